Source: an optimization exercise on an open RTL-to-GDS flow (aim: small area and a short achievable clock period). Production flows keep margins and buffers that such runs may drop.
Where RTL was checked, it was by simulation tests only, not by an equivalence proof against the original.
Runs are listed by start time; runs that overlapped did not see each other's results, and the first one shown may already differ from the original design.
Some runs may be left out. An edit can pass the tests and still lose a function that they never use.
The RTL of runs 9 to 11 was laid out without a check of its function.

==> design.v <==
`timescale 1ns / 1ps
module SIN_LUT(Clk, addr, Dout);
   parameter WIDTH = 18;
   parameter DEPTH = 9;
   input                          Clk;
   output reg    [WIDTH-1:0]      Dout;
   input         [DEPTH-1:0]      addr;
   reg           [DEPTH-1:0]      addr_reg;
   always @ (posedge Clk) begin
      addr_reg <= addr;                       
      case (addr_reg)
         9'b000000000: Dout <= 18'b000000000000000000;
         9'b000000001: Dout <= 18'b111111111111111001;
         9'b000000010: Dout <= 18'b111111111111110011;
         9'b000000011: Dout <= 18'b111111111111101101;
         9'b000000100: Dout <= 18'b111111111111100110;
         9'b000000101: Dout <= 18'b111111111111100000;
         9'b000000110: Dout <= 18'b111111111111011010;
         9'b000000111: Dout <= 18'b111111111111010100;
         9'b000001000: Dout <= 18'b111111111111001101;
         9'b000001001: Dout <= 18'b111111111111000111;
         9'b000001010: Dout <= 18'b111111111111000001;
         9'b000001011: Dout <= 18'b111111111110111010;
         9'b000001100: Dout <= 18'b111111111110110100;
         9'b000001101: Dout <= 18'b111111111110101110;
         9'b000001110: Dout <= 18'b111111111110101000;
         9'b000001111: Dout <= 18'b111111111110100001;
         9'b000010000: Dout <= 18'b111111111110011011;
         9'b000010001: Dout <= 18'b111111111110010101;
         9'b000010010: Dout <= 18'b111111111110001111;
         9'b000010011: Dout <= 18'b111111111110001000;
         9'b000010100: Dout <= 18'b111111111110000010;
         9'b000010101: Dout <= 18'b111111111101111100;
         9'b000010110: Dout <= 18'b111111111101110110;
         9'b000010111: Dout <= 18'b111111111101101111;
         9'b000011000: Dout <= 18'b111111111101101001;
         9'b000011001: Dout <= 18'b111111111101100011;
         9'b000011010: Dout <= 18'b111111111101011101;
         9'b000011011: Dout <= 18'b111111111101010111;
         9'b000011100: Dout <= 18'b111111111101010000;
         9'b000011101: Dout <= 18'b111111111101001010;
         9'b000011110: Dout <= 18'b111111111101000100;
         9'b000011111: Dout <= 18'b111111111100111110;
         9'b000100000: Dout <= 18'b111111111100111000;
         9'b000100001: Dout <= 18'b111111111100110010;
         9'b000100010: Dout <= 18'b111111111100101011;
         9'b000100011: Dout <= 18'b111111111100100101;
         9'b000100100: Dout <= 18'b111111111100011111;
         9'b000100101: Dout <= 18'b111111111100011001;
         9'b000100110: Dout <= 18'b111111111100010011;
         9'b000100111: Dout <= 18'b111111111100001101;
         9'b000101000: Dout <= 18'b111111111100000111;
         9'b000101001: Dout <= 18'b111111111100000001;
         9'b000101010: Dout <= 18'b111111111011111011;
         9'b000101011: Dout <= 18'b111111111011110100;
         9'b000101100: Dout <= 18'b111111111011101110;
         9'b000101101: Dout <= 18'b111111111011101000;
         9'b000101110: Dout <= 18'b111111111011100010;
         9'b000101111: Dout <= 18'b111111111011011100;
         9'b000110000: Dout <= 18'b111111111011010110;
         9'b000110001: Dout <= 18'b111111111011010000;
         9'b000110010: Dout <= 18'b111111111011001010;
         9'b000110011: Dout <= 18'b111111111011000100;
         9'b000110100: Dout <= 18'b111111111010111110;
         9'b000110101: Dout <= 18'b111111111010111000;
         9'b000110110: Dout <= 18'b111111111010110010;
         9'b000110111: Dout <= 18'b111111111010101100;
         9'b000111000: Dout <= 18'b111111111010100111;
         9'b000111001: Dout <= 18'b111111111010100001;
         9'b000111010: Dout <= 18'b111111111010011011;
         9'b000111011: Dout <= 18'b111111111010010101;
         9'b000111100: Dout <= 18'b111111111010001111;
         9'b000111101: Dout <= 18'b111111111010001001;
         9'b000111110: Dout <= 18'b111111111010000011;
         9'b000111111: Dout <= 18'b111111111001111101;
         9'b001000000: Dout <= 18'b111111111001111000;
         9'b001000001: Dout <= 18'b111111111001110010;
         9'b001000010: Dout <= 18'b111111111001101100;
         9'b001000011: Dout <= 18'b111111111001100110;
         9'b001000100: Dout <= 18'b111111111001100001;
         9'b001000101: Dout <= 18'b111111111001011011;
         9'b001000110: Dout <= 18'b111111111001010101;
         9'b001000111: Dout <= 18'b111111111001001111;
         9'b001001000: Dout <= 18'b111111111001001010;
         9'b001001001: Dout <= 18'b111111111001000100;
         9'b001001010: Dout <= 18'b111111111000111110;
         9'b001001011: Dout <= 18'b111111111000111001;
         9'b001001100: Dout <= 18'b111111111000110011;
         9'b001001101: Dout <= 18'b111111111000101101;
         9'b001001110: Dout <= 18'b111111111000101000;
         9'b001001111: Dout <= 18'b111111111000100010;
         9'b001010000: Dout <= 18'b111111111000011101;
         9'b001010001: Dout <= 18'b111111111000010111;
         9'b001010010: Dout <= 18'b111111111000010010;
         9'b001010011: Dout <= 18'b111111111000001100;
         9'b001010100: Dout <= 18'b111111111000000111;
         9'b001010101: Dout <= 18'b111111111000000001;
         9'b001010110: Dout <= 18'b111111110111111100;
         9'b001010111: Dout <= 18'b111111110111110110;
         9'b001011000: Dout <= 18'b111111110111110001;
         9'b001011001: Dout <= 18'b111111110111101100;
         9'b001011010: Dout <= 18'b111111110111100110;
         9'b001011011: Dout <= 18'b111111110111100001;
         9'b001011100: Dout <= 18'b111111110111011100;
         9'b001011101: Dout <= 18'b111111110111010110;
         9'b001011110: Dout <= 18'b111111110111010001;
         9'b001011111: Dout <= 18'b111111110111001100;
         9'b001100000: Dout <= 18'b111111110111000111;
         9'b001100001: Dout <= 18'b111111110111000001;
         9'b001100010: Dout <= 18'b111111110110111100;
         9'b001100011: Dout <= 18'b111111110110110111;
         9'b001100100: Dout <= 18'b111111110110110010;
         9'b001100101: Dout <= 18'b111111110110101101;
         9'b001100110: Dout <= 18'b111111110110101000;
         9'b001100111: Dout <= 18'b111111110110100011;
         9'b001101000: Dout <= 18'b111111110110011110;
         9'b001101001: Dout <= 18'b111111110110011000;
         9'b001101010: Dout <= 18'b111111110110010011;
         9'b001101011: Dout <= 18'b111111110110001110;
         9'b001101100: Dout <= 18'b111111110110001010;
         9'b001101101: Dout <= 18'b111111110110000101;
         9'b001101110: Dout <= 18'b111111110110000000;
         9'b001101111: Dout <= 18'b111111110101111011;
         9'b001110000: Dout <= 18'b111111110101110110;
         9'b001110001: Dout <= 18'b111111110101110001;
         9'b001110010: Dout <= 18'b111111110101101100;
         9'b001110011: Dout <= 18'b111111110101100111;
         9'b001110100: Dout <= 18'b111111110101100011;
         9'b001110101: Dout <= 18'b111111110101011110;
         9'b001110110: Dout <= 18'b111111110101011001;
         9'b001110111: Dout <= 18'b111111110101010100;
         9'b001111000: Dout <= 18'b111111110101010000;
         9'b001111001: Dout <= 18'b111111110101001011;
         9'b001111010: Dout <= 18'b111111110101000111;
         9'b001111011: Dout <= 18'b111111110101000010;
         9'b001111100: Dout <= 18'b111111110100111101;
         9'b001111101: Dout <= 18'b111111110100111001;
         9'b001111110: Dout <= 18'b111111110100110100;
         9'b001111111: Dout <= 18'b111111110100110000;
         9'b010000000: Dout <= 18'b111111110100101011;
         9'b010000001: Dout <= 18'b111111110100100111;
         9'b010000010: Dout <= 18'b111111110100100011;
         9'b010000011: Dout <= 18'b111111110100011110;
         9'b010000100: Dout <= 18'b111111110100011010;
         9'b010000101: Dout <= 18'b111111110100010110;
         9'b010000110: Dout <= 18'b111111110100010001;
         9'b010000111: Dout <= 18'b111111110100001101;
         9'b010001000: Dout <= 18'b111111110100001001;
         9'b010001001: Dout <= 18'b111111110100000101;
         9'b010001010: Dout <= 18'b111111110100000000;
         9'b010001011: Dout <= 18'b111111110011111100;
         9'b010001100: Dout <= 18'b111111110011111000;
         9'b010001101: Dout <= 18'b111111110011110100;
         9'b010001110: Dout <= 18'b111111110011110000;
         9'b010001111: Dout <= 18'b111111110011101100;
         9'b010010000: Dout <= 18'b111111110011101000;
         9'b010010001: Dout <= 18'b111111110011100100;
         9'b010010010: Dout <= 18'b111111110011100000;
         9'b010010011: Dout <= 18'b111111110011011100;
         9'b010010100: Dout <= 18'b111111110011011000;
         9'b010010101: Dout <= 18'b111111110011010100;
         9'b010010110: Dout <= 18'b111111110011010001;
         9'b010010111: Dout <= 18'b111111110011001101;
         9'b010011000: Dout <= 18'b111111110011001001;
         9'b010011001: Dout <= 18'b111111110011000101;
         9'b010011010: Dout <= 18'b111111110011000010;
         9'b010011011: Dout <= 18'b111111110010111110;
         9'b010011100: Dout <= 18'b111111110010111010;
         9'b010011101: Dout <= 18'b111111110010110111;
         9'b010011110: Dout <= 18'b111111110010110011;
         9'b010011111: Dout <= 18'b111111110010110000;
         9'b010100000: Dout <= 18'b111111110010101100;
         9'b010100001: Dout <= 18'b111111110010101001;
         9'b010100010: Dout <= 18'b111111110010100101;
         9'b010100011: Dout <= 18'b111111110010100010;
         9'b010100100: Dout <= 18'b111111110010011110;
         9'b010100101: Dout <= 18'b111111110010011011;
         9'b010100110: Dout <= 18'b111111110010011000;
         9'b010100111: Dout <= 18'b111111110010010100;
         9'b010101000: Dout <= 18'b111111110010010001;
         9'b010101001: Dout <= 18'b111111110010001110;
         9'b010101010: Dout <= 18'b111111110010001011;
         9'b010101011: Dout <= 18'b111111110010001000;
         9'b010101100: Dout <= 18'b111111110010000101;
         9'b010101101: Dout <= 18'b111111110010000001;
         9'b010101110: Dout <= 18'b111111110001111110;
         9'b010101111: Dout <= 18'b111111110001111011;
         9'b010110000: Dout <= 18'b111111110001111000;
         9'b010110001: Dout <= 18'b111111110001110101;
         9'b010110010: Dout <= 18'b111111110001110011;
         9'b010110011: Dout <= 18'b111111110001110000;
         9'b010110100: Dout <= 18'b111111110001101101;
         9'b010110101: Dout <= 18'b111111110001101010;
         9'b010110110: Dout <= 18'b111111110001100111;
         9'b010110111: Dout <= 18'b111111110001100101;
         9'b010111000: Dout <= 18'b111111110001100010;
         9'b010111001: Dout <= 18'b111111110001011111;
         9'b010111010: Dout <= 18'b111111110001011101;
         9'b010111011: Dout <= 18'b111111110001011010;
         9'b010111100: Dout <= 18'b111111110001010111;
         9'b010111101: Dout <= 18'b111111110001010101;
         9'b010111110: Dout <= 18'b111111110001010010;
         9'b010111111: Dout <= 18'b111111110001010000;
         9'b011000000: Dout <= 18'b111111110001001101;
         9'b011000001: Dout <= 18'b111111110001001011;
         9'b011000010: Dout <= 18'b111111110001001001;
         9'b011000011: Dout <= 18'b111111110001000110;
         9'b011000100: Dout <= 18'b111111110001000100;
         9'b011000101: Dout <= 18'b111111110001000010;
         9'b011000110: Dout <= 18'b111111110001000000;
         9'b011000111: Dout <= 18'b111111110000111101;
         9'b011001000: Dout <= 18'b111111110000111011;
         9'b011001001: Dout <= 18'b111111110000111001;
         9'b011001010: Dout <= 18'b111111110000110111;
         9'b011001011: Dout <= 18'b111111110000110101;
         9'b011001100: Dout <= 18'b111111110000110011;
         9'b011001101: Dout <= 18'b111111110000110001;
         9'b011001110: Dout <= 18'b111111110000101111;
         9'b011001111: Dout <= 18'b111111110000101101;
         9'b011010000: Dout <= 18'b111111110000101100;
         9'b011010001: Dout <= 18'b111111110000101010;
         9'b011010010: Dout <= 18'b111111110000101000;
         9'b011010011: Dout <= 18'b111111110000100110;
         9'b011010100: Dout <= 18'b111111110000100101;
         9'b011010101: Dout <= 18'b111111110000100011;
         9'b011010110: Dout <= 18'b111111110000100001;
         9'b011010111: Dout <= 18'b111111110000100000;
         9'b011011000: Dout <= 18'b111111110000011110;
         9'b011011001: Dout <= 18'b111111110000011101;
         9'b011011010: Dout <= 18'b111111110000011011;
         9'b011011011: Dout <= 18'b111111110000011010;
         9'b011011100: Dout <= 18'b111111110000011000;
         9'b011011101: Dout <= 18'b111111110000010111;
         9'b011011110: Dout <= 18'b111111110000010110;
         9'b011011111: Dout <= 18'b111111110000010100;
         9'b011100000: Dout <= 18'b111111110000010011;
         9'b011100001: Dout <= 18'b111111110000010010;
         9'b011100010: Dout <= 18'b111111110000010001;
         9'b011100011: Dout <= 18'b111111110000010000;
         9'b011100100: Dout <= 18'b111111110000001111;
         9'b011100101: Dout <= 18'b111111110000001110;
         9'b011100110: Dout <= 18'b111111110000001101;
         9'b011100111: Dout <= 18'b111111110000001100;
         9'b011101000: Dout <= 18'b111111110000001011;
         9'b011101001: Dout <= 18'b111111110000001010;
         9'b011101010: Dout <= 18'b111111110000001001;
         9'b011101011: Dout <= 18'b111111110000001000;
         9'b011101100: Dout <= 18'b111111110000000111;
         9'b011101101: Dout <= 18'b111111110000000110;
         9'b011101110: Dout <= 18'b111111110000000110;
         9'b011101111: Dout <= 18'b111111110000000101;
         9'b011110000: Dout <= 18'b111111110000000100;
         9'b011110001: Dout <= 18'b111111110000000100;
         9'b011110010: Dout <= 18'b111111110000000011;
         9'b011110011: Dout <= 18'b111111110000000011;
         9'b011110100: Dout <= 18'b111111110000000010;
         9'b011110101: Dout <= 18'b111111110000000010;
         9'b011110110: Dout <= 18'b111111110000000001;
         9'b011110111: Dout <= 18'b111111110000000001;
         9'b011111000: Dout <= 18'b111111110000000001;
         9'b011111001: Dout <= 18'b111111110000000000;
         9'b011111010: Dout <= 18'b111111110000000000;
         9'b011111011: Dout <= 18'b111111110000000000;
         9'b011111100: Dout <= 18'b111111110000000000;
         9'b011111101: Dout <= 18'b111111110000000000;
         9'b011111110: Dout <= 18'b111111110000000000;
         9'b011111111: Dout <= 18'b111111110000000000;
         9'b100000000: Dout <= 18'b111111110000000000;
         9'b100000001: Dout <= 18'b111111110000000000;
         9'b100000010: Dout <= 18'b111111110000000000;
         9'b100000011: Dout <= 18'b111111110000000000;
         9'b100000100: Dout <= 18'b111111110000000000;
         9'b100000101: Dout <= 18'b111111110000000000;
         9'b100000110: Dout <= 18'b111111110000000000;
         9'b100000111: Dout <= 18'b111111110000000000;
         9'b100001000: Dout <= 18'b111111110000000001;
         9'b100001001: Dout <= 18'b111111110000000001;
         9'b100001010: Dout <= 18'b111111110000000001;
         9'b100001011: Dout <= 18'b111111110000000010;
         9'b100001100: Dout <= 18'b111111110000000010;
         9'b100001101: Dout <= 18'b111111110000000011;
         9'b100001110: Dout <= 18'b111111110000000011;
         9'b100001111: Dout <= 18'b111111110000000100;
         9'b100010000: Dout <= 18'b111111110000000100;
         9'b100010001: Dout <= 18'b111111110000000101;
         9'b100010010: Dout <= 18'b111111110000000110;
         9'b100010011: Dout <= 18'b111111110000000110;
         9'b100010100: Dout <= 18'b111111110000000111;
         9'b100010101: Dout <= 18'b111111110000001000;
         9'b100010110: Dout <= 18'b111111110000001001;
         9'b100010111: Dout <= 18'b111111110000001010;
         9'b100011000: Dout <= 18'b111111110000001011;
         9'b100011001: Dout <= 18'b111111110000001100;
         9'b100011010: Dout <= 18'b111111110000001101;
         9'b100011011: Dout <= 18'b111111110000001110;
         9'b100011100: Dout <= 18'b111111110000001111;
         9'b100011101: Dout <= 18'b111111110000010000;
         9'b100011110: Dout <= 18'b111111110000010001;
         9'b100011111: Dout <= 18'b111111110000010010;
         9'b100100000: Dout <= 18'b111111110000010011;
         9'b100100001: Dout <= 18'b111111110000010100;
         9'b100100010: Dout <= 18'b111111110000010110;
         9'b100100011: Dout <= 18'b111111110000010111;
         9'b100100100: Dout <= 18'b111111110000011000;
         9'b100100101: Dout <= 18'b111111110000011010;
         9'b100100110: Dout <= 18'b111111110000011011;
         9'b100100111: Dout <= 18'b111111110000011101;
         9'b100101000: Dout <= 18'b111111110000011110;
         9'b100101001: Dout <= 18'b111111110000100000;
         9'b100101010: Dout <= 18'b111111110000100001;
         9'b100101011: Dout <= 18'b111111110000100011;
         9'b100101100: Dout <= 18'b111111110000100101;
         9'b100101101: Dout <= 18'b111111110000100110;
         9'b100101110: Dout <= 18'b111111110000101000;
         9'b100101111: Dout <= 18'b111111110000101010;
         9'b100110000: Dout <= 18'b111111110000101100;
         9'b100110001: Dout <= 18'b111111110000101101;
         9'b100110010: Dout <= 18'b111111110000101111;
         9'b100110011: Dout <= 18'b111111110000110001;
         9'b100110100: Dout <= 18'b111111110000110011;
         9'b100110101: Dout <= 18'b111111110000110101;
         9'b100110110: Dout <= 18'b111111110000110111;
         9'b100110111: Dout <= 18'b111111110000111001;
         9'b100111000: Dout <= 18'b111111110000111011;
         9'b100111001: Dout <= 18'b111111110000111101;
         9'b100111010: Dout <= 18'b111111110001000000;
         9'b100111011: Dout <= 18'b111111110001000010;
         9'b100111100: Dout <= 18'b111111110001000100;
         9'b100111101: Dout <= 18'b111111110001000110;
         9'b100111110: Dout <= 18'b111111110001001001;
         9'b100111111: Dout <= 18'b111111110001001011;
         9'b101000000: Dout <= 18'b111111110001001101;
         9'b101000001: Dout <= 18'b111111110001010000;
         9'b101000010: Dout <= 18'b111111110001010010;
         9'b101000011: Dout <= 18'b111111110001010101;
         9'b101000100: Dout <= 18'b111111110001010111;
         9'b101000101: Dout <= 18'b111111110001011010;
         9'b101000110: Dout <= 18'b111111110001011101;
         9'b101000111: Dout <= 18'b111111110001011111;
         9'b101001000: Dout <= 18'b111111110001100010;
         9'b101001001: Dout <= 18'b111111110001100101;
         9'b101001010: Dout <= 18'b111111110001100111;
         9'b101001011: Dout <= 18'b111111110001101010;
         9'b101001100: Dout <= 18'b111111110001101101;
         9'b101001101: Dout <= 18'b111111110001110000;
         9'b101001110: Dout <= 18'b111111110001110011;
         9'b101001111: Dout <= 18'b111111110001110101;
         9'b101010000: Dout <= 18'b111111110001111000;
         9'b101010001: Dout <= 18'b111111110001111011;
         9'b101010010: Dout <= 18'b111111110001111110;
         9'b101010011: Dout <= 18'b111111110010000001;
         9'b101010100: Dout <= 18'b111111110010000101;
         9'b101010101: Dout <= 18'b111111110010001000;
         9'b101010110: Dout <= 18'b111111110010001011;
         9'b101010111: Dout <= 18'b111111110010001110;
         9'b101011000: Dout <= 18'b111111110010010001;
         9'b101011001: Dout <= 18'b111111110010010100;
         9'b101011010: Dout <= 18'b111111110010011000;
         9'b101011011: Dout <= 18'b111111110010011011;
         9'b101011100: Dout <= 18'b111111110010011110;
         9'b101011101: Dout <= 18'b111111110010100010;
         9'b101011110: Dout <= 18'b111111110010100101;
         9'b101011111: Dout <= 18'b111111110010101001;
         9'b101100000: Dout <= 18'b111111110010101100;
         9'b101100001: Dout <= 18'b111111110010110000;
         9'b101100010: Dout <= 18'b111111110010110011;
         9'b101100011: Dout <= 18'b111111110010110111;
         9'b101100100: Dout <= 18'b111111110010111010;
         9'b101100101: Dout <= 18'b111111110010111110;
         9'b101100110: Dout <= 18'b111111110011000010;
         9'b101100111: Dout <= 18'b111111110011000101;
         9'b101101000: Dout <= 18'b111111110011001001;
         9'b101101001: Dout <= 18'b111111110011001101;
         9'b101101010: Dout <= 18'b111111110011010001;
         9'b101101011: Dout <= 18'b111111110011010100;
         9'b101101100: Dout <= 18'b111111110011011000;
         9'b101101101: Dout <= 18'b111111110011011100;
         9'b101101110: Dout <= 18'b111111110011100000;
         9'b101101111: Dout <= 18'b111111110011100100;
         9'b101110000: Dout <= 18'b111111110011101000;
         9'b101110001: Dout <= 18'b111111110011101100;
         9'b101110010: Dout <= 18'b111111110011110000;
         9'b101110011: Dout <= 18'b111111110011110100;
         9'b101110100: Dout <= 18'b111111110011111000;
         9'b101110101: Dout <= 18'b111111110011111100;
         9'b101110110: Dout <= 18'b111111110100000000;
         9'b101110111: Dout <= 18'b111111110100000101;
         9'b101111000: Dout <= 18'b111111110100001001;
         9'b101111001: Dout <= 18'b111111110100001101;
         9'b101111010: Dout <= 18'b111111110100010001;
         9'b101111011: Dout <= 18'b111111110100010110;
         9'b101111100: Dout <= 18'b111111110100011010;
         9'b101111101: Dout <= 18'b111111110100011110;
         9'b101111110: Dout <= 18'b111111110100100011;
         9'b101111111: Dout <= 18'b111111110100100111;
         9'b110000000: Dout <= 18'b111111110100101011;
         9'b110000001: Dout <= 18'b111111110100110000;
         9'b110000010: Dout <= 18'b111111110100110100;
         9'b110000011: Dout <= 18'b111111110100111001;
         9'b110000100: Dout <= 18'b111111110100111101;
         9'b110000101: Dout <= 18'b111111110101000010;
         9'b110000110: Dout <= 18'b111111110101000111;
         9'b110000111: Dout <= 18'b111111110101001011;
         9'b110001000: Dout <= 18'b111111110101010000;
         9'b110001001: Dout <= 18'b111111110101010100;
         9'b110001010: Dout <= 18'b111111110101011001;
         9'b110001011: Dout <= 18'b111111110101011110;
         9'b110001100: Dout <= 18'b111111110101100011;
         9'b110001101: Dout <= 18'b111111110101100111;
         9'b110001110: Dout <= 18'b111111110101101100;
         9'b110001111: Dout <= 18'b111111110101110001;
         9'b110010000: Dout <= 18'b111111110101110110;
         9'b110010001: Dout <= 18'b111111110101111011;
         9'b110010010: Dout <= 18'b111111110110000000;
         9'b110010011: Dout <= 18'b111111110110000101;
         9'b110010100: Dout <= 18'b111111110110001010;
         9'b110010101: Dout <= 18'b111111110110001110;
         9'b110010110: Dout <= 18'b111111110110010011;
         9'b110010111: Dout <= 18'b111111110110011000;
         9'b110011000: Dout <= 18'b111111110110011110;
         9'b110011001: Dout <= 18'b111111110110100011;
         9'b110011010: Dout <= 18'b111111110110101000;
         9'b110011011: Dout <= 18'b111111110110101101;
         9'b110011100: Dout <= 18'b111111110110110010;
         9'b110011101: Dout <= 18'b111111110110110111;
         9'b110011110: Dout <= 18'b111111110110111100;
         9'b110011111: Dout <= 18'b111111110111000001;
         9'b110100000: Dout <= 18'b111111110111000111;
         9'b110100001: Dout <= 18'b111111110111001100;
         9'b110100010: Dout <= 18'b111111110111010001;
         9'b110100011: Dout <= 18'b111111110111010110;
         9'b110100100: Dout <= 18'b111111110111011100;
         9'b110100101: Dout <= 18'b111111110111100001;
         9'b110100110: Dout <= 18'b111111110111100110;
         9'b110100111: Dout <= 18'b111111110111101100;
         9'b110101000: Dout <= 18'b111111110111110001;
         9'b110101001: Dout <= 18'b111111110111110110;
         9'b110101010: Dout <= 18'b111111110111111100;
         9'b110101011: Dout <= 18'b111111111000000001;
         9'b110101100: Dout <= 18'b111111111000000111;
         9'b110101101: Dout <= 18'b111111111000001100;
         9'b110101110: Dout <= 18'b111111111000010010;
         9'b110101111: Dout <= 18'b111111111000010111;
         9'b110110000: Dout <= 18'b111111111000011101;
         9'b110110001: Dout <= 18'b111111111000100010;
         9'b110110010: Dout <= 18'b111111111000101000;
         9'b110110011: Dout <= 18'b111111111000101101;
         9'b110110100: Dout <= 18'b111111111000110011;
         9'b110110101: Dout <= 18'b111111111000111001;
         9'b110110110: Dout <= 18'b111111111000111110;
         9'b110110111: Dout <= 18'b111111111001000100;
         9'b110111000: Dout <= 18'b111111111001001010;
         9'b110111001: Dout <= 18'b111111111001001111;
         9'b110111010: Dout <= 18'b111111111001010101;
         9'b110111011: Dout <= 18'b111111111001011011;
         9'b110111100: Dout <= 18'b111111111001100001;
         9'b110111101: Dout <= 18'b111111111001100110;
         9'b110111110: Dout <= 18'b111111111001101100;
         9'b110111111: Dout <= 18'b111111111001110010;
         9'b111000000: Dout <= 18'b111111111001111000;
         9'b111000001: Dout <= 18'b111111111001111101;
         9'b111000010: Dout <= 18'b111111111010000011;
         9'b111000011: Dout <= 18'b111111111010001001;
         9'b111000100: Dout <= 18'b111111111010001111;
         9'b111000101: Dout <= 18'b111111111010010101;
         9'b111000110: Dout <= 18'b111111111010011011;
         9'b111000111: Dout <= 18'b111111111010100001;
         9'b111001000: Dout <= 18'b111111111010100111;
         9'b111001001: Dout <= 18'b111111111010101100;
         9'b111001010: Dout <= 18'b111111111010110010;
         9'b111001011: Dout <= 18'b111111111010111000;
         9'b111001100: Dout <= 18'b111111111010111110;
         9'b111001101: Dout <= 18'b111111111011000100;
         9'b111001110: Dout <= 18'b111111111011001010;
         9'b111001111: Dout <= 18'b111111111011010000;
         9'b111010000: Dout <= 18'b111111111011010110;
         9'b111010001: Dout <= 18'b111111111011011100;
         9'b111010010: Dout <= 18'b111111111011100010;
         9'b111010011: Dout <= 18'b111111111011101000;
         9'b111010100: Dout <= 18'b111111111011101110;
         9'b111010101: Dout <= 18'b111111111011110100;
         9'b111010110: Dout <= 18'b111111111011111011;
         9'b111010111: Dout <= 18'b111111111100000001;
         9'b111011000: Dout <= 18'b111111111100000111;
         9'b111011001: Dout <= 18'b111111111100001101;
         9'b111011010: Dout <= 18'b111111111100010011;
         9'b111011011: Dout <= 18'b111111111100011001;
         9'b111011100: Dout <= 18'b111111111100011111;
         9'b111011101: Dout <= 18'b111111111100100101;
         9'b111011110: Dout <= 18'b111111111100101011;
         9'b111011111: Dout <= 18'b111111111100110010;
         9'b111100000: Dout <= 18'b111111111100111000;
         9'b111100001: Dout <= 18'b111111111100111110;
         9'b111100010: Dout <= 18'b111111111101000100;
         9'b111100011: Dout <= 18'b111111111101001010;
         9'b111100100: Dout <= 18'b111111111101010000;
         9'b111100101: Dout <= 18'b111111111101010111;
         9'b111100110: Dout <= 18'b111111111101011101;
         9'b111100111: Dout <= 18'b111111111101100011;
         9'b111101000: Dout <= 18'b111111111101101001;
         9'b111101001: Dout <= 18'b111111111101101111;
         9'b111101010: Dout <= 18'b111111111101110110;
         9'b111101011: Dout <= 18'b111111111101111100;
         9'b111101100: Dout <= 18'b111111111110000010;
         9'b111101101: Dout <= 18'b111111111110001000;
         9'b111101110: Dout <= 18'b111111111110001111;
         9'b111101111: Dout <= 18'b111111111110010101;
         9'b111110000: Dout <= 18'b111111111110011011;
         9'b111110001: Dout <= 18'b111111111110100001;
         9'b111110010: Dout <= 18'b111111111110101000;
         9'b111110011: Dout <= 18'b111111111110101110;
         9'b111110100: Dout <= 18'b111111111110110100;
         9'b111110101: Dout <= 18'b111111111110111010;
         9'b111110110: Dout <= 18'b111111111111000001;
         9'b111110111: Dout <= 18'b111111111111000111;
         9'b111111000: Dout <= 18'b111111111111001101;
         9'b111111001: Dout <= 18'b111111111111010100;
         9'b111111010: Dout <= 18'b111111111111011010;
         9'b111111011: Dout <= 18'b111111111111100000;
         9'b111111100: Dout <= 18'b111111111111100110;
         9'b111111101: Dout <= 18'b111111111111101101;
         9'b111111110: Dout <= 18'b111111111111110011;
         9'b111111111: Dout <= 18'b111111111111111001;
      endcase
   end
endmodule
`timescale 1ns / 1ps
module COS_LUT(Clk, addr, Dout);
   parameter WIDTH = 18;
   parameter DEPTH = 9;
   input                          Clk;
   output reg    [WIDTH-1:0]      Dout;
   input         [DEPTH-1:0]      addr;
   reg           [DEPTH-1:0]      addr_reg;
   always @ (posedge Clk) begin
      addr_reg <= addr;                       
      case (addr_reg)
         9'b000000000: Dout <= 18'b000000010000000000;
         9'b000000001: Dout <= 18'b000000001111111111;
         9'b000000010: Dout <= 18'b000000001111111111;
         9'b000000011: Dout <= 18'b000000001111111111;
         9'b000000100: Dout <= 18'b000000001111111111;
         9'b000000101: Dout <= 18'b000000001111111111;
         9'b000000110: Dout <= 18'b000000001111111111;
         9'b000000111: Dout <= 18'b000000001111111111;
         9'b000001000: Dout <= 18'b000000001111111110;
         9'b000001001: Dout <= 18'b000000001111111110;
         9'b000001010: Dout <= 18'b000000001111111110;
         9'b000001011: Dout <= 18'b000000001111111101;
         9'b000001100: Dout <= 18'b000000001111111101;
         9'b000001101: Dout <= 18'b000000001111111100;
         9'b000001110: Dout <= 18'b000000001111111100;
         9'b000001111: Dout <= 18'b000000001111111011;
         9'b000010000: Dout <= 18'b000000001111111011;
         9'b000010001: Dout <= 18'b000000001111111010;
         9'b000010010: Dout <= 18'b000000001111111001;
         9'b000010011: Dout <= 18'b000000001111111001;
         9'b000010100: Dout <= 18'b000000001111111000;
         9'b000010101: Dout <= 18'b000000001111110111;
         9'b000010110: Dout <= 18'b000000001111110110;
         9'b000010111: Dout <= 18'b000000001111110101;
         9'b000011000: Dout <= 18'b000000001111110100;
         9'b000011001: Dout <= 18'b000000001111110011;
         9'b000011010: Dout <= 18'b000000001111110010;
         9'b000011011: Dout <= 18'b000000001111110001;
         9'b000011100: Dout <= 18'b000000001111110000;
         9'b000011101: Dout <= 18'b000000001111101111;
         9'b000011110: Dout <= 18'b000000001111101110;
         9'b000011111: Dout <= 18'b000000001111101101;
         9'b000100000: Dout <= 18'b000000001111101100;
         9'b000100001: Dout <= 18'b000000001111101011;
         9'b000100010: Dout <= 18'b000000001111101001;
         9'b000100011: Dout <= 18'b000000001111101000;
         9'b000100100: Dout <= 18'b000000001111100111;
         9'b000100101: Dout <= 18'b000000001111100101;
         9'b000100110: Dout <= 18'b000000001111100100;
         9'b000100111: Dout <= 18'b000000001111100010;
         9'b000101000: Dout <= 18'b000000001111100001;
         9'b000101001: Dout <= 18'b000000001111011111;
         9'b000101010: Dout <= 18'b000000001111011110;
         9'b000101011: Dout <= 18'b000000001111011100;
         9'b000101100: Dout <= 18'b000000001111011010;
         9'b000101101: Dout <= 18'b000000001111011001;
         9'b000101110: Dout <= 18'b000000001111010111;
         9'b000101111: Dout <= 18'b000000001111010101;
         9'b000110000: Dout <= 18'b000000001111010011;
         9'b000110001: Dout <= 18'b000000001111010010;
         9'b000110010: Dout <= 18'b000000001111010000;
         9'b000110011: Dout <= 18'b000000001111001110;
         9'b000110100: Dout <= 18'b000000001111001100;
         9'b000110101: Dout <= 18'b000000001111001010;
         9'b000110110: Dout <= 18'b000000001111001000;
         9'b000110111: Dout <= 18'b000000001111000110;
         9'b000111000: Dout <= 18'b000000001111000100;
         9'b000111001: Dout <= 18'b000000001111000010;
         9'b000111010: Dout <= 18'b000000001110111111;
         9'b000111011: Dout <= 18'b000000001110111101;
         9'b000111100: Dout <= 18'b000000001110111011;
         9'b000111101: Dout <= 18'b000000001110111001;
         9'b000111110: Dout <= 18'b000000001110110110;
         9'b000111111: Dout <= 18'b000000001110110100;
         9'b001000000: Dout <= 18'b000000001110110010;
         9'b001000001: Dout <= 18'b000000001110101111;
         9'b001000010: Dout <= 18'b000000001110101101;
         9'b001000011: Dout <= 18'b000000001110101010;
         9'b001000100: Dout <= 18'b000000001110101000;
         9'b001000101: Dout <= 18'b000000001110100101;
         9'b001000110: Dout <= 18'b000000001110100010;
         9'b001000111: Dout <= 18'b000000001110100000;
         9'b001001000: Dout <= 18'b000000001110011101;
         9'b001001001: Dout <= 18'b000000001110011010;
         9'b001001010: Dout <= 18'b000000001110011000;
         9'b001001011: Dout <= 18'b000000001110010101;
         9'b001001100: Dout <= 18'b000000001110010010;
         9'b001001101: Dout <= 18'b000000001110001111;
         9'b001001110: Dout <= 18'b000000001110001100;
         9'b001001111: Dout <= 18'b000000001110001010;
         9'b001010000: Dout <= 18'b000000001110000111;
         9'b001010001: Dout <= 18'b000000001110000100;
         9'b001010010: Dout <= 18'b000000001110000001;
         9'b001010011: Dout <= 18'b000000001101111110;
         9'b001010100: Dout <= 18'b000000001101111010;
         9'b001010101: Dout <= 18'b000000001101110111;
         9'b001010110: Dout <= 18'b000000001101110100;
         9'b001010111: Dout <= 18'b000000001101110001;
         9'b001011000: Dout <= 18'b000000001101101110;
         9'b001011001: Dout <= 18'b000000001101101011;
         9'b001011010: Dout <= 18'b000000001101100111;
         9'b001011011: Dout <= 18'b000000001101100100;
         9'b001011100: Dout <= 18'b000000001101100001;
         9'b001011101: Dout <= 18'b000000001101011101;
         9'b001011110: Dout <= 18'b000000001101011010;
         9'b001011111: Dout <= 18'b000000001101010110;
         9'b001100000: Dout <= 18'b000000001101010011;
         9'b001100001: Dout <= 18'b000000001101001111;
         9'b001100010: Dout <= 18'b000000001101001100;
         9'b001100011: Dout <= 18'b000000001101001000;
         9'b001100100: Dout <= 18'b000000001101000101;
         9'b001100101: Dout <= 18'b000000001101000001;
         9'b001100110: Dout <= 18'b000000001100111101;
         9'b001100111: Dout <= 18'b000000001100111010;
         9'b001101000: Dout <= 18'b000000001100110110;
         9'b001101001: Dout <= 18'b000000001100110010;
         9'b001101010: Dout <= 18'b000000001100101110;
         9'b001101011: Dout <= 18'b000000001100101011;
         9'b001101100: Dout <= 18'b000000001100100111;
         9'b001101101: Dout <= 18'b000000001100100011;
         9'b001101110: Dout <= 18'b000000001100011111;
         9'b001101111: Dout <= 18'b000000001100011011;
         9'b001110000: Dout <= 18'b000000001100010111;
         9'b001110001: Dout <= 18'b000000001100010011;
         9'b001110010: Dout <= 18'b000000001100001111;
         9'b001110011: Dout <= 18'b000000001100001011;
         9'b001110100: Dout <= 18'b000000001100000111;
         9'b001110101: Dout <= 18'b000000001100000011;
         9'b001110110: Dout <= 18'b000000001011111111;
         9'b001110111: Dout <= 18'b000000001011111010;
         9'b001111000: Dout <= 18'b000000001011110110;
         9'b001111001: Dout <= 18'b000000001011110010;
         9'b001111010: Dout <= 18'b000000001011101110;
         9'b001111011: Dout <= 18'b000000001011101001;
         9'b001111100: Dout <= 18'b000000001011100101;
         9'b001111101: Dout <= 18'b000000001011100001;
         9'b001111110: Dout <= 18'b000000001011011100;
         9'b001111111: Dout <= 18'b000000001011011000;
         9'b010000000: Dout <= 18'b000000001011010100;
         9'b010000001: Dout <= 18'b000000001011001111;
         9'b010000010: Dout <= 18'b000000001011001011;
         9'b010000011: Dout <= 18'b000000001011000110;
         9'b010000100: Dout <= 18'b000000001011000010;
         9'b010000101: Dout <= 18'b000000001010111101;
         9'b010000110: Dout <= 18'b000000001010111000;
         9'b010000111: Dout <= 18'b000000001010110100;
         9'b010001000: Dout <= 18'b000000001010101111;
         9'b010001001: Dout <= 18'b000000001010101011;
         9'b010001010: Dout <= 18'b000000001010100110;
         9'b010001011: Dout <= 18'b000000001010100001;
         9'b010001100: Dout <= 18'b000000001010011100;
         9'b010001101: Dout <= 18'b000000001010011000;
         9'b010001110: Dout <= 18'b000000001010010011;
         9'b010001111: Dout <= 18'b000000001010001110;
         9'b010010000: Dout <= 18'b000000001010001001;
         9'b010010001: Dout <= 18'b000000001010000100;
         9'b010010010: Dout <= 18'b000000001001111111;
         9'b010010011: Dout <= 18'b000000001001111010;
         9'b010010100: Dout <= 18'b000000001001110101;
         9'b010010101: Dout <= 18'b000000001001110001;
         9'b010010110: Dout <= 18'b000000001001101100;
         9'b010010111: Dout <= 18'b000000001001100111;
         9'b010011000: Dout <= 18'b000000001001100001;
         9'b010011001: Dout <= 18'b000000001001011100;
         9'b010011010: Dout <= 18'b000000001001010111;
         9'b010011011: Dout <= 18'b000000001001010010;
         9'b010011100: Dout <= 18'b000000001001001101;
         9'b010011101: Dout <= 18'b000000001001001000;
         9'b010011110: Dout <= 18'b000000001001000011;
         9'b010011111: Dout <= 18'b000000001000111110;
         9'b010100000: Dout <= 18'b000000001000111000;
         9'b010100001: Dout <= 18'b000000001000110011;
         9'b010100010: Dout <= 18'b000000001000101110;
         9'b010100011: Dout <= 18'b000000001000101001;
         9'b010100100: Dout <= 18'b000000001000100011;
         9'b010100101: Dout <= 18'b000000001000011110;
         9'b010100110: Dout <= 18'b000000001000011001;
         9'b010100111: Dout <= 18'b000000001000010011;
         9'b010101000: Dout <= 18'b000000001000001110;
         9'b010101001: Dout <= 18'b000000001000001001;
         9'b010101010: Dout <= 18'b000000001000000011;
         9'b010101011: Dout <= 18'b000000000111111110;
         9'b010101100: Dout <= 18'b000000000111111000;
         9'b010101101: Dout <= 18'b000000000111110011;
         9'b010101110: Dout <= 18'b000000000111101101;
         9'b010101111: Dout <= 18'b000000000111101000;
         9'b010110000: Dout <= 18'b000000000111100010;
         9'b010110001: Dout <= 18'b000000000111011101;
         9'b010110010: Dout <= 18'b000000000111010111;
         9'b010110011: Dout <= 18'b000000000111010010;
         9'b010110100: Dout <= 18'b000000000111001100;
         9'b010110101: Dout <= 18'b000000000111000110;
         9'b010110110: Dout <= 18'b000000000111000001;
         9'b010110111: Dout <= 18'b000000000110111011;
         9'b010111000: Dout <= 18'b000000000110110101;
         9'b010111001: Dout <= 18'b000000000110110000;
         9'b010111010: Dout <= 18'b000000000110101010;
         9'b010111011: Dout <= 18'b000000000110100100;
         9'b010111100: Dout <= 18'b000000000110011110;
         9'b010111101: Dout <= 18'b000000000110011001;
         9'b010111110: Dout <= 18'b000000000110010011;
         9'b010111111: Dout <= 18'b000000000110001101;
         9'b011000000: Dout <= 18'b000000000110000111;
         9'b011000001: Dout <= 18'b000000000110000010;
         9'b011000010: Dout <= 18'b000000000101111100;
         9'b011000011: Dout <= 18'b000000000101110110;
         9'b011000100: Dout <= 18'b000000000101110000;
         9'b011000101: Dout <= 18'b000000000101101010;
         9'b011000110: Dout <= 18'b000000000101100100;
         9'b011000111: Dout <= 18'b000000000101011110;
         9'b011001000: Dout <= 18'b000000000101011000;
         9'b011001001: Dout <= 18'b000000000101010011;
         9'b011001010: Dout <= 18'b000000000101001101;
         9'b011001011: Dout <= 18'b000000000101000111;
         9'b011001100: Dout <= 18'b000000000101000001;
         9'b011001101: Dout <= 18'b000000000100111011;
         9'b011001110: Dout <= 18'b000000000100110101;
         9'b011001111: Dout <= 18'b000000000100101111;
         9'b011010000: Dout <= 18'b000000000100101001;
         9'b011010001: Dout <= 18'b000000000100100011;
         9'b011010010: Dout <= 18'b000000000100011101;
         9'b011010011: Dout <= 18'b000000000100010111;
         9'b011010100: Dout <= 18'b000000000100010001;
         9'b011010101: Dout <= 18'b000000000100001011;
         9'b011010110: Dout <= 18'b000000000100000100;
         9'b011010111: Dout <= 18'b000000000011111110;
         9'b011011000: Dout <= 18'b000000000011111000;
         9'b011011001: Dout <= 18'b000000000011110010;
         9'b011011010: Dout <= 18'b000000000011101100;
         9'b011011011: Dout <= 18'b000000000011100110;
         9'b011011100: Dout <= 18'b000000000011100000;
         9'b011011101: Dout <= 18'b000000000011011010;
         9'b011011110: Dout <= 18'b000000000011010100;
         9'b011011111: Dout <= 18'b000000000011001101;
         9'b011100000: Dout <= 18'b000000000011000111;
         9'b011100001: Dout <= 18'b000000000011000001;
         9'b011100010: Dout <= 18'b000000000010111011;
         9'b011100011: Dout <= 18'b000000000010110101;
         9'b011100100: Dout <= 18'b000000000010101111;
         9'b011100101: Dout <= 18'b000000000010101000;
         9'b011100110: Dout <= 18'b000000000010100010;
         9'b011100111: Dout <= 18'b000000000010011100;
         9'b011101000: Dout <= 18'b000000000010010110;
         9'b011101001: Dout <= 18'b000000000010010000;
         9'b011101010: Dout <= 18'b000000000010001001;
         9'b011101011: Dout <= 18'b000000000010000011;
         9'b011101100: Dout <= 18'b000000000001111101;
         9'b011101101: Dout <= 18'b000000000001110111;
         9'b011101110: Dout <= 18'b000000000001110000;
         9'b011101111: Dout <= 18'b000000000001101010;
         9'b011110000: Dout <= 18'b000000000001100100;
         9'b011110001: Dout <= 18'b000000000001011110;
         9'b011110010: Dout <= 18'b000000000001010111;
         9'b011110011: Dout <= 18'b000000000001010001;
         9'b011110100: Dout <= 18'b000000000001001011;
         9'b011110101: Dout <= 18'b000000000001000101;
         9'b011110110: Dout <= 18'b000000000000111110;
         9'b011110111: Dout <= 18'b000000000000111000;
         9'b011111000: Dout <= 18'b000000000000110010;
         9'b011111001: Dout <= 18'b000000000000101011;
         9'b011111010: Dout <= 18'b000000000000100101;
         9'b011111011: Dout <= 18'b000000000000011111;
         9'b011111100: Dout <= 18'b000000000000011001;
         9'b011111101: Dout <= 18'b000000000000010010;
         9'b011111110: Dout <= 18'b000000000000001100;
         9'b011111111: Dout <= 18'b000000000000000110;
         9'b100000000: Dout <= 18'b000000000000000000;
         9'b100000001: Dout <= 18'b111111111111111001;
         9'b100000010: Dout <= 18'b111111111111110011;
         9'b100000011: Dout <= 18'b111111111111101101;
         9'b100000100: Dout <= 18'b111111111111100110;
         9'b100000101: Dout <= 18'b111111111111100000;
         9'b100000110: Dout <= 18'b111111111111011010;
         9'b100000111: Dout <= 18'b111111111111010100;
         9'b100001000: Dout <= 18'b111111111111001101;
         9'b100001001: Dout <= 18'b111111111111000111;
         9'b100001010: Dout <= 18'b111111111111000001;
         9'b100001011: Dout <= 18'b111111111110111010;
         9'b100001100: Dout <= 18'b111111111110110100;
         9'b100001101: Dout <= 18'b111111111110101110;
         9'b100001110: Dout <= 18'b111111111110101000;
         9'b100001111: Dout <= 18'b111111111110100001;
         9'b100010000: Dout <= 18'b111111111110011011;
         9'b100010001: Dout <= 18'b111111111110010101;
         9'b100010010: Dout <= 18'b111111111110001111;
         9'b100010011: Dout <= 18'b111111111110001000;
         9'b100010100: Dout <= 18'b111111111110000010;
         9'b100010101: Dout <= 18'b111111111101111100;
         9'b100010110: Dout <= 18'b111111111101110110;
         9'b100010111: Dout <= 18'b111111111101101111;
         9'b100011000: Dout <= 18'b111111111101101001;
         9'b100011001: Dout <= 18'b111111111101100011;
         9'b100011010: Dout <= 18'b111111111101011101;
         9'b100011011: Dout <= 18'b111111111101010111;
         9'b100011100: Dout <= 18'b111111111101010000;
         9'b100011101: Dout <= 18'b111111111101001010;
         9'b100011110: Dout <= 18'b111111111101000100;
         9'b100011111: Dout <= 18'b111111111100111110;
         9'b100100000: Dout <= 18'b111111111100111000;
         9'b100100001: Dout <= 18'b111111111100110010;
         9'b100100010: Dout <= 18'b111111111100101011;
         9'b100100011: Dout <= 18'b111111111100100101;
         9'b100100100: Dout <= 18'b111111111100011111;
         9'b100100101: Dout <= 18'b111111111100011001;
         9'b100100110: Dout <= 18'b111111111100010011;
         9'b100100111: Dout <= 18'b111111111100001101;
         9'b100101000: Dout <= 18'b111111111100000111;
         9'b100101001: Dout <= 18'b111111111100000001;
         9'b100101010: Dout <= 18'b111111111011111011;
         9'b100101011: Dout <= 18'b111111111011110100;
         9'b100101100: Dout <= 18'b111111111011101110;
         9'b100101101: Dout <= 18'b111111111011101000;
         9'b100101110: Dout <= 18'b111111111011100010;
         9'b100101111: Dout <= 18'b111111111011011100;
         9'b100110000: Dout <= 18'b111111111011010110;
         9'b100110001: Dout <= 18'b111111111011010000;
         9'b100110010: Dout <= 18'b111111111011001010;
         9'b100110011: Dout <= 18'b111111111011000100;
         9'b100110100: Dout <= 18'b111111111010111110;
         9'b100110101: Dout <= 18'b111111111010111000;
         9'b100110110: Dout <= 18'b111111111010110010;
         9'b100110111: Dout <= 18'b111111111010101100;
         9'b100111000: Dout <= 18'b111111111010100111;
         9'b100111001: Dout <= 18'b111111111010100001;
         9'b100111010: Dout <= 18'b111111111010011011;
         9'b100111011: Dout <= 18'b111111111010010101;
         9'b100111100: Dout <= 18'b111111111010001111;
         9'b100111101: Dout <= 18'b111111111010001001;
         9'b100111110: Dout <= 18'b111111111010000011;
         9'b100111111: Dout <= 18'b111111111001111101;
         9'b101000000: Dout <= 18'b111111111001111000;
         9'b101000001: Dout <= 18'b111111111001110010;
         9'b101000010: Dout <= 18'b111111111001101100;
         9'b101000011: Dout <= 18'b111111111001100110;
         9'b101000100: Dout <= 18'b111111111001100001;
         9'b101000101: Dout <= 18'b111111111001011011;
         9'b101000110: Dout <= 18'b111111111001010101;
         9'b101000111: Dout <= 18'b111111111001001111;
         9'b101001000: Dout <= 18'b111111111001001010;
         9'b101001001: Dout <= 18'b111111111001000100;
         9'b101001010: Dout <= 18'b111111111000111110;
         9'b101001011: Dout <= 18'b111111111000111001;
         9'b101001100: Dout <= 18'b111111111000110011;
         9'b101001101: Dout <= 18'b111111111000101101;
         9'b101001110: Dout <= 18'b111111111000101000;
         9'b101001111: Dout <= 18'b111111111000100010;
         9'b101010000: Dout <= 18'b111111111000011101;
         9'b101010001: Dout <= 18'b111111111000010111;
         9'b101010010: Dout <= 18'b111111111000010010;
         9'b101010011: Dout <= 18'b111111111000001100;
         9'b101010100: Dout <= 18'b111111111000000111;
         9'b101010101: Dout <= 18'b111111111000000001;
         9'b101010110: Dout <= 18'b111111110111111100;
         9'b101010111: Dout <= 18'b111111110111110110;
         9'b101011000: Dout <= 18'b111111110111110001;
         9'b101011001: Dout <= 18'b111111110111101100;
         9'b101011010: Dout <= 18'b111111110111100110;
         9'b101011011: Dout <= 18'b111111110111100001;
         9'b101011100: Dout <= 18'b111111110111011100;
         9'b101011101: Dout <= 18'b111111110111010110;
         9'b101011110: Dout <= 18'b111111110111010001;
         9'b101011111: Dout <= 18'b111111110111001100;
         9'b101100000: Dout <= 18'b111111110111000111;
         9'b101100001: Dout <= 18'b111111110111000001;
         9'b101100010: Dout <= 18'b111111110110111100;
         9'b101100011: Dout <= 18'b111111110110110111;
         9'b101100100: Dout <= 18'b111111110110110010;
         9'b101100101: Dout <= 18'b111111110110101101;
         9'b101100110: Dout <= 18'b111111110110101000;
         9'b101100111: Dout <= 18'b111111110110100011;
         9'b101101000: Dout <= 18'b111111110110011110;
         9'b101101001: Dout <= 18'b111111110110011000;
         9'b101101010: Dout <= 18'b111111110110010011;
         9'b101101011: Dout <= 18'b111111110110001110;
         9'b101101100: Dout <= 18'b111111110110001010;
         9'b101101101: Dout <= 18'b111111110110000101;
         9'b101101110: Dout <= 18'b111111110110000000;
         9'b101101111: Dout <= 18'b111111110101111011;
         9'b101110000: Dout <= 18'b111111110101110110;
         9'b101110001: Dout <= 18'b111111110101110001;
         9'b101110010: Dout <= 18'b111111110101101100;
         9'b101110011: Dout <= 18'b111111110101100111;
         9'b101110100: Dout <= 18'b111111110101100011;
         9'b101110101: Dout <= 18'b111111110101011110;
         9'b101110110: Dout <= 18'b111111110101011001;
         9'b101110111: Dout <= 18'b111111110101010100;
         9'b101111000: Dout <= 18'b111111110101010000;
         9'b101111001: Dout <= 18'b111111110101001011;
         9'b101111010: Dout <= 18'b111111110101000111;
         9'b101111011: Dout <= 18'b111111110101000010;
         9'b101111100: Dout <= 18'b111111110100111101;
         9'b101111101: Dout <= 18'b111111110100111001;
         9'b101111110: Dout <= 18'b111111110100110100;
         9'b101111111: Dout <= 18'b111111110100110000;
         9'b110000000: Dout <= 18'b111111110100101011;
         9'b110000001: Dout <= 18'b111111110100100111;
         9'b110000010: Dout <= 18'b111111110100100011;
         9'b110000011: Dout <= 18'b111111110100011110;
         9'b110000100: Dout <= 18'b111111110100011010;
         9'b110000101: Dout <= 18'b111111110100010110;
         9'b110000110: Dout <= 18'b111111110100010001;
         9'b110000111: Dout <= 18'b111111110100001101;
         9'b110001000: Dout <= 18'b111111110100001001;
         9'b110001001: Dout <= 18'b111111110100000101;
         9'b110001010: Dout <= 18'b111111110100000000;
         9'b110001011: Dout <= 18'b111111110011111100;
         9'b110001100: Dout <= 18'b111111110011111000;
         9'b110001101: Dout <= 18'b111111110011110100;
         9'b110001110: Dout <= 18'b111111110011110000;
         9'b110001111: Dout <= 18'b111111110011101100;
         9'b110010000: Dout <= 18'b111111110011101000;
         9'b110010001: Dout <= 18'b111111110011100100;
         9'b110010010: Dout <= 18'b111111110011100000;
         9'b110010011: Dout <= 18'b111111110011011100;
         9'b110010100: Dout <= 18'b111111110011011000;
         9'b110010101: Dout <= 18'b111111110011010100;
         9'b110010110: Dout <= 18'b111111110011010001;
         9'b110010111: Dout <= 18'b111111110011001101;
         9'b110011000: Dout <= 18'b111111110011001001;
         9'b110011001: Dout <= 18'b111111110011000101;
         9'b110011010: Dout <= 18'b111111110011000010;
         9'b110011011: Dout <= 18'b111111110010111110;
         9'b110011100: Dout <= 18'b111111110010111010;
         9'b110011101: Dout <= 18'b111111110010110111;
         9'b110011110: Dout <= 18'b111111110010110011;
         9'b110011111: Dout <= 18'b111111110010110000;
         9'b110100000: Dout <= 18'b111111110010101100;
         9'b110100001: Dout <= 18'b111111110010101001;
         9'b110100010: Dout <= 18'b111111110010100101;
         9'b110100011: Dout <= 18'b111111110010100010;
         9'b110100100: Dout <= 18'b111111110010011110;
         9'b110100101: Dout <= 18'b111111110010011011;
         9'b110100110: Dout <= 18'b111111110010011000;
         9'b110100111: Dout <= 18'b111111110010010100;
         9'b110101000: Dout <= 18'b111111110010010001;
         9'b110101001: Dout <= 18'b111111110010001110;
         9'b110101010: Dout <= 18'b111111110010001011;
         9'b110101011: Dout <= 18'b111111110010001000;
         9'b110101100: Dout <= 18'b111111110010000101;
         9'b110101101: Dout <= 18'b111111110010000001;
         9'b110101110: Dout <= 18'b111111110001111110;
         9'b110101111: Dout <= 18'b111111110001111011;
         9'b110110000: Dout <= 18'b111111110001111000;
         9'b110110001: Dout <= 18'b111111110001110101;
         9'b110110010: Dout <= 18'b111111110001110011;
         9'b110110011: Dout <= 18'b111111110001110000;
         9'b110110100: Dout <= 18'b111111110001101101;
         9'b110110101: Dout <= 18'b111111110001101010;
         9'b110110110: Dout <= 18'b111111110001100111;
         9'b110110111: Dout <= 18'b111111110001100101;
         9'b110111000: Dout <= 18'b111111110001100010;
         9'b110111001: Dout <= 18'b111111110001011111;
         9'b110111010: Dout <= 18'b111111110001011101;
         9'b110111011: Dout <= 18'b111111110001011010;
         9'b110111100: Dout <= 18'b111111110001010111;
         9'b110111101: Dout <= 18'b111111110001010101;
         9'b110111110: Dout <= 18'b111111110001010010;
         9'b110111111: Dout <= 18'b111111110001010000;
         9'b111000000: Dout <= 18'b111111110001001101;
         9'b111000001: Dout <= 18'b111111110001001011;
         9'b111000010: Dout <= 18'b111111110001001001;
         9'b111000011: Dout <= 18'b111111110001000110;
         9'b111000100: Dout <= 18'b111111110001000100;
         9'b111000101: Dout <= 18'b111111110001000010;
         9'b111000110: Dout <= 18'b111111110001000000;
         9'b111000111: Dout <= 18'b111111110000111101;
         9'b111001000: Dout <= 18'b111111110000111011;
         9'b111001001: Dout <= 18'b111111110000111001;
         9'b111001010: Dout <= 18'b111111110000110111;
         9'b111001011: Dout <= 18'b111111110000110101;
         9'b111001100: Dout <= 18'b111111110000110011;
         9'b111001101: Dout <= 18'b111111110000110001;
         9'b111001110: Dout <= 18'b111111110000101111;
         9'b111001111: Dout <= 18'b111111110000101101;
         9'b111010000: Dout <= 18'b111111110000101100;
         9'b111010001: Dout <= 18'b111111110000101010;
         9'b111010010: Dout <= 18'b111111110000101000;
         9'b111010011: Dout <= 18'b111111110000100110;
         9'b111010100: Dout <= 18'b111111110000100101;
         9'b111010101: Dout <= 18'b111111110000100011;
         9'b111010110: Dout <= 18'b111111110000100001;
         9'b111010111: Dout <= 18'b111111110000100000;
         9'b111011000: Dout <= 18'b111111110000011110;
         9'b111011001: Dout <= 18'b111111110000011101;
         9'b111011010: Dout <= 18'b111111110000011011;
         9'b111011011: Dout <= 18'b111111110000011010;
         9'b111011100: Dout <= 18'b111111110000011000;
         9'b111011101: Dout <= 18'b111111110000010111;
         9'b111011110: Dout <= 18'b111111110000010110;
         9'b111011111: Dout <= 18'b111111110000010100;
         9'b111100000: Dout <= 18'b111111110000010011;
         9'b111100001: Dout <= 18'b111111110000010010;
         9'b111100010: Dout <= 18'b111111110000010001;
         9'b111100011: Dout <= 18'b111111110000010000;
         9'b111100100: Dout <= 18'b111111110000001111;
         9'b111100101: Dout <= 18'b111111110000001110;
         9'b111100110: Dout <= 18'b111111110000001101;
         9'b111100111: Dout <= 18'b111111110000001100;
         9'b111101000: Dout <= 18'b111111110000001011;
         9'b111101001: Dout <= 18'b111111110000001010;
         9'b111101010: Dout <= 18'b111111110000001001;
         9'b111101011: Dout <= 18'b111111110000001000;
         9'b111101100: Dout <= 18'b111111110000000111;
         9'b111101101: Dout <= 18'b111111110000000110;
         9'b111101110: Dout <= 18'b111111110000000110;
         9'b111101111: Dout <= 18'b111111110000000101;
         9'b111110000: Dout <= 18'b111111110000000100;
         9'b111110001: Dout <= 18'b111111110000000100;
         9'b111110010: Dout <= 18'b111111110000000011;
         9'b111110011: Dout <= 18'b111111110000000011;
         9'b111110100: Dout <= 18'b111111110000000010;
         9'b111110101: Dout <= 18'b111111110000000010;
         9'b111110110: Dout <= 18'b111111110000000001;
         9'b111110111: Dout <= 18'b111111110000000001;
         9'b111111000: Dout <= 18'b111111110000000001;
         9'b111111001: Dout <= 18'b111111110000000000;
         9'b111111010: Dout <= 18'b111111110000000000;
         9'b111111011: Dout <= 18'b111111110000000000;
         9'b111111100: Dout <= 18'b111111110000000000;
         9'b111111101: Dout <= 18'b111111110000000000;
         9'b111111110: Dout <= 18'b111111110000000000;
         9'b111111111: Dout <= 18'b111111110000000000;
      endcase
   end
endmodule
`timescale 1ns / 1ps
module complexMult(DinA, DinB, DinC, DinD, DoutR, DoutI);
	input 	signed [17:0] DinA, DinB, DinC, DinD;
	output 	[17:0] DoutR, DoutI;
	wire 		signed [35:0] tempReal, tempImag;
	assign 	tempReal = (DinA*DinC)-(DinB*DinD);
	assign 	tempImag = (DinA*DinD)+(DinC*DinB);
	assign	DoutR = tempReal[27:10];
	assign 	DoutI = tempImag[27:10];
endmodule
`timescale 1ns / 1ps
module fft_butterfly(clk, rst, in_valid, k,
                     ar, ai, br, bi,
                     out_valid, y0r, y0i, y1r, y1i);
   input                clk, rst, in_valid;
   input        [8:0]   k;
   input        [17:0]  ar, ai, br, bi;
   output reg           out_valid;
   output reg   [17:0]  y0r, y0i, y1r, y1i;
   reg                  v1;
   reg          [17:0]  ar1, ai1, br1, bi1;
   reg                  v2;
   reg          [17:0]  ar2, ai2, br2, bi2;
   wire         [17:0]  twCos, twSin;
   wire         [17:0]  tr, ti;
   COS_LUT cosTable(.Clk(clk), .addr(k), .Dout(twCos));
   SIN_LUT sinTable(.Clk(clk), .addr(k), .Dout(twSin));
   complexMult bottomTwiddle(.DinA(br2), .DinB(bi2), .DinC(twCos), .DinD(twSin),
                             .DoutR(tr), .DoutI(ti));
   always @(posedge clk) begin
      if (rst) begin
         v1        <= 1'b0;
         v2        <= 1'b0;
         out_valid <= 1'b0;
      end
      else begin
         v1        <= in_valid;
         v2        <= v1;
         out_valid <= v2;
      end
   end
   always @(posedge clk) begin
      ar1 <= ar;  ai1 <= ai;  br1 <= br;  bi1 <= bi;
      ar2 <= ar1; ai2 <= ai1; br2 <= br1; bi2 <= bi1;
      y0r <= ar2 + tr;
      y0i <= ai2 + ti;
      y1r <= ar2 - tr;
      y1i <= ai2 - ti;
   end
endmodule
==> run.sh <==
#!/bin/bash
# synth_recipe.tcl (not shown) runs the flow's synth.tcl, then flattens the netlist and writes it again
# the make line also repeats each setting of config.mk as NAME=value (left out here)
make -C /OpenROAD-flow-scripts/flow DESIGN_CONFIG=/design/flow/config.mk WORK_HOME=/design/flow/orfs CLKGATE_MAP_FILE= SYNTH_SCRIPT=/design/flow/synth_recipe.tcl finish
==> config.mk <==
export PLATFORM = sky130hd
export DESIGN_NAME = fft_butterfly
export DESIGN_NICKNAME = fft_butterfly
export VERILOG_FILES = /design/flow/design.v
export SDC_FILE = /design/flow/constraint.sdc
export NUM_CORES = 4
export LEC_CHECK = 0
export CAP_MARGIN = 20
export CORE_MARGIN = 2
export CORE_UTILIZATION = 40
export PLACE_DENSITY = 0.6
export SLEW_MARGIN = 20
export SYNTH_MEMORY_MAX_BITS = 32768
==> constraint.sdc <==
create_clock -name core_clock -period 10.0 [get_ports {clk}]
set_input_delay 2.0000 -clock core_clock [delete_from_list [all_inputs] [get_ports {clk}]]
set_output_delay 2.0000 -clock core_clock [all_outputs]
set_load 0.01 [all_outputs]
==> key figures, run 1 <==
Yosys
  • Post-synth top area share: 42.8%
  • Post-synthesis xor/xnor area fraction: 3.34%
  • Complex-gate fraction of the synthesized area: 8.50%
  • Largest family of logic cells by synthesized area: adder cells
  • Synth Area in Simple Gates: 13.0%
  • Largest cells by area after synthesis: fa_1 43%, inv_1 10%, dfxtp_1 10%
  • Post-synthesis async set-or-reset flop share: 0%
  • Post-synth EDFFs: 0
  • Cell area after synthesis: about 0.050 mm^2
  • Post-Syn Area per Cell: 8.94 um^2
  • Cells after Synth: around 5600
  • Most common flop cell mapped by yosys: dfxtp_1
  • Synth warnings: 3
  • Synth Area in Adders: 52.3%
  • Cell variety after synth: 81
  • Yosys reg bits: 249
  • Seq/Total Area, Yosys: 9.97%
  • Area leader, netlist: fa_1
  • Mux cell area share after synthesis: 0.438%

Clock network
  • CTS hold repair buffers: 0
  • CTS-repair resized insts: 0
  • Clock slew at reported path FFs: 0.06 ns
  • Root Driver: clkbuf_16
  • Num CTS Buffers: 34
  • H-tree level count: 2
  • CTS tree: done
  • Post-CTS Setup Bufs: 0
  • Worst skew pair latency: 0.60 ns
  • Clock sinks: 249
  • Max clock buf depth: 3

Cells and area
  • Final Non-Filler Cells: 7259
  • Share of post-route cells with drive strength above 1: 3.88%
  • Fin nets: 7127
  • Area delta synth->final: 9.22%
  • Commonest non-fill, non-tap cell in the layout: inv_1
  • Most frequent cells in the layout: 1337 x inv_1, 1068 x fa_1, 643 x nand2_1, 378 x ha_1, 344 x and2_1

STA
  • Final period util: between 90% and 100%
  • Setup TNS: 0 ns
  • Highest Clock Rate: 107 MHz
  • Clock skew: 0.0373 ns
  • Setup violators final: 0
  • Worst-Margin Slew: 1.12 ns
  • Worst setup margin: ~0.66 ns
  • Max-slew violation count: 0
  • Worst hold slack: 0.318 ns
  • Max transition margin: between 20% and 30%
  • Final Hold Fails: 0
  • Final min period: ~9.3 ns
  • RSZ-0062 raised after global routing: no

Die
  • Initial Utilization: about two fifths
  • Die area: roughly 0.13 mm^2
  • Std-Cell Core Area: around 0.12 mm^2
  • Die X: 357 um
  • Die Ht: about 360 um
  • Row count: 129
  • IO Count: 157

GRT
  • First-pass GRT wire length: ~230 mm
  • Vias in the first global route: about 40000
  • GR Util All Layers: between 20% and 30%
  • Grt total ovfl: 0
  • Largest net degree at the start of global routing: 89
  • Initial antenna violation count: 1

Routing
  • ANT nets after route: 0
  • Via density: roughly 5.1
  • Routed via count: 37200
  • Iteration-0 DRC count of the detailed router: 2690
  • Wirelength per Cell: between 15 and 20 um
  • First-pass iteration count of the detailed router: 6
  • DRT Wirelength: 142 mm
  • Residual DRC: 0

Setup path
  • CP required: ~11 ns
  • Most used cell along the critical path: fa_1
  • Worst Setup End Kind: flip-flop
  • Worst Path Arrival: 9.83 ns
  • Slowest-stage cell, CP: dfxtp_1
  • Setup CP Type: reg2reg
  • Crit-path max cell delay: 0.94 ns
  • FF-to-FF path depth: 34
  • CP max FO: 14
  • CP startpoint kind: flip-flop

Placement
  • Dpl cells: 7198
  • Post-DP HPWL: 115 mm
  • Routability Congestion: 0.975
  • Worst slack, placed: 0.649 ns
  • IO Port Bufs: 156

Min path
  • Worst hold path depth: 0
  • Hold WC Path Type: reg2reg

Outcome
  • Outcome: complete, no violations

Run
  • Max-cap viol count: 0
==> Yosys cell counts, types with 43 or more instances <==
cell type	instances
xnor2_1	146
nor2b_1	45
and2_1	344
nand3_1	43
a21oi_1	198
nand2_1	643
inv_1	1338
xor2_1	43
dfxtp_1	249
nor2_1	179
fa_1	1068
ha_1	378
a211oi_1	46
clkbuf_1	238
o21ai_0	163
==> layout make-up <==
cell class / count / area (um^2)
Multi-Input combinational cell: 3699 / 38800
Fill cell: 12100 / 69200
Tap cell: 1637 / 2050
Timing Repair Buffer: 271 / 2490
Antenna cell: 1 / 2.50
Clock inverter: 19 / 283
Clock buffer: 41 / 951
Sequential cell: 249 / 5010
Inverter: 1342 / 5040
==> layer usage <==
| metal | global-route usage (%) | vias up | part of all wire, % | routed length (um) |
|---|---|---|---|---|
| met5 | 0 | - | 0 | 0 |
| met4 | 9.39 | 0 | 4.4 | 6330 |
| met3 | 3.14 | 288 | 6.5 | 9260 |
| met2 | 38.8 | 1330 | 49 | 69300 |
| met1 | 30.0 | 18900 | 40 | 57600 |
| li1 | - | 16700 | - | - |
==> through the flow <==
step	util (%)	area (um^2)
final	44.1	54600
after floorplan	-	50000
after global placement	43.1	53300
after detailed placement	43.1	53300
after global routing	44.1	54600
after CTS	44.1	54600
==> kinds of logic (layout without fill, tap and decap cells) <==
family	after synthesis	after routing
compound gates	666	666
flops	249	249
buf+inv	1643	1673
simple gates	1382	1382
other cells	0	1
mux	14	14
xor+xnor	190	190
fa+ha+maj	1447	1447
==> critical path, delay by kind of cell (launching register included) <==
kind,cells,cell delay (ns)
and+or+nand+nor,8,1.37
buffers and inverters,7,0.69
adders and majority gates,10,4.59
xor gates and xnor gates,2,0.34
DFF,1,0.94
AOI/OAI and AO/OA,7,1.30
==> worst paths after layout <==
path                 from  endpoint  slack, ns
hold reg to reg   ai1[14]   ai2[14]       0.32
setup / recovery   br2[8]   y1r[17]       0.66
hold / removal    ai1[14]   ai2[14]       0.32
setup reg to reg   br2[8]   y1r[17]       0.66
Power of run 1 is left out: the tool's default activity adds up to more than one toggle a clock period on the data nets, which glitch-free logic cannot reach.
## Run 2: large edit since run 1, in outline
design.v: 1102 -> 1923 lines; modules unchanged: 0
  SIN_LUT: edited, 525 -> 265 lines
  COS_LUT: edited, 525 -> 265 lines, not shown
  complexMult: edited, 9 -> 1333 lines, shown in part
  fft_butterfly: edited, 39 -> 56 lines
==> module SIN_LUT as of run 2 <==
module SIN_LUT(addr, Dout);
   input      [7:0]  addr;
   output reg [9:0]  Dout;
   always @(*) begin
      case (addr)
         8'd0: Dout = 10'h0;
         8'd1: Dout = 10'h6;
         8'd2: Dout = 10'hc;
         8'd3: Dout = 10'h12;
         8'd4: Dout = 10'h19;
         8'd5: Dout = 10'h1f;
         8'd6: Dout = 10'h25;
         8'd7: Dout = 10'h2b;
         8'd8: Dout = 10'h32;
         8'd9: Dout = 10'h38;
         8'd10: Dout = 10'h3e;
         8'd11: Dout = 10'h45;
         8'd12: Dout = 10'h4b;
         8'd13: Dout = 10'h51;
         8'd14: Dout = 10'h57;
         8'd15: Dout = 10'h5e;
         8'd16: Dout = 10'h64;
         8'd17: Dout = 10'h6a;
         8'd18: Dout = 10'h70;
         8'd19: Dout = 10'h77;
         8'd20: Dout = 10'h7d;
         8'd21: Dout = 10'h83;
         8'd22: Dout = 10'h89;
         8'd23: Dout = 10'h90;
         8'd24: Dout = 10'h96;
         8'd25: Dout = 10'h9c;
         8'd26: Dout = 10'ha2;
         8'd27: Dout = 10'ha8;
         8'd28: Dout = 10'haf;
         8'd29: Dout = 10'hb5;
         8'd30: Dout = 10'hbb;
         8'd31: Dout = 10'hc1;
         8'd32: Dout = 10'hc7;
         8'd33: Dout = 10'hcd;
         8'd34: Dout = 10'hd4;
         8'd35: Dout = 10'hda;
         8'd36: Dout = 10'he0;
         8'd37: Dout = 10'he6;
         8'd38: Dout = 10'hec;
         8'd39: Dout = 10'hf2;
         8'd40: Dout = 10'hf8;
         8'd41: Dout = 10'hfe;
         8'd42: Dout = 10'h104;
         8'd43: Dout = 10'h10b;
         8'd44: Dout = 10'h111;
         8'd45: Dout = 10'h117;
         8'd46: Dout = 10'h11d;
         8'd47: Dout = 10'h123;
         8'd48: Dout = 10'h129;
         8'd49: Dout = 10'h12f;
         8'd50: Dout = 10'h135;
         8'd51: Dout = 10'h13b;
         8'd52: Dout = 10'h141;
         8'd53: Dout = 10'h147;
         8'd54: Dout = 10'h14d;
         8'd55: Dout = 10'h153;
         8'd56: Dout = 10'h158;
         8'd57: Dout = 10'h15e;
         8'd58: Dout = 10'h164;
         8'd59: Dout = 10'h16a;
         8'd60: Dout = 10'h170;
         8'd61: Dout = 10'h176;
         8'd62: Dout = 10'h17c;
         8'd63: Dout = 10'h182;
         8'd64: Dout = 10'h187;
         8'd65: Dout = 10'h18d;
         8'd66: Dout = 10'h193;
         8'd67: Dout = 10'h199;
         8'd68: Dout = 10'h19e;
         8'd69: Dout = 10'h1a4;
         8'd70: Dout = 10'h1aa;
         8'd71: Dout = 10'h1b0;
         8'd72: Dout = 10'h1b5;
         8'd73: Dout = 10'h1bb;
         8'd74: Dout = 10'h1c1;
         8'd75: Dout = 10'h1c6;
         8'd76: Dout = 10'h1cc;
         8'd77: Dout = 10'h1d2;
         8'd78: Dout = 10'h1d7;
         8'd79: Dout = 10'h1dd;
         8'd80: Dout = 10'h1e2;
         8'd81: Dout = 10'h1e8;
         8'd82: Dout = 10'h1ed;
         8'd83: Dout = 10'h1f3;
         8'd84: Dout = 10'h1f8;
         8'd85: Dout = 10'h1fe;
         8'd86: Dout = 10'h203;
         8'd87: Dout = 10'h209;
         8'd88: Dout = 10'h20e;
         8'd89: Dout = 10'h213;
         8'd90: Dout = 10'h219;
         8'd91: Dout = 10'h21e;
         8'd92: Dout = 10'h223;
         8'd93: Dout = 10'h229;
         8'd94: Dout = 10'h22e;
         8'd95: Dout = 10'h233;
         8'd96: Dout = 10'h238;
         8'd97: Dout = 10'h23e;
         8'd98: Dout = 10'h243;
         8'd99: Dout = 10'h248;
         8'd100: Dout = 10'h24d;
         8'd101: Dout = 10'h252;
         8'd102: Dout = 10'h257;
         8'd103: Dout = 10'h25c;
         8'd104: Dout = 10'h261;
         8'd105: Dout = 10'h267;
         8'd106: Dout = 10'h26c;
         8'd107: Dout = 10'h271;
         8'd108: Dout = 10'h275;
         8'd109: Dout = 10'h27a;
         8'd110: Dout = 10'h27f;
         8'd111: Dout = 10'h284;
         8'd112: Dout = 10'h289;
         8'd113: Dout = 10'h28e;
         8'd114: Dout = 10'h293;
         8'd115: Dout = 10'h298;
         8'd116: Dout = 10'h29c;
         8'd117: Dout = 10'h2a1;
         8'd118: Dout = 10'h2a6;
         8'd119: Dout = 10'h2ab;
         8'd120: Dout = 10'h2af;
         8'd121: Dout = 10'h2b4;
         8'd122: Dout = 10'h2b8;
         8'd123: Dout = 10'h2bd;
         8'd124: Dout = 10'h2c2;
         8'd125: Dout = 10'h2c6;
         8'd126: Dout = 10'h2cb;
         8'd127: Dout = 10'h2cf;
         8'd128: Dout = 10'h2d4;
         8'd129: Dout = 10'h2d8;
         8'd130: Dout = 10'h2dc;
         8'd131: Dout = 10'h2e1;
         8'd132: Dout = 10'h2e5;
         8'd133: Dout = 10'h2e9;
         8'd134: Dout = 10'h2ee;
         8'd135: Dout = 10'h2f2;
         8'd136: Dout = 10'h2f6;
         8'd137: Dout = 10'h2fa;
         8'd138: Dout = 10'h2ff;
         8'd139: Dout = 10'h303;
         8'd140: Dout = 10'h307;
         8'd141: Dout = 10'h30b;
         8'd142: Dout = 10'h30f;
         8'd143: Dout = 10'h313;
         8'd144: Dout = 10'h317;
         8'd145: Dout = 10'h31b;
         8'd146: Dout = 10'h31f;
         8'd147: Dout = 10'h323;
         8'd148: Dout = 10'h327;
         8'd149: Dout = 10'h32b;
         8'd150: Dout = 10'h32e;
         8'd151: Dout = 10'h332;
         8'd152: Dout = 10'h336;
         8'd153: Dout = 10'h33a;
         8'd154: Dout = 10'h33d;
         8'd155: Dout = 10'h341;
         8'd156: Dout = 10'h345;
         8'd157: Dout = 10'h348;
         8'd158: Dout = 10'h34c;
         8'd159: Dout = 10'h34f;
         8'd160: Dout = 10'h353;
         8'd161: Dout = 10'h356;
         8'd162: Dout = 10'h35a;
         8'd163: Dout = 10'h35d;
         8'd164: Dout = 10'h361;
         8'd165: Dout = 10'h364;
         8'd166: Dout = 10'h367;
         8'd167: Dout = 10'h36b;
         8'd168: Dout = 10'h36e;
         8'd169: Dout = 10'h371;
         8'd170: Dout = 10'h374;
         8'd171: Dout = 10'h377;
         8'd172: Dout = 10'h37a;
         8'd173: Dout = 10'h37e;
         8'd174: Dout = 10'h381;
         8'd175: Dout = 10'h384;
         8'd176: Dout = 10'h387;
         8'd177: Dout = 10'h38a;
         8'd178: Dout = 10'h38c;
         8'd179: Dout = 10'h38f;
         8'd180: Dout = 10'h392;
         8'd181: Dout = 10'h395;
         8'd182: Dout = 10'h398;
         8'd183: Dout = 10'h39a;
         8'd184: Dout = 10'h39d;
         8'd185: Dout = 10'h3a0;
         8'd186: Dout = 10'h3a2;
         8'd187: Dout = 10'h3a5;
         8'd188: Dout = 10'h3a8;
         8'd189: Dout = 10'h3aa;
         8'd190: Dout = 10'h3ad;
         8'd191: Dout = 10'h3af;
         8'd192: Dout = 10'h3b2;
         8'd193: Dout = 10'h3b4;
         8'd194: Dout = 10'h3b6;
         8'd195: Dout = 10'h3b9;
         8'd196: Dout = 10'h3bb;
         8'd197: Dout = 10'h3bd;
         8'd198: Dout = 10'h3bf;
         8'd199: Dout = 10'h3c2;
         8'd200: Dout = 10'h3c4;
         8'd201: Dout = 10'h3c6;
         8'd202: Dout = 10'h3c8;
         8'd203: Dout = 10'h3ca;
         8'd204: Dout = 10'h3cc;
         8'd205: Dout = 10'h3ce;
         8'd206: Dout = 10'h3d0;
         8'd207: Dout = 10'h3d2;
         8'd208: Dout = 10'h3d3;
         8'd209: Dout = 10'h3d5;
         8'd210: Dout = 10'h3d7;
         8'd211: Dout = 10'h3d9;
         8'd212: Dout = 10'h3da;
         8'd213: Dout = 10'h3dc;
         8'd214: Dout = 10'h3de;
         8'd215: Dout = 10'h3df;
         8'd216: Dout = 10'h3e1;
         8'd217: Dout = 10'h3e2;
         8'd218: Dout = 10'h3e4;
         8'd219: Dout = 10'h3e5;
         8'd220: Dout = 10'h3e7;
         8'd221: Dout = 10'h3e8;
         8'd222: Dout = 10'h3e9;
         8'd223: Dout = 10'h3eb;
         8'd224: Dout = 10'h3ec;
         8'd225: Dout = 10'h3ed;
         8'd226: Dout = 10'h3ee;
         8'd227: Dout = 10'h3ef;
         8'd228: Dout = 10'h3f0;
         8'd229: Dout = 10'h3f1;
         8'd230: Dout = 10'h3f2;
         8'd231: Dout = 10'h3f3;
         8'd232: Dout = 10'h3f4;
         8'd233: Dout = 10'h3f5;
         8'd234: Dout = 10'h3f6;
         8'd235: Dout = 10'h3f7;
         8'd236: Dout = 10'h3f8;
         8'd237: Dout = 10'h3f9;
         8'd238: Dout = 10'h3f9;
         8'd239: Dout = 10'h3fa;
         8'd240: Dout = 10'h3fb;
         8'd241: Dout = 10'h3fb;
         8'd242: Dout = 10'h3fc;
         8'd243: Dout = 10'h3fc;
         8'd244: Dout = 10'h3fd;
         8'd245: Dout = 10'h3fd;
         8'd246: Dout = 10'h3fe;
         8'd247: Dout = 10'h3fe;
         8'd248: Dout = 10'h3fe;
         8'd249: Dout = 10'h3ff;
         8'd250: Dout = 10'h3ff;
         8'd251: Dout = 10'h3ff;
         8'd252: Dout = 10'h3ff;
         8'd253: Dout = 10'h3ff;
         8'd254: Dout = 10'h3ff;
         8'd255: Dout = 10'h3ff;
         default: Dout = 10'h0;
      endcase
   end
endmodule
==> module complexMult, changes in run 2, first 35 of 1342 lines <==
@@ -1,9 +1,1333 @@
-module complexMult(DinA, DinB, DinC, DinD, DoutR, DoutI);
-	input 	signed [17:0] DinA, DinB, DinC, DinD;
-	output 	[17:0] DoutR, DoutI;
-	wire 		signed [35:0] tempReal, tempImag;
-	assign 	tempReal = (DinA*DinC)-(DinB*DinD);
-	assign 	tempImag = (DinA*DinD)+(DinC*DinB);
-	assign	DoutR = tempReal[27:10];
-	assign 	DoutI = tempImag[27:10];
+module complexMult(br1, bi1, twc1, tws1, pr_r1, pr_r2, pi_r1, pi_r2);
+   input  [17:0] br1, bi1;
+   input  [11:0] twc1, tws1;
+   output [27:0] pr_r1, pr_r2, pi_r1, pi_r2;
+   wire m1 = twc1[0] ^ 1'b0;
+   wire m2 = (twc1[1] & ~twc1[0] & ~1'b0) | (~twc1[1] & twc1[0] & 1'b0);
+   wire m3 = twc1[2] ^ twc1[1];
+   wire m4 = (twc1[3] & ~twc1[2] & ~twc1[1]) | (~twc1[3] & twc1[2] & twc1[1]);
+   wire m5 = twc1[4] ^ twc1[3];
+   wire m6 = (twc1[5] & ~twc1[4] & ~twc1[3]) | (~twc1[5] & twc1[4] & twc1[3]);
+   wire m7 = twc1[6] ^ twc1[5];
+   wire m8 = (twc1[7] & ~twc1[6] & ~twc1[5]) | (~twc1[7] & twc1[6] & twc1[5]);
+   wire m9 = twc1[8] ^ twc1[7];
+   wire m10 = (twc1[9] & ~twc1[8] & ~twc1[7]) | (~twc1[9] & twc1[8] & twc1[7]);
+   wire m11 = twc1[10] ^ twc1[9];
+   wire m12 = (twc1[11] & ~twc1[10] & ~twc1[9]) | (~twc1[11] & twc1[10] & twc1[9]);
+   wire m13 = tws1[0] ^ 1'b0;
+   wire m14 = (tws1[1] & ~tws1[0] & ~1'b0) | (~tws1[1] & tws1[0] & 1'b0);
+   wire m15 = tws1[2] ^ tws1[1];
+   wire m16 = (tws1[3] & ~tws1[2] & ~tws1[1]) | (~tws1[3] & tws1[2] & tws1[1]);
+   wire m17 = tws1[4] ^ tws1[3];
+   wire m18 = (tws1[5] & ~tws1[4] & ~tws1[3]) | (~tws1[5] & tws1[4] & tws1[3]);
+   wire m19 = tws1[6] ^ tws1[5];
+   wire m20 = (tws1[7] & ~tws1[6] & ~tws1[5]) | (~tws1[7] & tws1[6] & tws1[5]);
+   wire m21 = tws1[8] ^ tws1[7];
+   wire m22 = (tws1[9] & ~tws1[8] & ~tws1[7]) | (~tws1[9] & tws1[8] & tws1[7]);
==> module fft_butterfly as of run 2 <==
module fft_butterfly(clk, rst, in_valid, k,
                     ar, ai, br, bi,
                     out_valid, y0r, y0i, y1r, y1i);
   input                clk, rst, in_valid;
   input        [8:0]   k;
   input        [17:0]  ar, ai, br, bi;
   output reg           out_valid;
   output reg   [17:0]  y0r, y0i, y1r, y1i;
   wire [9:0]  tp, tq;
   COS_LUT cosTable(.addr(k[7:0]), .Dout(tp));
   SIN_LUT sinTable(.addr(k[7:0]), .Dout(tq));
   wire        tz = (k[7:0] == 8'd0);
   wire [11:0] twc = tz ? {1'b0, ~k[8], 10'd0} : (k[8] ? {2'b11, ~tq} : {2'b00, tp});
   wire [11:0] tws = tz ? {k[8], k[8], 10'd0} : {2'b11, ~(k[8] ? tp : tq)};
   reg                  v1, v2;
   reg          [17:0]  ar1, ai1, br1, bi1;
   reg          [11:0]  twc1, tws1;
   wire         [27:0]  pr_r1, pr_r2, pi_r1, pi_r2;
   complexMult bottomTwiddle(.br1(br1), .bi1(bi1), .twc1(twc1), .tws1(tws1),
                             .pr_r1(pr_r1), .pr_r2(pr_r2), .pi_r1(pi_r1), .pi_r2(pi_r2));
   wire         [10:0]  lr = {1'b0, pr_r1[9:0]} + {1'b0, pr_r2[9:0]};
   wire         [10:0]  li = {1'b0, pi_r1[9:0]} + {1'b0, pi_r2[9:0]};
   reg          [17:0]  ar2, ai2, hr1, hr2, hi1, hi2;
   reg                  cr2, ci2;
   wire         [17:0]  sr  = ar2 ^ hr1 ^ hr2;
   wire         [17:0]  c0r = (ar2 & hr1) | (ar2 & hr2) | (hr1 & hr2);
   wire         [17:0]  c1r = (ar2 & ~hr1) | (ar2 & ~hr2) | (~hr1 & ~hr2);
   wire         [17:0]  si  = ai2 ^ hi1 ^ hi2;
   wire         [17:0]  c0i = (ai2 & hi1) | (ai2 & hi2) | (hi1 & hi2);
   wire         [17:0]  c1i = (ai2 & ~hi1) | (ai2 & ~hi2) | (~hi1 & ~hi2);
   wire         [18:0]  d1r = {sr, 1'b1} + {c1r[16:0], 1'b1, ~cr2};
   wire         [18:0]  d1i = {si, 1'b1} + {c1i[16:0], 1'b1, ~ci2};
   always @(posedge clk) begin
      if (rst) begin
         v1        <= 1'b0;
         v2        <= 1'b0;
         out_valid <= 1'b0;
      end
      else begin
         v1        <= in_valid;
         v2        <= v1;
         out_valid <= v2;
      end
   end
   always @(posedge clk) begin
      ar1 <= ar;  ai1 <= ai;  br1 <= br;  bi1 <= bi;
      twc1 <= twc; tws1 <= tws;
      ar2 <= ar1; ai2 <= ai1;
      hr1 <= pr_r1[27:10]; hr2 <= pr_r2[27:10]; cr2 <= lr[10];
      hi1 <= pi_r1[27:10]; hi2 <= pi_r2[27:10]; ci2 <= li[10];
      y0r <= sr + {c0r[16:0], cr2};
      y0i <= si + {c0i[16:0], ci2};
      y1r <= d1r[18:1];
      y1i <= d1i[18:1];
   end
endmodule
--- a/config.mk
+++ b/config.mk
@@ -5,6 +5,7 @@
 export SDC_FILE = /design/flow/constraint.sdc
 export NUM_CORES = 4
 export LEC_CHECK = 0
+export ABC_AREA = 1
 export CAP_MARGIN = 20
 export CORE_MARGIN = 2
 export CORE_UTILIZATION = 40
==> run 2 against run 1 <==
  * Die area shrank 36%
  * Sequential cell count increased by 29
  * First-iteration DRC count grew 13%
  * Clock skew down 0.013 ns
  * Sequential share of layout area grew 6.6 points
  * Still clean
  * Critical endpoint is now ci2
==> key figures, run 2 <==
STA
  • Worst-Margin Slew: between 1 and 1.5 ns
  • Setup violators final: 0
  • Highest Clock Rate: 179 MHz
  • Clock skew: 0.0243 ns
  • Max transition margin: 23.7%
  • Max-slew violation count: 0
  • Final Hold Fails: 0
  • Final period util: 56.0%
  • RSZ-0062 raised after global routing: no
  • Setup TNS: 0 ns
  • Final min period: 5.60 ns

Yosys
  • Post-synthesis xor/xnor area fraction: 12.8%
  • Largest cells by area after synthesis: fa_1 27%, dfxtp_1 17%, xor2_1 12%
  • Most common flop cell mapped by yosys: dfxtp_1
  • Complex-gate fraction of the synthesized area: 13.1%
  • Seq/Total Area, Yosys: between 10% and 20%
  • Synth Area in Simple Gates: 13.0%
  • Yosys reg bits: approximately 280
  • Cell variety after synth: 47
  • Mux cell area share after synthesis: 0%
  • Post-synthesis async set-or-reset flop share: 0%
  • Cell with the most instances after synthesis: nand2_1
  • Synth Area in Adders: 32.9%
  • Post-synth top area share: 26.6%
  • Synth warnings: 3
  • Cells after Synth: 3879
  • Largest family of logic cells by synthesized area: adder cells
  • Area leader, netlist: fa_1
  • Post-synth EDFFs: 0
  • Post-Syn Area per Cell: approximately 8.2 um^2
  • Most frequent cells after synthesis: 611 x nand2_1, 589 x inv_1, 439 x xor2_1
  • Cell area after synthesis: 0.0319 mm^2

Cells and area
  • Commonest non-fill, non-tap cell in the layout: nand2_1
  • Share of post-route cells with drive strength above 1: 4.39%
  • Fin nets: 4559
  • Ant diodes: 0
  • Area delta synth->final: 10.8%
  • Layout fillers: a little under 8000
  • Most frequent cells in the layout: 608 x nand2_1, 589 x inv_1, 439 x xor2_1, 424 x fa_1, 376 x o22ai_1

Placement
  • Routability Congestion: between 0.9 and 1
  • Post-DP HPWL: 79.7 mm
  • IO Port Bufs: 156

GRT
  • Vias in the first global route: 27900
  • Grt total ovfl: 0
  • Initial antenna violation count: 1
  • GR Util All Layers: 26.3%
  • Largest net degree at the start of global routing: between 70 and 80
  • First-pass GRT wire length: 167 mm

Setup path
  • CP max FO: 28
  • Setup CP Type: reg2reg
  • FF-to-FF End: ci2
  • Setup crit end: ci2
  • FF-to-FF path depth: 17
  • Worst Path Arrival: a little over 6 ns
  • Worst Setup End Kind: flip-flop
  • CP startpoint: tws1[5]
  • CP startpoint kind: flip-flop
  • CP required: roughly 10 ns
  • R2R Setup Slk: 4.40 ns
  • RR Startpoint: tws1[5]

Routing
  • Residual DRC: 0
  • Routed via count: between 20000 and 30000
  • Wirelength per Cell: 21.8 um
  • Iteration-0 DRC count of the detailed router: 3035
  • Via density: ~5.6
  • DRT Wirelength: between 100 and 150 mm
  • ANT nets after route: 0
  • First-pass iteration count of the detailed router: 6

Clock network
  • Clock sinks: around 280
  • Max clock buf depth: 3
  • CTS-repair resized insts: 0
  • Clock slew at reported path FFs: 0.06 ns
  • H-tree level count: 2
  • CTS hold repair buffers: 0
  • Post-CTS Setup Bufs: 0
  • Root Driver: clkbuf_16
  • CTS tree: done
  • Num CTS Buffers: 37
  • Worst skew pair latency: between 0.5 and 0.6 ns

Die
  • Die X: 286 um
  • Initial Utilization: 40.4%
  • Die area: between 0.08 and 0.09 mm^2
  • Std-Cell Core Area: 0.0789 mm^2
  • IO Count: 157
  • Row count: approximately 100
  • Die Ht: 286 um

Min path
  • Worst hold path depth: 0
  • Hold WC Path Type: reg2reg

Outcome
  • Outcome: complete, no violations

Run
  • Max-cap viol count: 0
==> run 2: cell count changes in the layout (fill, tap and decap cells not counted), sizes merged, moves of 46 or more <==
cell | before | now
xnor2 | 147 | 27
nand3 | 43 | 193
and2 | 345 | 1
inv | 1347 | 611
a211oi | 49 | 3
ha | 378 | 159
xor2 | 43 | 439
buf | 115 | 61
fa | 1068 | 424
a21oi | 200 | 109
o22ai | 22 | 376
==> run 2: logic make-up after synthesis <==
logic type,count (synthesis)
xor gates and xnor gates,466
AOI/OAI and AO/OA,698
and+or+nand+nor,1002
adders and majority gates,583
DFF,278
buffers and inverters,852
==> run 2: worst max-delay path, cell delays in order, from the launching register on <==
cell	delay, ns
dfxtp_1	0.30
buf_4	0.32
inv_2	0.39
o21ai_2	0.75
buf_4	0.38
o22ai_1	0.12
xor2_1	0.21
fa_1	0.47
fa_1	0.49
inv_1	0.05
fa_1	0.54
fa_1	0.43
ha_1	0.29
ha_1	0.31
a21oi_1	0.12
o21ai_0	0.09
a21oi_1	0.12
o41ai_1	0.08
==> run 2: through the flow <==
stage | instances | instance area [um^2] | worst slack (ns) | utilization, % | hold slack, ns
after global placement | 4902 | 34000 | 4.53 | 43.2 | 0.312
final | 4969 | 35300 | 4.40 | 44.8 | 0.324
after global routing | 4969 | 35300 | 4.21 | 44.8 | 0.330
after floorplan | 3879 | 31900 | 5.66 | - | 0.310
after CTS | 4968 | 35300 | 4.52 | 44.7 | 0.325
after detailed placement | 4902 | 34100 | 4.51 | 43.2 | 0.312
==> run 2: layout make-up <==
class | count | area (um^2) | share of cell area, %
Timing Repair Buffer | 215 | 2010 | 5.70
Sequential cell | 278 | 5570 | 15.8
Clock buffer | 48 | 1050 | 2.97
Inverter | 611 | 2300 | 6.52
Clock inverter | 18 | 181 | 0.514
Tap cell | 1050 | 1310 | 3.72
Multi-Input combinational cell | 2749 | 22900 | 64.8
==> run 2: worst min path at each step <==
stage,from,endpoint,slack [ns]
floorplan,ai1[0],ai2[0],0.31
global placement,ai1[1],ai2[1],0.31
detailed placement,ar1[0],ar2[0],0.31
CTS,ar1[0],ar2[0],0.32
global route,ai1[6],ai2[6],0.33
finish,ai1[6],ai2[6],0.32
==> run 2: per-layer routing <==
metal	GRT usage (%)	up-vias	share of wire (%)
met4	10.9	2	4.4
met3	6.11	330	10
li1	-	12400	-
met5	0	-	0.010
met1	34.2	13400	40
met2	42.2	1610	46
Power of run 2 is not shown: the default activity estimate is doubtful for this run.
--- run 3: outline of the changes from run 2 ---
design.v: 1923 -> 2561 lines; modules unchanged: 0
  HA: new, 6 lines
  COS_LUT: edited, 265 -> 269 lines
  FA: new, 6 lines
  fft_butterfly: edited, 56 -> 2276 lines, shown in part
  removed: SIN_LUT, complexMult
==> module HA as of run 3 <==
module HA(a, b, s, co);
   input  a, b;
   output s, co;
   assign s  = a ^ b;
   assign co = a & b;
endmodule
==> module COS_LUT as of run 3 <==
module COS_LUT(k, c, s);
   input      [8:0]  k;
   output     [11:0] c, s;
   reg        [9:0]  p, q;
   always @(*) begin
      case (k[7:0])
         8'd0: {p, q} = 20'h00000;
         8'd1: {p, q} = 20'hffc06;
         8'd2: {p, q} = 20'hffc0c;
         8'd3: {p, q} = 20'hffc12;
         8'd4: {p, q} = 20'hffc19;
         8'd5: {p, q} = 20'hffc1f;
         8'd6: {p, q} = 20'hffc25;
         8'd7: {p, q} = 20'hffc2b;
         8'd8: {p, q} = 20'hff832;
         8'd9: {p, q} = 20'hff838;
         8'd10: {p, q} = 20'hff83e;
         8'd11: {p, q} = 20'hff445;
         8'd12: {p, q} = 20'hff44b;
         8'd13: {p, q} = 20'hff051;
         8'd14: {p, q} = 20'hff057;
         8'd15: {p, q} = 20'hfec5e;
         8'd16: {p, q} = 20'hfec64;
         8'd17: {p, q} = 20'hfe86a;
         8'd18: {p, q} = 20'hfe470;
         8'd19: {p, q} = 20'hfe477;
         8'd20: {p, q} = 20'hfe07d;
         8'd21: {p, q} = 20'hfdc83;
         8'd22: {p, q} = 20'hfd889;
         8'd23: {p, q} = 20'hfd490;
         8'd24: {p, q} = 20'hfd096;
         8'd25: {p, q} = 20'hfcc9c;
         8'd26: {p, q} = 20'hfc8a2;
         8'd27: {p, q} = 20'hfc4a8;
         8'd28: {p, q} = 20'hfc0af;
         8'd29: {p, q} = 20'hfbcb5;
         8'd30: {p, q} = 20'hfb8bb;
         8'd31: {p, q} = 20'hfb4c1;
         8'd32: {p, q} = 20'hfb0c7;
         8'd33: {p, q} = 20'hfaccd;
         8'd34: {p, q} = 20'hfa4d4;
         8'd35: {p, q} = 20'hfa0da;
         8'd36: {p, q} = 20'hf9ce0;
         8'd37: {p, q} = 20'hf94e6;
         8'd38: {p, q} = 20'hf90ec;
         8'd39: {p, q} = 20'hf88f2;
         8'd40: {p, q} = 20'hf84f8;
         8'd41: {p, q} = 20'hf7cfe;
         8'd42: {p, q} = 20'hf7904;
         8'd43: {p, q} = 20'hf710b;
         8'd44: {p, q} = 20'hf6911;
         8'd45: {p, q} = 20'hf6517;
         8'd46: {p, q} = 20'hf5d1d;
         8'd47: {p, q} = 20'hf5523;
         8'd48: {p, q} = 20'hf4d29;
         8'd49: {p, q} = 20'hf492f;
         8'd50: {p, q} = 20'hf4135;
         8'd51: {p, q} = 20'hf393b;
         8'd52: {p, q} = 20'hf3141;
         8'd53: {p, q} = 20'hf2947;
         8'd54: {p, q} = 20'hf214d;
         8'd55: {p, q} = 20'hf1953;
         8'd56: {p, q} = 20'hf1158;
         8'd57: {p, q} = 20'hf095e;
         8'd58: {p, q} = 20'hefd64;
         8'd59: {p, q} = 20'hef56a;
         8'd60: {p, q} = 20'heed70;
         8'd61: {p, q} = 20'hee576;
         8'd62: {p, q} = 20'hed97c;
         8'd63: {p, q} = 20'hed182;
         8'd64: {p, q} = 20'hec987;
         8'd65: {p, q} = 20'hebd8d;
         8'd66: {p, q} = 20'heb593;
         8'd67: {p, q} = 20'hea999;
         8'd68: {p, q} = 20'hea19e;
         8'd69: {p, q} = 20'he95a4;
         8'd70: {p, q} = 20'he89aa;
         8'd71: {p, q} = 20'he81b0;
         8'd72: {p, q} = 20'he75b5;
         8'd73: {p, q} = 20'he69bb;
         8'd74: {p, q} = 20'he61c1;
         8'd75: {p, q} = 20'he55c6;
         8'd76: {p, q} = 20'he49cc;
         8'd77: {p, q} = 20'he3dd2;
         8'd78: {p, q} = 20'he31d7;
         8'd79: {p, q} = 20'he29dd;
         8'd80: {p, q} = 20'he1de2;
         8'd81: {p, q} = 20'he11e8;
         8'd82: {p, q} = 20'he05ed;
         8'd83: {p, q} = 20'hdf9f3;
         8'd84: {p, q} = 20'hde9f8;
         8'd85: {p, q} = 20'hdddfe;
         8'd86: {p, q} = 20'hdd203;
         8'd87: {p, q} = 20'hdc609;
         8'd88: {p, q} = 20'hdba0e;
         8'd89: {p, q} = 20'hdae13;
         8'd90: {p, q} = 20'hd9e19;
         8'd91: {p, q} = 20'hd921e;
         8'd92: {p, q} = 20'hd8623;
         8'd93: {p, q} = 20'hd7629;
         8'd94: {p, q} = 20'hd6a2e;
         8'd95: {p, q} = 20'hd5a33;
         8'd96: {p, q} = 20'hd4e38;
         8'd97: {p, q} = 20'hd3e3e;
         8'd98: {p, q} = 20'hd3243;
         8'd99: {p, q} = 20'hd2248;
         8'd100: {p, q} = 20'hd164d;
         8'd101: {p, q} = 20'hd0652;
         8'd102: {p, q} = 20'hcf657;
         8'd103: {p, q} = 20'hcea5c;
         8'd104: {p, q} = 20'hcda61;
         8'd105: {p, q} = 20'hcca67;
         8'd106: {p, q} = 20'hcba6c;
         8'd107: {p, q} = 20'hcae71;
         8'd108: {p, q} = 20'hc9e75;
         8'd109: {p, q} = 20'hc8e7a;
         8'd110: {p, q} = 20'hc7e7f;
         8'd111: {p, q} = 20'hc6e84;
         8'd112: {p, q} = 20'hc5e89;
         8'd113: {p, q} = 20'hc4e8e;
         8'd114: {p, q} = 20'hc3e93;
         8'd115: {p, q} = 20'hc2e98;
         8'd116: {p, q} = 20'hc1e9c;
         8'd117: {p, q} = 20'hc0ea1;
         8'd118: {p, q} = 20'hbfea6;
         8'd119: {p, q} = 20'hbeaab;
         8'd120: {p, q} = 20'hbdaaf;
         8'd121: {p, q} = 20'hbcab4;
         8'd122: {p, q} = 20'hbbab8;
         8'd123: {p, q} = 20'hba6bd;
         8'd124: {p, q} = 20'hb96c2;
         8'd125: {p, q} = 20'hb86c6;
         8'd126: {p, q} = 20'hb72cb;
         8'd127: {p, q} = 20'hb62cf;
         8'd128: {p, q} = 20'hb52d4;
         8'd129: {p, q} = 20'hb3ed8;
         8'd130: {p, q} = 20'hb2edc;
         8'd131: {p, q} = 20'hb1ae1;
         8'd132: {p, q} = 20'hb0ae5;
         8'd133: {p, q} = 20'haf6e9;
         8'd134: {p, q} = 20'hae2ee;
         8'd135: {p, q} = 20'had2f2;
         8'd136: {p, q} = 20'habef6;
         8'd137: {p, q} = 20'haaefa;
         8'd138: {p, q} = 20'ha9aff;
         8'd139: {p, q} = 20'ha8703;
         8'd140: {p, q} = 20'ha7307;
         8'd141: {p, q} = 20'ha630b;
         8'd142: {p, q} = 20'ha4f0f;
         8'd143: {p, q} = 20'ha3b13;
         8'd144: {p, q} = 20'ha2717;
         8'd145: {p, q} = 20'ha131b;
         8'd146: {p, q} = 20'h9ff1f;
         8'd147: {p, q} = 20'h9eb23;
         8'd148: {p, q} = 20'h9d727;
         8'd149: {p, q} = 20'h9c72b;
         8'd150: {p, q} = 20'h9b32e;
         8'd151: {p, q} = 20'h99f32;
         8'd152: {p, q} = 20'h98736;
         8'd153: {p, q} = 20'h9733a;
         8'd154: {p, q} = 20'h95f3d;
         8'd155: {p, q} = 20'h94b41;
         8'd156: {p, q} = 20'h93745;
         8'd157: {p, q} = 20'h92348;
         8'd158: {p, q} = 20'h90f4c;
         8'd159: {p, q} = 20'h8fb4f;
         8'd160: {p, q} = 20'h8e353;
         8'd161: {p, q} = 20'h8cf56;
         8'd162: {p, q} = 20'h8bb5a;
         8'd163: {p, q} = 20'h8a75d;
         8'd164: {p, q} = 20'h88f61;
         8'd165: {p, q} = 20'h87b64;
         8'd166: {p, q} = 20'h86767;
         8'd167: {p, q} = 20'h84f6b;
         8'd168: {p, q} = 20'h83b6e;
         8'd169: {p, q} = 20'h82771;
         8'd170: {p, q} = 20'h80f74;
         8'd171: {p, q} = 20'h7fb77;
         8'd172: {p, q} = 20'h7e37a;
         8'd173: {p, q} = 20'h7cf7e;
         8'd174: {p, q} = 20'h7b781;
         8'd175: {p, q} = 20'h7a384;
         8'd176: {p, q} = 20'h78b87;
         8'd177: {p, q} = 20'h7778a;
         8'd178: {p, q} = 20'h75f8c;
         8'd179: {p, q} = 20'h74b8f;
         8'd180: {p, q} = 20'h73392;
         8'd181: {p, q} = 20'h71b95;
         8'd182: {p, q} = 20'h70798;
         8'd183: {p, q} = 20'h6ef9a;
         8'd184: {p, q} = 20'h6d79d;
         8'd185: {p, q} = 20'h6c3a0;
         8'd186: {p, q} = 20'h6aba2;
         8'd187: {p, q} = 20'h693a5;
         8'd188: {p, q} = 20'h67ba8;
         8'd189: {p, q} = 20'h667aa;
         8'd190: {p, q} = 20'h64fad;
         8'd191: {p, q} = 20'h637af;
         8'd192: {p, q} = 20'h61fb2;
         8'd193: {p, q} = 20'h60bb4;
         8'd194: {p, q} = 20'h5f3b6;
         8'd195: {p, q} = 20'h5dbb9;
         8'd196: {p, q} = 20'h5c3bb;
         8'd197: {p, q} = 20'h5abbd;
         8'd198: {p, q} = 20'h593bf;
         8'd199: {p, q} = 20'h57bc2;
         8'd200: {p, q} = 20'h563c4;
         8'd201: {p, q} = 20'h54fc6;
         8'd202: {p, q} = 20'h537c8;
         8'd203: {p, q} = 20'h51fca;
         8'd204: {p, q} = 20'h507cc;
         8'd205: {p, q} = 20'h4efce;
         8'd206: {p, q} = 20'h4d7d0;
         8'd207: {p, q} = 20'h4bfd2;
         8'd208: {p, q} = 20'h4a7d3;
         8'd209: {p, q} = 20'h48fd5;
         8'd210: {p, q} = 20'h477d7;
         8'd211: {p, q} = 20'h45fd9;
         8'd212: {p, q} = 20'h447da;
         8'd213: {p, q} = 20'h42fdc;
         8'd214: {p, q} = 20'h413de;
         8'd215: {p, q} = 20'h3fbdf;
         8'd216: {p, q} = 20'h3e3e1;
         8'd217: {p, q} = 20'h3cbe2;
         8'd218: {p, q} = 20'h3b3e4;
         8'd219: {p, q} = 20'h39be5;
         8'd220: {p, q} = 20'h383e7;
         8'd221: {p, q} = 20'h36be8;
         8'd222: {p, q} = 20'h353e9;
         8'd223: {p, q} = 20'h337eb;
         8'd224: {p, q} = 20'h31fec;
         8'd225: {p, q} = 20'h307ed;
         8'd226: {p, q} = 20'h2efee;
         8'd227: {p, q} = 20'h2d7ef;
         8'd228: {p, q} = 20'h2bff0;
         8'd229: {p, q} = 20'h2a3f1;
         8'd230: {p, q} = 20'h28bf2;
         8'd231: {p, q} = 20'h273f3;
         8'd232: {p, q} = 20'h25bf4;
         8'd233: {p, q} = 20'h243f5;
         8'd234: {p, q} = 20'h227f6;
         8'd235: {p, q} = 20'h20ff7;
         8'd236: {p, q} = 20'h1f7f8;
         8'd237: {p, q} = 20'h1dff9;
         8'd238: {p, q} = 20'h1c3f9;
         8'd239: {p, q} = 20'h1abfa;
         8'd240: {p, q} = 20'h193fb;
         8'd241: {p, q} = 20'h17bfb;
         8'd242: {p, q} = 20'h15ffc;
         8'd243: {p, q} = 20'h147fc;
         8'd244: {p, q} = 20'h12ffd;
         8'd245: {p, q} = 20'h117fd;
         8'd246: {p, q} = 20'h0fbfe;
         8'd247: {p, q} = 20'h0e3fe;
         8'd248: {p, q} = 20'h0cbfe;
         8'd249: {p, q} = 20'h0afff;
         8'd250: {p, q} = 20'h097ff;
         8'd251: {p, q} = 20'h07fff;
         8'd252: {p, q} = 20'h067ff;
         8'd253: {p, q} = 20'h04bff;
         8'd254: {p, q} = 20'h033ff;
         8'd255: {p, q} = 20'h01bff;
         default: {p, q} = 20'h0;
      endcase
   end
   wire       z = (k[7:0] == 8'd0);
   assign c = z ? {1'b0, ~k[8], 10'd0} : (k[8] ? {2'b11, ~q} : {2'b00, p});
   assign s = z ? {k[8], k[8], 10'd0} : {2'b11, ~(k[8] ? p : q)};
endmodule
==> module FA as of run 3 <==
module FA(a, b, c, s, co);
   input a, b, c;
   output s, co;
   assign s  = a ^ b ^ c;
   assign co = (a & b) | (a & c) | (b & c);
endmodule
==> module fft_butterfly, changes in run 3, first 43 of 2310 lines <==
@@ -6,51 +6,2271 @@
    input        [17:0]  ar, ai, br, bi;
    output reg           out_valid;
    output reg   [17:0]  y0r, y0i, y1r, y1i;
-   wire [9:0]  tp, tq;
-   COS_LUT cosTable(.addr(k[7:0]), .Dout(tp));
-   SIN_LUT sinTable(.addr(k[7:0]), .Dout(tq));
-   wire        tz = (k[7:0] == 8'd0);
-   wire [11:0] twc = tz ? {1'b0, ~k[8], 10'd0} : (k[8] ? {2'b11, ~tq} : {2'b00, tp});
-   wire [11:0] tws = tz ? {k[8], k[8], 10'd0} : {2'b11, ~(k[8] ? tp : tq)};
-   reg                  v1, v2;
-   reg          [17:0]  ar1, ai1, br1, bi1;
-   reg          [11:0]  twc1, tws1;
-   wire         [27:0]  pr_r1, pr_r2, pi_r1, pi_r2;
-   complexMult bottomTwiddle(.br1(br1), .bi1(bi1), .twc1(twc1), .tws1(tws1),
-                             .pr_r1(pr_r1), .pr_r2(pr_r2), .pi_r1(pi_r1), .pi_r2(pi_r2));
-   wire         [10:0]  lr = {1'b0, pr_r1[9:0]} + {1'b0, pr_r2[9:0]};
-   wire         [10:0]  li = {1'b0, pi_r1[9:0]} + {1'b0, pi_r2[9:0]};
-   reg          [17:0]  ar2, ai2, hr1, hr2, hi1, hi2;
-   reg                  cr2, ci2;
-   wire         [17:0]  sr  = ar2 ^ hr1 ^ hr2;
-   wire         [17:0]  c0r = (ar2 & hr1) | (ar2 & hr2) | (hr1 & hr2);
-   wire         [17:0]  c1r = (ar2 & ~hr1) | (ar2 & ~hr2) | (~hr1 & ~hr2);
-   wire         [17:0]  si  = ai2 ^ hi1 ^ hi2;
-   wire         [17:0]  c0i = (ai2 & hi1) | (ai2 & hi2) | (hi1 & hi2);
-   wire         [17:0]  c1i = (ai2 & ~hi1) | (ai2 & ~hi2) | (~hi1 & ~hi2);
-   wire         [18:0]  d1r = {sr, 1'b1} + {c1r[16:0], 1'b1, ~cr2};
-   wire         [18:0]  d1i = {si, 1'b1} + {c1i[16:0], 1'b1, ~ci2};
+   reg v1;
+   reg v2;
+   reg v3;
+   reg q1_k_0;
+   reg q1_k_1;
+   reg q1_k_2;
+   reg q1_k_3;
+   reg q1_k_4;
+   reg q1_k_5;
+   reg q1_k_6;
+   reg q1_k_7;
+   reg q1_k_8;
+   reg q2_n25;
+   reg q1_br_0;
+   reg q2_br_0;
--- a/config.mk
+++ b/config.mk
@@ -11,4 +11,5 @@
 export CORE_UTILIZATION = 40
 export PLACE_DENSITY = 0.6
 export SLEW_MARGIN = 20
+export SYNTH_HIERARCHICAL = 1
 export SYNTH_MEMORY_MAX_BITS = 32768
==> run 3 against run 2 <==
  * Global-route usage down 1.7 points
  * Sequential share of layout area rose by 7.1 points
  * Highest routed layer is now met4
  * Wire length rose by 2.8%
  * Clock skew rose by 0.030 ns
  * Still clean on timing, DRC and antenna
  * First-iteration DRC count increased by 15%
  * Clock-buffer cell count is 14 higher
  * Fmax up 28%
  * Non-clock buffer count decreased by 15
  * Core utilization is 0.25 points higher
  * Register-to-register slack improved by 1.2 ns
==> key figures, run 3 <==
Cells and area
  • Fin nets: 4530
  • Layout fillers: 8427
  • Biggest registers after layout: y0i x18, y0r x18
  • Area of the multi-input gates: 0.0239 mm^2
  • FF+latch area: 0.00896 mm^2
  • Area delta synth->final: 11.5%
  • Most frequent cells in the layout: 563 x nand2_1, 489 x xor2_1, 439 x dfxtp_1, 436 x fa_1, 408 x o22ai_1
  • Commonest non-fill, non-tap cell in the layout: nand2_1
  • Final Non-Filler Cells: between 5000 and 6000
  • Ant diodes: 0
  • Share of post-route cells with drive strength above 1: under 10%

Yosys
  • Cell area after synthesis: 0.0351 mm^2
  • Yosys reg bits: 447
  • Post-synth top area share: 25.5%
  • Area leader, netlist: dfxtp_1
  • Largest cells by area after synthesis: dfxtp_1 25%, fa_1 25%, xor2_1 12%
  • Post-Syn Area per Cell: 9.12 um^2
  • Post-synth EDFFs: 0
  • Most frequent cells after synthesis: 563 x nand2_1, 489 x xor2_1, 447 x dfxtp_1
  • Synth warnings: 8
  • Cell variety after synth: 50
  • Seq/Total Area, Yosys: ~25%
  • Cells after Synth: between 3000 and 4000
  • Most common flop cell mapped by yosys: dfxtp_1
  • Post-synthesis async set-or-reset flop share: 0%
  • Cell with the most instances after synthesis: nand2_1

GRT
  • Met1 GRT Util: 34.2%
  • GR Util met2: a little under two fifths
  • Busiest layer in global routing: met2
  • First-pass GRT wire length: between 150 and 200 mm
  • Vias in the first global route: 28600
  • Met3 GRT Util: around 6.4%
  • GR Util All Layers: 24.7%
  • Initial antenna violation count: 0
  • Grt total ovfl: 0
  • Largest net degree at the start of global routing: 62

STA
  • Final min period: 4.38 ns
  • Setup TNS: 0 ns
  • Clock skew: 0.0541 ns
  • Worst-Margin Slew: ~1.2 ns
  • Worst setup margin: 5.62 ns
  • Final period util: 43.8%
  • Setup violators final: 0
  • Highest Clock Rate: 228 MHz
  • Final Hold Fails: 0
  • Max transition margin: 19.7%
  • Worst hold slack: slightly above 0.3 ns
  • Max-slew violation count: 0
  • RSZ-0062 raised after global routing: no

Routing
  • Residual DRC: 0
  • ANT nets after route: 0
  • Wirelength per Cell: 22.1 um
  • Via density: 5.58
  • First-pass iteration count of the detailed router: 10
  • Routed via count: between 20000 and 30000
  • Iteration-0 DRC count of the detailed router: roughly 3500
  • DRT Wirelength: 112 mm

Clock network
  • CTS tree: done
  • Num CTS Buffers: 51
  • Post-CTS Setup Bufs: 0
  • Worst skew pair latency: 0.66 ns
  • H-tree level count: 2
  • Max clock buf depth: 3
  • CTS-repair resized insts: 0
  • Clock slew at reported path FFs: 0.06 ns
  • Root Driver: clkbuf_16
  • CTS hold repair buffers: 0
  • Clock sinks: 447

Run
  • Max-cap viol count: 0

Die
  • Std-Cell Core Area: slightly below 0.09 mm^2
  • IO Count: ~160
  • Die area: 0.0901 mm^2
  • Initial Utilization: 40.4%
  • Row count: 108
  • Die X: roughly 300 um
  • Die Ht: 300 um

Setup path
  • Worst Setup End Kind: flip-flop
  • CP max FO: 24
  • Worst Path Arrival: 4.89 ns
  • Setup CP Type: reg2reg
  • CP startpoint kind: flip-flop
  • CP required: 10.51 ns

Placement
  • Routability Congestion: between 0.9 and 1
  • Post-DP HPWL: 79.8 mm
  • Dpl cells: 4960
  • Worst slack, placed: 5.88 ns
  • IO Port Bufs: 156

Min path
  • Hold WC Path Type: reg2reg

Outcome
  • Outcome: complete, no violations
run 3: cell count changes in the layout (fill, tap and decap cells not counted), moves of 23 or more:
cell	change
clkinv_1	+23
a21oi_1	+37
o22ai_1	+32
nand2_1	-45
nor2_1	+40
xor2_1	+50
nand3_1	-27
dfxtp_1	+162
o21ai_0	-32
inv_1	-331
run 3: kinds of logic (layout without fill, tap and decap cells):
logic type	Yosys count	after routing	synth area share (%)
buffers and inverters	553	598	6.51
flip-flops	447	447	25.5
AO/OA/AOI/OAI	734	734	12.5
adder cells (fa/ha/maj)	587	587	30.3
XOR/XNOR	524	524	13.1
AND/OR/NAND/NOR	1001	1001	12.1
other	1	10	0.0107
run 3: path summary, 6_finish.rpt:
path | from | endpoint | slack [ns] | cells after the start
min reg2reg | q1_ai_12 | q2_ai_12 | 0.31 | 0
min | q1_ai_12 | q2_ai_12 | 0.31 | 0
max reg2reg | q2_bi_6 | q3_n1184 | 5.62 | 8
max | q2_bi_6 | q3_n1184 | 5.62 | 8
run 3: metrics by stage:
stage               util (%)  cell area [um^2]
floorplan                  -             35100
global placement        43.0             37300
detailed placement      43.0             37300
CTS                     45.0             39100
global route            45.0             39100
finish                  45.0             39100
run 3: final cells by class:
cell class / instances / share of cell area, %
repair buffers: 200 / 4.89
flip-flops and latches: 447 / 22.9
inverters: 303 / 2.91
well taps: 1155 / 3.69
clock buffers: 62 / 3.44
multi-input cells: 2856 / 61.1
clock inverters: 33 / 1.08
run 3: Yosys stat by module, one instance, submodules excluded:
module	cells	area, um^2	flip-flops and latches	times used
FA	1	20.0	0	366
HA	1	12.5	0	44
COS_LUT	926	4280	0	1
fft_butterfly	2511	22900	447	1
run 3: routing by layer:
metal | vias to the layer above | routed length, um
li1 | 12600 | -
met5 | - | 0
met4 | 0 | 3490
met3 | 263 | 12900
met2 | 1711 | 49000
met1 | 13600 | 46300
run 3: critical path: stages (launching register included):
cell and delay (ns):
dfxtp_1 0.31, clkinv_1 0.85, o22ai_1 0.57, xor2_1 0.25, fa_1 0.48, fa_1 0.40
fa_1 0.45, fa_1 0.53, fa_1 0.41
Power of run 3 is not shown: the default activity estimate is doubtful for this run.
==> inputs of run 4 (changes only) <==
==> flow/run.sh (new file) <==
#!/bin/bash
# Layout flow: the standard ORFS flow (standard.sh, unchanged synthesis),
# with the port buffers made of sky130_fd_sc_hd__buf_2 cells instead of the
# delay-buffer cells buffer_ports picks by default. Every input and output
# port still gets its own buffer. Each tool's output goes to flow.log here;
# ORFS keeps its per-step logs under orfs/logs/.
set -euo pipefail
cd "$(dirname "$0")/.."
bash standard.sh "BUFFER_PORTS_ARGS=-buffer_cell sky130_fd_sc_hd__buf_2" finish > flow.log 2>&1
==> standard.sh (new file) <==
#!/bin/bash
# synth_recipe.tcl (not shown) runs the flow's synth.tcl, then flattens the netlist and writes it again
# the make line also repeats each setting of config.mk as NAME=value (left out here)
make -C /OpenROAD-flow-scripts/flow DESIGN_CONFIG=/design/flow/config.mk WORK_HOME=/design/flow/orfs CLKGATE_MAP_FILE= SYNTH_SCRIPT=/design/flow/synth_recipe.tcl "${@:-finish}"
removed: run.sh
==> run 4 against run 3 <==
  * Still clean on timing, DRC and antenna
  * Sequential cell count did not move
  * Worst hold slack improved by 0.013 ns
  * Final cell count fell by 0.12%
  * Non-clock buffer count did not move
  * Synthesized area did not move
  * Synthesized cell count did not move
  * Clock skew fell by 0.014 ns
  * Register-to-register slack improved by 0.28 ns
  * Clock-buffer cell count rose by 1
  * Core utilization fell by 0.96 points
  * Critical path type unchanged
  * Highest routed layer unchanged
==> key figures, run 4 <==
Outcome
  • Outcome: complete, no violations

GRT
  • Largest net degree at the start of global routing: 66
  • Grt total ovfl: 0
  • Vias in the first global route: 28100
  • Initial antenna violation count: 0
  • First-pass GRT wire length: 164 mm
  • GR Util All Layers: 23.4%

Routing
  • Iteration-0 DRC count of the detailed router: between 3000 and 4000
  • Residual DRC: 0
  • Routed via count: 28000
  • Wirelength per Cell: roughly 21 um
  • Via density: roughly 5.5
  • ANT nets after route: 0
  • First-pass iteration count of the detailed router: 6
  • DRT Wirelength: 105 mm

Die
  • Die X: ~300 um
  • IO Count: 157
  • Die area: 0.0901 mm^2
  • Initial Utilization: 40.4%
  • Row count: 108
  • Die Ht: roughly 300 um
  • Std-Cell Core Area: 0.0869 mm^2

Clock network
  • Root Driver: clkbuf_16
  • Worst skew pair latency: between 0.6 and 0.7 ns
  • CTS hold repair buffers: 0
  • Clock sinks: roughly 450
  • Max clock buf depth: 3
  • Clock slew at reported path FFs: 0.06 ns
  • CTS tree: done
  • CTS-repair resized insts: 0
  • Num CTS Buffers: 50
  • H-tree level count: 2
  • Post-CTS Setup Bufs: 0

Yosys
  • Post-Syn Area per Cell: 9.12 um^2
  • Cell variety after synth: 50
  • Post-synth EDFFs: 0
  • Post-synth top area share: 25.5%
  • Cells after Synth: 3847
  • Yosys reg bits: 447
  • Most frequent cells after synthesis: 563 x nand2_1, 489 x xor2_1, 447 x dfxtp_1
  • Cell area after synthesis: 0.0351 mm^2
  • Area leader, netlist: dfxtp_1
  • Most common flop cell mapped by yosys: dfxtp_1
  • Largest cells by area after synthesis: dfxtp_1 25%, fa_1 25%, xor2_1 12%
  • Cell with the most instances after synthesis: nand2_1
  • Post-synthesis async set-or-reset flop share: 0%
  • Synth warnings: 8
  • Seq/Total Area, Yosys: between 20% and 30%

Setup path
  • CP startpoint kind: flip-flop
  • Crit-path max cell delay: ~0.75 ns
  • CP max FO: 24
  • CP required: between 10 and 15 ns
  • FF-to-FF path depth: 8
  • R2R Setup Slk: 5.90 ns
  • Most used cell along the critical path: fa_1
  • FF-to-FF End: q3_n1272
  • Cell Chain, Critical Path: inv_1 -> o22ai_1 -> xor2_1 -> fa_1 -> fa_1 -> fa_1 -> fa_1 -> fa_1
  • Worst Setup End Kind: flip-flop
  • Largest delay contributor family on the critical path: adder cells
  • RR Startpoint: q2_br_13
  • Critical path depth in cells: 8
  • Setup CP Type: reg2reg
  • Worst path bufs/invs: 1
  • Worst Path Arrival: 4.60 ns
  • Slowest-stage cell, CP: inv_1

Cells and area
  • Fin nets: roughly 4500
  • FF+latch area: between 0.008 and 0.009 mm^2
  • Area of the multi-input gates: around 0.024 mm^2
  • Area delta synth->final: 9.09%
  • Layout fillers: 8473
  • Commonest non-fill, non-tap cell in the layout: nand2_1
  • Ant diodes: 0
  • Most frequent cells in the layout: 563 x nand2_1, 489 x xor2_1, 440 x dfxtp_1, 436 x fa_1, 408 x o22ai_1
  • Share of post-route cells with drive strength above 1: ~9.6%
  • Biggest registers after layout: y0i x18, y0r x18
  • Post-Route Utilization: 44.1%

STA
  • Setup TNS: 0 ns
  • Highest Clock Rate: 244 MHz
  • Final period util: 41.0%
  • Final Hold Fails: 0
  • Setup violators final: 0
  • Worst hold slack: 0.320 ns
  • Worst-Margin Slew: 1.15 ns
  • RSZ-0062 raised after global routing: no
  • Max transition margin: 23.0%
  • Clock skew: 0.0403 ns
  • Max-slew violation count: 0
  • Final min period: roughly 4.1 ns

Placement
  • Post-DP HPWL: 77.2 mm
  • Routability Congestion: between 0.9 and 1
  • IO Port Bufs: 156

Min path
  • Worst hold path depth: 0
  • Hold path endpoint: q2_ai_2
  • Min-delay src: q1_ai_2
  • Hold WC Path Type: reg2reg

Run
  • Max-cap viol count: 0
-- run 4: cell counts after synthesis --
Identical to the previous run, type by type.
-- run 4: worst reg2reg max path, delay by kind of cell, from the launching register on --
family	cells	cell delay, ns
buffers and inverters	1	0.75
AO/OA/AOI/OAI	1	0.25
flip-flops	1	0.30
XOR/XNOR	1	0.22
adder cells (fa/ha/maj)	5	2.45
-- run 4: Yosys stat by module, one instance, submodules excluded --
module,cells,area (um^2),flops+latches,times used
fft_butterfly,2511,22900,447,1
COS_LUT,926,4280,0,1
HA,1,12.5,0,44
FA,1,20.0,0,366
-- run 4: worst max path at each step --
stage              from  endpoint  slack, ns
2_1_floorplan    q2_n28   q3_n519       6.52
3_3_place_gp    q2_n983   q3_n453       6.01
3_5_place_dp   q2_br_11  q3_n1206       5.97
4_1_cts        q2_br_11  q3_n1206       5.92
5_1_grt          q1_k_0    q2_n85       5.74
6_report       q2_br_13  q3_n1272       5.90
-- run 4: kinds of logic after synthesis --
| kind of cell | after synthesis | synth area share (%) |
|---|---|---|
| XOR/XNOR | 524 | 13.1 |
| adder cells (fa/ha/maj) | 587 | 30.3 |
| AND/OR/NAND/NOR | 1001 | 12.1 |
| buffers and inverters | 553 | 6.51 |
| other | 1 | 0.0107 |
| flip-flops | 447 | 25.5 |
| AO/OA/AOI/OAI | 734 | 12.5 |
-- run 4: stage by stage --
stage / setup WS [ns] / cells / area (um^2)
floorplan: 6.52 / 3856 / 35100
finish: 5.90 / 5050 / 38300
global placement: 6.01 / 4960 / 36500
CTS: 5.92 / 5049 / 38300
global route: 5.74 / 5050 / 38300
detailed placement: 5.97 / 4960 / 36500
-- run 4: cell type report --
| cell class | count | area share (%) |
|---|---|---|
| Clock buffer | 63 | 3.60 |
| Multi-Input combinational cell | 2856 | 62.4 |
| Inverter | 303 | 2.97 |
| Tap cell | 1155 | 3.77 |
| Sequential cell | 447 | 23.4 |
| Timing Repair Buffer | 200 | 2.92 |
| Clock inverter | 26 | 0.918 |
-- run 4: routing by layer --
metal | vias to the layer above | GRT usage (%) | wire [um]
met3 | 246 | 4.74 | 10700
met2 | 1657 | 36.0 | 46100
met5 | - | 0 | 0
li1 | 12600 | - | -
met1 | 13400 | 32.6 | 44600
met4 | 0 | 8.42 | 3860
Power of run 4 is not shown: the default activity estimate is doubtful for this run.
==> inputs of run 5 (changes only) <==
==> run.sh (new file) <==
#!/bin/bash
# synth_recipe.tcl (not shown) runs the flow's synth.tcl, then flattens the netlist and writes it again
# the make line also repeats each setting of config.mk as NAME=value (left out here)
make -C /OpenROAD-flow-scripts/flow DESIGN_CONFIG=/design/flow/config.mk WORK_HOME=/design/flow/orfs CLKGATE_MAP_FILE= SYNTH_SCRIPT=/design/flow/synth_recipe.tcl finish
--- a/config.mk
+++ b/config.mk
@@ -6,10 +6,10 @@
 export NUM_CORES = 4
 export LEC_CHECK = 0
 export ABC_AREA = 1
-export CAP_MARGIN = 20
+export CAP_MARGIN = 50
 export CORE_MARGIN = 2
 export CORE_UTILIZATION = 40
 export PLACE_DENSITY = 0.6
-export SLEW_MARGIN = 20
+export SLEW_MARGIN = 70
 export SYNTH_HIERARCHICAL = 1
 export SYNTH_MEMORY_MAX_BITS = 32768
removed: flow/run.sh
removed: standard.sh
==> run 5 against run 4 <==
  * Still clean
  * Non-clock buffer count up 12
  * Worst hold slack gained 0.0011 ns
  * Clock skew is 0.015 ns higher
  * Design area is 3.8% higher
  * Worst setup slack improved by 0.094 ns
  * Global-route usage up 1.2 points
  * Critical path depth is the same
  * First-iteration DRC count decreased by 1.7%
  * Via count is 1.5% higher
  * Synthesized area is the same
  * Sequential cell count did not move
  * Die area stayed put
  * Critical path type unchanged
  * Largest cell class unchanged
==> key figures, run 5 <==
Outcome
  • Outcome: complete, no violations

Cells and area
  • Most frequent cells in the layout: 559 x nand2_1, 488 x xor2_1, 436 x fa_1, 414 x dfxtp_1, 408 x o22ai_1
  • Biggest registers after layout: y0i x18, y0r x18
  • Final Non-Filler Cells: 5066
  • Area delta synth->final: 13.2%
  • Layout fillers: 8414
  • Ant diodes: 0
  • Fin nets: 4541
  • Area of the multi-input gates: 0.0240 mm^2
  • Share of post-route cells with drive strength above 1: ~8.4%
  • Commonest non-fill, non-tap cell in the layout: nand2_1
  • FF+latch area: about 0.009 mm^2

STA
  • Final min period: roughly 4 ns
  • Setup violators final: 0
  • Final period util: 40.1%
  • Setup TNS: 0 ns
  • Worst setup margin: 5.99 ns
  • Clock skew: 0.0551 ns
  • Worst hold slack: 0.321 ns
  • Max-slew violation count: 0
  • Highest Clock Rate: 249 MHz
  • Final Hold Fails: 0
  • RSZ-0062 raised after global routing: no

GRT
  • Largest net degree at the start of global routing: 62
  • GR Util met2: 37.2%
  • Busiest layer in global routing: met2
  • Met1 GRT Util: between 30% and 40%
  • Grt total ovfl: 0
  • Vias in the first global route: 28600
  • Met3 GRT Util: roughly 6.7%
  • Initial antenna violation count: 2
  • GR Util All Layers: 24.6%
  • First-pass GRT wire length: 171 mm

Min path
  • Hold WC Path Type: reg2reg
  • Min-delay src: q1_ar_9

Clock network
  • CTS-repair resized insts: 0
  • Clock sinks: 447
  • Root Driver: clkbuf_16
  • CTS hold repair buffers: 0
  • Num CTS Buffers: 50
  • CTS tree: done
  • Worst skew pair latency: 0.65 ns
  • Clock slew at reported path FFs: 0.06 ns
  • H-tree level count: 2
  • Max clock buf depth: 3
  • Post-CTS Setup Bufs: 0

Setup path
  • Worst Path Arrival: 4.50 ns
  • CP startpoint kind: flip-flop
  • Setup CP Type: reg2reg
  • CP startpoint: q2_br_17
  • CP max FO: 17
  • Worst Setup End Kind: flip-flop
  • RR Startpoint: q2_br_17
  • CP required: around 10 ns

Yosys
  • Post-synth top area share: 25.5%
  • Post-synth EDFFs: 0
  • Cell with the most instances after synthesis: nand2_1
  • Yosys reg bits: 447
  • Cell variety after synth: 50
  • Cells after Synth: 3847
  • Largest cells by area after synthesis: dfxtp_1 25%, fa_1 25%, xor2_1 12%
  • Seq/Total Area, Yosys: 25.5%
  • Cell area after synthesis: 0.0351 mm^2
  • Post-synthesis async set-or-reset flop share: 0%
  • Synth warnings: 8
  • Most common flop cell mapped by yosys: dfxtp_1
  • Area leader, netlist: dfxtp_1
  • Post-Syn Area per Cell: around 9.1 um^2
  • Most frequent cells after synthesis: 563 x nand2_1, 489 x xor2_1, 447 x dfxtp_1

Die
  • Initial Utilization: 40.4%
  • Die Ht: ~300 um
  • Std-Cell Core Area: slightly below 0.09 mm^2
  • Die area: 0.0901 mm^2
  • Die X: around 300 um
  • IO Count: 157
  • Row count: 108

Placement
  • Dpl cells: 4970
  • Post-DP HPWL: 80.7 mm
  • IO Port Bufs: ~160
  • Worst slack, placed: 6.25 ns
  • Routability Congestion: 0.937

Routing
  • Iteration-0 DRC count of the detailed router: 3177
  • Via density: 5.61
  • ANT nets after route: 0
  • Residual DRC: 0
  • Routed via count: roughly 28000
  • First-pass iteration count of the detailed router: 6
  • Wirelength per Cell: between 20 and 25 um
  • DRT Wirelength: around 110 mm

Run
  • Max-cap viol count: 0
[run 5: kinds of logic (layout without fill, tap and decap cells)]
family / after synthesis / in the layout / synth area share [%]
and+or+nand+nor: 1001 / 1001 / 12.1
buffers and inverters: 553 / 608 / 6.51
DFF: 447 / 447 / 25.5
AOI/OAI and AO/OA: 734 / 734 / 12.5
other: 1 / 10 / 0.0107
xor gates and xnor gates: 524 / 524 / 13.1
adders and majority gates: 587 / 587 / 30.3
[run 5: area by class of cell]
cell class                 instances  area share, %
multi-input combinational       2856           60.3
sequential                       447           22.7
timing repair buffer             212           5.45
tap                             1155           3.64
clock buffer                      58           3.38
inverter                         303           3.11
clock inverter                    35           1.35
[run 5: per-layer routing]
metal,vias to the layer above,routed length (um)
met2,1662,48800
met1,13700,46000
met3,308,12400
li1,12700,-
met5,-,0
met4,0,4200
[run 5: final timing paths]
kind / to / slack (ns) / depth (start not counted)
setup / recovery: q3_n1316 / 5.99 / 8
hold / removal: q2_ar_9 / 0.32 / 0
setup reg to reg: q3_n1316 / 5.99 / 8
hold reg to reg: q2_ar_9 / 0.32 / 0
[run 5: per-module statistics from Yosys (local to each module, per instance)]
module | flip-flops and latches | cells inside | copies in the design
COS_LUT | 0 | 926 | 1
FA | 0 | 1 | 366
HA | 0 | 1 | 44
fft_butterfly | 447 | 2511 | 1
[run 5: through the flow]
step / cell area (um^2) / utilization (%)
final: 39700 / 45.7
after floorplan: 35100 / -
after detailed placement: 37800 / 43.5
after global routing: 39700 / 45.7
after global placement: 37300 / 43.0
after CTS: 39600 / 45.6
[run 5: worst max-delay path, cell delays in order, from the launching register on]
cell and delay, ns:
dfxtp_1 0.52, clkinv_2 0.41, o22ai_1 0.31, xor2_1 0.24, fa_1 0.48, fa_1 0.52
fa_1 0.43, fa_1 0.54, fa_1 0.40
Power of run 5 is not shown: the default activity estimate is doubtful for this run.
==> inputs of run 6 (changes only) <==
==> flow/run.sh (new file) <==
#!/bin/bash
# Layout flow: the standard ORFS flow (standard.sh, unchanged synthesis),
# with two changes to how the layout is made:
#  - the port buffers are sky130_fd_sc_hd__buf_2 cells instead of the delay
#    buffers buffer_ports picks by default (every port still gets a buffer);
#  - ORFS's repair_timing steps aim at a setup margin of SETUP_MARGIN ns below
#    the 10 ns clock, so they size up the slowest paths.
# The clock period and constraints are the design's. Each tool's output goes
# to flow.log here; ORFS keeps its per-step logs under orfs/logs/.
set -euo pipefail
cd "$(dirname "$0")/.."
SETUP_MARGIN=$(cat flow/setup_margin.txt)
bash standard.sh "BUFFER_PORTS_ARGS=-buffer_cell sky130_fd_sc_hd__buf_2" \
  "SETUP_SLACK_MARGIN=$SETUP_MARGIN" finish > flow.log 2>&1
==> flow/setup_margin.txt (new file) <==
6.3
==> standard.sh (new file) <==
#!/bin/bash
# synth_recipe.tcl (not shown) runs the flow's synth.tcl, then flattens the netlist and writes it again
# the make line also repeats each setting of config.mk as NAME=value (left out here)
make -C /OpenROAD-flow-scripts/flow DESIGN_CONFIG=/design/flow/config.mk WORK_HOME=/design/flow/orfs CLKGATE_MAP_FILE= SYNTH_SCRIPT=/design/flow/synth_recipe.tcl "${@:-finish}"
removed: run.sh
==> run 6 against run 5 <==
  * Critical path depth increased by 1
  * Critical endpoint is now q3_n453
  * Sequential cell count unchanged
  * Still clean on timing, DRC and antenna
  * Synthesized area unchanged
  * Synthesized cell count unchanged
  * Largest cell class unchanged
  * Non-clock buffer count decreased by 2
==> key figures, run 6 <==
Outcome
  • Outcome: complete, no violations

Yosys
  • Yosys reg bits: roughly 450
  • Cell with the most instances after synthesis: nand2_1
  • Post-synth EDFFs: 0
  • Cell variety after synth: 50
  • Synth warnings: 8
  • Most frequent cells after synthesis: 563 x nand2_1, 489 x xor2_1, 447 x dfxtp_1
  • Post-synth top area share: about a quarter
  • Post-Syn Area per Cell: 9.12 um^2
  • Seq/Total Area, Yosys: 25.5%
  • Most common flop cell mapped by yosys: dfxtp_1
  • Cell area after synthesis: 0.0351 mm^2
  • Post-synthesis async set-or-reset flop share: 0%
  • Largest cells by area after synthesis: dfxtp_1 25%, fa_1 25%, xor2_1 12%
  • Cells after Synth: 3847
  • Area leader, netlist: dfxtp_1

Routing
  • Met3 WL post-DR: roughly 11 mm
  • DRT Wirelength: 106 mm
  • Residual DRC: 0
  • ANT nets after route: 0
  • Wirelength per Cell: between 20 and 25 um
  • First-pass iteration count of the detailed router: 9
  • Iteration-0 DRC count of the detailed router: 3338
  • Max layer used: met4
  • Via density: 5.54
  • DRT met1 WL: about 45 mm
  • WL met2: 47.0 mm
  • Routed via count: 28000

Setup path
  • Cell Chain, Critical Path: buf_8 -> buf_12 -> inv_1 -> xor2_2 -> fa_1 -> fa_1 -> fa_1 -> fa_1 -> fa_1
  • Most used cell along the critical path: fa_1
  • FF-to-FF path depth: 9
  • Crit-path max cell delay: about 0.50 ns
  • CP required: 10.49 ns
  • Worst Setup End Kind: flip-flop
  • RR Startpoint: q2_n983
  • CP startpoint kind: flip-flop
  • CP max FO: 24
  • Worst Path Arrival: 4.09 ns
  • Slowest-stage cell, CP: fa_1
  • FF-to-FF End: q3_n453
  • R2R Setup Slk: between 6 and 7 ns
  • Setup CP Type: reg2reg

GRT
  • GR Util All Layers: a little under a quarter
  • Grt total ovfl: 0
  • Vias in the first global route: between 20000 and 30000
  • Largest net degree at the start of global routing: 66
  • Initial antenna violation count: 0
  • First-pass GRT wire length: 165 mm

STA
  • Highest Clock Rate: between 200 and 300 MHz
  • Setup TNS: 0 ns
  • Clock skew: 0.0301 ns
  • Max-slew violation count: 0
  • Max transition margin: about two thirds
  • Worst-Margin Slew: 0.496 ns
  • RSZ-0062 raised after global routing: no
  • Final min period: 3.60 ns
  • Final Hold Fails: 0
  • Setup violators final: 0
  • Final period util: 36.0%

Clock network
  • H-tree level count: 2
  • Clock slew at reported path FFs: 0.06 ns
  • Max clock buf depth: 3
  • Post-CTS Setup Bufs: 0
  • CTS hold repair buffers: 0
  • Worst skew pair latency: 0.64 ns
  • Clock sinks: approximately 450
  • Root Driver: clkbuf_16
  • Num CTS Buffers: 50
  • CTS tree: done

Die
  • Row count: 108
  • Die X: 300 um
  • Std-Cell Core Area: just under 0.09 mm^2
  • IO Count: roughly 160
  • Initial Utilization: between 40 and 50%
  • Die area: 0.0901 mm^2
  • Die Ht: 300 um

Min path
  • Hold path endpoint: q3_ai_1
  • Worst hold path depth: 0
  • Hold WC Path Type: reg2reg
  • Min-delay src: q2_ai_1

Run
  • Max-cap viol count: 0

Cells and area
  • Most frequent cells in the layout: 559 x nand2_1, 488 x xor2_1, 436 x fa_1, 412 x dfxtp_1, 408 x o22ai_1
  • Fin nets: between 4000 and 5000
  • Ant diodes: 0
  • Share of post-route cells with drive strength above 1: 12.1%
  • Biggest registers after layout: y0i x18, y0r x18
  • Area delta synth->final: 10.5%
  • Layout fillers: ~8400
  • Commonest non-fill, non-tap cell in the layout: nand2_1

Placement
  • Post-DP HPWL: 78.2 mm
  • IO Port Bufs: 156
  • Routability Congestion: approximately 0.96
## run 6: cell count changes in the layout (fill, tap and decap cells not counted), moves of 3 or more
cell and delta:
dfxtp_4 -7, clkinvlp_4 +4, clkinv_2 -20, buf_6 -3, inv_1 -3, dfxtp_2 +9
nor2_1 +4, clkinv_4 -4, inv_4 +17, clkdlybuf4s50_1 -156, buf_2 +157, bufinv_16 -5
clkbuf_1 +9
## run 6: repair_timing
item	in CTS	in global routing
endpoints found under the setup margin	9	51
pin swaps	0	1
gates resized for setup	2	22
## run 6: layout make-up
class	instances	area, um^2	area share (%)
repair buffers	210	1380	3.56
clock inverters	23	339	0.874
flip-flops and latches	447	9020	23.3
well taps	1155	1450	3.73
multi-input cells	2856	23900	61.8
inverters	303	1260	3.24
clock buffers	68	1390	3.58
## run 6: per-module statistics from Yosys, one instance, submodules excluded
module | area [um^2] | copies in the design
fft_butterfly | 22900 | 1
HA | 12.5 | 44
COS_LUT | 4280 | 1
FA | 20.0 | 366
## run 6: metal layers
| metal | vias to the layer above | global-route usage, % |
|---|---|---|
| met3 | 243 | 4.97 |
| met1 | 13500 | 32.3 |
| met2 | 1594 | 36.5 |
| met4 | 0 | 8.21 |
| li1 | 12700 | - |
| met5 | - | 0 |
## run 6: worst max-delay path by stage
| stage | cells past startpoint | slack, ns | startpoint | to |
|---|---|---|---|---|
| final | 9 | 6.40 | q2_n983 | q3_n453 |
| after global routing | 7 | 6.31 | q2_n784 | q3_n1206 |
| after CTS | 8 | 6.30 | q2_n963 | q3_n453 |
| after detailed placement | 8 | 6.26 | q2_br_17 | q3_n1316 |
| after global placement | 8 | 6.01 | q2_n983 | q3_n453 |
| after floorplan | 9 | 6.52 | q2_n28 | q3_n519 |
## run 6: kinds of logic (layout without fill, tap and decap cells)
group	count (synthesis)	in the layout	share of synthesized area, %
DFF	447	447	25.5
and+or+nand+nor	1001	1001	12.1
xor gates and xnor gates	524	524	13.1
AOI/OAI and AO/OA	734	734	12.5
buffers and inverters	553	604	6.51
other	1	10	0.0107
adders and majority gates	587	587	30.3
## run 6: stage by stage
step / setup WS, ns / hold WS (ns) / utilization, % / instance area [um^2] / std cells
after floorplan: 6.52 / 0.310 / - / 35100 / 3856
after global placement: 6.01 / 0.311 / 42.1 / 36500 / 4960
after detailed placement: 6.26 / 0.312 / 42.5 / 36900 / 4968
after CTS: 6.30 / 0.320 / 44.5 / 38600 / 5059
after global routing: 6.31 / 0.324 / 44.6 / 38800 / 5062
final: 6.40 / 0.324 / 44.6 / 38800 / 5062
## run 6: worst max-delay path, delay by kind of cell (launching register included)
family	cells	cell delay, ns
flops	1	0.33
fa+ha+maj	5	2.23
buf+inv	3	0.60
xor+xnor	1	0.28
Power of run 6 is not shown: the default activity estimate is doubtful for this run.
## Run 7: large edit since run 6, in outline
design.v: 2561 -> 2369 lines; modules unchanged: 2
  COS_LUT: edited, 269 -> 144 lines
  fft_butterfly: edited, 2276 -> 2209 lines, shown in part
==> module COS_LUT as of run 7 <==
module COS_LUT(m, sw, k8, z, c, s);
   input      [7:0]  m;
   input             sw, k8, z;
   output     [11:0] c, s;
   reg        [9:0]  t1, t2;
   always @(*) begin
      case (m)
         8'd0: {t1, t2} = 20'h00000;
         8'd1: {t1, t2} = 20'hffc06;
         8'd2: {t1, t2} = 20'hffc0c;
         8'd3: {t1, t2} = 20'hffc12;
         8'd4: {t1, t2} = 20'hffc19;
         8'd5: {t1, t2} = 20'hffc1f;
         8'd6: {t1, t2} = 20'hffc25;
         8'd7: {t1, t2} = 20'hffc2b;
         8'd8: {t1, t2} = 20'hff832;
         8'd9: {t1, t2} = 20'hff838;
         8'd10: {t1, t2} = 20'hff83e;
         8'd11: {t1, t2} = 20'hff445;
         8'd12: {t1, t2} = 20'hff44b;
         8'd13: {t1, t2} = 20'hff051;
         8'd14: {t1, t2} = 20'hff057;
         8'd15: {t1, t2} = 20'hfec5e;
         8'd16: {t1, t2} = 20'hfec64;
         8'd17: {t1, t2} = 20'hfe86a;
         8'd18: {t1, t2} = 20'hfe470;
         8'd19: {t1, t2} = 20'hfe477;
         8'd20: {t1, t2} = 20'hfe07d;
         8'd21: {t1, t2} = 20'hfdc83;
         8'd22: {t1, t2} = 20'hfd889;
         8'd23: {t1, t2} = 20'hfd490;
         8'd24: {t1, t2} = 20'hfd096;
         8'd25: {t1, t2} = 20'hfcc9c;
         8'd26: {t1, t2} = 20'hfc8a2;
         8'd27: {t1, t2} = 20'hfc4a8;
         8'd28: {t1, t2} = 20'hfc0af;
         8'd29: {t1, t2} = 20'hfbcb5;
         8'd30: {t1, t2} = 20'hfb8bb;
         8'd31: {t1, t2} = 20'hfb4c1;
         8'd32: {t1, t2} = 20'hfb0c7;
         8'd33: {t1, t2} = 20'hfaccd;
         8'd34: {t1, t2} = 20'hfa4d4;
         8'd35: {t1, t2} = 20'hfa0da;
         8'd36: {t1, t2} = 20'hf9ce0;
         8'd37: {t1, t2} = 20'hf94e6;
         8'd38: {t1, t2} = 20'hf90ec;
         8'd39: {t1, t2} = 20'hf88f2;
         8'd40: {t1, t2} = 20'hf84f8;
         8'd41: {t1, t2} = 20'hf7cfe;
         8'd42: {t1, t2} = 20'hf7904;
         8'd43: {t1, t2} = 20'hf710b;
         8'd44: {t1, t2} = 20'hf6911;
         8'd45: {t1, t2} = 20'hf6517;
         8'd46: {t1, t2} = 20'hf5d1d;
         8'd47: {t1, t2} = 20'hf5523;
         8'd48: {t1, t2} = 20'hf4d29;
         8'd49: {t1, t2} = 20'hf492f;
         8'd50: {t1, t2} = 20'hf4135;
         8'd51: {t1, t2} = 20'hf393b;
         8'd52: {t1, t2} = 20'hf3141;
         8'd53: {t1, t2} = 20'hf2947;
         8'd54: {t1, t2} = 20'hf214d;
         8'd55: {t1, t2} = 20'hf1953;
         8'd56: {t1, t2} = 20'hf1158;
         8'd57: {t1, t2} = 20'hf095e;
         8'd58: {t1, t2} = 20'hefd64;
         8'd59: {t1, t2} = 20'hef56a;
         8'd60: {t1, t2} = 20'heed70;
         8'd61: {t1, t2} = 20'hee576;
         8'd62: {t1, t2} = 20'hed97c;
         8'd63: {t1, t2} = 20'hed182;
         8'd64: {t1, t2} = 20'hec987;
         8'd65: {t1, t2} = 20'hebd8d;
         8'd66: {t1, t2} = 20'heb593;
         8'd67: {t1, t2} = 20'hea999;
         8'd68: {t1, t2} = 20'hea19e;
         8'd69: {t1, t2} = 20'he95a4;
         8'd70: {t1, t2} = 20'he89aa;
         8'd71: {t1, t2} = 20'he81b0;
         8'd72: {t1, t2} = 20'he75b5;
         8'd73: {t1, t2} = 20'he69bb;
         8'd74: {t1, t2} = 20'he61c1;
         8'd75: {t1, t2} = 20'he55c6;
         8'd76: {t1, t2} = 20'he49cc;
         8'd77: {t1, t2} = 20'he3dd2;
         8'd78: {t1, t2} = 20'he31d7;
         8'd79: {t1, t2} = 20'he29dd;
         8'd80: {t1, t2} = 20'he1de2;
         8'd81: {t1, t2} = 20'he11e8;
         8'd82: {t1, t2} = 20'he05ed;
         8'd83: {t1, t2} = 20'hdf9f3;
         8'd84: {t1, t2} = 20'hde9f8;
         8'd85: {t1, t2} = 20'hdddfe;
         8'd86: {t1, t2} = 20'hdd203;
         8'd87: {t1, t2} = 20'hdc609;
         8'd88: {t1, t2} = 20'hdba0e;
         8'd89: {t1, t2} = 20'hdae13;
         8'd90: {t1, t2} = 20'hd9e19;
         8'd91: {t1, t2} = 20'hd921e;
         8'd92: {t1, t2} = 20'hd8623;
         8'd93: {t1, t2} = 20'hd7629;
         8'd94: {t1, t2} = 20'hd6a2e;
         8'd95: {t1, t2} = 20'hd5a33;
         8'd96: {t1, t2} = 20'hd4e38;
         8'd97: {t1, t2} = 20'hd3e3e;
         8'd98: {t1, t2} = 20'hd3243;
         8'd99: {t1, t2} = 20'hd2248;
         8'd100: {t1, t2} = 20'hd164d;
         8'd101: {t1, t2} = 20'hd0652;
         8'd102: {t1, t2} = 20'hcf657;
         8'd103: {t1, t2} = 20'hcea5c;
         8'd104: {t1, t2} = 20'hcda61;
         8'd105: {t1, t2} = 20'hcca67;
         8'd106: {t1, t2} = 20'hcba6c;
         8'd107: {t1, t2} = 20'hcae71;
         8'd108: {t1, t2} = 20'hc9e75;
         8'd109: {t1, t2} = 20'hc8e7a;
         8'd110: {t1, t2} = 20'hc7e7f;
         8'd111: {t1, t2} = 20'hc6e84;
         8'd112: {t1, t2} = 20'hc5e89;
         8'd113: {t1, t2} = 20'hc4e8e;
         8'd114: {t1, t2} = 20'hc3e93;
         8'd115: {t1, t2} = 20'hc2e98;
         8'd116: {t1, t2} = 20'hc1e9c;
         8'd117: {t1, t2} = 20'hc0ea1;
         8'd118: {t1, t2} = 20'hbfea6;
         8'd119: {t1, t2} = 20'hbeaab;
         8'd120: {t1, t2} = 20'hbdaaf;
         8'd121: {t1, t2} = 20'hbcab4;
         8'd122: {t1, t2} = 20'hbbab8;
         8'd123: {t1, t2} = 20'hba6bd;
         8'd124: {t1, t2} = 20'hb96c2;
         8'd125: {t1, t2} = 20'hb86c6;
         8'd126: {t1, t2} = 20'hb72cb;
         8'd127: {t1, t2} = 20'hb62cf;
         8'd128: {t1, t2} = 20'hb52d4;
         default: {t1, t2} = 20'h0;
      endcase
   end
   wire [9:0] cm = (sw ? t2 : t1) ^ {10{k8}};
   wire [9:0] sm = ~(sw ? t1 : t2);
   assign c = z ? {1'b0, ~k8, 10'd0} : {k8, k8, cm};
   assign s = z ? {k8, k8, 10'd0} : {2'b11, sm};
endmodule
==> module fft_butterfly, changes in run 7, first 110 of 3779 lines <==
@@ -9,22 +9,24 @@
    reg v1;
    reg v2;
    reg v3;
-   reg q1_k_0;
-   reg q1_k_1;
-   reg q1_k_2;
-   reg q1_k_3;
-   reg q1_k_4;
-   reg q1_k_5;
-   reg q1_k_6;
-   reg q1_k_7;
-   reg q1_k_8;
-   reg q2_n25;
+   reg q1_n1;
+   reg q1_n2;
+   reg q1_n3;
+   reg q1_n4;
+   reg q1_n5;
+   reg q1_n6;
+   reg q1_n7;
+   reg q1_n8;
+   reg q1_n9;
+   reg q1_n10;
+   reg q1_n11;
+   reg q2_n36;
    reg q1_br_0;
    reg q2_br_0;
-   reg q2_n97;
+   reg q2_n72;
    reg q1_br_1;
    reg q2_br_1;
-   reg q2_n26;
+   reg q2_n37;
    reg q1_br_2;
    reg q2_br_2;
    reg q1_br_3;
@@ -57,28 +59,28 @@
    reg q2_br_16;
    reg q1_br_17;
    reg q2_br_17;
-   reg q2_n28;
-   reg q2_n117;
-   reg q2_n29;
-   reg q2_n31;
-   reg q2_n137;
-   reg q2_n32;
-   reg q2_n34;
-   reg q2_n157;
-   reg q2_n35;
-   reg q2_n37;
-   reg q2_n177;
-   reg q2_n38;
+   reg q2_n39;
+   reg q2_n92;
    reg q2_n40;
-   reg q2_n197;
-   reg q2_n41;
+   reg q2_n42;
+   reg q2_n112;
    reg q2_n43;
+   reg q2_n45;
+   reg q2_n132;
+   reg q2_n46;
+   reg q2_n48;
+   reg q2_n152;
+   reg q2_n49;
+   reg q2_n51;
+   reg q2_n172;
+   reg q2_n52;
+   reg q2_n54;
    reg q1_bi_0;
    reg q2_bi_0;
-   reg q2_n216;
+   reg q2_n191;
    reg q1_bi_1;
    reg q2_bi_1;
-   reg q2_n44;
+   reg q2_n55;
    reg q1_bi_2;
    reg q2_bi_2;
    reg q1_bi_3;
@@ -111,72 +113,72 @@
    reg q2_bi_16;
    reg q1_bi_17;
    reg q2_bi_17;
-   reg q2_n46;
-   reg q2_n236;
-   reg q2_n47;
-   reg q2_n49;
-   reg q2_n256;
-   reg q2_n50;
-   reg q2_n52;
-   reg q2_n276;
-   reg q2_n53;
-   reg q2_n55;
-   reg q2_n296;
-   reg q2_n56;
+   reg q2_n57;
+   reg q2_n211;
    reg q2_n58;
-   reg q2_n316;
-   reg q2_n59;
+   reg q2_n60;
+   reg q2_n231;
+   reg q2_n61;
+   reg q2_n63;
+   reg q2_n251;
+   reg q2_n64;
+   reg q2_n66;
==> run 7 against run 6 <==
  * Still clean on timing, DRC and antenna
  * Register-to-register slack got worse by 0.05 ns
  * Sequential cell count fell by 22
  * Core utilization rose by 0.50 points
  * Worst hold slack worse by 0.0095 ns
  * Clock-buffer cell count decreased by 11
  * Critical path type unchanged
  * Largest cell class unchanged
  * Highest routed layer unchanged
==> key figures, run 7 <==
Die
  • Initial Utilization: 40.5%
  • Die X: 292 um
  • Std-Cell Core Area: ~0.082 mm^2
  • IO Count: approximately 160
  • Die area: 0.0854 mm^2
  • Row count: ~110
  • Die Ht: between 200 and 300 um

Setup path
  • RR Startpoint: q2_n66
  • Setup CP Type: reg2reg
  • CP startpoint kind: flip-flop
  • CP required: 10.46 ns
  • FF-to-FF path depth: 8
  • Worst Setup End Kind: flip-flop
  • CP startpoint: q2_n66
  • R2R Setup Slk: 6.35 ns
  • Worst Path Arrival: between 4 and 5 ns
  • FF-to-FF End: q3_n1247
  • CP max FO: 34

Cells and area
  • Commonest non-fill, non-tap cell in the layout: xor2_1
  • Fin nets: between 4000 and 5000
  • Area delta synth->final: 11.5%
  • Ant diodes: 0
  • Biggest registers after layout: y0i x18, y0r x18
  • Layout fillers: 7896
  • Share of post-route cells with drive strength above 1: a little over an eighth
  • Most frequent cells in the layout: 480 x xor2_1, 434 x fa_1, 428 x nand2_1, 398 x dfxtp_1, 397 x o22ai_1

Yosys
  • Post-synthesis async set-or-reset flop share: 0%
  • Synth warnings: 8
  • Cell variety after synth: 52
  • Area leader, netlist: fa_1
  • Post-synth top area share: 26.3%
  • Most common flop cell mapped by yosys: dfxtp_1
  • Yosys reg bits: 425
  • Cell with the most instances after synthesis: xor2_1
  • Post-synth EDFFs: 0
  • Cells after Synth: 3494
  • Seq/Total Area, Yosys: 25.6%
  • Largest cells by area after synthesis: fa_1 26%, dfxtp_1 26%, xor2_1 13%
  • Post-Syn Area per Cell: 9.51 um^2
  • Cell area after synthesis: around 0.033 mm^2
  • Most frequent cells after synthesis: 493 x xor2_1, 436 x fa_1, 428 x nand2_1

Placement
  • Routability Congestion: 0.971
  • IO Port Bufs: 156
  • Post-DP HPWL: 73.0 mm

GRT
  • Vias in the first global route: 26100
  • Grt total ovfl: 0
  • GR Util All Layers: 23.2%
  • Initial antenna violation count: 0
  • First-pass GRT wire length: approximately 150 mm
  • Largest net degree at the start of global routing: 40

STA
  • Final period util: between 30 and 40%
  • Highest Clock Rate: 274 MHz
  • Worst hold slack: 0.314 ns
  • RSZ-0062 raised after global routing: yes
  • Final Hold Fails: 0
  • Setup TNS: 0 ns
  • Final min period: approximately 3.7 ns
  • Setup violators final: 0
  • Clock skew: 0.0384 ns
  • Max-slew violation count: 0

Clock network
  • H-tree level count: 2
  • Clock slew at reported path FFs: 0.07 ns
  • Num CTS Buffers: 48
  • Root Driver: clkbuf_16
  • CTS tree: done
  • Worst skew pair latency: 0.62 ns
  • Clock sinks: 425
  • Max clock buf depth: 3

Routing
  • Via density: 5.61
  • Residual DRC: 0
  • DRT Wirelength: between 100 and 150 mm
  • First-pass iteration count of the detailed router: 8
  • ANT nets after route: 0
  • Routed via count: between 20000 and 30000
  • Iteration-0 DRC count of the detailed router: 2944
  • Wirelength per Cell: about 22 um

Min path
  • Hold WC Path Type: reg2reg
  • Worst hold path depth: 0
  • Hold path endpoint: q2_ai_9
  • Min-delay src: q1_ai_9

Run
  • Max-cap viol count: 0

Outcome
  • Outcome: complete, no violations
[run 7: cell types whose count changed after synthesis, moves of 22 or more]
cell      change
a21oi_1      -42
buf_1        -25
buf_2        -37
clkbuf_1     +38
dfxtp_1      -22
nand2_1     -135
nand3_1      -33
nor2_1       -28
o21ai_0      -38
[run 7: cell type report]
type / instances / area [um^2] / share of cell area [%]
Multi-Input combinational cell: 2573 / 22900 / 61.9
Sequential cell: 425 / 8550 / 23.1
Timing Repair Buffer: 207 / 1380 / 3.73
Tap cell: 1070 / 1340 / 3.61
Clock buffer: 57 / 1280 / 3.47
Inverter: 278 / 1240 / 3.36
Clock inverter: 32 / 318 / 0.858
[run 7: per-stage QoR]
step	instance area, um^2	setup slack (ns)	instances	utilization, %
after floorplan	33300	6.53	3503	-
after detailed placement	35000	6.13	4539	42.6
after global routing	37100	6.25	4642	45.1
after CTS	36600	6.26	4628	44.6
final	37100	6.35	4642	45.1
after global placement	34600	5.58	4539	42.2
[run 7: worst max-delay path by stage]
stage                           to  slack [ns]  cells past startpoint
after floorplan            q3_n494        6.53                      8
after global placement    q3_n1203        5.58                      8
after detailed placement   q3_n472        6.13                      9
after CTS                  q3_n472        6.26                      8
after global routing       q3_n538        6.25                      9
final                     q3_n1247        6.35                      8
[run 7: Yosys stat by module (local to each module, per instance)]
| module | times used | cells |
|---|---|---|
| COS_LUT | 1 | 572 |
| FA | 366 | 1 |
| HA | 44 | 1 |
| fft_butterfly | 1 | 2512 |
[run 7: kinds of logic after synthesis]
logic type / after synthesis / share of synthesized area (%)
xor gates and xnor gates: 536 / 14.2
buffers and inverters: 505 / 6.24
adders and majority gates: 585 / 31.9
AOI/OAI and AO/OA: 649 / 11.8
DFF: 425 / 25.6
muxes: 5 / 0.169
other: 1 / 0.0113
and+or+nand+nor: 788 / 10.1
[run 7: repair_timing]
action / in CTS / in global routing
setup endpoints to repair: 26 / 45
gates resized for setup: 8 / 49
setup buffers: 0 / 7
gates cloned: 0 / 2
hold buffers: 0 / 0
pin swaps: 0 / 11
[run 7: layer usage]
| metal | vias up | wire length [um] | global-route usage [%] |
|---|---|---|---|
| met1 | 12800 | 41500 | 31.5 |
| met5 | - | 0 | 0 |
| met2 | 1429 | 44400 | 36.1 |
| met3 | 263 | 10300 | 5.79 |
| met4 | 0 | 3740 | 7.54 |
| li1 | 11600 | - | - |
[run 7: critical path, stage by stage, from the launching register on]
cell	delay, ns
dfxtp_2	0.47
inv_6	0.20
o22ai_1	0.27
xor2_1	0.22
fa_1	0.47
fa_1	0.48
fa_1	0.41
fa_1	0.53
fa_1	0.41
Power of run 7 is left out: the tool's default activity adds up to more than one toggle a clock period on the data nets, which glitch-free logic cannot reach.
## Run 8: large edit since run 7, in outline
design.v: 2369 -> 2593 lines; modules unchanged: 3
  fft_butterfly: edited, 2209 -> 2433 lines, shown in part
==> module fft_butterfly, changes in run 8, first 103 of 2188 lines <==
@@ -159,29 +159,17 @@
    reg q3_n675;
    reg q3_n688;
    reg q3_n677;
-   reg q3_n192;
-   reg q3_n311;
-   reg q3_n316;
-   reg q3_n322;
-   reg q3_n332;
-   reg q3_n342;
-   reg q3_n345;
    reg q3_n370;
-   reg q3_n373;
-   reg q3_n391;
-   reg q3_n310;
-   reg q3_n312;
-   reg q3_n318;
-   reg q3_n324;
-   reg q3_n334;
-   reg q3_n344;
-   reg q3_n358;
    reg q3_n372;
+   reg q3_n728;
+   reg q3_n373;
    reg q3_n390;
+   reg q3_n391;
    reg q3_n408;
    reg q1_ar_0;
    reg q2_ar_0;
    reg q3_ar_0;
+   reg q3_n428;
    reg q1_ar_1;
    reg q2_ar_1;
    reg q3_ar_1;
@@ -224,89 +212,74 @@
    reg q1_ar_14;
    reg q2_ar_14;
    reg q3_ar_14;
+   reg q3_n702;
    reg q1_ar_15;
    reg q2_ar_15;
    reg q3_ar_15;
+   reg q3_n703;
+   reg q3_n710;
    reg q1_ar_16;
    reg q2_ar_16;
    reg q3_ar_16;
-   reg q1_ar_17;
-   reg q2_ar_17;
-   reg q3_ar_17;
-   reg q3_n428;
-   reg q3_n703;
    reg q3_n711;
-   reg q3_n719;
-   reg q3_n702;
-   reg q3_n710;
    reg q3_n718;
-   reg q3_n721;
-   reg q2_n759;
-   reg q2_n779;
-   reg q2_n799;
-   reg q2_n819;
-   reg q2_n839;
-   reg q2_n859;
-   reg q2_n878;
-   reg q2_n898;
-   reg q2_n918;
-   reg q2_n938;
-   reg q2_n958;
-   reg q2_n978;
-   reg q3_n1113;
-   reg q3_n1096;
-   reg q3_n1116;
-   reg q3_n1137;
-   reg q3_n1138;
+   reg q1_ar_17;
+   reg q2_ar_17;
+   reg q3_n783;
+   reg q2_n822;
+   reg q2_n842;
+   reg q2_n862;
+   reg q2_n882;
+   reg q2_n902;
+   reg q2_n922;
+   reg q2_n941;
+   reg q2_n961;
+   reg q2_n981;
+   reg q2_n1001;
+   reg q2_n1021;
+   reg q2_n1041;
+   reg q3_n1176;
    reg q3_n1159;
-   reg q3_n1160;
-   reg q3_n1181;
-   reg q3_n1182;
-   reg q3_n1203;
-   reg q3_n1204;
-   reg q3_n1225;
-   reg q3_n1226;
-   reg q3_n1247;
-   reg q3_n1248;
-   reg q3_n1269;
-   reg q3_n1270;
==> flow/setup_margin.txt (replaced) <==
6.4
--- a/config.mk
+++ b/config.mk
@@ -8,8 +8,9 @@
 export ABC_AREA = 1
 export CAP_MARGIN = 50
 export CORE_MARGIN = 2
-export CORE_UTILIZATION = 40
-export PLACE_DENSITY = 0.6
+export CORE_UTILIZATION = 55
+export CTS_BUF_LIST = sky130_fd_sc_hd__clkbuf_4 sky130_fd_sc_hd__clkbuf_8
+export PLACE_DENSITY = 0.7
 export SLEW_MARGIN = 70
 export SYNTH_HIERARCHICAL = 1
 export SYNTH_MEMORY_MAX_BITS = 32768
==> run 8 against run 7 <==
  * Sequential cell count down 30
  * First-iteration DRC count fell by 3.4%
  * Synthesized area decreased by 6.1%
  * Die area decreased by 31%
  * Non-clock buffer count is 2 higher
  * Design area down 6.6%
  * Critical endpoint is now q3_n1244
==> key figures, run 8 <==
Outcome
  • Outcome: complete, no violations

Setup path
  • Cell Chain, Critical Path: inv_1 -> clkbuf_8 -> o22ai_2 -> xor2_1 -> fa_1 -> fa_1 -> fa_1 -> fa_1 -> fa_1
  • Crit-path max cell delay: about 0.53 ns
  • Slowest-stage cell, CP: fa_1
  • FF-to-FF path depth: 9
  • CP max FO: 33
  • Worst Setup End Kind: flip-flop
  • FF-to-FF End: q3_n1244
  • Most used cell along the critical path: fa_1
  • Setup crit end: q3_n1244
  • Worst path bufs/invs: 2
  • CP startpoint: q2_n70
  • Critical path depth in cells: 9
  • R2R Setup Slk: 6.43 ns
  • CP startpoint kind: flip-flop
  • CP required: ~11 ns
  • Setup CP Type: reg2reg
  • Worst Path Arrival: just over 4 ns
  • RR Startpoint: q2_n70
  • Largest delay contributor family on the critical path: adder cells

Die
  • Die area: 0.0587 mm^2
  • Std-Cell Core Area: ~0.056 mm^2
  • Row count: 87
  • Die Ht: about 240 um
  • IO Count: between 150 and 200
  • Initial Utilization: 55.5%
  • Die X: 242 um

Yosys
  • Post-synthesis async set-or-reset flop share: 0%
  • Most frequent cells after synthesis: 463 x xor2_1, 438 x fa_1, 417 x nand2_1
  • Synth warnings: 8
  • Area leader, netlist: fa_1
  • Cells after Synth: 3253
  • Most common flop cell mapped by yosys: dfxtp_1
  • Cell variety after synth: 48
  • Post-synth top area share: between 20 and 30%
  • Seq/Total Area, Yosys: about a quarter
  • Cell with the most instances after synthesis: xor2_1
  • Post-synth EDFFs: 0
  • Largest cells by area after synthesis: fa_1 28%, dfxtp_1 25%, xor2_1 13%
  • Cell area after synthesis: approximately 0.031 mm^2
  • Yosys reg bits: 395
  • Post-Syn Area per Cell: 9.59 um^2

Cells and area
  • Layout fillers: between 4000 and 5000
  • Fin nets: 3959
  • Biggest registers after layout: y0r x18, y1i x18
  • Area of the multi-input gates: 0.0215 mm^2
  • Most frequent cells in the layout: 457 x xor2_1, 429 x fa_1, 416 x nand2_1, 402 x o22ai_1, 357 x dfxtp_1
  • Share of post-route cells with drive strength above 1: between 10 and 15%
  • Area delta synth->final: 11.0%
  • Commonest non-fill, non-tap cell in the layout: xor2_1
  • Final Instance Area: approximately 0.035 mm^2
  • FF+latch area: approximately 0.0080 mm^2

Clock network
  • CTS hold repair buffers: 0
  • Num CTS Buffers: 67
  • Max clock buf depth: 3
  • Worst skew pair latency: 0.68 ns
  • H-tree level count: 3
  • Clock slew at reported path FFs: 0.07 ns
  • Clock sinks: a little under 400
  • Root Driver: clkbuf_8
  • CTS tree: done

STA
  • Clock skew: between 0.03 and 0.04 ns
  • RSZ-0062 raised after global routing: yes
  • Max-slew violation count: 0
  • Highest Clock Rate: around 280 MHz
  • Final period util: 35.7%
  • Max transition margin: between 60% and 70%
  • Final Hold Fails: 0
  • Setup violators final: 0
  • Setup TNS: 0 ns
  • Worst-Margin Slew: 0.510 ns
  • Final min period: 3.57 ns

Routing
  • Wirelength per Cell: approximately 23 um
  • Via density: 6.18
  • Routed via count: 25400
  • Iteration-0 DRC count of the detailed router: 2845
  • Residual DRC: 0
  • DRT Wirelength: 95.1 mm
  • ANT nets after route: 0
  • First-pass iteration count of the detailed router: 7

GRT
  • Largest net degree at the start of global routing: about 40
  • First-pass GRT wire length: 147 mm
  • Grt total ovfl: 0
  • Vias in the first global route: 26900
  • GR Util All Layers: between 30 and 40%
  • Initial antenna violation count: 3

Placement
  • Post-DP HPWL: 64.2 mm
  • IO Port Bufs: 156
  • DP Area: 0.0326 mm^2
  • Routability Congestion: 0.945

Run
  • Max-cap viol count: 0

Min path
  • Hold WC Path Type: reg2reg
run 8: changes by cell type after synthesis, sizes merged, moves of 21 or more:
| cell | previous run | this run |
|---|---|---|
| dfxtp | 425 | 395 |
| nand3 | 138 | 90 |
| a21oi | 109 | 79 |
| nor2 | 167 | 122 |
| nand2 | 440 | 419 |
| o21ai | 81 | 109 |
| xor2 | 493 | 466 |
| ha | 149 | 123 |
run 8: logic make-up (layout without fill, tap and decap cells):
| group | Yosys count | after routing | synth area share, % |
|---|---|---|---|
| simple gates | 653 | 653 | 8.48 |
| compound gates | 651 | 651 | 12.5 |
| fa+ha+maj | 561 | 561 | 33.0 |
| xor+xnor | 499 | 499 | 14.1 |
| buf+inv | 488 | 586 | 6.34 |
| flops | 395 | 395 | 25.3 |
| mux | 5 | 5 | 0.180 |
| other cells | 1 | 12 | 0.0120 |
run 8: metal layers:
| layer | vias to the layer above | GRT usage (%) | share of wire (%) |
|---|---|---|---|
| met5 | - | 0 | 0.19 |
| met4 | 8 | 16.2 | 5.5 |
| met3 | 507 | 11.4 | 13 |
| met2 | 1880 | 50.1 | 45 |
| met1 | 12200 | 39.9 | 36 |
| li1 | 10800 | - | - |
run 8: final cells by class:
| type | count | share of cell area, % |
|---|---|---|
| inverters | 262 | 3.55 |
| repair buffers | 209 | 4.14 |
| clock inverters | 26 | 0.979 |
| well taps | 756 | 2.73 |
| multi-input cells | 2379 | 62.1 |
| diodes | 2 | 0.0145 |
| clock buffers | 89 | 3.36 |
| flip-flops and latches | 395 | 23.1 |
run 8: stage by stage:
stage	worst slack (ns)	cells	utilization (%)	hold slack (ns)
6_report	6.43	4118	61.5	0.308
5_1_grt	6.38	4117	61.5	0.313
4_1_cts	6.36	4101	60.7	0.309
3_5_place_dp	6.21	3982	57.9	0.312
3_3_place_gp	5.98	3978	57.2	0.310
2_1_floorplan	6.52	3262	-	0.310
run 8: worst min path at each step:
stage                         from  endpoint  slack [ns]  cells past startpoint
after floorplan            q1_ai_0   q2_ai_0        0.31                      0
after global placement    q1_br_14  q2_br_14        0.31                      0
after detailed placement  q2_ai_12  q3_ai_12        0.31                      0
after CTS                  q1_ai_4   q2_ai_4        0.31                      0
after global routing       q1_ar_1   q2_ar_1        0.31                      0
final                      q1_ai_4   q2_ai_4        0.31                      0
run 8: timing repair:
action	CTS	global route
hold endpoints to repair	0	0
resized for setup	23	97
pin swaps	1	11
cloned	0	2
setup buffers	4	11
setup endpoints to repair	51	43
run 8: Yosys stat by module (local to each module, per instance):
module,flops+latches,cell area (um^2),cells,copies in the design
fft_butterfly,395,19900,2224,1
COS_LUT,0,2690,583,1
FA,0,20.0,1,402
HA,0,12.5,1,44
run 8: worst reg2reg max path, delay by kind of cell, from the launching register on:
| kind | cells | cell delay [ns] |
|---|---|---|
| adders and majority gates | 5 | 2.34 |
| AOI/OAI and AO/OA | 1 | 0.18 |
| xor gates and xnor gates | 1 | 0.21 |
| buffers and inverters | 2 | 0.38 |
| DFF | 1 | 0.31 |
Power of run 8 is left out for the same reason.
## Run 9: large edit since run 8, in outline
design.v: 2593 -> 2569 lines; modules unchanged: 3
  fft_butterfly: edited, 2433 -> 2409 lines, shown in part
==> module fft_butterfly, changes in run 9, first 96 of 1232 lines <==
@@ -20,10 +20,10 @@
    reg q1_n9;
    reg q1_n10;
    reg q1_n11;
+   reg q2_n38;
    reg q2_n36;
    reg q1_br_0;
    reg q2_br_0;
-   reg q2_n72;
    reg q1_br_1;
    reg q2_br_1;
    reg q2_n37;
@@ -59,25 +59,25 @@
    reg q2_br_16;
    reg q1_br_17;
    reg q2_br_17;
+   reg q2_n41;
    reg q2_n39;
-   reg q2_n92;
    reg q2_n40;
+   reg q2_n44;
    reg q2_n42;
-   reg q2_n112;
    reg q2_n43;
+   reg q2_n47;
    reg q2_n45;
-   reg q2_n132;
    reg q2_n46;
+   reg q2_n50;
    reg q2_n48;
-   reg q2_n152;
    reg q2_n49;
+   reg q2_n53;
    reg q2_n51;
-   reg q2_n172;
    reg q2_n52;
+   reg q2_n56;
    reg q2_n54;
    reg q1_bi_0;
    reg q2_bi_0;
-   reg q2_n191;
    reg q1_bi_1;
    reg q2_bi_1;
    reg q2_n55;
@@ -113,20 +113,20 @@
    reg q2_bi_16;
    reg q1_bi_17;
    reg q2_bi_17;
+   reg q2_n59;
    reg q2_n57;
-   reg q2_n211;
    reg q2_n58;
+   reg q2_n62;
    reg q2_n60;
-   reg q2_n231;
    reg q2_n61;
+   reg q2_n65;
    reg q2_n63;
-   reg q2_n251;
    reg q2_n64;
+   reg q2_n68;
    reg q2_n66;
-   reg q2_n271;
    reg q2_n67;
+   reg q2_n71;
    reg q2_n69;
-   reg q2_n291;
    reg q2_n70;
    reg q3_n426;
    reg q3_n409;
@@ -226,18 +226,6 @@
    reg q1_ar_17;
    reg q2_ar_17;
    reg q3_n783;
-   reg q2_n822;
-   reg q2_n842;
-   reg q2_n862;
-   reg q2_n882;
-   reg q2_n902;
-   reg q2_n922;
-   reg q2_n941;
-   reg q2_n961;
-   reg q2_n981;
-   reg q2_n1001;
-   reg q2_n1021;
-   reg q2_n1041;
    reg q3_n1176;
    reg q3_n1159;
    reg q3_n1179;
@@ -411,250 +399,250 @@
    wire n69 = (n34 ^ n33);
    wire n70 = ((n35 & ~n34 & ~n33) | (~n35 & n34 & n33));
    wire n71 = n35;
-   wire n72 = n38;
-   wire n73 = (q2_n36 & q2_br_0) ^ q2_n72;
-   wire n74 = ((q2_n36 & q2_br_1) | (q2_n37 & q2_br_0)) ^ q2_n72;
==> flow/run.sh (replaced) <==
#!/bin/bash
# Layout flow: the standard ORFS flow (standard.sh, unchanged synthesis),
# with two changes to how the layout is made:
#  - the port buffers are sky130_fd_sc_hd__buf_1 cells instead of the delay
#    buffers buffer_ports picks by default (every port still gets a buffer);
#  - ORFS's repair_timing steps aim at a setup margin of SETUP_MARGIN ns below
#    the 10 ns clock, so they size up the slowest paths.
# The clock period and constraints are the design's. Each tool's output goes
# to flow.log here; ORFS keeps its per-step logs under orfs/logs/.
set -euo pipefail
cd "$(dirname "$0")/.."
SETUP_MARGIN=$(cat flow/setup_margin.txt)
bash standard.sh "BUFFER_PORTS_ARGS=-buffer_cell sky130_fd_sc_hd__buf_1" \
  "SETUP_SLACK_MARGIN=$SETUP_MARGIN" finish > flow.log 2>&1
--- a/config.mk
+++ b/config.mk
@@ -8,9 +8,9 @@
 export ABC_AREA = 1
 export CAP_MARGIN = 50
 export CORE_MARGIN = 2
-export CORE_UTILIZATION = 55
+export CORE_UTILIZATION = 60
 export CTS_BUF_LIST = sky130_fd_sc_hd__clkbuf_4 sky130_fd_sc_hd__clkbuf_8
-export PLACE_DENSITY = 0.7
+export PLACE_DENSITY = 0.72
 export SLEW_MARGIN = 70
 export SYNTH_HIERARCHICAL = 1
 export SYNTH_MEMORY_MAX_BITS = 32768
==> run 9 against run 8 <==
  * Worst hold slack worse by 0.0035 ns
  * Highest routed layer is now met4
  * Clock skew is 0.048 ns higher
  * Worst setup slack worse by 0.085 ns
  * Synthesized cell count is 0.89% lower
  * Non-clock buffer count is 22 higher
  * Via count is 0.61% higher
  * Wire length is 2.2% higher
  * Sequential share of layout area is 0.74 points lower
==> key figures, run 9 <==
Die
  • Die area: 0.0539 mm^2
  • IO Count: ~160
  • Std-Cell Core Area: slightly above 0.05 mm^2
  • Row count: between 80 and 90
  • Die Ht: approximately 230 um
  • Initial Utilization: ~61%
  • Die X: 232 um

Setup path
  • CP max FO: 33
  • Worst Path Arrival: 4.20 ns
  • Worst Setup End Kind: flip-flop
  • Slowest-stage cell, CP: fa_1
  • CP required: 10.54 ns
  • Cell Chain, Critical Path: inv_1 -> buf_12 -> o22ai_1 -> xor2_1 -> fa_1 -> fa_1 -> fa_1 -> fa_1 -> fa_1
  • Most used cell along the critical path: fa_1
  • CP startpoint kind: flip-flop
  • Setup CP Type: reg2reg
  • Largest delay contributor family on the critical path: adder cells
  • Worst path bufs/invs: 2
  • Crit-path max cell delay: 0.56 ns

GRT
  • Initial antenna violation count: 1
  • First-pass GRT wire length: 148 mm
  • Largest net degree at the start of global routing: 41
  • Vias in the first global route: between 20000 and 30000
  • Grt total ovfl: 0
  • GR Util All Layers: between 30% and 40%

Yosys
  • Yosys reg bits: 389
  • Post-synth top area share: 28.1%
  • Most common flop cell mapped by yosys: dfxtp_1
  • Area leader, netlist: fa_1
  • Most frequent cells after synthesis: 472 x xor2_1, 438 x fa_1, 411 x nand2_1, 411 x o22ai_1, 389 x dfxtp_1
  • Cell area after synthesis: 0.0312 mm^2
  • Largest cells by area after synthesis: fa_1 28%, dfxtp_1 25%, xor2_1 13%
  • Post-Syn Area per Cell: around 9.7 um^2
  • Cell variety after synth: 50
  • Post-synthesis async set-or-reset flop share: 0%
  • Cells after Synth: 3224
  • Cell with the most instances after synthesis: xor2_1
  • Synth warnings: 8
  • Seq/Total Area, Yosys: 24.9%
  • Post-synth EDFFs: 0

Cells and area
  • Biggest registers after layout: y0r x18, y1i x18
  • Share of post-route cells with drive strength above 1: between 10% and 20%
  • FF+latch area: 0.00787 mm^2
  • Area of the multi-input gates: 0.0221 mm^2
  • Commonest non-fill, non-tap cell in the layout: xor2_1
  • Layout fillers: 3915
  • Area delta synth->final: 12.7%
  • Most frequent cells in the layout: 456 x xor2_1, 409 x nand2_1, 401 x fa_1, 359 x o22ai_1, 355 x dfxtp_1
  • Fin nets: 3956

Clock network
  • Clock slew at reported path FFs: 0.06 ns
  • CTS tree: done
  • Root Driver: clkbuf_8
  • H-tree level count: 3
  • Worst skew pair latency: approximately 0.72 ns
  • Num CTS Buffers: about 70
  • Max clock buf depth: 3
  • Clock sinks: 389

Routing
  • First-pass iteration count of the detailed router: 9
  • ANT nets after route: 0
  • Routed via count: 25600
  • DRT Wirelength: 97.2 mm
  • Wirelength per Cell: 24.0 um
  • Max layer used: met4
  • Iteration-0 DRC count of the detailed router: 3344
  • Met3 WL post-DR: around 13 mm
  • Via density: between 6 and 7
  • DRT met1 WL: 34.8 mm
  • WL met2: 43.2 mm
  • Residual DRC: 0

STA
  • Final Hold Fails: 0
  • RSZ-0062 raised after global routing: yes
  • Final period util: a little over a third
  • Setup violators final: 0
  • Clock skew: between 0.08 and 0.09 ns
  • Max-slew violation count: 0
  • Final min period: between 3 and 4 ns
  • Setup TNS: 0 ns
  • Highest Clock Rate: 273 MHz

Min path
  • Hold WC Path Type: reg2reg

Placement
  • IO Port Bufs: 156
  • Post-DP HPWL: roughly 65 mm
  • Routability Congestion: between 0.9 and 1

Outcome
  • Outcome: complete, no violations

Run
  • Max-cap viol count: 0
[run 9: cell types whose count changed in the layout (fill, tap and decap cells not counted), moves of 14 or more]
cell	change
nand3_1	+17
o22ai_1	-43
fa_2	+28
o21ai_1	-14
buf_2	-155
nor2_1	-18
a21oi_1	-19
buf_1	+155
o22ai_2	+41
fa_1	-28
inv_8	-21
[run 9: worst paths after layout]
kind	startpoint	to	slack [ns]	cells after the start
max	q2_n69	q3_n1354	6.34	9
min	q2_ai_0	q3_ai_0	0.30	0
max reg2reg	q2_n69	q3_n1354	6.34	9
min reg2reg	q2_ai_0	q3_ai_0	0.30	0
[run 9: modules after synthesis (local to each module, per instance)]
module / flops+latches / cell area [um^2] / times used
fft_butterfly: 389 / 19800 / 1
COS_LUT: 0 / 2800 / 1
FA: 0 / 20.0 / 402
HA: 0 / 12.5 / 44
[run 9: layout make-up]
cell class              count  area share (%)
inverters                 251            3.31
diodes                      1         0.00711
clock inverters            25           0.764
multi-input cells        2368            62.8
well taps                 680            2.42
repair buffers            231            4.70
clock buffers              98            3.58
repair inverters            2          0.0498
flip-flops and latches    389            22.4
[run 9: through the flow]
| stage | worst slack, ns | utilization [%] | cell area (um^2) | cells | hold slack (ns) |
|---|---|---|---|---|---|
| finish | 6.34 | 68.5 | 35200 | 4045 | 0.305 |
| global route | 6.26 | 68.5 | 35200 | 4045 | 0.308 |
| CTS | 6.40 | 66.7 | 34300 | 4029 | 0.301 |
| detailed placement | 5.98 | 62.8 | 32300 | 3892 | 0.312 |
| global placement | 5.51 | 62.2 | 32000 | 3889 | 0.310 |
| floorplan | 6.52 | - | 31200 | 3233 | 0.310 |
[run 9: kinds of logic (layout without fill, tap and decap cells)]
family	Yosys count	count (layout)	synth area share, %
AOI/OAI and AO/OA	617	617	12.0
xor gates and xnor gates	498	498	14.2
and+or+nand+nor	672	672	9.06
muxes	10	10	0.361
buffers and inverters	476	607	6.46
other	1	11	0.0120
DFF	389	389	24.9
adders and majority gates	561	561	33.0
[run 9: timing repair]
action / in CTS / in global routing
setup buffers: 11 / 7
gates resized for setup: 73 / 145
gates cloned: 3 / 5
hold buffers: 0 / 0
endpoints found under the setup margin: 70 / 54
pin swaps: 7 / 35
[run 9: per-layer routing]
metal  vias up  track usage [%]
met1     12300             44.8
met3       584             12.2
met5         -                0
met4         0             21.0
li1      10800                -
met2      1882             54.8
Power of run 9 is left out for the same reason.
==> inputs of run 10 (changes only) <==
--- a/config.mk
+++ b/config.mk
@@ -10,6 +10,8 @@
 export CORE_MARGIN = 2
 export CORE_UTILIZATION = 60
 export CTS_BUF_LIST = sky130_fd_sc_hd__clkbuf_4 sky130_fd_sc_hd__clkbuf_8
+export CTS_CLUSTER_DIAMETER = 60
+export CTS_CLUSTER_SIZE = 14
 export PLACE_DENSITY = 0.72
 export SLEW_MARGIN = 70
 export SYNTH_HIERARCHICAL = 1
==> run 10 against run 9 <==
  * Still clean
  * Non-clock buffer count unchanged
  * Sequential cell count unchanged
  * Register-to-register slack got worse by 0.02 ns
  * Sequential share of layout area increased by 0.70 points
  * Critical path depth unchanged
  * Clock-buffer cell count decreased by 55
  * Synthesized cell count unchanged
  * Wire length decreased by 1.7%
  * Design area decreased by 3.0%
  * Critical path type unchanged
  * Largest cell class unchanged
==> key figures, run 10 <==
GRT
  • Initial antenna violation count: 1
  • Vias in the first global route: 26400
  • Grt total ovfl: 0
  • GR Util All Layers: 35.5%
  • First-pass GRT wire length: 146 mm
  • Largest net degree at the start of global routing: just over 40

Cells and area
  • Final Instance Area: 0.0341 mm^2
  • Share of post-route cells with drive strength above 1: 10.7%
  • Biggest registers after layout: y0r x18, y1i x18
  • Layout fillers: between 4000 and 5000
  • Post-Route Utilization: around two thirds
  • Most frequent cells in the layout: 460 x xor2_1, 409 x nand2_1, 404 x fa_1, 379 x o22ai_1, 355 x dfxtp_1
  • Area delta synth->final: 9.34%
  • Final Non-Filler Cells: roughly 4000
  • Fin nets: 3926
  • Commonest non-fill, non-tap cell in the layout: xor2_1

Routing
  • ANT nets after route: 0
  • Residual DRC: 0
  • First-pass iteration count of the detailed router: 7
  • DRT Wirelength: 95.6 mm
  • Via density: 6.35
  • Routed via count: 25200
  • Iteration-0 DRC count of the detailed router: 3325
  • Wirelength per Cell: 24.0 um

Yosys
  • Post-synth EDFFs: 0
  • Synth warnings: 8
  • Most common flop cell mapped by yosys: dfxtp_1
  • Cell with the most instances after synthesis: xor2_1
  • Seq/Total Area, Yosys: 24.9%
  • Cells after Synth: roughly 3200
  • Cell variety after synth: 50
  • Cell area after synthesis: 0.0312 mm^2
  • Area leader, netlist: fa_1
  • Post-Syn Area per Cell: roughly 9.7 um^2
  • Post-synthesis async set-or-reset flop share: 0%
  • Post-synth top area share: about 28%
  • Largest cells by area after synthesis: fa_1 28%, dfxtp_1 25%, xor2_1 13%
  • Most frequent cells after synthesis: 472 x xor2_1, 438 x fa_1, 411 x nand2_1, 411 x o22ai_1, 389 x dfxtp_1
  • Yosys reg bits: 389

Die
  • Row count: a little over 80
  • Die X: 232 um
  • Die area: roughly 0.054 mm^2
  • IO Count: 157
  • Initial Utilization: slightly above 60%
  • Std-Cell Core Area: between 0.05 and 0.06 mm^2
  • Die Ht: approximately 230 um

STA
  • Setup TNS: 0 ns
  • Highest Clock Rate: 272 MHz
  • Clock skew: approximately 0.041 ns
  • Setup violators final: 0
  • RSZ-0062 raised after global routing: yes
  • Final Hold Fails: 0
  • Final period util: 36.8%
  • Final min period: 3.68 ns
  • Max-slew violation count: 0

Placement
  • Dpl cells: 3892
  • DP Area: 0.0323 mm^2
  • IO Port Bufs: 156
  • Routability Congestion: 0.977
  • Post-DP HPWL: 65.2 mm

Clock network
  • Clock slew at reported path FFs: approximately 0.080 ns
  • Root Driver: clkbuf_8
  • Max clock buf depth: 3
  • H-tree level count: 2
  • CTS hold repair buffers: 0
  • Clock sinks: 389
  • Worst skew pair latency: 0.66 ns
  • CTS tree: done
  • Num CTS Buffers: 38

Run
  • Max-cap viol count: 0

Setup path
  • Worst Path Arrival: between 4 and 5 ns
  • Setup CP Type: reg2reg
  • CP startpoint kind: flip-flop
  • CP max FO: 33
  • Worst Setup End Kind: flip-flop
  • CP required: 10.51 ns

Outcome
  • Outcome: complete, no violations

Min path
  • Hold WC Path Type: reg2reg
==> run 10: changes by cell type in the layout (fill, tap and decap cells not counted), sizes merged <==
cell	before	now
bufinv	6	0
clkbuf	102	47
clkinvlp	6	5
inv	240	237
clkinv	26	21
==> run 10: what timing repair did <==
item                       4_1_cts  5_1_grt
gates resized for setup         81      103
gates cloned                     2        6
pin swaps                        7       16
buffers inserted                10        8
setup endpoints to repair       71       55
==> run 10: routing by layer <==
metal	up-vias	share of wire (%)	GRT usage (%)
met5	-	0	0
met4	0	6.6	18.1
met3	535	13	11.6
met2	1863	44	54.3
met1	12100	36	45.0
li1	10700	-	-
==> run 10: cells by family after synthesis <==
group | share of synthesized area [%]
mux | 0.361
compound gates | 12.0
fa+ha+maj | 33.0
buf+inv | 6.46
simple gates | 9.06
other cells | 0.0120
xor+xnor | 14.2
flops | 24.9
==> run 10: Yosys stat by module, one instance, submodules excluded <==
module / cells / cell area [um^2] / flip-flops and latches / times used
COS_LUT: 572 / 2800 / 0 / 1
FA: 1 / 20.0 / 0 / 402
HA: 1 / 12.5 / 0 / 44
fft_butterfly: 2206 / 19800 / 389 / 1
==> run 10: path summary, 6_finish.rpt <==
kind / from / end / slack, ns / depth (start not counted)
setup reg to reg: q2_n51 / q3_n1354 / 6.32 / 9
hold reg to reg: q1_bi_0 / q2_bi_0 / 0.32 / 0
hold / removal: q1_bi_0 / q2_bi_0 / 0.32 / 0
setup / recovery: q2_n51 / q3_n1354 / 6.32 / 9
==> run 10: final cells by class <==
type	count	area, um^2	share of cell area, %
Tap cell	680	851	2.49
Timing Repair inverter	2	17.5	0.0513
Clock buffer	43	579	1.70
Antenna cell	1	2.50	0.00733
Multi-Input combinational cell	2368	21900	64.3
Sequential cell	389	7870	23.1
Clock inverter	10	101	0.297
Timing Repair Buffer	231	1650	4.82
Inverter	251	1130	3.32
==> run 10: critical path, cell delays in order, from the launching register on <==
cell,delay (ns)
dfxtp_2,0.38
inv_1,0.10
buf_8,0.28
o22ai_1,0.18
xor2_1,0.20
fa_1,0.43
fa_1,0.50
fa_1,0.41
fa_1,0.58
fa_1,0.42
==> run 10: metrics by stage <==
step	hold slack (ns)	setup WS, ns
after global placement	0.310	5.51
final	0.316	6.32
after global routing	0.314	6.27
after floorplan	0.310	6.52
after detailed placement	0.312	5.98
after CTS	0.315	6.39
Power of run 10 is left out for the same reason.
==> inputs of run 11 (changes only) <==
==> flow/run.sh (replaced) <==
#!/bin/bash
# Layout flow: the standard ORFS flow (standard.sh, unchanged synthesis),
# with two changes to how the layout is made:
#  - the port buffers are sky130_fd_sc_hd__buf_2 cells instead of the delay
#    buffers buffer_ports picks by default (every port still gets a buffer);
#  - ORFS's repair_timing steps aim at a setup margin of SETUP_MARGIN ns below
#    the 10 ns clock, so they size up the slowest paths.
# The clock period and constraints are the design's. Each tool's output goes
# to flow.log here; ORFS keeps its per-step logs under orfs/logs/.
set -euo pipefail
cd "$(dirname "$0")/.."
SETUP_MARGIN=$(cat flow/setup_margin.txt)
bash standard.sh "BUFFER_PORTS_ARGS=-buffer_cell sky130_fd_sc_hd__buf_2" \
  "SETUP_SLACK_MARGIN=$SETUP_MARGIN" finish > flow.log 2>&1
--- a/config.mk
+++ b/config.mk
@@ -8,11 +8,9 @@
 export ABC_AREA = 1
 export CAP_MARGIN = 50
 export CORE_MARGIN = 2
-export CORE_UTILIZATION = 60
+export CORE_UTILIZATION = 55
 export CTS_BUF_LIST = sky130_fd_sc_hd__clkbuf_4 sky130_fd_sc_hd__clkbuf_8
-export CTS_CLUSTER_DIAMETER = 60
-export CTS_CLUSTER_SIZE = 14
-export PLACE_DENSITY = 0.72
+export PLACE_DENSITY = 0.7
 export SLEW_MARGIN = 70
 export SYNTH_HIERARCHICAL = 1
 export SYNTH_MEMORY_MAX_BITS = 32768
==> run 11 against run 10 <==
  * Sequential share of layout area fell by 1.0 points
  * Register-to-register slack improved by 0.08 ns
  * Synthesized cell count did not move
  * Worst hold slack improved by 0.0029 ns
  * Die area rose by 8.9%
  * Non-clock buffer count rose by 18
  * Via count rose by 2.4%
  * Design area rose by 4.7%
  * Clock-buffer cell count rose by 47
  * Sequential cell count did not move
  * Critical endpoint is now q3_n1394
==> key figures, run 11 <==
Outcome
  • Outcome: complete, no violations

Routing
  • Iteration-0 DRC count of the detailed router: 3476
  • Routed via count: 25800
  • Via density: 6.24
  • DRT Wirelength: between 90 and 100 mm
  • Wirelength per Cell: between 20 and 25 um
  • ANT nets after route: 0
  • Residual DRC: 0
  • First-pass iteration count of the detailed router: 9

Placement
  • Post-DP HPWL: roughly 65 mm
  • Routability Congestion: about 0.99
  • IO Port Bufs: 156
  • Dpl cells: 3968

Yosys
  • Area leader, netlist: fa_1
  • Largest cells by area after synthesis: fa_1 28%, dfxtp_1 25%, xor2_1 13%
  • Post-Syn Area per Cell: 9.68 um^2
  • Most common flop cell mapped by yosys: dfxtp_1
  • Post-synth EDFFs: 0
  • Cell area after synthesis: 0.0312 mm^2
  • Post-synthesis async set-or-reset flop share: 0%
  • Synth warnings: 8
  • Yosys reg bits: 389
  • Seq/Total Area, Yosys: 24.9%
  • Most frequent cells after synthesis: 472 x xor2_1, 438 x fa_1, 411 x nand2_1, 411 x o22ai_1, 389 x dfxtp_1
  • Cell with the most instances after synthesis: xor2_1
  • Cells after Synth: 3224
  • Post-synth top area share: 28.1%
  • Cell variety after synth: 50

GRT
  • Grt total ovfl: 0
  • Met3 GRT Util: 10.3%
  • Vias in the first global route: between 20000 and 30000
  • Initial antenna violation count: 3
  • First-pass GRT wire length: 150 mm
  • GR Util All Layers: 32.9%
  • Largest net degree at the start of global routing: a little over 40
  • Busiest layer in global routing: met2
  • Met1 GRT Util: 41.5%
  • GR Util met2: around half

Setup path
  • CP max FO: 16
  • CP startpoint kind: flip-flop
  • FF-to-FF End: q3_n1394
  • Worst Setup End Kind: flip-flop
  • CP startpoint: q2_n69
  • Slowest-stage cell, CP: fa_1
  • FF-to-FF path depth: 10
  • RR Startpoint: q2_n69
  • R2R Setup Slk: roughly 6.4 ns
  • Worst Path Arrival: ~4.2 ns
  • Setup crit end: q3_n1394
  • CP required: 10.55 ns
  • Crit-path max cell delay: 0.55 ns
  • Cell Chain, Critical Path: clkinvlp_4 -> buf_12 -> clkbuf_16 -> o22ai_2 -> xor2_1 -> fa_1 -> fa_2 -> fa_2 -> fa_1 -> fa_1
  • Setup CP Type: reg2reg
  • Most used cell along the critical path: fa_1

STA
  • Setup violators final: 0
  • RSZ-0062 raised after global routing: yes
  • Worst-Margin Slew: 0.511 ns
  • Max transition margin: 65.6%
  • Final min period: 3.60 ns
  • Clock skew: 0.0403 ns
  • Highest Clock Rate: 278 MHz
  • Final Hold Fails: 0
  • Max-slew violation count: 0
  • Setup TNS: 0 ns
  • Final period util: 36.0%

Clock network
  • Root Driver: clkbuf_8
  • Num CTS Buffers: 67
  • Worst skew pair latency: 0.69 ns
  • Clock sinks: roughly 400
  • Max clock buf depth: 3
  • Clock slew at reported path FFs: approximately 0.070 ns
  • H-tree level count: 3
  • CTS tree: done

Cells and area
  • Commonest non-fill, non-tap cell in the layout: xor2_1
  • Biggest registers after layout: y0r x18, y1i x18
  • Final Non-Filler Cells: 4136
  • Share of post-route cells with drive strength above 1: 18.6%
  • Fin nets: 3975
  • Most frequent cells in the layout: 456 x xor2_1, 410 x nand2_1, 391 x fa_1, 364 x o22ai_1, 356 x dfxtp_1
  • Area delta synth->final: 14.4%

Die
  • Die X: 242 um
  • IO Count: 157
  • Row count: 87
  • Std-Cell Core Area: 0.0563 mm^2
  • Die Ht: 242 um
  • Die area: just under 0.06 mm^2
  • Initial Utilization: 55.5%

Run
  • Max-cap viol count: 0

Min path
  • Hold WC Path Type: reg2reg
==> run 11: cell counts after synthesis <==
No cell type changed its count.
==> run 11: cell families (layout without fill, tap and decap cells) <==
group	count (synthesis)	count (layout)	synth area share, %
adders and majority gates	561	561	33.0
DFF	389	389	24.9
xor gates and xnor gates	498	498	14.2
buffers and inverters	476	622	6.46
muxes	10	10	0.361
AOI/OAI and AO/OA	617	617	12.0
and+or+nand+nor	672	672	9.06
other	1	11	0.0120
==> run 11: timing repair <==
| item | in CTS | in global routing |
|---|---|---|
| endpoints found under the setup margin | 72 | 60 |
| pin swaps | 7 | 46 |
| hold buffers | 0 | 0 |
| setup buffers | 21 | 12 |
| cloned | 5 | 7 |
| resized for setup | 65 | 157 |
==> run 11: layer usage <==
metal  vias up  wire [um]
met5         -         13
met3       607      13500
met2      1962      43000
li1      10800          -
met1     12400      35300
met4         2       6900
==> run 11: modules after synthesis (local to each module, per instance) <==
module	cells	copies in the design	flip-flops and latches
FA	1	402	0
fft_butterfly	2206	1	389
HA	1	44	0
COS_LUT	572	1	0
==> run 11: how the worst min path moves through the flow <==
stage             start       end  slack (ns)  cells after the start
4_1_cts        q1_ar_16  q2_ar_16        0.31                      0
6_report       q2_ai_13  q3_ai_13        0.32                      0
3_3_place_gp    q1_ar_5   q2_ar_5        0.31                      0
3_5_place_dp    q1_ai_2   q2_ai_2        0.31                      0
2_1_floorplan   q1_ai_0   q2_ai_0        0.31                      0
5_1_grt        q1_ar_11  q2_ar_11        0.33                      0
==> run 11: layout make-up <==
cell class	count	area, um^2
diodes	1	2.50
repair buffers	249	2110
inverters	251	1150
flip-flops and latches	389	7870
multi-input cells	2368	22100
clock buffers	90	1170
fillers	4504	20600
well taps	756	946
clock inverters	28	358
repair inverters	4	35.0
==> run 11: critical path, delay by kind of cell, from the launching register on <==
kind | cells | cell delay, ns
compound gates | 1 | 0.20
xor+xnor | 1 | 0.21
fa+ha+maj | 5 | 2.19
buf+inv | 3 | 0.47
flops | 1 | 0.38
==> run 11: through the flow <==
step | hold WS, ns | utilization, % | cell area, um^2 | setup WS, ns
floorplan | 0.310 | - | 31200 | 6.52
global placement | 0.310 | 57.3 | 32200 | 5.51
detailed placement | 0.312 | 57.9 | 32600 | 5.98
CTS | 0.314 | 61.5 | 34600 | 6.34
global route | 0.330 | 63.5 | 35700 | 6.33
finish | 0.319 | 63.5 | 35700 | 6.40
Power of run 11 is left out for the same reason.
==> inputs of run 12 (changes only) <==
==> design.v: back to that of run 8 <==
==> flow/setup_margin.txt (replaced) <==
6.2
==> run 12 against run 11 <==
  * Still clean on timing, DRC and antenna
  * Core utilization fell by 2.6 points
  * Fmax fell by 5.1%
  * Wire length fell by 4.5%
  * Non-clock buffer count fell by 55
  * Clock-buffer cell count fell by 1
  * Critical endpoint is now q3_n604
==> key figures, run 12 <==
Outcome
  • Outcome: complete, no violations

Setup path
  • RR Startpoint: q2_n51
  • CP required: 10.52 ns
  • Worst Setup End Kind: flip-flop
  • Worst path bufs/invs: 1
  • CP max FO: 34
  • Setup CP Type: reg2reg
  • Cell Chain, Critical Path: inv_6 -> o22ai_1 -> xor2_1 -> fa_1 -> fa_1 -> fa_1 -> fa_1 -> fa_1
  • Slowest-stage cell, CP: dfxtp_1
  • FF-to-FF End: q3_n604
  • CP startpoint kind: flip-flop
  • FF-to-FF path depth: 8
  • Most used cell along the critical path: fa_1
  • Crit-path max cell delay: 0.55 ns
  • Worst Path Arrival: 4.31 ns
  • Largest delay contributor family on the critical path: adder cells
  • R2R Setup Slk: 6.21 ns

Cells and area
  • Fin nets: 3944
  • Commonest non-fill, non-tap cell in the layout: xor2_1
  • Area delta synth->final: 9.79%
  • Biggest registers after layout: y0r x18, y1i x18
  • Most frequent cells in the layout: 459 x xor2_1, 438 x fa_1, 417 x nand2_1, 410 x o22ai_1, 370 x dfxtp_1
  • Final Non-Filler Cells: 4105
  • Share of post-route cells with drive strength above 1: about an eighth

Yosys
  • Post-synth EDFFs: 0
  • Cell with the most instances after synthesis: xor2_1
  • Post-synthesis async set-or-reset flop share: 0%
  • Cell area after synthesis: between 0.03 and 0.04 mm^2
  • Area leader, netlist: fa_1
  • Most frequent cells after synthesis: 463 x xor2_1, 438 x fa_1, 417 x nand2_1
  • Post-synth top area share: 28.1%
  • Most common flop cell mapped by yosys: dfxtp_1
  • Synth warnings: 8
  • Post-Syn Area per Cell: 9.59 um^2
  • Seq/Total Area, Yosys: 25.3%
  • Largest cells by area after synthesis: fa_1 28%, dfxtp_1 25%, xor2_1 13%
  • Yosys reg bits: 395
  • Cell variety after synth: 48
  • Cells after Synth: 3253

GRT
  • GR Util All Layers: between 30% and 40%
  • Busiest layer in global routing: met2
  • Initial antenna violation count: 7
  • GR Util met2: around half
  • Vias in the first global route: 26900
  • Met3 GRT Util: between 10% and 20%
  • Largest net degree at the start of global routing: 41
  • Grt total ovfl: 0
  • First-pass GRT wire length: 147 mm
  • Met1 GRT Util: 39.8%

Clock network
  • CTS tree: done
  • H-tree level count: 3
  • Clock sinks: ~400
  • Clock slew at reported path FFs: 0.06 ns
  • Num CTS Buffers: 67
  • Worst skew pair latency: 0.67 ns
  • Max clock buf depth: 3
  • Root Driver: clkbuf_8

Placement
  • IO Port Bufs: between 150 and 200
  • Post-DP HPWL: about 64 mm
  • Routability Congestion: 0.945
  • Dpl cells: 3982
  • Worst slack, placed: 6.21 ns

STA
  • Setup TNS: 0 ns
  • Final period util: 37.9%
  • Worst hold slack: 0.309 ns
  • Clock skew: 0.0304 ns
  • Max transition margin: 61.7%
  • Worst-Margin Slew: around 0.57 ns
  • Setup violators final: 0
  • Max-slew violation count: 0
  • RSZ-0062 raised after global routing: no
  • Worst setup margin: 6.21 ns
  • Final Hold Fails: 0
  • Highest Clock Rate: between 200 and 300 MHz
  • Final min period: ~3.8 ns

Routing
  • Iteration-0 DRC count of the detailed router: 2716
  • ANT nets after route: 0
  • Via density: 6.18
  • Residual DRC: 0
  • Routed via count: 25400
  • First-pass iteration count of the detailed router: 8
  • Wirelength per Cell: around 23 um
  • DRT Wirelength: 94.3 mm

Min path
  • Worst hold path depth: 0
  • Hold WC Path Type: reg2reg
  • Min-delay src: q1_ai_4
  • Hold path endpoint: q2_ai_4

Die
  • Std-Cell Core Area: 0.0563 mm^2
  • Initial Utilization: a little under three fifths
  • Die area: 0.0587 mm^2
  • Die Ht: 242 um
  • IO Count: 157
  • Row count: 87
  • Die X: 242 um

Run
  • Max-cap viol count: 0
## run 12: worst max-delay path by stage
| stage | to | cells past startpoint | slack (ns) | from |
|---|---|---|---|---|
| 3_3_place_gp | q3_n472 | 8 | 5.98 | q2_n1041 |
| 4_1_cts | q3_n1244 | 8 | 6.23 | q2_n66 |
| 2_1_floorplan | q3_n494 | 8 | 6.52 | q2_n941 |
| 5_1_grt | q3_n494 | 8 | 6.21 | q2_n42 |
| 3_5_place_dp | q3_n1354 | 8 | 6.21 | q2_br_17 |
| 6_report | q3_n604 | 8 | 6.21 | q2_n51 |
## run 12: stage by stage
| step | area, um^2 | util, % |
|---|---|---|
| global route | 34300 | 60.9 |
| global placement | 32200 | 57.2 |
| detailed placement | 32600 | 57.9 |
| CTS | 34100 | 60.5 |
| floorplan | 31200 | - |
| finish | 34300 | 60.9 |
## run 12: cells by family (layout without fill, tap and decap cells)
family	Yosys count	in the layout	share of synthesized area [%]
buf+inv	488	571	6.34
compound gates	651	651	12.5
xor+xnor	499	499	14.1
flops	395	395	25.3
fa+ha+maj	561	561	33.0
simple gates	653	653	8.48
other cells	1	14	0.0120
mux	5	5	0.180
## run 12: area by class of cell
cell class	count	area (um^2)
Clock inverter	26	339
Timing Repair Buffer	194	1270
Tap cell	756	946
Antenna cell	4	10.0
Clock buffer	89	1160
Multi-Input combinational cell	2379	21400
Inverter	262	1160
Fill cell	4678	22000
Sequential cell	395	7950
## run 12: layer usage
| metal | share of wire [%] | vias to the layer above |
|---|---|---|
| met3 | 13 | 543 |
| met2 | 44 | 1784 |
| li1 | - | 10800 |
| met5 | 0.036 | - |
| met1 | 37 | 12200 |
| met4 | 6.0 | 6 |
## run 12: per-module statistics from Yosys, one instance, submodules excluded
module         cell area [um^2]  cells
COS_LUT                    2690    583
HA                         12.5      1
FA                         20.0      1
fft_butterfly             19900   2224
## run 12: repair_timing
action / 4_1_cts / 5_1_grt
gates cloned: 0 / 1
pin swaps: 0 / 1
hold endpoints to repair: 0 / 0
resized for setup: 1 / 11
setup buffers: 0 / 0
hold buffers: 0 / 0
endpoints found under the setup margin: 1 / 19
## run 12: worst register-to-register path: cells and delay by family (launching register included)
family,cells,cell delay (ns)
flip-flops,1,0.55
XOR/XNOR,1,0.24
adder cells (fa/ha/maj),5,2.34
AO/OA/AOI/OAI,1,0.31
buffers and inverters,1,0.22
Power of run 12 is left out for the same reason.
==> inputs of run 13 (changes only) <==
==> flow/setup_margin.txt (replaced) <==
6.5
==> run 13 against run 12 <==
  * Sequential share of layout area shrank 0.52 points
  * Worst hold slack got worse by 0.00062 ns
  * Largest cell class unchanged
  * Critical endpoint is now q3_n1354
  * Sequential cell count unchanged
  * Critical path depth unchanged
==> key figures, run 13 <==
Yosys
  • Cells after Synth: 3253
  • Most common flop cell mapped by yosys: dfxtp_1
  • Cell with the most instances after synthesis: xor2_1
  • Post-Syn Area per Cell: 9.59 um^2
  • Largest family of logic cells by synthesized area: adder cells
  • Complex-gate fraction of the synthesized area: 12.5%
  • Post-synthesis xor/xnor area fraction: about 14%
  • Synth Area in Adders: between 30 and 40%
  • Most frequent cells after synthesis: 463 x xor2_1, 438 x fa_1, 417 x nand2_1
  • Post-synth EDFFs: 0
  • Synth Area in Simple Gates: 8.48%
  • Largest cells by area after synthesis: fa_1 28%, dfxtp_1 25%, xor2_1 13%
  • Post-synth top area share: 28.1%
  • Post-synthesis async set-or-reset flop share: 0%
  • Yosys reg bits: 395
  • Cell variety after synth: 48
  • Seq/Total Area, Yosys: 25.3%
  • Mux cell area share after synthesis: 0.180%
  • Synth warnings: 8
  • Cell area after synthesis: between 0.03 and 0.04 mm^2
  • Area leader, netlist: fa_1

STA
  • Max-slew violation count: 0
  • RSZ-0062 raised after global routing: yes
  • Worst setup margin: 6.40 ns
  • Clock skew: roughly 0.039 ns
  • Final Hold Fails: 0
  • Worst-Margin Slew: 0.507 ns
  • Highest Clock Rate: 278 MHz
  • Setup violators final: 0
  • Final period util: about 36%
  • Setup TNS: 0 ns
  • Max transition margin: 66.1%
  • Final min period: ~3.6 ns

Die
  • Row count: 87
  • Die X: 242 um
  • Initial Utilization: 55.5%
  • Die Ht: 242 um
  • Std-Cell Core Area: 0.0563 mm^2
  • IO Count: roughly 160
  • Die area: between 0.05 and 0.06 mm^2

Cells and area
  • Final Instance Area: 0.0354 mm^2
  • Area delta synth->final: 13.4%
  • Fin nets: ~4000
  • Share of post-route cells with drive strength above 1: 16.5%
  • Commonest non-fill, non-tap cell in the layout: xor2_1
  • Biggest registers after layout: y0r x18, y1i x18
  • Most frequent cells in the layout: 451 x xor2_1, 414 x nand2_1, 409 x fa_1, 380 x o22ai_1, 350 x dfxtp_1

Clock network
  • Num CTS Buffers: 67
  • Root Driver: clkbuf_8
  • H-tree level count: 3
  • Clock sinks: 395
  • Clock slew at reported path FFs: around 0.060 ns
  • CTS tree: done
  • Worst skew pair latency: 0.68 ns
  • Max clock buf depth: 3

Routing
  • First-pass iteration count of the detailed router: 11
  • DRT Wirelength: approximately 100 mm
  • Residual DRC: 0
  • ANT nets after route: 0
  • Wirelength per Cell: 24.0 um
  • Via density: 6.27
  • Iteration-0 DRC count of the detailed router: 3357
  • Routed via count: 26000

Setup path
  • Largest delay contributor family on the critical path: adder cells
  • FF-to-FF End: q3_n1354
  • Most used cell along the critical path: fa_1
  • Setup CP Type: reg2reg
  • FF-to-FF path depth: 8
  • Critical path depth in cells: 8
  • R2R Setup Slk: 6.40 ns
  • Slowest-stage cell, CP: fa_1
  • CP startpoint kind: flip-flop
  • Worst Path Arrival: 4.13 ns
  • Crit-path max cell delay: between 0.5 and 0.6 ns
  • CP required: 10.53 ns
  • Worst path bufs/invs: 1
  • RR Startpoint: q2_n57
  • Worst Setup End Kind: flip-flop
  • Cell Chain, Critical Path: clkinv_8 -> o22ai_1 -> xor2_1 -> fa_1 -> fa_1 -> fa_1 -> fa_1 -> fa_1
  • CP max FO: 17

GRT
  • First-pass GRT wire length: 149 mm
  • Largest net degree at the start of global routing: between 40 and 50
  • Vias in the first global route: approximately 27000
  • Initial antenna violation count: 5
  • GR Util All Layers: between 30% and 40%
  • Grt total ovfl: 0

Run
  • Max-cap viol count: 0

Min path
  • Min-delay src: q1_ai_4
  • Hold WC Path Type: reg2reg
  • Worst hold path depth: 0
  • Hold path endpoint: q2_ai_4

Placement
  • Worst slack, placed: 6.21 ns
  • Routability Congestion: 0.945
  • Post-DP HPWL: 64.2 mm
  • IO Port Bufs: roughly 160
  • DP Area: 0.0326 mm^2

Outcome
  • Outcome: complete, no violations
[run 13: timing repair]
item,4_1_cts,5_1_grt
gates resized for setup,98,133
hold buffers,0,0
buffers inserted,6,19
gates cloned,4,11
setup endpoints to repair,60,59
pin swaps,13,19
[run 13: metal layers]
| metal | GRT usage [%] | part of all wire (%) | up-vias |
|---|---|---|---|
| met5 | 0.735 | 0.11 | - |
| met4 | 17.6 | 6.9 | 8 |
| met3 | 11.4 | 14 | 618 |
| met2 | 50.4 | 44 | 1975 |
| met1 | 40.5 | 35 | 12500 |
| li1 | - | - | 10900 |
[run 13: layout make-up]
type | instances | area (um^2)
Clock inverter | 26 | 339
Antenna cell | 2 | 5.00
Sequential cell | 395 | 8030
Tap cell | 756 | 946
Multi-Input combinational cell | 2379 | 21800
Timing Repair Buffer | 221 | 1660
Fill cell | 4537 | 20900
Timing Repair inverter | 11 | 106
Clock buffer | 89 | 1160
Inverter | 262 | 1400
[run 13: cell families after synthesis]
| kind of cell | after synthesis |
|---|---|
| xor+xnor | 499 |
| mux | 5 |
| fa+ha+maj | 561 |
| simple gates | 653 |
| compound gates | 651 |
| flops | 395 |
| buf+inv | 488 |
| other cells | 1 |
[run 13: how the worst max path moves through the flow]
stage               end     start
2_1_floorplan   q3_n494   q2_n941
3_3_place_gp    q3_n472  q2_n1041
3_5_place_dp   q3_n1354  q2_br_17
4_1_cts         q3_n604    q2_n37
5_1_grt        q3_n1354    q2_n57
6_report       q3_n1354    q2_n57
[run 13: per-module statistics from Yosys (local to each module, per instance)]
module | area, um^2 | cells
fft_butterfly | 19900 | 2224
COS_LUT | 2690 | 583
FA | 20.0 | 1
HA | 12.5 | 1
[run 13: metrics by stage]
| stage | std cells | hold WS, ns | util, % |
|---|---|---|---|
| floorplan | 3262 | 0.310 | - |
| global placement | 3978 | 0.310 | 57.2 |
| detailed placement | 3982 | 0.312 | 57.9 |
| CTS | 4107 | 0.309 | 61.3 |
| global route | 4141 | 0.313 | 62.9 |
| finish | 4141 | 0.309 | 62.9 |
Power of run 13 is left out for the same reason.
==> inputs of run 14 (changes only) <==
==> flow/setup_margin.txt (replaced) <==
6.6
==> run 14 against run 13 <==
  * Clock skew up 0.0060 ns
  * Core utilization up 0.64 points
  * Synthesized area unchanged
  * Wire length down 0.70%
  * Worst setup slack better by 0.077 ns
  * Fmax up 2.2%
  * Global-route usage up 0.18 points
  * Design area up 1.0%
  * Highest routed layer unchanged
==> key figures, run 14 <==
Cells and area
  • Share of post-route cells with drive strength above 1: approximately 18%
  • Most frequent cells in the layout: 446 x xor2_1, 412 x nand2_1, 385 x fa_1, 371 x o22ai_1, 345 x dfxtp_1
  • Fin nets: 3984
  • Commonest non-fill, non-tap cell in the layout: xor2_1
  • Biggest registers after layout: y0r x18, y1i x18
  • Post-Route Utilization: between 60% and 70%
  • Area delta synth->final: 14.6%
  • Final Non-Filler Cells: 4141
  • Ant diodes: 0

Clock network
  • CTS tree: done
  • H-tree level count: 3
  • Clock slew at reported path FFs: about 0.060 ns
  • Root Driver: clkbuf_8
  • Num CTS Buffers: 66
  • Worst skew pair latency: 0.68 ns
  • Clock sinks: roughly 400
  • Max clock buf depth: 3

Die
  • Std-Cell Core Area: 0.0563 mm^2
  • Row count: 87
  • Initial Utilization: 55.5%
  • IO Count: 157
  • Die Ht: ~240 um
  • Die area: 0.0587 mm^2
  • Die X: 242 um

STA
  • Setup TNS: 0 ns
  • Worst-Margin Slew: 0.556 ns
  • Max-slew violation count: 0
  • Highest Clock Rate: 284 MHz
  • Final Hold Fails: 0
  • Max transition margin: between 60% and 70%
  • Worst hold slack: 0.308 ns
  • Final min period: between 3 and 4 ns
  • RSZ-0062 raised after global routing: yes
  • Clock skew: 0.0449 ns
  • Setup violators final: 0
  • Final period util: a little over a third

Routing
  • Wirelength per Cell: ~24 um
  • Residual DRC: 0
  • Via density: 6.27
  • Iteration-0 DRC count of the detailed router: between 2000 and 3000
  • Routed via count: 26000
  • ANT nets after route: 0
  • DRT Wirelength: 98.9 mm
  • First-pass iteration count of the detailed router: 9

Yosys
  • Post-synth EDFFs: 0
  • Cell area after synthesis: 0.0312 mm^2
  • Post-synth top area share: around 28%
  • Cell variety after synth: 48
  • Most frequent cells after synthesis: 463 x xor2_1, 438 x fa_1, 417 x nand2_1
  • Largest cells by area after synthesis: fa_1 28%, dfxtp_1 25%, xor2_1 13%
  • Most common flop cell mapped by yosys: dfxtp_1
  • Post-synthesis async set-or-reset flop share: 0%
  • Area leader, netlist: fa_1
  • Yosys reg bits: just under 400
  • Synth warnings: 8
  • Post-Syn Area per Cell: 9.59 um^2
  • Cells after Synth: 3253
  • Cell with the most instances after synthesis: xor2_1
  • Seq/Total Area, Yosys: 25.3%

GRT
  • Grt total ovfl: 0
  • First-pass GRT wire length: 150 mm
  • GR Util All Layers: about a third
  • Largest net degree at the start of global routing: 41
  • Initial antenna violation count: 3
  • Vias in the first global route: 27100

Setup path
  • CP required: 10.52 ns
  • CP startpoint kind: flip-flop
  • Worst Setup End Kind: flip-flop
  • Worst Path Arrival: just over 4 ns
  • Crit-path max cell delay: 0.54 ns
  • CP max FO: 24
  • Cell Chain, Critical Path: inv_6 -> o22ai_1 -> xor2_1 -> fa_1 -> fa_1 -> fa_2 -> fa_1 -> fa_1
  • R2R Setup Slk: 6.48 ns
  • Setup CP Type: reg2reg
  • Most used cell along the critical path: fa_1
  • CP startpoint: q2_br_15
  • Slowest-stage cell, CP: fa_1
  • Worst path bufs/invs: 1
  • RR Startpoint: q2_br_15
  • Largest delay contributor family on the critical path: adder cells
  • FF-to-FF End: q3_n1354
  • FF-to-FF path depth: 8

Run
  • Max-cap viol count: 0

Min path
  • Hold path endpoint: q2_ar_9
  • Hold WC Path Type: reg2reg
  • Min-delay src: q1_ar_9
  • Worst hold path depth: 0

Placement
  • IO Port Bufs: approximately 160
  • Post-DP HPWL: 63.4 mm
  • Routability Congestion: 0.941
  • Dpl cells: 3981

Outcome
  • Outcome: complete, no violations
-- run 14: cell counts after synthesis --
No cell type changed its count.
-- run 14: per-module statistics from Yosys (local to each module, per instance) --
module         area (um^2)  cells inside  copies in the design  flops+latches
fft_butterfly        19900          2224                     1            395
COS_LUT               2690           583                     1              0
FA                    20.0             1                   402              0
HA                    12.5             1                    44              0
-- run 14: worst register-to-register path: stages (launching register included) --
cell and delay [ns]:
dfxtp_1 0.39, inv_6 0.13, o22ai_1 0.23, xor2_1 0.28, fa_1 0.51, fa_1 0.50, fa_2 0.36, fa_1 0.54
fa_1 0.43
-- run 14: stage by stage --
stage	area (um^2)	worst slack (ns)
after floorplan	31300	6.60
after global placement	32200	5.98
after detailed placement	32600	6.22
after CTS	35000	6.55
after global routing	35800	6.49
final	35800	6.48
-- run 14: worst max-delay path by stage --
stage                           to  slack (ns)  depth (start not counted)
after global placement     q3_n472        5.98                          8
after global routing      q3_n1354        6.49                          8
after floorplan           q3_n1266        6.60                          9
final                     q3_n1354        6.48                          8
after detailed placement  q3_n1354        6.22                          8
after CTS                  q3_n472        6.55                          8
-- run 14: routing by layer --
metal / vias to the layer above / share of wire (%) / GRT usage (%) / routed length, um
li1: 10900 / - / - / -
met1: 12600 / 36 / 40.7 / 35200
met2: 1965 / 44 / 50.7 / 43900
met3: 560 / 13 / 10.9 / 13200
met4: 4 / 6.5 / 18.9 / 6420
met5: - / 0.10 / 0 / 99
-- run 14: cell type report --
| class | count | area [um^2] |
|---|---|---|
| repair inverters | 4 | 50.0 |
| fillers | 4511 | 20500 |
| well taps | 756 | 946 |
| clock inverters | 22 | 215 |
| repair buffers | 231 | 1840 |
| flip-flops and latches | 395 | 8040 |
| clock buffers | 92 | 1200 |
| multi-input cells | 2379 | 22000 |
| inverters | 262 | 1430 |
-- run 14: kinds of logic after synthesis --
logic type | Yosys count | share of synthesized area, %
other | 1 | 0.0120
and+or+nand+nor | 653 | 8.48
buffers and inverters | 488 | 6.34
DFF | 395 | 25.3
muxes | 5 | 0.180
xor gates and xnor gates | 499 | 14.1
adders and majority gates | 561 | 33.0
AOI/OAI and AO/OA | 651 | 12.5
-- run 14: repair_timing --
item                                    in CTS  in global routing
gates cloned                                 7                  6
setup buffers                               23                  9
hold buffers                                 0                  0
endpoints found under the setup margin      72                 71
gates resized for setup                    207                131
pin swaps                                   25                 45
Power of run 14 is left out for the same reason.

[what the ideal ports hide]
The results above use ideal ports. As a check the final layouts listed here were re-extracted and re-timed, cells and wires unchanged. Step 1: set_driving_cell puts a clkbuf_16 on clk and a buf_2 on each other input, an assumption about the parent block. Step 2, shift: input delay + t, output delay - t, t = (earliest + latest rising clock arrival at the registers) / 2. This alone moves slack from input paths to output paths. Three values: ideal ports, drivers, drivers and shift; two values: the first two.
| run | t, ns | setup WS [ns] | hold slack, ns | worst setup path at the end |
|---|---|---|---|---|
| run 1 | 0.653 | 0.664 / 0.664 / 0.664 | 0.318 / 0.318 / 0.318 | register to register |
| run 2 | 0.614 | 4.399 / 4.399 / 4.399 | 0.324 / 0.324 / 0.324 | register to register |
| run 3 | 0.699 | 5.622 / 5.622 / 5.622 | 0.307 / 0.307 / 0.307 | register to register |
| run 4 | 0.694 | 5.898 / 5.898 / 5.898 | 0.320 / 0.320 / 0.320 | register to register |
| run 5 | 0.685 | 5.992 / 5.992 / 5.992 | 0.321 / 0.321 / 0.321 | register to register |
| run 6 | 0.692 | 6.399 / 6.399 / 6.399 | 0.324 / 0.324 / 0.324 | register to register |
| run 7 | 0.668 | 6.348 / 6.348 / 6.348 | 0.314 / 0.314 / 0.314 | register to register |
| run 8 | 0.724 | 6.425 / 6.425 / 6.425 | 0.308 / 0.308 / 0.308 | register to register |
| run 9 | 0.734 | 6.340 / 6.340 / 6.340 | 0.305 / 0.305 / 0.305 | register to register |
| run 10 | 0.705 | 6.319 / 6.319 / 6.319 | 0.316 / 0.316 / 0.316 | register to register |
| run 11 | 0.732 | 6.398 / 6.398 / 6.398 | 0.319 / 0.319 / 0.319 | register to register |
| run 12 | 0.714 | 6.206 / 6.206 / 6.206 | 0.309 / 0.309 / 0.309 | register to register |
| run 13 | 0.734 | 6.401 / 6.401 / 6.401 | 0.309 / 0.309 / 0.309 | register to register |
| run 14 | 0.718 | 6.478 / 6.478 / 6.478 | 0.308 / 0.308 / 0.308 | register to register |
After both steps setup and hold are still met in every run listed.
